Background: an optimization exercise with open tools, aiming at small area, a short achievable clock period and few clock cycles per item. Do not read the settings as production practice.
Where RTL was checked, it was by simulation tests only, not by an equivalence proof against the original.
Order is by start time. A run may have started before the one above it ended, and the first run may already hold edits.
The series may have gaps, and a smaller design here may also do less where the tests do not look.
Function not checked in runs 3 to 5, 13, 19 and 20: the RTL went through the layout flow alone.

[design/flow/run.sh]
#!/bin/bash
# synth_recipe.tcl (not shown) runs the flow's synth.tcl, then flattens the netlist and writes it again
# the make line also repeats each setting of config.mk as NAME=value (left out here)
make -C /OpenROAD-flow-scripts/flow DESIGN_CONFIG=/design/flow/config.mk WORK_HOME=/design/flow/orfs CLKGATE_MAP_FILE= SYNTH_SCRIPT=/design/flow/synth_recipe.tcl finish
[design/flow/config.mk]
export PLATFORM = sky130hd
export DESIGN_NAME = prince_top
export DESIGN_NICKNAME = prince_top
export VERILOG_FILES = /design/flow/design.v
export SDC_FILE = /design/flow/constraint.sdc
export NUM_CORES = 4
export LEC_CHECK = 0
export CAP_MARGIN = 20
export CORE_MARGIN = 2
export CORE_UTILIZATION = 40
export SETUP_SLACK_MARGIN = 0.3
export SLEW_MARGIN = 20
[design/flow/constraint.sdc]
create_clock -name core_clock -period 5.5 [get_ports {clk}]
set_input_delay 1.1000 -clock core_clock [delete_from_list [all_inputs] [get_ports {clk}]]
set_output_delay 1.1000 -clock core_clock [all_outputs]
set_load 0.01 [all_outputs]
[design/flow/design.v]
`timescale 1ns / 1ps
module Sbox(
  input [3:0] in,
  output reg [3:0] out
);
  always @(*) begin
    case (in)
      4'h0: out = 4'hB;
      4'h1: out = 4'hF;
      4'h2: out = 4'h3;
      4'h3: out = 4'h2;
      4'h4: out = 4'hA;
      4'h5: out = 4'hC;
      4'h6: out = 4'h9;
      4'h7: out = 4'h1;
      4'h8: out = 4'h6;
      4'h9: out = 4'h7;
      4'hA: out = 4'h8;
      4'hB: out = 4'h0;
      4'hC: out = 4'hE;
      4'hD: out = 4'h5;
      4'hE: out = 4'hD;
      4'hF: out = 4'h4;
      default: out = 4'h0;
    endcase
  end
endmodule
`timescale 1ns / 1ps
module InvSbox(
  input [3:0] in,
  output reg [3:0] out
);
  always @(*) begin
    case (in)
      4'h0: out = 4'hB;
      4'h1: out = 4'h7;
      4'h2: out = 4'h3;
      4'h3: out = 4'h2;
      4'h4: out = 4'hF;
      4'h5: out = 4'hD;
      4'h6: out = 4'h8;
      4'h7: out = 4'h9;
      4'h8: out = 4'hA;
      4'h9: out = 4'h6;
      4'hA: out = 4'h4;
      4'hB: out = 4'h0;
      4'hC: out = 4'h5;
      4'hD: out = 4'hE;
      4'hE: out = 4'hC;
      4'hF: out = 4'h1;
      default: out = 4'h0;
    endcase
  end
endmodule
`timescale 1ns / 1ps
module MPrime(
  input [63:0] in,
  output [63:0] out
);
		assign out[63] = in[59] ^ in[55] ^ in[51];
        assign out[62] = in[62] ^ in[54] ^ in[50];
        assign out[61] = in[61] ^ in[57] ^ in[49];
        assign out[60] = in[60] ^ in[56] ^ in[52];
        assign out[59] = in[63] ^ in[59] ^ in[55];
        assign out[58] = in[58] ^ in[54] ^ in[50];
        assign out[57] = in[61] ^ in[53] ^ in[49];
        assign out[56] = in[60] ^ in[56] ^ in[48];
        assign out[55] = in[63] ^ in[59] ^ in[51];
        assign out[54] = in[62] ^ in[58] ^ in[54];
        assign out[53] = in[57] ^ in[53] ^ in[49];
        assign out[52] = in[60] ^ in[52] ^ in[48];
        assign out[51] = in[63] ^ in[55] ^ in[51];
        assign out[50] = in[62] ^ in[58] ^ in[50];
        assign out[49] = in[61] ^ in[57] ^ in[53];
        assign out[48] = in[56] ^ in[52] ^ in[48];
        assign out[47] = in[47] ^ in[43] ^ in[39];
        assign out[46] = in[42] ^ in[38] ^ in[34];
        assign out[45] = in[45] ^ in[37] ^ in[33];
        assign out[44] = in[44] ^ in[40] ^ in[32];
        assign out[43] = in[47] ^ in[43] ^ in[35];
        assign out[42] = in[46] ^ in[42] ^ in[38];
        assign out[41] = in[41] ^ in[37] ^ in[33];
        assign out[40] = in[44] ^ in[36] ^ in[32];
        assign out[39] = in[47] ^ in[39] ^ in[35];
        assign out[38] = in[46] ^ in[42] ^ in[34];
        assign out[37] = in[45] ^ in[41] ^ in[37];
        assign out[36] = in[40] ^ in[36] ^ in[32];
        assign out[35] = in[43] ^ in[39] ^ in[35];
        assign out[34] = in[46] ^ in[38] ^ in[34];
        assign out[33] = in[45] ^ in[41] ^ in[33];
        assign out[32] = in[44] ^ in[40] ^ in[36];
        assign out[31] = in[31] ^ in[27] ^ in[23];
        assign out[30] = in[26] ^ in[22] ^ in[18];
        assign out[29] = in[29] ^ in[21] ^ in[17];
        assign out[28] = in[28] ^ in[24] ^ in[16];
        assign out[27] = in[31] ^ in[27] ^ in[19];
        assign out[26] = in[30] ^ in[26] ^ in[22];
        assign out[25] = in[25] ^ in[21] ^ in[17];
        assign out[24] = in[28] ^ in[20] ^ in[16];
        assign out[23] = in[31] ^ in[23] ^ in[19];
        assign out[22] = in[30] ^ in[26] ^ in[18];
        assign out[21] = in[29] ^ in[25] ^ in[21];
        assign out[20] = in[24] ^ in[20] ^ in[16];
        assign out[19] = in[27] ^ in[23] ^ in[19];
        assign out[18] = in[30] ^ in[22] ^ in[18];
        assign out[17] = in[29] ^ in[25] ^ in[17];
        assign out[16] = in[28] ^ in[24] ^ in[20];
        assign out[15] = in[11] ^ in[7]  ^ in[3];
        assign out[14] = in[14] ^ in[6]  ^ in[2];
        assign out[13] = in[13] ^ in[9]  ^ in[1];
        assign out[12] = in[12] ^ in[8]  ^ in[4];
        assign out[11] = in[15] ^ in[11] ^ in[7];
        assign out[10] = in[10] ^ in[6]  ^ in[2];
        assign out[9]  = in[13] ^ in[5]  ^ in[1];
        assign out[8]  = in[12] ^ in[8]  ^ in[0];
        assign out[7]  = in[15] ^ in[11] ^ in[3];
        assign out[6]  = in[14] ^ in[10] ^ in[6];
        assign out[5]  = in[9]  ^ in[5]  ^ in[1];
        assign out[4]  = in[12] ^ in[4]  ^ in[0];
        assign out[3]  = in[15] ^ in[7]  ^ in[3];
        assign out[2]  = in[14] ^ in[10] ^ in[2];
        assign out[1]  = in[13] ^ in[9]  ^ in[5];
        assign out[0]  = in[8]  ^ in[4]  ^ in[0];
endmodule
`timescale 1ns / 1ps
module M(
  input [63:0] in,
  output [63:0] out
);
  wire [63:0] temp;
  assign out[63:60] = temp[63:60];
  assign out[59:56] = temp[43:40];
  assign out[55:52] = temp[23:20];
  assign out[51:48] = temp[3:0];
  assign out[47:44] = temp[47:44];
  assign out[43:40] = temp[27:24];
  assign out[39:36] = temp[7:4];
  assign out[35:32] = temp[51:48];
  assign out[31:28] = temp[31:28];
  assign out[27:24] = temp[11:8];
  assign out[23:20] = temp[55:52];
  assign out[19:16] = temp[35:32];
  assign out[15:12] = temp[15:12];
  assign out[11:8] = temp[59:56];
  assign out[7:4] = temp[39:36];
  assign out[3:0] = temp[19:16];
  MPrime mp1(.in(in), .out(temp));
endmodule
`timescale 1ns / 1ps
module Minv(
  input [63:0] in,
  output [63:0] out
);
  wire [63:0] temp;
  assign temp[63 : 60] = in[63 : 60];
  assign temp[59 : 56] = in[11 : 8];
  assign temp[55 : 52] = in[23 : 20];
  assign temp[51 : 48] = in[35 : 32];
  assign temp[47 : 44] = in[47 : 44];
  assign temp[43 : 40] = in[59 : 56];
  assign temp[39 : 36] = in[7 : 4];
  assign temp[35 : 32] = in[19 : 16];
  assign temp[31 : 28] = in[31 : 28];
  assign temp[27 : 24] = in[43 : 40];
  assign temp[23 : 20] = in[55 : 52];
  assign temp[19 : 16] = in[3 : 0];
  assign temp[15 : 12] = in[15 : 12];
  assign temp[11 : 8]  = in[27 : 24];
  assign temp[7 : 4]   = in[39 : 36];
  assign temp[3 : 0]   = in[51 : 48];
  MPrime mp1(.in(temp), .out(out));
endmodule
`timescale 1ns / 1ps
module PrinceCore(
  input clk,
  input rst,
  input [63:0] in,
  input start,
  input [63:0] key,
  output [63:0] out,
  output last
);
  wire [63:0] RC [12:0];
  wire [63:0] sb_out, M_out, MPr_out, isb_out, isbPr_out, im_out;
  reg [3:0] round;
  reg [63:0] temp, temp_next, isb_out_pre;
  assign RC[0] = 64'h0000000000000000;
  assign RC[1] = 64'h13198a2e03707344;
  assign RC[2] = 64'ha4093822299f31d0;
  assign RC[3] = 64'h082efa98ec4e6c89;
  assign RC[4] = 64'h452821e638d01377;
  assign RC[5] = 64'hbe5466cf34e90c6c;
  assign RC[6] = 64'hFFFFFFFFFFFFFFFF;
  assign RC[7] = 64'h7ef84f78fd955cb1;
  assign RC[8] = 64'h85840851f1ac43aa;
  assign RC[9] = 64'hc882d32f25323c54;
  assign RC[10] = 64'h64a51195e0e3610d;
  assign RC[11] = 64'hd3b5a399ca0c2399;
  assign RC[12] = 64'hc0ac29b7c97c50dd;
  Sbox s1(.in(temp_next[3:0]), .out(sb_out[3:0]));
  Sbox s2(.in(temp_next[7:4]), .out(sb_out[7:4]));
  Sbox s3(.in(temp_next[11:8]), .out(sb_out[11:8]));
  Sbox s4(.in(temp_next[15:12]), .out(sb_out[15:12]));
  Sbox s5(.in(temp_next[19:16]), .out(sb_out[19:16]));
  Sbox s6(.in(temp_next[23:20]), .out(sb_out[23:20]));
  Sbox s7(.in(temp_next[27:24]), .out(sb_out[27:24]));
  Sbox s8(.in(temp_next[31:28]), .out(sb_out[31:28]));
  Sbox s9(.in(temp_next[35:32]), .out(sb_out[35:32]));
  Sbox s10(.in(temp_next[39:36]), .out(sb_out[39:36]));
  Sbox s11(.in(temp_next[43:40]), .out(sb_out[43:40]));
  Sbox s12(.in(temp_next[47:44]), .out(sb_out[47:44]));
  Sbox s13(.in(temp_next[51:48]), .out(sb_out[51:48]));
  Sbox s14(.in(temp_next[55:52]), .out(sb_out[55:52]));
  Sbox s15(.in(temp_next[59:56]), .out(sb_out[59:56]));
  Sbox s16(.in(temp_next[63:60]), .out(sb_out[63:60]));
  M m1(.in(sb_out), .out(M_out));
  MPrime mp1(.in(sb_out), .out(MPr_out));
  InvSbox is1(.in(MPr_out[3:0]), .out(isbPr_out[3:0]));
  InvSbox is2(.in(MPr_out[7:4]), .out(isbPr_out[7:4]));
  InvSbox is3(.in(MPr_out[11:8]), .out(isbPr_out[11:8]));
  InvSbox is4(.in(MPr_out[15:12]), .out(isbPr_out[15:12]));
  InvSbox is5(.in(MPr_out[19:16]), .out(isbPr_out[19:16]));
  InvSbox is6(.in(MPr_out[23:20]), .out(isbPr_out[23:20]));
  InvSbox is7(.in(MPr_out[27:24]), .out(isbPr_out[27:24]));
  InvSbox is8(.in(MPr_out[31:28]), .out(isbPr_out[31:28]));
  InvSbox is9(.in(MPr_out[35:32]), .out(isbPr_out[35:32]));
  InvSbox is10(.in(MPr_out[39:36]), .out(isbPr_out[39:36]));
  InvSbox is11(.in(MPr_out[43:40]), .out(isbPr_out[43:40]));
  InvSbox is12(.in(MPr_out[47:44]), .out(isbPr_out[47:44]));
  InvSbox is13(.in(MPr_out[51:48]), .out(isbPr_out[51:48]));
  InvSbox is14(.in(MPr_out[55:52]), .out(isbPr_out[55:52]));
  InvSbox is15(.in(MPr_out[59:56]), .out(isbPr_out[59:56]));
  InvSbox is16(.in(MPr_out[63:60]), .out(isbPr_out[63:60]));
  Minv mi1(.in(temp), .out(im_out));
  InvSbox is17(.in(im_out[3:0]), .out(isb_out[3:0]));
  InvSbox is18(.in(im_out[7:4]), .out(isb_out[7:4]));
  InvSbox is19(.in(im_out[11:8]), .out(isb_out[11:8]));
  InvSbox is20(.in(im_out[15:12]), .out(isb_out[15:12]));
  InvSbox is21(.in(im_out[19:16]), .out(isb_out[19:16]));
  InvSbox is22(.in(im_out[23:20]), .out(isb_out[23:20]));
  InvSbox is23(.in(im_out[27:24]), .out(isb_out[27:24]));
  InvSbox is24(.in(im_out[31:28]), .out(isb_out[31:28]));
  InvSbox is25(.in(im_out[35:32]), .out(isb_out[35:32]));
  InvSbox is26(.in(im_out[39:36]), .out(isb_out[39:36]));
  InvSbox is27(.in(im_out[43:40]), .out(isb_out[43:40]));
  InvSbox is28(.in(im_out[47:44]), .out(isb_out[47:44]));
  InvSbox is30(.in(im_out[51:48]), .out(isb_out[51:48]));
  InvSbox is31(.in(im_out[55:52]), .out(isb_out[55:52]));
  InvSbox is32(.in(im_out[59:56]), .out(isb_out[59:56]));
  InvSbox is33(.in(im_out[63:60]), .out(isb_out[63:60]));
  always @(*) begin
    temp = 64'h0;
    if (round == 4'd0) temp = in ^ key ^ RC[0];
    else if (round <= 4'd5) temp = M_out ^ RC[round] ^ key;
    else if (round == 4'd6) temp = isbPr_out;
    else if (round == 4'd7) temp = temp_next ^ key ^ RC[round];
    else if (round > 4'd7) temp = isb_out_pre ^ key ^ RC[round];
  end
  always @(posedge clk) begin
      if(rst) round <= 'd0;
      else if(round == 4'd11) round <= 4'd0;
      else if(round != 4'd0 || start) round <= round + 1'b1;
  end
  always @(posedge clk) begin
      temp_next <= temp;
      isb_out_pre <= isb_out;
  end
  assign out = RC[12] ^ key ^ isb_out;
  assign last = (round == 4'd11);
endmodule
`timescale 1ns / 1ps
module Encrypt(
    input [63:0] data,
    input [127:0] key,
    input clk,
    input rst,
    input start,
    output [63:0] out,
    output last
    );
    wire [63:0] k0, k1, k0p;
    wire [63:0] corein, coreout;
    assign k0 = key[127:64];
    assign k1 = key[63:0];
    assign k0p = {k0[0], k0[63 : 2], (k0[1] ^ k0[63])};
    assign corein = data ^ k0;
    PrinceCore pc1(.clk(clk), .rst(rst), .start(start), .in(corein), .key(k1), .out(coreout), .last(last));
    assign out = coreout ^ k0p;
endmodule
`timescale 1ns / 1ps
module Decrypt(
    input [63:0] data,
    input [127:0] key,
    input clk,
    input rst,
    input start,
    output [63:0] out,
    output last
    );
    wire [63:0] k0, k1, k0p;
    wire [63:0] corein, coreout;
    wire [63:0] alpha;
    assign alpha = 64'hc0ac29b7c97c50dd;
    assign k0p = key[127:64];
    assign k1 = key[63:0] ^ alpha;
    assign k0 = {k0p[0], k0p[63 : 2], (k0p[1] ^ k0p[63])};
    assign corein = data ^ k0;
    PrinceCore pc1(.clk(clk), .rst(rst), .start(start), .in(corein), .key(k1), .out(coreout), .last(last));
    assign out = coreout ^ k0p;
endmodule
`timescale 1ns / 1ps
module prince_top(
  input [63:0] data,
  input [127:0] key,
  input en_de,
  input clk,
  input rst,
  input start,
  output reg [63:0] out,
  output reg done);
  wire [63:0] outEn, outDe;
  wire lastEn, lastDe;
  Encrypt e1(.data(data), .key(key), .clk(clk), .rst(rst), .start(start), .out(outEn), .last(lastEn));
  Decrypt d1(.data(data), .key(key), .clk(clk), .rst(rst), .start(start), .out(outDe), .last(lastDe));
  always @(posedge clk) begin
    if (rst) done <= 1'b0;
    else done <= lastEn;
    if (lastEn) out <= en_de ? outEn : outDe;
  end
endmodule
==> results of run 1 <==
==> synth_stat cells (all sizes together) (69+ instances only) <==
master | count | area (µm²)
dfxtp | 393 | 7870
a211oi | 119 | 961
a21oi | 271 | 1400
clkbuf | 165 | 619
ha | 413 | 5170
nor3 | 166 | 915
nand2 | 272 | 1030
nor2 | 307 | 1200
mux2i | 212 | 2160
xor2 | 345 | 3030
inv | 300 | 1130
nand2b | 69 | 432
o21ai | 275 | 1380
buf | 233 | 1400
a221oi | 79 | 898
xnor2 | 748 | 6810
xnor3 | 95 | 2140
nand3 | 98 | 495
==> cell type report <==
cell class	instances	area [µm²]	area share, %
antenna	9	22.5	0.0357
clock buffer	95	1890	3.01
clock inverter	25	325	0.516
inverter	306	1150	1.83
multi-input combinational	4556	38400	60.9
sequential	457	9810	15.6
tap	1650	2060	3.28
timing repair buffer	1085	9380	14.9
==> repair_timing <==
item,in CTS,in global routing
cloned,0,3
pin swaps,1,19
setup buffers,0,19
gates resized for setup,19,85
hold endpoints to repair,0,0
endpoints found under the setup margin,21,64
==> path summary, 6_finish.rpt <==
kind / slack [ns] / end / startpoint
setup / recovery: 0.41 / out[61] / e1.pc1.round[0]
hold / removal: 0.54 / d1.pc1.round[1] / d1.pc1.round[1]
hold reg to reg: 0.54 / d1.pc1.round[1] / d1.pc1.round[1]
setup reg to reg: 0.41 / out[61] / e1.pc1.round[0]
==> sequential cells by signal, indices dropped and copies added (netlist names), 64 cells and up <==
name / count
d1.pc1.isb_out_pre: 64
d1.pc1.temp_next: 64
e1.pc1.isb_out_pre: 64
e1.pc1.temp_next: 64
out: 64
==> metrics by stage <==
step / hold slack (ns) / utilization, % / setup slack (ns) / cell area, µm²
6_report: 0.540 / 50.1 / 0.409 / 63000
5_1_grt: 0.551 / 50.1 / 0.208 / 63000
4_1_cts: 0.575 / 49.6 / 0.130 / 62300
3_5_place_dp: 0.522 / 47.7 / -0.166 / 60000
3_3_place_gp: 0.506 / 47.7 / -0.116 / 60000
2_1_floorplan: 0.475 / - / 0.477 / 50700
==> routing by layer <==
metal | GRT usage (%) | share of wire [%] | up-vias
met1 | 52.6 | 40 | 24200
li1 | - | - | 21700
met3 | 10.9 | 12 | 655
met5 | 0.555 | 0.061 | -
met2 | 55.9 | 40 | 3202
met4 | 24.1 | 7.2 | 12
==> cell families after synthesis <==
kind of cell               Yosys count  share of synthesized area [%]
DFF                                457                           19.3
AOI/OAI and AO/OA                 1297                           18.5
buffers and inverters              704                           6.24
muxes                              262                           5.81
adders and majority gates          414                           10.2
and+or+nand+nor                   1350                           14.3
xor gates and xnor gates          1232                           25.7
==> critical path: cells and delay by family (launching register included) <==
family,cells,cell delay [ns]
fa+ha+maj,2,0.50
flops,1,0.34
simple gates,5,1.26
compound gates,8,1.29
xor+xnor,4,0.61
buf+inv,5,0.82
==> results.txt, run 1 <==
status: timing/DRC/antenna clean
count of cell types in the netlist: 144
Final ANT Viol Nets: 0
H-tree levels: 3
Die X: 360 µm
critical-path cell list: inv_1, ha_2, or3b_4, a21oi_4, a311oi_2, buf_4, nor2_2, xnor2_1, a221oi_2, o21ai_1, a31oi_2, buf_4, inv_1, xnor2_2, buf_4, xnor2_1, ha_1, nand4_1, a22oi_1, or4_1, o31a_1, xor2_1, nand3b_1, o2111ai_1
filler-free cell count of the finished design: 8183
CP dominant cell by count: buf_4
CTS max path bufs: 3
Fin. Hold Viols: 0
DR iter-0 viols: 7192
Root Buffer: clkbuf_16
Total Wirelength: 266 mm
via count: 49.9k
commonest non-fill, non-tap cell in the layout: buf_4
Worst setup EP type: flop
RePlAce Congestion: 1.09
Final setup viols: 0
relative slew slack: 29.0%
CP Launch Type: flop
register bit count reported by yosys: 457
crit path DAT: 5.51 ns
Worst Hold Class: reg2reg
Initial Util: 40.3%
initial antenna violation count: 16
die area: 130000 µm²
clock sinks: 457
Period minus WS final: 5.09 ns
Reg2Reg Depth: 24
most frequent cells in the layout: buf_4, xnor2_1, ha_1
Mapped Nets: 6325
final slew viol count: 0
# IOs: 261
DRC: 0
port buffer count: 260
post-synthesis sequential area ratio: 19.3%
Overflow after GRT: 0
Final nets: 7081
first-pass GRT wire length: 361 mm
Crit Path Class: reg2reg
core footprint: 126000 µm²
Clock Skew: 0.0367 ns
RSZ-0062 raised after global routing: true
Worst-Skew Late Latency: 0.69 ns
CTS tree: built
Post-synth top flop: dfxtp_1
aggregate global-route resource usage: 39.4%
Critical-path top delay cell: or4_1
pin slew with the least headroom to its limit: 1.06 ns
DR WL/cell: 32.5 µm
largest net degree at the start of global routing: 141
Syn Area/Cell: 8.87 µm²
Post-DP HPWL: 216 mm
fraction of layout cells with a size suffix above 1: 20.0%
vias in the first global route: 46.0k
Die Ht: 360 µm
Post-synth EDFFs: 64
Num CTS Buffers: 66
Max-Cap Viols: 0
FP Rows: 130
Syn Std Cell Area: 50700 µm²
Synth Warn #: 4
crit-path max cell delay: 0.53 ns
Period Utilization, post-route: 92.6%
fmax: 196 MHz
WP data required: 5.92 ns
Layout area overhead: 24.3%
Worst Path Max Fanout: 4
worst hold stages: 2
Post-Synthesis Cells: 5716
number of fill cells: 11.9k
CTS Hold Bufs: 0
Async SR Flop Fraction: 0%
Post-Route Setup TNS: 0 ns
drt first pass iters: 6
Avg Vias per Cell: 6.09
DP Cell Count: 8032
clock-pin slew on the worst setup and hold paths: 0.06 ns
Testbench counts, summed over its fixed seeds: cycles 28,808, items 2,400.
Power of run 1 is left out: the tool's default activity adds up to more than one toggle a clock period on the data nets, which glitch-free logic cannot reach.
==> inputs of run 2 (changes only) <==
==> design/flow/design.v (replaced) <==
module Sbox(
  input [3:0] in,
  output [3:0] out
);
  assign out[0] = (in == 4'h0) | (in == 4'h1) | (in == 4'h2) | (in == 4'h6) | (in == 4'h7) | (in == 4'h9) | (in == 4'hD) | (in == 4'hE);
  assign out[1] = (in == 4'h0) | (in == 4'h1) | (in == 4'h2) | (in == 4'h3) | (in == 4'h4) | (in == 4'h8) | (in == 4'h9) | (in == 4'hC);
  assign out[2] = (in == 4'h1) | (in == 4'h5) | (in == 4'h8) | (in == 4'h9) | (in == 4'hC) | (in == 4'hD) | (in == 4'hE) | (in == 4'hF);
  assign out[3] = (in == 4'h0) | (in == 4'h1) | (in == 4'h4) | (in == 4'h5) | (in == 4'h6) | (in == 4'hA) | (in == 4'hC) | (in == 4'hE);
endmodule
module InvSbox(
  input [3:0] in,
  output [3:0] out
);
  assign out[0] = (in == 4'h0) | (in == 4'h1) | (in == 4'h2) | (in == 4'h4) | (in == 4'h5) | (in == 4'h7) | (in == 4'hC) | (in == 4'hF);
  assign out[1] = (in == 4'h0) | (in == 4'h1) | (in == 4'h2) | (in == 4'h3) | (in == 4'h4) | (in == 4'h8) | (in == 4'h9) | (in == 4'hD);
  assign out[2] = (in == 4'h1) | (in == 4'h4) | (in == 4'h5) | (in == 4'h9) | (in == 4'hA) | (in == 4'hC) | (in == 4'hD) | (in == 4'hE);
  assign out[3] = (in == 4'h0) | (in == 4'h4) | (in == 4'h5) | (in == 4'h6) | (in == 4'h7) | (in == 4'h8) | (in == 4'hD) | (in == 4'hE);
endmodule
module MPrime(
  input [63:0] in,
  output [63:0] out
);
  assign out[63] = in[59] ^ in[55] ^ in[51];
  assign out[62] = in[62] ^ in[54] ^ in[50];
  assign out[61] = in[61] ^ in[57] ^ in[49];
  assign out[60] = in[60] ^ in[56] ^ in[52];
  assign out[59] = in[63] ^ in[59] ^ in[55];
  assign out[58] = in[58] ^ in[54] ^ in[50];
  assign out[57] = in[61] ^ in[53] ^ in[49];
  assign out[56] = in[60] ^ in[56] ^ in[48];
  assign out[55] = in[63] ^ in[59] ^ in[51];
  assign out[54] = in[62] ^ in[58] ^ in[54];
  assign out[53] = in[57] ^ in[53] ^ in[49];
  assign out[52] = in[60] ^ in[52] ^ in[48];
  assign out[51] = in[63] ^ in[55] ^ in[51];
  assign out[50] = in[62] ^ in[58] ^ in[50];
  assign out[49] = in[61] ^ in[57] ^ in[53];
  assign out[48] = in[56] ^ in[52] ^ in[48];
  assign out[47] = in[47] ^ in[43] ^ in[39];
  assign out[46] = in[42] ^ in[38] ^ in[34];
  assign out[45] = in[45] ^ in[37] ^ in[33];
  assign out[44] = in[44] ^ in[40] ^ in[32];
  assign out[43] = in[47] ^ in[43] ^ in[35];
  assign out[42] = in[46] ^ in[42] ^ in[38];
  assign out[41] = in[41] ^ in[37] ^ in[33];
  assign out[40] = in[44] ^ in[36] ^ in[32];
  assign out[39] = in[47] ^ in[39] ^ in[35];
  assign out[38] = in[46] ^ in[42] ^ in[34];
  assign out[37] = in[45] ^ in[41] ^ in[37];
  assign out[36] = in[40] ^ in[36] ^ in[32];
  assign out[35] = in[43] ^ in[39] ^ in[35];
  assign out[34] = in[46] ^ in[38] ^ in[34];
  assign out[33] = in[45] ^ in[41] ^ in[33];
  assign out[32] = in[44] ^ in[40] ^ in[36];
  assign out[31] = in[31] ^ in[27] ^ in[23];
  assign out[30] = in[26] ^ in[22] ^ in[18];
  assign out[29] = in[29] ^ in[21] ^ in[17];
  assign out[28] = in[28] ^ in[24] ^ in[16];
  assign out[27] = in[31] ^ in[27] ^ in[19];
  assign out[26] = in[30] ^ in[26] ^ in[22];
  assign out[25] = in[25] ^ in[21] ^ in[17];
  assign out[24] = in[28] ^ in[20] ^ in[16];
  assign out[23] = in[31] ^ in[23] ^ in[19];
  assign out[22] = in[30] ^ in[26] ^ in[18];
  assign out[21] = in[29] ^ in[25] ^ in[21];
  assign out[20] = in[24] ^ in[20] ^ in[16];
  assign out[19] = in[27] ^ in[23] ^ in[19];
  assign out[18] = in[30] ^ in[22] ^ in[18];
  assign out[17] = in[29] ^ in[25] ^ in[17];
  assign out[16] = in[28] ^ in[24] ^ in[20];
  assign out[15] = in[11] ^ in[7] ^ in[3];
  assign out[14] = in[14] ^ in[6] ^ in[2];
  assign out[13] = in[13] ^ in[9] ^ in[1];
  assign out[12] = in[12] ^ in[8] ^ in[4];
  assign out[11] = in[15] ^ in[11] ^ in[7];
  assign out[10] = in[10] ^ in[6] ^ in[2];
  assign out[9] = in[13] ^ in[5] ^ in[1];
  assign out[8] = in[12] ^ in[8] ^ in[0];
  assign out[7] = in[15] ^ in[11] ^ in[3];
  assign out[6] = in[14] ^ in[10] ^ in[6];
  assign out[5] = in[9] ^ in[5] ^ in[1];
  assign out[4] = in[12] ^ in[4] ^ in[0];
  assign out[3] = in[15] ^ in[7] ^ in[3];
  assign out[2] = in[14] ^ in[10] ^ in[2];
  assign out[1] = in[13] ^ in[9] ^ in[5];
  assign out[0] = in[8] ^ in[4] ^ in[0];
endmodule
module PrinceCore(
  input clk,
  input rst,
  input start,
  input en_de,
  input [63:0] data,
  input [127:0] key,
  output [63:0] out,
  output reg done
);
  reg [3:0] rnd;
  reg [63:0] st;
  reg idle, fwd, inv, last;    
  wire load = start & idle;
  wire [3:0] rnd_n = rst ? 4'd0 : last ? 4'd0 : (!idle || start) ? rnd + 4'd1 : rnd;
  wire [63:0] k0 = key[127:64];
  wire [63:0] k1 = key[63:0];
  wire [63:0] k0p = {k0[0], k0[63:2], k0[1] ^ k0[63]};
  wire use_k0 = (load & en_de) | (last & ~en_de);
  wire use_k0p = (load & ~en_de) | (last & en_de);
  wire [63:0] wk = ({64{use_k0}} & k0) | ({64{use_k0p}} & k0p);
  wire [63:0] alpha = 64'hc0ac29b7c97c50dd;
  reg [63:0] rc;
  always @(*) begin
    rc = 64'h0;
    if (rnd == 4'd1) rc = 64'h13198a2e03707344;
    if (rnd == 4'd2) rc = 64'ha4093822299f31d0;
    if (rnd == 4'd3) rc = 64'h082efa98ec4e6c89;
    if (rnd == 4'd4) rc = 64'h452821e638d01377;
    if (rnd == 4'd5) rc = 64'hbe5466cf34e90c6c;
    if (rnd == 4'd6) rc = 64'h7ef84f78fd955cb1;
    if (rnd == 4'd7) rc = 64'h85840851f1ac43aa;
    if (rnd == 4'd8) rc = 64'hc882d32f25323c54;
    if (rnd == 4'd9) rc = 64'h64a51195e0e3610d;
    if (rnd == 4'd10) rc = 64'hd3b5a399ca0c2399;
    if (rnd == 4'd11) rc = 64'hc0ac29b7c97c50dd;
  end
  wire [63:0] kk = k1 ^ rc ^ ({64{~en_de}} & alpha) ^ wk;
  wire [63:0] s1, a, m, s2, b, x;
  genvar i;
  generate for (i = 0; i < 16; i = i + 1) begin : g
    Sbox s(.in(st[4*i+3:4*i]), .out(s1[4*i+3:4*i]));
    InvSbox si(.in(m[4*i+3:4*i]), .out(s2[4*i+3:4*i]));
  end endgenerate
  wire [63:0] st_sri = {st[63:60], st[11:8], st[23:20], st[35:32], st[47:44], st[59:56], st[7:4], st[19:16], st[31:28], st[43:40], st[55:52], st[3:0], st[15:12], st[27:24], st[39:36], st[51:48]};
  assign a = fwd ? s1 : st_sri;
  MPrime mp(.in(a), .out(m));
  wire [63:0] m_sr = {m[63:60], m[43:40], m[23:20], m[3:0], m[47:44], m[27:24], m[7:4], m[51:48], m[31:28], m[11:8], m[55:52], m[35:32], m[15:12], m[59:56], m[39:36], m[19:16]};
  assign b = inv ? s2 : m_sr;
  assign x = load ? data : b;
  always @(posedge clk) begin
    rnd <= rnd_n;
    idle <= (rnd_n == 4'd0);
    fwd <= (rnd_n >= 4'd1) && (rnd_n <= 4'd6);
    inv <= (rnd_n >= 4'd6);
    last <= (rnd_n == 4'd11);
    if (rst) done <= 1'b0;
    else done <= last;
    st <= x ^ kk;
  end
  assign out = st;
endmodule
module prince_top(
  input [63:0] data,
  input [127:0] key,
  input en_de,
  input clk,
  input rst,
  input start,
  output [63:0] out,
  output done);
  PrinceCore core(.clk(clk), .rst(rst), .start(start), .en_de(en_de), .data(data), .key(key),
                  .out(out), .done(done));
endmodule
==> results.txt, run 2 <==
Post-DP HPWL: 35.3 mm
vias in the first global route: 10.4k
Avg Vias per Cell: 6.07
CP Launch Type: flop
Crit Path Class: reg2reg
RePlAce Congestion: 0.986
most common cell in the netlist: xnor2_1
Syn Std Cell Area: 11100 µm²
Post-Route Setup TNS: 0 ns
Root Buffer: clkbuf_16
Fin. Hold Viols: 0
port buffer count: 260
clock-pin slew on the worst setup and hold paths: 0.07 ns
status: timing/DRC/antenna clean
CTS tree: built
DRC: 0
Core Util, Final: 52.0%
Overflow after GRT: 0
Max-Cap Viols: 0
initial antenna violation count: 0
Clock Skew: 0.0144 ns
# IOs: 261
post-synthesis sequential area ratio: 13.2%
DP Worst Slack: 1.63 ns
drt first pass iters: 7
Post-synth top flop: dfxtp_1
Async SR Flop Fraction: 0%
Area contributors post-synth: xnor2_1, dfxtp_1, a21oi_1, xor2_1, a22oi_1
Post-synth EDFFs: 0
core footprint: 27000 µm²
ant diodes: 0
Layout area overhead: 27.1%
fmax: 260 MHz
Worst Path Max Fanout: 61
Die Ht: 170 µm
WP buf/inv: 1
Final nets: 1765
Critical-path top delay cell: buf_4
Initial Util: 40.9%
aggregate global-route resource usage: 30.2%
Worst setup EP type: flop
CTS Hold Bufs: 0
DR WL/cell: 23.3 µm
critical-path cell list: buf_4, a21boi_1, a22oi_1, xnor2_1, xor2_1, nand2b_1, mux2i_1, a21oi_1, o21ai_1, xnor2_1
Mapped Nets: 1572
WP data required: 5.72 ns
Worst-Skew Late Latency: 0.35 ns
Syn Area/Cell: 8.06 µm²
count of cell types in the netlist: 102
Worst Hold Class: reg2reg
Final ANT Viol Nets: 0
post-CTS sizing: 0
Synth Warn #: 1
Die X: 170 µm
fraction of layout cells with a size suffix above 1: 9.04%
CP top delay family: XOR/XNOR gates
via count: 11.6k
crit-path max cell delay: 0.70 ns
pin slew with the least headroom to its limit: 1.04 ns
post-CTS setup buffer count: 0
FP Rows: 60
crit path DAT: 4.07 ns
Yosys top cell by area: xnor2_1
top post-synthesis cells by count: xnor2_1, a21oi_1, nor2_1
Final setup viols: 0
RSZ-0062 raised after global routing: false
clock sinks: 73
largest net degree at the start of global routing: 62
H-tree levels: 3
die area: 29000 µm²
Period minus WS final: 3.85 ns
share of the synthesized area in the top cell type: 16.4%
final slew viol count: 0
max FFs per register: 64
final worst slack: 1.65 ns
Period Utilization, post-route: 69.9%
commonest non-fill, non-tap cell in the layout: clkdlybuf4s50_1
DR iter-0 viols: 1256
Total Wirelength: 44.4 mm
register bit count reported by yosys: 73
Regs by FF count: core.st x64, core.rnd x4
CTS max path bufs: 2
most frequent cells in the layout: clkdlybuf4s50_1, xnor2_1, a21oi_1
Post-Synthesis Cells: 1372
relative slew slack: 30.2%
CP dominant cell by count: xnor2_1
first-pass GRT wire length: 65.4 mm
Biggest register: core.st
Num CTS Buffers: 9
run 2: changes by cell type in the layout (fill, tap and decap cells not counted), sizes merged, moves of 141 or more:
| cell | previous run | this run |
|---|---|---|
| a21oi | 271 | 130 |
| xnor2 | 748 | 223 |
| nand2 | 272 | 63 |
| nor3 | 166 | 16 |
| buf | 824 | 15 |
| ha | 413 | 4 |
| xor2 | 345 | 84 |
| inv | 302 | 34 |
| dfxtp | 393 | 73 |
| mux2i | 212 | 15 |
| o21ai | 275 | 97 |
| nor2 | 308 | 96 |
run 2: final cells by class:
| class | count | area, µm² |
|---|---|---|
| inverter | 33 | 124 |
| multi-input combinational | 1174 | 9020 |
| fill | 2634 | 13000 |
| sequential | 73 | 1470 |
| clock buffer | 10 | 239 |
| timing repair buffer | 274 | 2700 |
| tap | 341 | 427 |
| clock inverter | 6 | 72.6 |
run 2: worst paths after layout:
kind	startpoint	end	slack (ns)	cells past startpoint
min reg2reg	core.last	core.done	0.52	1
min	core.last	core.done	0.52	1
max reg2reg	core.fwd	core.st[62]	1.65	10
max	core.fwd	core.st[62]	1.65	10
run 2: per-layer routing:
| layer | up-vias | track usage (%) | part of all wire, % |
|---|---|---|---|
| met2 | 667 | 44.7 | 43 |
| li1 | 5390 | - | - |
| met5 | - | 0 | 0 |
| met4 | 0 | 9.96 | 3.3 |
| met3 | 77 | 6.98 | 11 |
| met1 | 5461 | 42.9 | 43 |
run 2: stage by stage:
| stage | instances | area [µm²] | hold slack (ns) |
|---|---|---|---|
| 6_report | 1911 | 14100 | 0.519 |
| 5_1_grt | 1911 | 14100 | 0.538 |
| 4_1_cts | 1911 | 14100 | 0.525 |
| 3_5_place_dp | 1895 | 13700 | 0.508 |
| 3_3_place_gp | 1895 | 13700 | 0.508 |
| 2_1_floorplan | 1372 | 11100 | 0.602 |
run 2: kinds of logic after synthesis:
kind of cell / Yosys count / share of synthesized area, %
adder cells (fa/ha/maj): 8 / 0.837
AND/OR/NAND/NOR: 286 / 12.5
buffers and inverters: 125 / 5.34
XOR/XNOR: 328 / 31.3
multiplexers: 17 / 1.67
flip-flops: 73 / 13.2
AO/OA/AOI/OAI: 535 / 35.2
Testbench counts for the RTL of run 2, summed over its fixed seeds: cycles 28,808, items 2,400.
Power of run 2 is left out for the same reason.
==> inputs of run 3 (changes only) <==
--- a/design/flow/design.v
+++ b/design/flow/design.v
@@ -98,13 +98,12 @@
   reg [3:0] rnd;
   reg [63:0] st;
   reg idle, fwd, inv, last;    
-  wire load = start & idle;
   wire [3:0] rnd_n = rst ? 4'd0 : last ? 4'd0 : (!idle || start) ? rnd + 4'd1 : rnd;
   wire [63:0] k0 = key[127:64];
   wire [63:0] k1 = key[63:0];
   wire [63:0] k0p = {k0[0], k0[63:2], k0[1] ^ k0[63]};
-  wire use_k0 = (load & en_de) | (last & ~en_de);
-  wire use_k0p = (load & ~en_de) | (last & en_de);
+  wire use_k0 = (idle & en_de) | (last & ~en_de);
+  wire use_k0p = (idle & ~en_de) | (last & en_de);
   wire [63:0] wk = ({64{use_k0}} & k0) | ({64{use_k0p}} & k0p);
   wire [63:0] alpha = 64'hc0ac29b7c97c50dd;
   reg [63:0] rc;
@@ -134,7 +133,7 @@
   MPrime mp(.in(a), .out(m));
   wire [63:0] m_sr = {m[63:60], m[43:40], m[23:20], m[3:0], m[47:44], m[27:24], m[7:4], m[51:48], m[31:28], m[11:8], m[55:52], m[35:32], m[15:12], m[59:56], m[39:36], m[19:16]};
   assign b = inv ? s2 : m_sr;
-  assign x = load ? data : b;
+  assign x = idle ? data : b;
   always @(posedge clk) begin
     rnd <= rnd_n;
     idle <= (rnd_n == 4'd0);
--- a/design/flow/config.mk
+++ b/design/flow/config.mk
@@ -8,5 +8,5 @@
 export CAP_MARGIN = 20
 export CORE_MARGIN = 2
 export CORE_UTILIZATION = 40
-export SETUP_SLACK_MARGIN = 0.3
+export SETUP_SLACK_MARGIN = 2.6
 export SLEW_MARGIN = 20
==> results.txt, run 3 <==
relative slew slack: 34.1%
core footprint: 27000 µm²
Layout area overhead: 32.9%
startpoint of the worst hold path: core.rnd[1]
RePlAce Congestion: 0.970
worst hold stages: 2
post-synthesis sequential area ratio: 13.3%
Final nets: 1774
pin slew with the least headroom to its limit: 0.987 ns
commonest non-fill, non-tap cell in the layout: clkdlybuf4s50_1
Period Utilization, post-route: 51.8%
vias in the first global route: 10.5k
DRC: 0
first-pass GRT wire length: 65.9 mm
Final setup viols: 0
top post-synthesis cells by count: xnor2_1, a21oi_1, o21ai_0
Initial Util: 40.8%
FF-to-FF End: core.st[41]
Syn Area/Cell: 8.07 µm²
DP Worst Slack: 1.84 ns
Core Util, Final: 54.2%
WHS: 0.669 ns
fmax: 351 MHz
port buffer count: 260
Post-synth top flop: dfxtp_1
Hold Crit Endpoint: core.rnd[1]
final slew viol count: 0
DR WL/cell: 23.6 µm
Post-Route Setup TNS: 0 ns
aggregate global-route resource usage: 30.4%
Reg2Reg Depth: 9
crit path DAT: 3.12 ns
Worst-Skew Late Latency: 0.36 ns
Fin. Hold Viols: 0
Post-synth EDFFs: 0
drt first pass iters: 6
Async SR Flop Fraction: 0%
Regs by FF count: core.st x64, core.rnd x4
CP Launch Type: flop
RSZ-0062 raised after global routing: true
# IOs: 261
Root Buffer: clkbuf_16
Num CTS Buffers: 9
H-tree levels: 3
Overflow after GRT: 0
r2r setup slk: 2.65 ns
Die X: 170 µm
Max-Cap Viols: 0
register bit count reported by yosys: 73
Area contributors post-synth: xnor2_1, dfxtp_1, xor2_1, a21oi_1, a22oi_1
Syn Std Cell Area: 11000 µm²
fraction of layout cells with a size suffix above 1: 13.0%
Avg Vias per Cell: 6.07
CTS tree: built
most common cell in the netlist: xnor2_1
Post-Synthesis Cells: 1365
Biggest register: core.st
Worst Path Max Fanout: 10
CTS max path bufs: 2
largest net degree at the start of global routing: 69
most frequent cells in the layout: clkdlybuf4s50_1, xnor2_1, a21oi_1
Mapped Nets: 1565
Worst setup EP type: flop
initial antenna violation count: 0
Yosys top cell by area: xnor2_1
Post-DP HPWL: 35.3 mm
max FFs per register: 64
Clock Skew: 0.00824 ns
clock-pin slew on the worst setup and hold paths: 0.07 ns
die area: 28900 µm²
via count: 11.7k
Synth Warn #: 1
Total Wirelength: 45.3 mm
final worst slack: 2.65 ns
Worst Hold Class: reg2reg
Period minus WS final: 2.85 ns
ant diodes: 0
status: timing/DRC/antenna clean
crit path from: core.st[37]
Final ANT Viol Nets: 0
DR iter-0 viols: 1358
Die Ht: 170 µm
count of cell types in the netlist: 103
clock sinks: 73
share of the synthesized area in the top cell type: 16.1%
RR Startpoint: core.st[37]
Crit Path Class: reg2reg
WP data required: 5.78 ns
FP Rows: 60
run 3: worst max-delay path: stages, from the launching register on:
cell,delay [ns]
dfxtp_2,0.49
mux2i_1,0.12
or2_1,0.23
a41oi_2,0.24
xnor3_2,0.58
or3_1,0.40
o2111ai_1,0.13
o21ai_1,0.10
o21ai_1,0.31
xnor2_1,0.17
run 3: timing repair:
action,in CTS,in global routing
setup buffers,3,12
resized for setup,29,69
setup endpoints to repair,63,54
pin swaps,5,13
gates cloned,0,1
hold buffers,0,0
run 3: per-layer routing:
metal,GRT usage [%],vias up,wire (µm)
li1,-,5427,-
met1,43.9,5543,20000
met2,46.9,639,20100
met3,4.53,47,4130
met4,8.32,0,991
met5,0,-,0
run 3: cell type report:
class / count / area [µm²]
clock inverter: 6 / 50.0
inverter: 37 / 139
sequential: 73 / 1490
timing repair buffer: 290 / 2870
tap: 341 / 427
clock buffer: 10 / 239
fill: 2571 / 12400
multi-input combinational: 1163 / 9430
run 3: cells by family after synthesis:
group | synth area share [%]
compound gates | 34.8
xor+xnor | 32.2
fa+ha+maj | 0.647
buf+inv | 5.20
flops | 13.3
mux | 1.85
simple gates | 12.0
run 3: metrics by stage:
step,std cells,instance area (µm²)
2_1_floorplan,1365,11000
3_3_place_gp,1888,13700
3_5_place_dp,1888,13700
4_1_cts,1907,14200
5_1_grt,1920,14600
6_report,1920,14600
run 3: worst max-delay path by stage:
| stage | endpoint | slack [ns] |
|---|---|---|
| after floorplan | core.st[53] | 2.84 |
| after global placement | core.st[0] | 1.88 |
| after detailed placement | core.st[0] | 1.84 |
| after CTS | core.st[20] | 2.61 |
| after global routing | core.st[32] | 2.52 |
| final | core.st[41] | 2.65 |
Power of run 3 is left out for the same reason.
==> inputs of run 4 (changes only) <==
--- a/design/flow/config.mk
+++ b/design/flow/config.mk
@@ -8,5 +8,5 @@
 export CAP_MARGIN = 20
 export CORE_MARGIN = 2
 export CORE_UTILIZATION = 40
-export SETUP_SLACK_MARGIN = 2.6
+export SETUP_SLACK_MARGIN = 3.4
 export SLEW_MARGIN = 20
==> results.txt, run 4 <==
max FFs per register: 64
CP Launch Type: flop
Core Util, Final: 72.5%
H-tree levels: 3
Regs by FF count: core.st x64, core.rnd x4
Overflow after GRT: 0
synthesized-area fraction occupied by and/or/nand/nor cells: 12.0%
Worst-Skew Late Latency: 0.37 ns
die area: 28900 µm²
DP Worst Slack: 1.71 ns
fmax: 350 MHz
Final ANT Viol Nets: 0
fraction of synthesized area in multiplexers: 1.85%
Clock Skew: 0.0161 ns
DR iter-0 viols: 2124
Mapped Nets: 1565
most frequent cells in the layout: buf_4, clkdlybuf4s50_1, xnor2_1
Final setup viols: 0
Final nets: 2049
FF+latch area: 1710 µm²
Syn Area/Cell: 8.07 µm²
register bit count reported by yosys: 73
main combinational cell family by area after synthesis: compound AO/OA/AOI/OAI gates
Initial Util: 40.8%
count of cell types in the netlist: 103
drt first pass iters: 8
Worst Path Max Fanout: 6
initial antenna violation count: 1
port buffer count: 260
Async SR Flop Fraction: 0%
Die Ht: 170 µm
Synth Warn #: 1
largest net degree at the start of global routing: 62
Worst Hold Class: reg2reg
commonest non-fill, non-tap cell in the layout: buf_4
pin slew with the least headroom to its limit: 1.11 ns
Biggest register: core.st
via count: 14.0k
most common cell in the netlist: xnor2_1
Crit Path Class: reg2reg
Post-synth EDFFs: 0
Post-Synthesis Cells: 1365
final slew viol count: 0
Multi-input gate area: 11500 µm²
Period minus WS final: 2.86 ns
vias in the first global route: 12.7k
Post-Route Setup TNS: 0 ns
Worst setup EP type: flop
Max-Cap Viols: 0
Layout area overhead: 77.9%
aggregate global-route resource usage: 37.1%
Die X: 170 µm
RePlAce Congestion: 0.950
share of the synthesized area in the top cell type: 16.1%
Yosys top cell by area: xnor2_1
number of fill cells: 1916
fraction of layout cells with a size suffix above 1: 46.5%
CTS max path bufs: 2
FP Rows: 60
RSZ-0062 raised after global routing: true
Syn Std Cell Area: 11000 µm²
Period Utilization, post-route: 51.9%
CTS tree: built
Root Buffer: clkbuf_16
relative slew slack: 25.9%
WP data required: 5.78 ns
Compound-Gate Fraction of Synth Area: 34.8%
clock sinks: 73
Post-DP HPWL: 36.7 mm
post-synthesis sequential area ratio: 13.3%
DR WL/cell: 27.1 µm
Fin. Hold Viols: 0
first-pass GRT wire length: 79.7 mm
# IOs: 261
adder-cell share of the synthesized area: 0.647%
status: timing/DRC/antenna clean
Post-Synth XOR/XNOR Area: 32.2%
DRC: 0
clock-pin slew on the worst setup and hold paths: 0.07 ns
Area contributors post-synth: xnor2_1, dfxtp_1, xor2_1, a21oi_1, a22oi_1
Total Wirelength: 59.5 mm
top post-synthesis cells by count: xnor2_1, a21oi_1, o21ai_0
crit path DAT: 3.14 ns
Num CTS Buffers: 9
Post-synth top flop: dfxtp_1
Avg Vias per Cell: 6.35
core footprint: 27000 µm²
final worst slack: 2.64 ns
[run 4: cell counts after synthesis]
Identical to the previous run, type by type.
[run 4: logic make-up after synthesis]
family          count (synthesis)
simple gates                  280
mux                            20
fa+ha+maj                       6
compound gates                530
buf+inv                       130
xor+xnor                      326
flops                          73
[run 4: final timing paths]
path	from	to	slack (ns)	cells past startpoint
hold / removal	core.rnd[1]	core.rnd[1]	0.77	2
hold reg to reg	core.rnd[1]	core.rnd[1]	0.77	2
setup reg to reg	core.fwd	core.st[59]	2.64	12
setup / recovery	core.fwd	core.st[59]	2.64	12
[run 4: area by class of cell]
cell class | count | area share, %
multi-input cells | 1166 | 58.5
repair buffers | 561 | 28.1
flip-flops and latches | 73 | 8.72
well taps | 341 | 2.18
clock buffers | 10 | 1.22
inverters | 37 | 0.792
clock inverters | 6 | 0.370
repair inverters | 1 | 0.0575
diodes | 1 | 0.0128
[run 4: timing repair]
item,CTS,global route
endpoints found under the setup margin,135,114
pin swaps,165,114
endpoints found under the hold margin,0,0
resized for setup,614,181
hold buffers,0,0
buffers inserted,194,83
gates cloned,12,1
[run 4: critical path, stage by stage, from the launching register on]
cell and delay (ns):
dfxtp_4 0.37, buf_12 0.15, buf_16 0.14, nor2b_1 0.13, a32o_2 0.27, a31oi_4 0.32
xnor2_4 0.20, buf_6 0.18, xnor2_4 0.11, a31oi_2 0.39, o22ai_4 0.15, a21oi_4 0.22
xnor2_1 0.13
[run 4: layer usage]
metal	global-route usage [%]	routed length [µm]	part of all wire, %	up-vias
met3	10.1	7040	12	263
met2	56.9	25900	43	1034
met4	15.6	3620	6.1	0
met1	49.1	23000	39	6657
li1	-	-	-	5997
met5	0	0	0	-
[run 4: metrics by stage]
step	cell area, µm²	cells	hold slack (ns)
floorplan	11900	1365	0.609
global route	19600	2196	0.823
CTS	18200	2111	0.718
finish	19600	2196	0.770
global placement	14400	1888	0.649
detailed placement	14400	1889	0.656
Power of run 4 is left out for the same reason.
==> inputs of run 5 (changes only) <==
--- a/design/flow/config.mk
+++ b/design/flow/config.mk
@@ -8,5 +8,5 @@
 export CAP_MARGIN = 20
 export CORE_MARGIN = 2
 export CORE_UTILIZATION = 40
-export SETUP_SLACK_MARGIN = 3.4
+export SETUP_SLACK_MARGIN = 3.0
 export SLEW_MARGIN = 20
==> results.txt, run 5 <==
Final setup viols: 0
Crit Path Class: reg2reg
Post-Route Setup TNS: 0 ns
Num CTS Buffers: 9
CTS Hold Bufs: 0
fraction of layout cells with a size suffix above 1: 32.1%
Worst Path Max Fanout: 7
status: timing/DRC/antenna clean
top post-synthesis cells by count: xnor2_1, a21oi_1, o21ai_0
Post-Synthesis Cells: 1365
Post-synth top flop: dfxtp_1
aggregate global-route resource usage: 34.1%
Reg2Reg Depth: 13
die area: 28900 µm²
clock-pin slew on the worst setup and hold paths: 0.07 ns
Period minus WS final: 2.80 ns
FF+latch area: 1610 µm²
Post-DP HPWL: 35.7 mm
port buffer count: 260
Area contributors post-synth: xnor2_1, dfxtp_1, xor2_1, a21oi_1, a22oi_1
startpoint of the worst hold path: core.rnd[1]
H-tree levels: 3
core footprint: 27000 µm²
DR iter-0 viols: 1777
final slew viol count: 0
vias in the first global route: 11.7k
Clock Skew: 0.0116 ns
Core Util, Final: 65.0%
Overflow after GRT: 0
max FFs per register: 64
clock sinks: 73
most frequent cells in the layout: clkdlybuf4s50_1, xnor2_1, buf_4
Die Ht: 170 µm
Fin. Hold Viols: 0
Worst Hold Class: reg2reg
GR Layer Usage met3: 5.19%
Regs by FF count: core.st x64, core.rnd x4
count of cell types in the netlist: 103
relative slew slack: 49.4%
most common cell in the netlist: xnor2_1
Worst-Skew Late Latency: 0.36 ns
Root Buffer: clkbuf_16
ant diodes: 0
CTS tree: built
FP Rows: 60
share of the synthesized area in the top cell type: 16.1%
Syn Area/Cell: 8.07 µm²
Worst setup EP type: flop
fmax: 357 MHz
CTS max path bufs: 2
Final nets: 1932
commonest non-fill, non-tap cell in the layout: clkdlybuf4s50_1
Avg Vias per Cell: 6.33
Max-Cap Viols: 0
Async SR Flop Fraction: 0%
# IOs: 261
number of fill cells: 2144
GR Util met2: 52.5%
RePlAce Congestion: 0.978
Synth Warn #: 1
post-synthesis sequential area ratio: 13.3%
Period Utilization, post-route: 50.9%
Hold Crit Endpoint: core.rnd[1]
Biggest register: core.st
pin slew with the least headroom to its limit: 0.759 ns
RR Startpoint: core.fwd
RSZ-0062 raised after global routing: true
Yosys top cell by area: xnor2_1
initial antenna violation count: 0
Post-synth EDFFs: 0
Total Wirelength: 53.1 mm
largest net degree at the start of global routing: 54
r2r setup slk: 2.70 ns
worst hold stages: 2
register bit count reported by yosys: 73
DRC: 0
WP data required: 5.77 ns
Multi-input gate area: 10600 µm²
DR WL/cell: 25.5 µm
via count: 13.2k
crit path DAT: 3.07 ns
Mapped Nets: 1565
Layout area overhead: 59.5%
M1 GR Usage: 47.5%
Die X: 170 µm
drt first pass iters: 6
Syn Std Cell Area: 11000 µm²
Final ANT Viol Nets: 0
CP Launch Type: flop
layer with the highest usage: met2
FF-to-FF End: core.st[59]
first-pass GRT wire length: 73.4 mm
Initial Util: 40.8%
[run 5: cell counts after synthesis]
No cell type changed its count.
[run 5: critical path: stages (launching register included)]
cell and delay [ns]:
dfxtp_4 0.42, clkinvlp_4 0.12, buf_12 0.16, buf_8 0.13, a32o_2 0.24, a31oi_4 0.27, xnor2_4 0.15, buf_12 0.16
xnor2_4 0.24, buf_6 0.15, and3_4 0.19, o22ai_4 0.07, a21oi_4 0.23, xnor2_1 0.17
[run 5: cell families after synthesis]
logic type      share of synthesized area [%]
xor+xnor                                 32.2
fa+ha+maj                               0.647
flops                                    13.3
compound gates                           34.8
mux                                      1.85
simple gates                             12.0
buf+inv                                  5.20
[run 5: routing by layer]
| layer | share of wire [%] | vias up | wire length (µm) |
|---|---|---|---|
| met2 | 43 | 994 | 23000 |
| met1 | 40 | 6240 | 21200 |
| met4 | 5.4 | 0 | 2870 |
| li1 | - | 5751 | - |
| met5 | 0 | - | 0 |
| met3 | 11 | 178 | 6040 |
[run 5: layout make-up]
class	instances	area share, %
Clock buffer	9	1.28
Clock inverter	7	0.712
Inverter	37	0.812
Multi-Input combinational cell	1166	60.4
Sequential cell	73	9.17
Tap cell	341	2.43
Timing Repair Buffer	445	25.2
[run 5: worst max path at each step]
stage,startpoint,end,cells past startpoint
floorplan,core.st[33],core.st[41],10
global placement,en_de,core.st[20],7
detailed placement,en_de,core.st[25],7
CTS,core.fwd,core.st[55],11
global route,core.fwd,core.st[59],13
finish,core.fwd,core.st[59],13
[run 5: timing repair]
| action | in CTS | in global routing |
|---|---|---|
| setup buffers | 103 | 57 |
| pin swaps | 116 | 120 |
| endpoints found under the setup margin | 121 | 85 |
| resized for setup | 288 | 154 |
| cloned | 10 | 0 |
[run 5: metrics by stage]
| stage | hold WS (ns) | setup slack (ns) | instance area (µm²) | std cells |
|---|---|---|---|---|
| finish | 0.676 | 2.70 | 17600 | 2078 |
| global route | 0.693 | 2.64 | 17600 | 2078 |
| CTS | 0.671 | 2.79 | 16400 | 2021 |
| detailed placement | 0.655 | 1.88 | 13800 | 1892 |
| global placement | 0.662 | 1.93 | 13800 | 1892 |
| floorplan | 0.602 | 3.01 | 11000 | 1365 |
Power of run 5 is left out for the same reason.
==> inputs of run 6 (changes only) <==
==> design/flow/design.v (replaced) <==
module Sbox(
  input [3:0] in,
  output [3:0] out
);
  assign out[0] = (in == 4'h0) | (in == 4'h1) | (in == 4'h2) | (in == 4'h6) | (in == 4'h7) | (in == 4'h9) | (in == 4'hD) | (in == 4'hE);
  assign out[1] = (in == 4'h0) | (in == 4'h1) | (in == 4'h2) | (in == 4'h3) | (in == 4'h4) | (in == 4'h8) | (in == 4'h9) | (in == 4'hC);
  assign out[2] = (in == 4'h1) | (in == 4'h5) | (in == 4'h8) | (in == 4'h9) | (in == 4'hC) | (in == 4'hD) | (in == 4'hE) | (in == 4'hF);
  assign out[3] = (in == 4'h0) | (in == 4'h1) | (in == 4'h4) | (in == 4'h5) | (in == 4'h6) | (in == 4'hA) | (in == 4'hC) | (in == 4'hE);
endmodule
module InvSbox(
  input [3:0] in,
  output [3:0] out
);
  assign out[0] = (in == 4'h0) | (in == 4'h1) | (in == 4'h2) | (in == 4'h4) | (in == 4'h5) | (in == 4'h7) | (in == 4'hC) | (in == 4'hF);
  assign out[1] = (in == 4'h0) | (in == 4'h1) | (in == 4'h2) | (in == 4'h3) | (in == 4'h4) | (in == 4'h8) | (in == 4'h9) | (in == 4'hD);
  assign out[2] = (in == 4'h1) | (in == 4'h4) | (in == 4'h5) | (in == 4'h9) | (in == 4'hA) | (in == 4'hC) | (in == 4'hD) | (in == 4'hE);
  assign out[3] = (in == 4'h0) | (in == 4'h4) | (in == 4'h5) | (in == 4'h6) | (in == 4'h7) | (in == 4'h8) | (in == 4'hD) | (in == 4'hE);
endmodule
module MPrime(
  input [63:0] in,
  output [63:0] out
);
  wire p0 = in[63] ^ in[59] ^ in[55] ^ in[51];
  assign out[63] = p0 ^ in[63];
  assign out[59] = p0 ^ in[51];
  assign out[55] = p0 ^ in[55];
  assign out[51] = p0 ^ in[59];
  wire p1 = in[62] ^ in[58] ^ in[54] ^ in[50];
  assign out[62] = p1 ^ in[58];
  assign out[58] = p1 ^ in[62];
  assign out[54] = p1 ^ in[50];
  assign out[50] = p1 ^ in[54];
  wire p2 = in[61] ^ in[57] ^ in[53] ^ in[49];
  assign out[61] = p2 ^ in[53];
  assign out[57] = p2 ^ in[57];
  assign out[53] = p2 ^ in[61];
  assign out[49] = p2 ^ in[49];
  wire p3 = in[60] ^ in[56] ^ in[52] ^ in[48];
  assign out[60] = p3 ^ in[48];
  assign out[56] = p3 ^ in[52];
  assign out[52] = p3 ^ in[56];
  assign out[48] = p3 ^ in[60];
  wire p4 = in[47] ^ in[43] ^ in[39] ^ in[35];
  assign out[47] = p4 ^ in[35];
  assign out[43] = p4 ^ in[39];
  assign out[39] = p4 ^ in[43];
  assign out[35] = p4 ^ in[47];
  wire p5 = in[46] ^ in[42] ^ in[38] ^ in[34];
  assign out[46] = p5 ^ in[46];
  assign out[42] = p5 ^ in[34];
  assign out[38] = p5 ^ in[38];
  assign out[34] = p5 ^ in[42];
  wire p6 = in[45] ^ in[41] ^ in[37] ^ in[33];
  assign out[45] = p6 ^ in[41];
  assign out[41] = p6 ^ in[45];
  assign out[37] = p6 ^ in[33];
  assign out[33] = p6 ^ in[37];
  wire p7 = in[44] ^ in[40] ^ in[36] ^ in[32];
  assign out[44] = p7 ^ in[36];
  assign out[40] = p7 ^ in[40];
  assign out[36] = p7 ^ in[44];
  assign out[32] = p7 ^ in[32];
  wire p8 = in[31] ^ in[27] ^ in[23] ^ in[19];
  assign out[31] = p8 ^ in[19];
  assign out[27] = p8 ^ in[23];
  assign out[23] = p8 ^ in[27];
  assign out[19] = p8 ^ in[31];
  wire p9 = in[30] ^ in[26] ^ in[22] ^ in[18];
  assign out[30] = p9 ^ in[30];
  assign out[26] = p9 ^ in[18];
  assign out[22] = p9 ^ in[22];
  assign out[18] = p9 ^ in[26];
  wire p10 = in[29] ^ in[25] ^ in[21] ^ in[17];
  assign out[29] = p10 ^ in[25];
  assign out[25] = p10 ^ in[29];
  assign out[21] = p10 ^ in[17];
  assign out[17] = p10 ^ in[21];
  wire p11 = in[28] ^ in[24] ^ in[20] ^ in[16];
  assign out[28] = p11 ^ in[20];
  assign out[24] = p11 ^ in[24];
  assign out[20] = p11 ^ in[28];
  assign out[16] = p11 ^ in[16];
  wire p12 = in[15] ^ in[11] ^ in[7] ^ in[3];
  assign out[15] = p12 ^ in[15];
  assign out[11] = p12 ^ in[3];
  assign out[7] = p12 ^ in[7];
  assign out[3] = p12 ^ in[11];
  wire p13 = in[14] ^ in[10] ^ in[6] ^ in[2];
  assign out[14] = p13 ^ in[10];
  assign out[10] = p13 ^ in[14];
  assign out[6] = p13 ^ in[2];
  assign out[2] = p13 ^ in[6];
  wire p14 = in[13] ^ in[9] ^ in[5] ^ in[1];
  assign out[13] = p14 ^ in[5];
  assign out[9] = p14 ^ in[9];
  assign out[5] = p14 ^ in[13];
  assign out[1] = p14 ^ in[1];
  wire p15 = in[12] ^ in[8] ^ in[4] ^ in[0];
  assign out[12] = p15 ^ in[0];
  assign out[8] = p15 ^ in[4];
  assign out[4] = p15 ^ in[8];
  assign out[0] = p15 ^ in[12];
endmodule
module PrinceCore(
  input clk,
  input rst,
  input start,
  input en_de,
  input [63:0] data,
  input [127:0] key,
  output [63:0] out,
  output reg done
);
  reg idle, h, fwd, last;
  reg [2:0] m;
  reg [63:0] st;
  reg idle_n, h_n;
  reg [2:0] m_n;
  always @(*) begin
    idle_n = idle; h_n = h; m_n = m;
    if (rst) begin
      idle_n = 1'b1; h_n = 1'b0; m_n = 3'd0;
    end else if (idle) begin
      if (start) begin idle_n = 1'b0; m_n = 3'd1; end
    end else if (!h) begin
      if (m == 3'd5) h_n = 1'b1;
      else m_n = m + 3'd1;
    end else begin
      if (m == 3'd0) begin idle_n = 1'b1; h_n = 1'b0; end
      else m_n = m - 3'd1;
    end
  end
  wire [63:0] k0 = key[127:64];
  wire [63:0] k1 = key[63:0];
  wire [63:0] k0p = {k0[0], k0[63:2], k0[1] ^ k0[63]};
  wire use_k0 = (idle & en_de) | (last & ~en_de);
  wire use_k0p = (idle & ~en_de) | (last & en_de);
  wire [63:0] wk = ({64{use_k0}} & k0) | ({64{use_k0p}} & k0p);
  wire [63:0] alpha = 64'hc0ac29b7c97c50dd;
  reg [63:0] rct;
  always @(*) begin
    rct = 64'h0;
    if (m == 3'd1) rct = 64'h13198a2e03707344;
    if (m == 3'd2) rct = 64'ha4093822299f31d0;
    if (m == 3'd3) rct = 64'h082efa98ec4e6c89;
    if (m == 3'd4) rct = 64'h452821e638d01377;
    if (m == 3'd5) rct = 64'hbe5466cf34e90c6c;
  end
  wire ax = ~(h ^ en_de);
  wire [63:0] kk = k1 ^ rct ^ ({64{ax}} & alpha) ^ wk;
  wire [63:0] s1, a, mo, s2, b, x;
  genvar i;
  generate for (i = 0; i < 16; i = i + 1) begin : g
    Sbox s(.in(st[4*i+3:4*i]), .out(s1[4*i+3:4*i]));
    InvSbox si(.in(mo[4*i+3:4*i]), .out(s2[4*i+3:4*i]));
  end endgenerate
  wire [63:0] st_sri = {st[63:60], st[11:8], st[23:20], st[35:32], st[47:44], st[59:56], st[7:4], st[19:16], st[31:28], st[43:40], st[55:52], st[3:0], st[15:12], st[27:24], st[39:36], st[51:48]};
  assign a = fwd ? s1 : st_sri;
  MPrime mp(.in(a), .out(mo));
  wire [63:0] m_sr = {mo[63:60], mo[43:40], mo[23:20], mo[3:0], mo[47:44], mo[27:24], mo[7:4], mo[51:48], mo[31:28], mo[11:8], mo[55:52], mo[35:32], mo[15:12], mo[59:56], mo[39:36], mo[19:16]};
  assign b = h ? s2 : m_sr;
  assign x = idle ? data : b;
  always @(posedge clk) begin
    idle <= idle_n;
    h <= h_n;
    m <= m_n;
    fwd <= !idle_n && (!h_n || m_n == 3'd5);
    last <= !idle_n && h_n && m_n == 3'd0;
    if (rst) done <= 1'b0;
    else done <= last;
    st <= x ^ kk;
  end
  assign out = st;
endmodule
module prince_top(
  input [63:0] data,
  input [127:0] key,
  input en_de,
  input clk,
  input rst,
  input start,
  output [63:0] out,
  output done);
  PrinceCore core(.clk(clk), .rst(rst), .start(start), .en_de(en_de), .data(data), .key(key),
                  .out(out), .done(done));
endmodule
==> design/flow/flow/run.sh (new file) <==
#!/bin/bash
# The standard layout, with the smallest plain buffer (buf_1) as the port buffer instead of
# the delay buffer that buffer_ports picks on its own. Every port still gets its buffer.
export BUFFER_PORTS_ARGS="-buffer_cell sky130_fd_sc_hd__buf_1"
bash standard.sh > standard.log 2>&1
==> design/flow/standard.sh (new file) <==
#!/bin/bash
# synth_recipe.tcl (not shown) runs the flow's synth.tcl, then flattens the netlist and writes it again
# the make line also repeats each setting of config.mk as NAME=value (left out here)
make -C /OpenROAD-flow-scripts/flow DESIGN_CONFIG=/design/flow/config.mk WORK_HOME=/design/flow/orfs CLKGATE_MAP_FILE= SYNTH_SCRIPT=/design/flow/synth_recipe.tcl "${@:-finish}"
removed: design/flow/run.sh
==> results.txt, run 6 <==
status: timing/DRC/antenna clean
Biggest register: core.st
Syn Area/Cell: 8.03 µm²
DR iter-0 viols: 1252
Synth Warn #: 1
Total Wirelength: 49.3 mm
fmax: 368 MHz
Worst Path Max Fanout: 7
Post-synth EDFFs: 0
Clock Skew: 0.0121 ns
initial antenna violation count: 0
core footprint: 25000 µm²
Period minus WS final: 2.72 ns
first-pass GRT wire length: 65.1 mm
Async SR Flop Fraction: 0%
most frequent cells in the layout: buf_1, xnor2_1, buf_4
die area: 26500 µm²
Worst-Skew Late Latency: 0.37 ns
adder-cell share of the synthesized area: 1.07%
clock-pin slew on the worst setup and hold paths: 0.07 ns
Mapped Nets: 1460
via count: 12.2k
top post-synthesis cells by count: xnor2_1, a22oi_1, a21oi_1, o21ai_0, xor2_1
Post-synth top flop: dfxtp_1
Post-Synth XOR/XNOR Area: 34.0%
Post-DP HPWL: 32.7 mm
FP Rows: 58
# IOs: 261
Worst setup EP type: flop
Compound-Gate Fraction of Synth Area: 33.6%
relative slew slack: 27.3%
critical-path cell list: a22oi_1, o21ai_0, a22oi_2, buf_4, xnor3_2, xor2_1, o22ai_1, a222oi_1, xnor2_1
clock sinks: 72
main combinational cell family by area after synthesis: XOR/XNOR gates
crit path DAT: 2.97 ns
count of cell types in the netlist: 94
DRC: 0
aggregate global-route resource usage: 32.9%
fraction of layout cells with a size suffix above 1: 32.1%
Syn Std Cell Area: 10100 µm²
Num CTS Buffers: 9
Initial Util: 40.5%
CTS tree: built
share of the synthesized area in the top cell type: 19.6%
M1 GR Usage: 44.1%
commonest non-fill, non-tap cell in the layout: buf_1
Die Ht: 163 µm
Die X: 163 µm
Layout area overhead: 50.3%
Crit Path Class: reg2reg
RR Startpoint: core.st[24]
layer with the highest usage: met2
Critical-path top delay cell: dfxtp_1
largest net degree at the start of global routing: 52
pin slew with the least headroom to its limit: 1.09 ns
CTS max path bufs: 2
CP Launch Type: flop
drt first pass iters: 7
Final setup viols: 0
crit path from: core.st[24]
Yosys top cell by area: xnor2_1
Post-Route Setup TNS: 0 ns
ant diodes: 0
DR WL/cell: 24.8 µm
post-synthesis sequential area ratio: 14.3%
Regs by FF count: core.st x64, core.m x3
H-tree levels: 3
startpoint of the worst hold path: core.last
CTS Hold Bufs: 0
RSZ-0062 raised after global routing: true
Period Utilization, post-route: 49.5%
GR Layer Usage met3: 5.35%
synthesized-area fraction occupied by and/or/nand/nor cells: 10.5%
Root Buffer: clkbuf_16
vias in the first global route: 10.5k
Avg Vias per Cell: 6.16
Worst Hold Class: reg2reg
crit-path max cell delay: 0.46 ns
register bit count reported by yosys: 72
max FFs per register: 64
Final ANT Viol Nets: 0
final slew viol count: 0
WP data required: 5.75 ns
RePlAce Congestion: 0.956
Post-Synthesis Cells: 1258
Final nets: 1852
Overflow after GRT: 0
fraction of synthesized area in multiplexers: 1.45%
Area contributors post-synth: xnor2_1, dfxtp_1, xor2_1, a22oi_1, a21oi_1
GR Util met2: 53.6%
Max-Cap Viols: 0
most common cell in the netlist: xnor2_1
Fin. Hold Viols: 0
port buffer count: 260
[run 6: timing repair]
| action | 4_1_cts | 5_1_grt |
|---|---|---|
| setup buffers | 66 | 106 |
| endpoints found under the setup margin | 67 | 66 |
| gates cloned | 7 | 9 |
| gates resized for setup | 189 | 215 |
| pin swaps | 50 | 115 |
| hold endpoints to repair | 0 | 0 |
[run 6: final timing paths]
path	end	slack (ns)	depth (start not counted)
hold reg to reg	core.done	0.63	1
setup / recovery	core.st[19]	2.78	9
setup reg to reg	core.st[19]	2.78	9
hold / removal	core.done	0.63	1
[run 6: through the flow]
step | hold slack [ns] | utilization (%) | std cells | area [µm²] | worst slack [ns]
2_1_floorplan | 0.456 | - | 1258 | 10200 | 2.85
3_3_place_gp | 0.497 | 45.1 | 1781 | 11300 | 1.88
3_5_place_dp | 0.489 | 45.1 | 1781 | 11300 | 1.82
4_1_cts | 0.619 | 52.9 | 1870 | 13200 | 2.89
5_1_grt | 0.635 | 60.8 | 1985 | 15200 | 2.76
6_report | 0.627 | 60.8 | 1985 | 15200 | 2.78
[run 6: per-layer routing]
| layer | vias up | routed length, µm |
|---|---|---|
| met5 | - | 0 |
| met4 | 0 | 2440 |
| met3 | 187 | 5580 |
| met2 | 891 | 22400 |
| met1 | 5770 | 18900 |
| li1 | 5379 | - |
[run 6: critical path, delay by kind of cell (launching register included)]
kind / cells / cell delay (ns)
AOI/OAI and AO/OA: 5 / 1.20
xor gates and xnor gates: 3 / 0.76
DFF: 1 / 0.46
buffers and inverters: 1 / 0.19
[run 6: logic make-up after synthesis]
family	Yosys count
flip-flops	72
buffers and inverters	116
AO/OA/AOI/OAI	486
multiplexers	14
adder cells (fa/ha/maj)	9
AND/OR/NAND/NOR	221
XOR/XNOR	340
[run 6: cell type report]
type | count | area [µm²]
multi-input combinational | 1077 | 9970
fill | 2199 | 9790
timing repair buffer | 448 | 2760
sequential | 72 | 1540
tap | 330 | 413
clock buffer | 10 | 250
inverter | 42 | 174
clock inverter | 6 | 66.3
Testbench counts for the RTL of run 6, summed over its fixed seeds: cycles 28,808, items 2,400.
Power of run 6 is not shown: the default activity estimate is doubtful for this run.
==> inputs of run 7 (changes only) <==
==> design/flow/flow/run.sh (replaced) <==
#!/bin/bash
# The standard layout, with the smallest plain buffer (buf_2) as the port buffer instead of
# the delay buffer that buffer_ports picks on its own. Every port still gets its buffer.
export BUFFER_PORTS_ARGS="-buffer_cell sky130_fd_sc_hd__buf_2"
bash standard.sh > standard.log 2>&1
--- a/design/flow/config.mk
+++ b/design/flow/config.mk
@@ -8,5 +8,5 @@
 export CAP_MARGIN = 20
 export CORE_MARGIN = 2
 export CORE_UTILIZATION = 40
-export SETUP_SLACK_MARGIN = 3.0
+export SETUP_SLACK_MARGIN = 2.6
 export SLEW_MARGIN = 20
==> results.txt, run 7 <==
status: timing/DRC/antenna clean
WP depth: 8
WP data required: 5.71 ns
Worst setup EP type: flop
Final setup viols: 0
Yosys top cell by area: xnor2_1
Crit Path Class: reg2reg
via count: 10.8k
drt first pass iters: 6
Final ANT Viol Nets: 0
# IOs: 261
die area: 26500 µm²
count of cell types in the netlist: 94
Post-Synthesis Cells: 1258
Synth Warn #: 1
DRC: 0
fraction of synthesized area in multiplexers: 1.45%
main combinational cell family by area after synthesis: XOR/XNOR gates
largest net degree at the start of global routing: 65
worst hold stages: 1
Post-DP HPWL: 32.3 mm
Multi-input gate area: 8600 µm²
register bit count reported by yosys: 72
vias in the first global route: 9572
Final nets: 1686
Worst Hold Class: reg2reg
RSZ-0062 raised after global routing: true
pin slew with the least headroom to its limit: 1.11 ns
DR WL/cell: 23.0 µm
most common cell in the netlist: xnor2_1
Layout area overhead: 24.7%
most frequent cells in the layout: buf_2, xnor2_1, o21ai_0
relative slew slack: 25.8%
commonest non-fill, non-tap cell in the layout: buf_2
crit path DAT: 3.09 ns
max FFs per register: 64
core footprint: 25000 µm²
Die Ht: 163 µm
Overflow after GRT: 0
Die X: 163 µm
Post-synth EDFFs: 0
Fin. Hold Viols: 0
critical-path cell list: mux2i_1, or2_2, a41oi_4, xnor3_2, xor2_1, o22ai_1, a222oi_1, xnor2_1
Compound-Gate Fraction of Synth Area: 33.6%
first-pass GRT wire length: 59.5 mm
Period Utilization, post-route: 52.3%
Post-synth top flop: dfxtp_1
Period minus WS final: 2.88 ns
crit-path max cell delay: 0.55 ns
initial antenna violation count: 1
Clock Skew: 0.0118 ns
Avg Vias per Cell: 5.95
DR iter-0 viols: 1190
Worst-Skew Late Latency: 0.36 ns
top post-synthesis cells by count: xnor2_1, a22oi_1, a21oi_1, o21ai_0, xor2_1
share of the synthesized area in the top cell type: 19.6%
final slew viol count: 0
Area contributors post-synth: xnor2_1, dfxtp_1, xor2_1, a22oi_1, a21oi_1
number of fill cells: 2498
Worst Path Max Fanout: 10
CTS tree: built
ant diodes: 0
Post-Route Setup TNS: 0 ns
FF+latch area: 1470 µm²
clock-pin slew on the worst setup and hold paths: 0.07 ns
CP Launch Type: flop
synthesized-area fraction occupied by and/or/nand/nor cells: 10.5%
fraction of layout cells with a size suffix above 1: 29.3%
post-synthesis sequential area ratio: 14.3%
Critical-path top delay cell: a222oi_1
Total Wirelength: 41.9 mm
port buffer count: 260
Initial Util: 40.5%
CP top delay family: compound AO/OA/AOI/OAI gates
Async SR Flop Fraction: 0%
aggregate global-route resource usage: 30.1%
WP buf/inv: 0
H-tree levels: 3
clock sinks: 72
Post-Synth XOR/XNOR Area: 34.0%
Regs by FF count: core.st x64, core.m x3
Max-Cap Viols: 0
RePlAce Congestion: 0.906
fmax: 348 MHz
Num CTS Buffers: 9
Syn Std Cell Area: 10100 µm²
Syn Area/Cell: 8.03 µm²
CTS max path bufs: 2
CTS Hold Bufs: 0
adder-cell share of the synthesized area: 1.07%
Biggest register: core.st
Root Buffer: clkbuf_16
Reg2Reg Depth: 8
FP Rows: 58
Mapped Nets: 1460
[run 7: cell counts after synthesis]
Identical to the previous run, type by type.
[run 7: area by class of cell]
type / count / area share, %
Inverter: 42 / 1.31
Sequential cell: 72 / 11.7
Clock buffer: 12 / 2.12
Timing Repair Buffer: 289 / 12.7
Clock inverter: 4 / 0.596
Tap cell: 330 / 3.28
Multi-Input combinational cell: 1070 / 68.3
[run 7: routing by layer]
layer / GRT usage [%] / share of wire [%] / vias up
li1: - / - / 5040
met1: 41.7 / 42 / 5072
met2: 46.4 / 44 / 641
met3: 6.85 / 11 / 70
met4: 9.73 / 2.9 / 2
met5: 0 / 0.031 / -
[run 7: final timing paths]
kind / from / end / slack, ns
setup / recovery: core.st[57] / core.st[51] / 2.62
hold / removal: core.last / core.done / 0.51
setup reg to reg: core.st[57] / core.st[51] / 2.62
hold reg to reg: core.last / core.done / 0.51
[run 7: per-stage QoR]
step	cell area, µm²	hold slack [ns]	utilization [%]	setup slack, ns	cells
2_1_floorplan	10100	0.454	-	2.69	1258
3_3_place_gp	11600	0.481	46.3	2.10	1784
3_5_place_dp	11600	0.489	46.3	2.05	1784
4_1_cts	12100	0.503	48.3	2.45	1800
5_1_grt	12600	0.529	50.4	2.51	1819
6_report	12600	0.505	50.4	2.62	1819
[run 7: what timing repair did]
item                                    4_1_cts  5_1_grt
cloned                                        0        2
resized for setup                            29       73
endpoints found under the setup margin       48       53
pin swaps                                     1       14
buffers inserted                              0       16
hold endpoints to repair                      0        0
[run 7: worst register-to-register path: cells and delay by family (launching register included)]
family          cells  cell delay, ns
compound gates      3            0.97
xor+xnor            3            0.92
flops               1            0.45
simple gates        1            0.30
mux                 1            0.09
[run 7: kinds of logic after synthesis]
kind of cell    after synthesis
compound gates              486
xor+xnor                    340
fa+ha+maj                     9
buf+inv                     116
flops                        72
mux                          14
simple gates                221
Power of run 7 is not shown: the default activity estimate is doubtful for this run.
==> inputs of run 8 (changes only) <==
==> design/flow/flow/run.sh (replaced) <==
#!/bin/bash
# The standard layout, with the smallest plain buffer (buf_1) as the port buffer instead of
# the delay buffer that buffer_ports picks on its own. Every port still gets its buffer.
export BUFFER_PORTS_ARGS="-buffer_cell sky130_fd_sc_hd__buf_1"
bash standard.sh > standard.log 2>&1
--- a/design/flow/config.mk
+++ b/design/flow/config.mk
@@ -8,5 +8,5 @@
 export CAP_MARGIN = 20
 export CORE_MARGIN = 2
 export CORE_UTILIZATION = 40
-export SETUP_SLACK_MARGIN = 2.6
+export SETUP_SLACK_MARGIN = 2.75
 export SLEW_MARGIN = 20
==> results.txt, run 8 <==
Period minus WS final: 2.74 ns
Mapped Nets: 1460
final slew viol count: 0
initial antenna violation count: 0
fraction of layout cells with a size suffix above 1: 15.5%
crit-path max cell delay: 0.47 ns
count of cell types in the netlist: 94
Yosys top cell by area: xnor2_1
core footprint: 25000 µm²
most frequent cells in the layout: buf_1, xnor2_1, a21oi_1
fmax: 366 MHz
Initial Util: 40.5%
Syn Std Cell Area: 10100 µm²
DR WL met2: 19.5 mm
Post-Route Setup TNS: 0 ns
aggregate global-route resource usage: 30.8%
Synth Warn #: 1
vias in the first global route: 9988
max FFs per register: 64
Num CTS Buffers: 9
most common cell in the netlist: xnor2_1
# IOs: 261
DR iter-0 viols: 1276
Die X: 163 µm
clock-pin slew on the worst setup and hold paths: 0.06 ns
DR WL/cell: 23.2 µm
WP data required: 5.79 ns
CTS max path bufs: 2
largest net degree at the start of global routing: 64
pin slew with the least headroom to its limit: 1.20 ns
top post-synthesis cells by count: xnor2_1, a22oi_1, a21oi_1, o21ai_0, xor2_1
number of fill cells: 2492
CTS tree: built
CTS Hold Bufs: 0
clock sinks: 72
crit path DAT: 3.02 ns
Final ANT Viol Nets: 0
status: timing/DRC/antenna clean
Layout area overhead: 24.8%
Period Utilization, post-route: 49.7%
Worst setup EP type: flop
first-pass GRT wire length: 61.2 mm
critical-path cell list: buf_8, o221ai_1, o21ai_1, xor2_2, xnor2_1, mux2_1, a32o_1, o31ai_2, xnor2_1
Max-Cap Viols: 0
ant diodes: 0
Critical-path top delay cell: dfxtp_4
Final nets: 1710
Clock Skew: 0.00880 ns
Overflow after GRT: 0
Avg Vias per Cell: 6.01
Area contributors post-synth: xnor2_1, dfxtp_1, xor2_1, a22oi_1, a21oi_1
post-synthesis sequential area ratio: 14.3%
register bit count reported by yosys: 72
via count: 11.1k
DRC: 0
Post-DP HPWL: 32.2 mm
drt first pass iters: 8
FP Rows: 58
Fin. Hold Viols: 0
Worst Path Max Fanout: 27
Syn Area/Cell: 8.03 µm²
CP dominant cell by count: xnor2_1
Worst Hold Class: reg2reg
WP buf/inv: 1
share of the synthesized area in the top cell type: 19.6%
port buffer count: 260
relative slew slack: 20.2%
Root Buffer: clkbuf_16
Biggest register: core.st
Die Ht: 163 µm
Post-synth EDFFs: 0
Total Wirelength: 42.6 mm
DR top layer: met4
Crit Path Class: reg2reg
RSZ-0062 raised after global routing: true
Async SR Flop Fraction: 0%
CP top delay family: compound AO/OA/AOI/OAI gates
H-tree levels: 3
RePlAce Congestion: 0.933
die area: 26500 µm²
Met3 Wirelength: 4.47 mm
commonest non-fill, non-tap cell in the layout: buf_1
Post-synth top flop: dfxtp_1
Worst-Skew Late Latency: 0.36 ns
CP Launch Type: flop
Post-Synthesis Cells: 1258
met1 wire length: 17.7 mm
Final setup viols: 0
Regs by FF count: core.st x64, core.m x3
==> run 8: cell counts after synthesis <==
Identical to the previous run, type by type.
==> run 8: what timing repair did <==
item,CTS,global route
pin swaps,8,23
setup endpoints to repair,65,60
cloned,1,0
setup buffers,14,28
resized for setup,67,82
==> run 8: path summary, 6_finish.rpt <==
check	from	slack, ns	depth (start not counted)	end
worst max-delay path	core.fwd	2.76	9	core.st[12]
worst min-delay path	core.last	0.53	1	core.done
worst max register to register	core.fwd	2.76	9	core.st[12]
worst min register to register	core.last	0.53	1	core.done
==> run 8: logic make-up after synthesis <==
family	after synthesis	synth area share [%]
flip-flops	72	14.3
multiplexers	14	1.45
buffers and inverters	116	5.08
XOR/XNOR	340	34.0
AO/OA/AOI/OAI	486	33.6
adder cells (fa/ha/maj)	9	1.07
AND/OR/NAND/NOR	221	10.5
==> run 8: stage by stage <==
stage	cells	worst slack [ns]	cell area (µm²)	util (%)	hold slack, ns
after CTS	1813	2.75	12000	48.1	0.516
final	1841	2.76	12600	50.5	0.528
after global routing	1841	2.65	12600	50.5	0.524
after detailed placement	1784	1.83	11300	45.1	0.490
after floorplan	1258	2.79	10100	-	0.454
after global placement	1784	1.93	11300	45.1	0.508
==> run 8: cell type report <==
type	instances	area (µm²)	area share, %
tap	330	413	3.28
sequential	72	1480	11.7
multi-input combinational	1070	8820	70.0
timing repair buffer	313	1470	11.7
inverter	42	165	1.31
clock inverter	1	5.00	0.0397
clock buffer	13	250	1.99
==> run 8: routing by layer <==
| metal | vias up | track usage, % |
|---|---|---|
| li1 | 5099 | - |
| met1 | 5203 | 41.9 |
| met2 | 684 | 49.7 |
| met3 | 74 | 5.68 |
| met4 | 0 | 9.01 |
| met5 | - | 0 |
Power of run 8 is not shown: the default activity estimate is doubtful for this run.
==> inputs of run 9 (changes only) <==
--- a/design/flow/config.mk
+++ b/design/flow/config.mk
@@ -8,5 +8,7 @@
 export CAP_MARGIN = 20
 export CORE_MARGIN = 2
 export CORE_UTILIZATION = 40
-export SETUP_SLACK_MARGIN = 2.75
+export CTS_BUF_LIST = sky130_fd_sc_hd__clkbuf_4 sky130_fd_sc_hd__clkbuf_8
+export CTS_CLUSTER_SIZE = 24
+export SETUP_SLACK_MARGIN = 2.6
 export SLEW_MARGIN = 20
==> results.txt, run 9 <==
status: timing/DRC/antenna clean
register bit count reported by yosys: 72
Worst-Skew Late Latency: 0.40 ns
Async SR Flop Fraction: 0%
GR Util met2: 47.9%
FP Rows: 58
Post-synth top flop: dfxtp_1
pin slew with the least headroom to its limit: 1.23 ns
Mapped Nets: 1460
DRC: 0
Final ANT Viol Nets: 0
clock-pin slew on the worst setup and hold paths: 0.11 ns
relative slew slack: 18.2%
CTS max path bufs: 2
worst hold stages: 1
Post-Route Setup TNS: 0 ns
Total Wirelength: 41.8 mm
Final setup viols: 0
ant diodes: 0
Worst setup EP type: flop
CP top delay family: XOR/XNOR gates
core footprint: 25000 µm²
RSZ-0062 raised after global routing: true
Overflow after GRT: 0
WP buf/inv: 2
die area: 26500 µm²
WP data required: 5.79 ns
Synth Warn #: 1
Fin. Hold Viols: 0
Worst Hold Class: reg2reg
Syn Std Cell Area: 10100 µm²
GR Layer Usage met3: 5.17%
Reg2Reg Depth: 9
critical-path cell list: inv_1, o21ai_0, a22oi_2, xnor2_1, xor2_2, inv_1, a22oi_2, mux2i_1, or4_1
Final nets: 1681
Area contributors post-synth: xnor2_1, dfxtp_1, xor2_1, a22oi_1, a21oi_1
CTS tree: built
Initial Util: 40.5%
most common cell in the netlist: xnor2_1
via count: 10.8k
crit path from: core.st[29]
crit path DAT: 3.15 ns
drt first pass iters: 6
Biggest register: core.st
commonest non-fill, non-tap cell in the layout: buf_1
Post-DP HPWL: 32.3 mm
Layout area overhead: 19.7%
vias in the first global route: 9554
Clock Skew: 0.0273 ns
max FFs per register: 64
count of cell types in the netlist: 94
Regs by FF count: core.st x64, core.m x3
RR Startpoint: core.st[29]
Root Buffer: clkbuf_8
Period minus WS final: 2.86 ns
clock sinks: 72
Worst Path Max Fanout: 8
RePlAce Congestion: 0.934
share of the synthesized area in the top cell type: 19.6%
Critical-path top delay cell: dfxtp_1
most frequent cells in the layout: buf_1, xnor2_1, o21ai_0, a21oi_1, a22oi_1
first-pass GRT wire length: 59.7 mm
Avg Vias per Cell: 5.96
Num CTS Buffers: 9
CP Launch Type: flop
top post-synthesis cells by count: xnor2_1, a22oi_1, a21oi_1, o21ai_0, xor2_1
Crit Path Class: reg2reg
initial antenna violation count: 0
aggregate global-route resource usage: 30.1%
fmax: 350 MHz
fraction of layout cells with a size suffix above 1: 11.7%
Die X: 163 µm
DR iter-0 viols: 1290
r2r setup slk: 2.64 ns
Die Ht: 163 µm
crit-path max cell delay: 0.54 ns
M1 GR Usage: 42.2%
port buffer count: 260
final slew viol count: 0
largest net degree at the start of global routing: 64
H-tree levels: 3
# IOs: 261
FF-to-FF End: core.st[24]
layer with the highest usage: met2
Hold Crit Endpoint: core.done
DR WL/cell: 23.1 µm
Max-Cap Viols: 0
post-synthesis sequential area ratio: 14.3%
Period Utilization, post-route: 51.9%
Syn Area/Cell: 8.03 µm²
Post-Synthesis Cells: 1258
startpoint of the worst hold path: core.last
Yosys top cell by area: xnor2_1
Post-synth EDFFs: 0
## run 9: cell counts after synthesis
No cell type changed its count.
## run 9: layout make-up
| class | instances | area, µm² |
|---|---|---|
| timing repair buffer | 283 | 1210 |
| sequential | 72 | 1470 |
| inverter | 42 | 163 |
| fill | 2575 | 12900 |
| multi-input combinational | 1071 | 8640 |
| clock buffer | 9 | 124 |
| tap | 330 | 413 |
| clock inverter | 7 | 70.1 |
## run 9: repair_timing
item,4_1_cts,5_1_grt
gates cloned,0,2
pin swaps,3,3
resized for setup,42,55
buffers inserted,5,7
hold buffers,0,0
endpoints found under the setup margin,64,58
## run 9: stage by stage
step	setup WS (ns)	util [%]	hold slack (ns)	cells	instance area, µm²
floorplan	2.69	-	0.454	1258	10100
global placement	1.93	45.0	0.481	1784	11200
detailed placement	1.84	45.0	0.491	1784	11200
CTS	2.52	46.8	0.510	1805	11700
global route	2.50	48.4	0.562	1814	12100
finish	2.64	48.4	0.551	1814	12100
## run 9: cells by family after synthesis
kind of cell	synth area share (%)
AO/OA/AOI/OAI	33.6
AND/OR/NAND/NOR	10.5
buffers and inverters	5.08
flip-flops	14.3
adder cells (fa/ha/maj)	1.07
XOR/XNOR	34.0
multiplexers	1.45
## run 9: layer usage
layer | wire [µm] | part of all wire [%] | vias to the layer above
li1 | - | - | 5029
met1 | 17900 | 43 | 5125
met2 | 19000 | 45 | 605
met3 | 4020 | 9.6 | 49
met4 | 888 | 2.1 | 0
met5 | 0 | 0 | -
## run 9: how the worst max path moves through the flow
stage	end	slack, ns	depth (start not counted)
finish	core.st[24]	2.64	9
global route	core.st[24]	2.50	9
CTS	core.st[59]	2.52	9
detailed placement	core.st[24]	1.84	7
global placement	core.st[24]	1.93	7
floorplan	core.st[24]	2.69	7
Power of run 9 is not shown: the default activity estimate is doubtful for this run.
==> inputs of run 10 (changes only) <==
--- a/design/flow/config.mk
+++ b/design/flow/config.mk
@@ -8,7 +8,5 @@
 export CAP_MARGIN = 20
 export CORE_MARGIN = 2
 export CORE_UTILIZATION = 40
-export CTS_BUF_LIST = sky130_fd_sc_hd__clkbuf_4 sky130_fd_sc_hd__clkbuf_8
-export CTS_CLUSTER_SIZE = 24
 export SETUP_SLACK_MARGIN = 2.6
 export SLEW_MARGIN = 20
==> results.txt, run 10 <==
max FFs per register: 64
Critical-path top delay cell: or4_1
Layout area overhead: 21.1%
ant diodes: 0
FF+latch area: 1470 µm²
Post-Route Setup TNS: 0 ns
most common cell in the netlist: xnor2_1
fmax: 352 MHz
relative slew slack: 21.1%
Biggest register: core.st
r2r setup slk: 2.66 ns
Num CTS Buffers: 9
Post-Synthesis Cells: 1258
Multi-input gate area: 8630 µm²
Area contributors post-synth: xnor2_1, dfxtp_1, xor2_1, a22oi_1, a21oi_1
WHS: 0.544 ns
initial antenna violation count: 0
status: timing/DRC/antenna clean
Fin. Hold Viols: 0
Regs by FF count: core.st x64, core.m x3
crit-path max cell delay: 0.52 ns
drt first pass iters: 6
clock-pin slew on the worst setup and hold paths: 0.07 ns
WP data required: 5.74 ns
DR iter-0 viols: 1239
top post-synthesis cells by count: xnor2_1, a22oi_1, a21oi_1, o21ai_0, xor2_1
RR Startpoint: core.st[17]
fraction of layout cells with a size suffix above 1: 12.1%
aggregate global-route resource usage: 30.3%
fraction of synthesized area in multiplexers: 1.45%
first-pass GRT wire length: 60.1 mm
Final nets: 1687
Root Buffer: clkbuf_16
FP Rows: 58
Worst Hold Class: reg2reg
WP depth: 9
Post-DP HPWL: 32.3 mm
core footprint: 25000 µm²
Syn Std Cell Area: 10100 µm²
Yosys top cell by area: xnor2_1
clock sinks: 72
Die Ht: 163 µm
pin slew with the least headroom to its limit: 1.18 ns
die area: 26500 µm²
CP top delay family: simple AND/OR/NAND/NOR gates
DR WL/cell: 23.0 µm
RePlAce Congestion: 0.934
CP Launch Type: flop
Worst setup EP type: flop
post-synthesis sequential area ratio: 14.3%
Final setup viols: 0
Period minus WS final: 2.84 ns
commonest non-fill, non-tap cell in the layout: buf_1
Post-Synth XOR/XNOR Area: 34.0%
adder-cell share of the synthesized area: 1.07%
Total Wirelength: 41.8 mm
crit path DAT: 3.08 ns
share of the synthesized area in the top cell type: 19.6%
final slew viol count: 0
port buffer count: 260
Post-synth top flop: dfxtp_1
Worst Path Max Fanout: 9
DRC: 0
FF-to-FF End: core.st[24]
Worst-Skew Late Latency: 0.36 ns
synthesized-area fraction occupied by and/or/nand/nor cells: 10.5%
largest net degree at the start of global routing: 64
register bit count reported by yosys: 72
Compound-Gate Fraction of Synth Area: 33.6%
RSZ-0062 raised after global routing: true
Max-Cap Viols: 0
Syn Area/Cell: 8.03 µm²
Overflow after GRT: 0
# IOs: 261
Period Utilization, post-route: 51.7%
via count: 10.9k
Worst Setup EP: core.st[24]
critical-path cell list: mux2i_1, or2_1, a41oi_4, xnor2_2, xor2_2, xnor2_1, a22oi_2, mux2i_1, or4_1
Clock Skew: 0.0168 ns
number of fill cells: 2567
Final ANT Viol Nets: 0
Avg Vias per Cell: 5.98
Crit Path Class: reg2reg
CTS Hold Bufs: 0
Mapped Nets: 1460
vias in the first global route: 9592
H-tree levels: 3
CTS max path bufs: 2
main combinational cell family by area after synthesis: XOR/XNOR gates
Initial Util: 40.5%
worst hold stages: 1
Synth Warn #: 1
Async SR Flop Fraction: 0%
CP dominant cell by count: mux2i_1
Reg2Reg Depth: 9
CTS tree: built
count of cell types in the netlist: 94
Post-synth EDFFs: 0
most frequent cells in the layout: buf_1, xnor2_1, o21ai_0
WP buf/inv: 0
crit path from: core.st[17]
Die X: 163 µm
run 10: kinds of logic (layout without fill, tap and decap cells):
kind of cell,Yosys count,after routing
buffers and inverters,116,347
muxes,14,15
xor gates and xnor gates,340,340
and+or+nand+nor,221,221
AOI/OAI and AO/OA,486,486
adders and majority gates,9,9
DFF,72,72
run 10: final cells by class:
| class | count | share of cell area (%) |
|---|---|---|
| clock buffer | 9 | 1.84 |
| clock inverter | 7 | 0.573 |
| inverter | 42 | 1.33 |
| multi-input combinational | 1071 | 70.6 |
| sequential | 72 | 12.0 |
| tap | 330 | 3.38 |
| timing repair buffer | 289 | 10.3 |
run 10: worst reg2reg max path, delay by kind of cell (launching register included):
kind | cells | cell delay [ns]
mux | 2 | 0.21
compound gates | 2 | 0.56
flops | 1 | 0.50
simple gates | 2 | 0.77
xor+xnor | 3 | 0.68
run 10: per-layer routing:
| layer | track usage, % | share of wire, % | vias up |
|---|---|---|---|
| li1 | - | - | 5055 |
| met5 | 0 | 0 | - |
| met2 | 48.0 | 45 | 643 |
| met1 | 42.3 | 42 | 5131 |
| met3 | 5.40 | 10 | 61 |
| met4 | 8.25 | 2.7 | 0 |
run 10: per-stage QoR:
step           instance area, µm²  worst slack (ns)  utilization (%)  std cells
6_report                    12200              2.66             49.0       1820
5_1_grt                     12200              2.57             49.0       1820
4_1_cts                     11800              2.50             47.3       1808
3_5_place_dp                11200              1.84             45.0       1784
3_3_place_gp                11200              1.93             45.0       1784
2_1_floorplan               10100              2.69                -       1258
run 10: repair_timing:
item | CTS | global route
hold endpoints to repair | 0 | 0
resized for setup | 42 | 56
pin swaps | 3 | 7
setup endpoints to repair | 64 | 58
cloned | 1 | 1
setup buffers | 7 | 11
run 10: worst min-delay path by stage:
stage | startpoint | end
finish | core.last | core.done
global route | core.last | core.done
CTS | core.last | core.done
detailed placement | core.last | core.done
global placement | core.last | core.done
floorplan | core.last | core.done
Power of run 10 is not shown: the default activity estimate is doubtful for this run.
==> inputs of run 11 (changes only) <==
--- a/design/flow/config.mk
+++ b/design/flow/config.mk
@@ -7,6 +7,6 @@
 export LEC_CHECK = 0
 export CAP_MARGIN = 20
 export CORE_MARGIN = 2
-export CORE_UTILIZATION = 40
+export CORE_UTILIZATION = 60
 export SETUP_SLACK_MARGIN = 2.6
 export SLEW_MARGIN = 20
==> results.txt, run 11 <==
status: timing/DRC/antenna clean
DR WL met2: 17.3 mm
final slew viol count: 0
pin slew with the least headroom to its limit: 0.986 ns
Yosys top cell by area: xnor2_1
RR Startpoint: core.fwd
Period minus WS final: 2.89 ns
Total Wirelength: 38.7 mm
RSZ-0062 raised after global routing: true
met1 wire length: 15.3 mm
r2r setup slk: 2.61 ns
Period Utilization, post-route: 52.6%
initial antenna violation count: 0
FP Rows: 47
Post-synth EDFFs: 0
Regs by FF count: core.st x64, core.m x3
clock sinks: 72
commonest non-fill, non-tap cell in the layout: buf_1
largest net degree at the start of global routing: 56
Worst setup EP type: flop
RePlAce Congestion: 0.988
DR iter-0 viols: 1450
via count: 11.2k
DP Worst Slack: 1.98 ns
fmax: 346 MHz
top post-synthesis cells by count: xnor2_1, a22oi_1, a21oi_1, o21ai_0, xor2_1
Crit Path Class: reg2reg
aggregate global-route resource usage: 41.0%
Syn Std Cell Area: 10100 µm²
CTS Hold Bufs: 0
fraction of layout cells with a size suffix above 1: 11.6%
Die X: 134 µm
Die Ht: 134 µm
Layout area overhead: 18.7%
Area contributors post-synth: xnor2_1, dfxtp_1, xor2_1, a22oi_1, a21oi_1
Final ANT Viol Nets: 0
post-synthesis sequential area ratio: 14.3%
Fin. Hold Viols: 0
Post-Synthesis Cells: 1258
Clock Skew: 0.00768 ns
ant diodes: 0
Num CTS Buffers: 9
Max-Cap Viols: 0
Synth Warn #: 1
share of the synthesized area in the top cell type: 19.6%
register bit count reported by yosys: 72
Final nets: 1693
Post-Route Setup TNS: 0 ns
die area: 17900 µm²
Root Buffer: clkbuf_16
Avg Vias per Cell: 6.53
final worst slack: 2.61 ns
port buffer count: 260
Post-synth top flop: dfxtp_1
crit path from: core.fwd
# IOs: 261
relative slew slack: 34.0%
Met3 Wirelength: 4.43 mm
Area after DPL: 11100 µm²
Multi-input gate area: 8530 µm²
H-tree levels: 3
count of cell types in the netlist: 94
CTS max path bufs: 2
Syn Area/Cell: 8.03 µm²
DR WL/cell: 22.5 µm
Async SR Flop Fraction: 0%
core footprint: 16500 µm²
max FFs per register: 64
crit path DAT: 3.12 ns
startpoint of the worst hold path: core.last
Mapped Nets: 1460
DR top layer: met4
Final setup viols: 0
number of fill cells: 1386
Worst Hold Class: reg2reg
vias in the first global route: 9654
first-pass GRT wire length: 55.8 mm
CTS tree: built
most frequent cells in the layout: buf_1, xnor2_1, o21ai_0
CP Launch Type: flop
WP data required: 5.73 ns
Worst-Skew Late Latency: 0.35 ns
Worst Path Max Fanout: 11
FF+latch area: 1460 µm²
Biggest register: core.st
design area: 12000 µm²
clock-pin slew on the worst setup and hold paths: 0.06 ns
drt first pass iters: 7
Post-DP HPWL: 28.7 mm
Initial Util: 61.1%
most common cell in the netlist: xnor2_1
DRC: 0
Overflow after GRT: 0
[run 11: per-layer routing]
metal,up-vias,global-route usage [%]
met5,-,0
met4,0,16.8
met3,104,5.56
met2,802,64.3
met1,5235,56.8
li1,5057,-
[run 11: per-stage QoR]
| stage | hold WS [ns] | std cells | util, % |
|---|---|---|---|
| final | 0.527 | 1715 | 72.6 |
| after CTS | 0.520 | 1693 | 70.1 |
| after detailed placement | 0.501 | 1674 | 67.1 |
| after global routing | 0.530 | 1715 | 72.6 |
| after floorplan | 0.454 | 1258 | - |
| after global placement | 0.507 | 1674 | 67.1 |
[run 11: cells by family (layout without fill, tap and decap cells)]
family | after synthesis | count (layout) | share of synthesized area (%)
and+or+nand+nor | 221 | 221 | 10.5
adders and majority gates | 9 | 9 | 1.07
buffers and inverters | 116 | 352 | 5.08
AOI/OAI and AO/OA | 486 | 487 | 33.6
DFF | 72 | 72 | 14.3
muxes | 14 | 14 | 1.45
xor gates and xnor gates | 340 | 340 | 34.0
[run 11: worst max-delay path, cell delays in order (launching register included)]
cell,delay (ns)
dfxtp_4,0.42
buf_4,0.23
a21boi_0,0.14
a22oi_1,0.46
xnor2_2,0.23
xnor2_1,0.45
o21ai_0,0.16
a221oi_1,0.35
o22ai_1,0.16
xnor2_1,0.15
[run 11: what timing repair did]
item	4_1_cts	5_1_grt
gates resized for setup	30	46
pin swaps	2	8
setup endpoints to repair	64	52
gates cloned	0	2
buffers inserted	4	20
[run 11: final cells by class]
| type | instances | area share, % |
|---|---|---|
| sequential | 72 | 12.2 |
| clock inverter | 4 | 0.167 |
| clock buffer | 11 | 2.11 |
| multi-input combinational | 1071 | 71.1 |
| inverter | 42 | 1.36 |
| tap | 220 | 2.30 |
| timing repair buffer | 295 | 10.7 |
[run 11: final timing paths]
kind / end / depth (start not counted)
worst max-delay path: core.st[9] / 9
worst min-delay path: core.done / 1
worst max register to register: core.st[9] / 9
worst min register to register: core.done / 1
Power of run 11 is not shown: the default activity estimate is doubtful for this run.
==> inputs of run 12 (changes only) <==
--- a/design/flow/config.mk
+++ b/design/flow/config.mk
@@ -7,6 +7,7 @@
 export LEC_CHECK = 0
 export CAP_MARGIN = 20
 export CORE_MARGIN = 2
-export CORE_UTILIZATION = 60
+export CORE_UTILIZATION = 40
+export GPL_TIMING_DRIVEN = 1
 export SETUP_SLACK_MARGIN = 2.6
 export SLEW_MARGIN = 20
==> results.txt, run 12 <==
Final setup viols: 0
Async SR Flop Fraction: 0%
Syn Area/Cell: 8.03 µm²
clock sinks: 72
Reg2Reg Depth: 9
Synth Warn #: 1
drt first pass iters: 6
adder-cell share of the synthesized area: 1.07%
Post-synth EDFFs: 0
initial antenna violation count: 0
Yosys top cell by area: xnor2_1
status: timing/DRC/antenna clean
port buffer count: 260
# IOs: 261
most common cell in the netlist: xnor2_1
RSZ-0062 raised after global routing: true
register bit count reported by yosys: 72
Fin. Hold Viols: 0
r2r setup slk: 2.66 ns
main combinational cell family by area after synthesis: XOR/XNOR gates
CTS tree: built
Regs by FF count: core.st x64, core.m x3
Worst-Skew Late Latency: 0.36 ns
Layout area overhead: 21.1%
DR iter-0 viols: 1239
DP Worst Slack: 1.84 ns
WP data required: 5.74 ns
Mapped Nets: 1460
Initial Util: 40.5%
first-pass GRT wire length: 60.1 mm
Max-Cap Viols: 0
crit path from: core.st[17]
CP Launch Type: flop
Num CTS Buffers: 9
DRC: 0
via count: 10.9k
ant diodes: 0
DR WL/cell: 23.0 µm
Final nets: 1687
Post-Synth XOR/XNOR Area: 34.0%
largest net degree at the start of global routing: 64
top post-synthesis cells by count: xnor2_1, a22oi_1, a21oi_1, o21ai_0, xor2_1
Worst Setup EP: core.st[24]
Root Buffer: clkbuf_16
CTS max path bufs: 2
Critical-path top delay cell: or4_1
Post-Route Setup TNS: 0 ns
fmax: 352 MHz
crit path DAT: 3.08 ns
Die Ht: 163 µm
final worst slack: 2.66 ns
Period minus WS final: 2.84 ns
share of the synthesized area in the top cell type: 19.6%
Area after DPL: 11200 µm²
Worst Path Max Fanout: 9
Worst setup EP type: flop
crit-path max cell delay: 0.52 ns
synthesized-area fraction occupied by and/or/nand/nor cells: 10.5%
Clock Skew: 0.0168 ns
aggregate global-route resource usage: 30.3%
worst hold stages: 1
Worst Hold Class: reg2reg
fraction of layout cells with a size suffix above 1: 12.1%
Post-synth top flop: dfxtp_1
FF-to-FF End: core.st[24]
clock-pin slew on the worst setup and hold paths: 0.07 ns
final slew viol count: 0
most frequent cells in the layout: buf_1, xnor2_1, o21ai_0
die area: 26500 µm²
count of cell types in the netlist: 94
Biggest register: core.st
Area contributors post-synth: xnor2_1, dfxtp_1, xor2_1, a22oi_1, a21oi_1
critical-path cell list: mux2i_1, or2_1, a41oi_4, xnor2_2, xor2_2, xnor2_1, a22oi_2, mux2i_1, or4_1
pin slew with the least headroom to its limit: 1.18 ns
core footprint: 25000 µm²
fraction of synthesized area in multiplexers: 1.45%
RePlAce Congestion: 0.934
Overflow after GRT: 0
CP dominant cell by count: mux2i_1
WP buf/inv: 0
Post-DP HPWL: 32.3 mm
max FFs per register: 64
Post-Synthesis Cells: 1258
FP Rows: 58
Total Wirelength: 41.8 mm
CP top delay family: simple AND/OR/NAND/NOR gates
commonest non-fill, non-tap cell in the layout: buf_1
Die X: 163 µm
H-tree levels: 3
Crit Path Class: reg2reg
design area: 12200 µm²
Period Utilization, post-route: 51.7%
Compound-Gate Fraction of Synth Area: 33.6%
vias in the first global route: 9592
Syn Std Cell Area: 10100 µm²
RR Startpoint: core.st[17]
relative slew slack: 21.1%
WP depth: 9
Avg Vias per Cell: 5.98
Final ANT Viol Nets: 0
post-synthesis sequential area ratio: 14.3%
-- run 12: cell type report --
cell class                      count  area (µm²)
Fill cell                        2567       12700
Multi-Input combinational cell   1071        8630
Sequential cell                    72        1470
Clock inverter                      7        70.1
Clock buffer                        9         225
Timing Repair Buffer              289        1260
Inverter                           42         163
Tap cell                          330         413
-- run 12: how the worst min path moves through the flow --
stage / slack, ns / endpoint / start
after floorplan: 0.45 / core.done / core.last
after global placement: 0.48 / core.done / core.last
after detailed placement: 0.49 / core.done / core.last
after CTS: 0.54 / core.done / core.last
after global routing: 0.56 / core.done / core.last
final: 0.54 / core.done / core.last
-- run 12: cell families (layout without fill, tap and decap cells) --
group	count (synthesis)	after routing
adders and majority gates	9	9
AOI/OAI and AO/OA	486	486
buffers and inverters	116	347
and+or+nand+nor	221	221
DFF	72	72
xor gates and xnor gates	340	340
muxes	14	15
-- run 12: per-layer routing --
layer	vias to the layer above	GRT usage [%]	share of wire, %
met5	-	0	0
met4	0	8.25	2.7
met3	61	5.40	10
met2	643	48.0	45
met1	5131	42.3	42
li1	5055	-	-
-- run 12: stage by stage --
step	std cells	util [%]	hold slack, ns
floorplan	1258	-	0.454
global placement	1784	45.0	0.481
detailed placement	1784	45.0	0.491
CTS	1808	47.3	0.543
global route	1820	49.0	0.556
finish	1820	49.0	0.544
-- run 12: worst register-to-register path: stages (launching register included) --
cell     delay [ns]
dfxtp_2        0.50
mux2i_1        0.12
or2_1          0.25
a41oi_4        0.33
xnor2_2        0.22
xor2_2         0.31
xnor2_1        0.15
a22oi_2        0.23
mux2i_1        0.09
or4_1          0.52
-- run 12: what timing repair did --
action	CTS	global route
cloned	1	1
setup endpoints to repair	64	58
hold endpoints to repair	0	0
hold buffers	0	0
gates resized for setup	42	56
pin swaps	3	7
setup buffers	7	11
Power of run 12 is not shown: the default activity estimate is doubtful for this run.
==> inputs of run 13 (changes only) <==
--- a/design/flow/design.v
+++ b/design/flow/design.v
@@ -20,86 +20,70 @@
   input [63:0] in,
   output [63:0] out
 );
-  wire p0 = in[63] ^ in[59] ^ in[55] ^ in[51];
-  assign out[63] = p0 ^ in[63];
-  assign out[59] = p0 ^ in[51];
-  assign out[55] = p0 ^ in[55];
-  assign out[51] = p0 ^ in[59];
-  wire p1 = in[62] ^ in[58] ^ in[54] ^ in[50];
-  assign out[62] = p1 ^ in[58];
-  assign out[58] = p1 ^ in[62];
-  assign out[54] = p1 ^ in[50];
-  assign out[50] = p1 ^ in[54];
-  wire p2 = in[61] ^ in[57] ^ in[53] ^ in[49];
-  assign out[61] = p2 ^ in[53];
-  assign out[57] = p2 ^ in[57];
-  assign out[53] = p2 ^ in[61];
-  assign out[49] = p2 ^ in[49];
-  wire p3 = in[60] ^ in[56] ^ in[52] ^ in[48];
-  assign out[60] = p3 ^ in[48];
-  assign out[56] = p3 ^ in[52];
-  assign out[52] = p3 ^ in[56];
-  assign out[48] = p3 ^ in[60];
-  wire p4 = in[47] ^ in[43] ^ in[39] ^ in[35];
-  assign out[47] = p4 ^ in[35];
-  assign out[43] = p4 ^ in[39];
-  assign out[39] = p4 ^ in[43];
-  assign out[35] = p4 ^ in[47];
-  wire p5 = in[46] ^ in[42] ^ in[38] ^ in[34];
-  assign out[46] = p5 ^ in[46];
-  assign out[42] = p5 ^ in[34];
-  assign out[38] = p5 ^ in[38];
-  assign out[34] = p5 ^ in[42];
-  wire p6 = in[45] ^ in[41] ^ in[37] ^ in[33];
-  assign out[45] = p6 ^ in[41];
-  assign out[41] = p6 ^ in[45];
-  assign out[37] = p6 ^ in[33];
-  assign out[33] = p6 ^ in[37];
-  wire p7 = in[44] ^ in[40] ^ in[36] ^ in[32];
-  assign out[44] = p7 ^ in[36];
-  assign out[40] = p7 ^ in[40];
-  assign out[36] = p7 ^ in[44];
-  assign out[32] = p7 ^ in[32];
-  wire p8 = in[31] ^ in[27] ^ in[23] ^ in[19];
-  assign out[31] = p8 ^ in[19];
-  assign out[27] = p8 ^ in[23];
-  assign out[23] = p8 ^ in[27];
-  assign out[19] = p8 ^ in[31];
-  wire p9 = in[30] ^ in[26] ^ in[22] ^ in[18];
-  assign out[30] = p9 ^ in[30];
-  assign out[26] = p9 ^ in[18];
-  assign out[22] = p9 ^ in[22];
-  assign out[18] = p9 ^ in[26];
-  wire p10 = in[29] ^ in[25] ^ in[21] ^ in[17];
-  assign out[29] = p10 ^ in[25];
-  assign out[25] = p10 ^ in[29];
-  assign out[21] = p10 ^ in[17];
-  assign out[17] = p10 ^ in[21];
-  wire p11 = in[28] ^ in[24] ^ in[20] ^ in[16];
-  assign out[28] = p11 ^ in[20];
-  assign out[24] = p11 ^ in[24];
-  assign out[20] = p11 ^ in[28];
-  assign out[16] = p11 ^ in[16];
-  wire p12 = in[15] ^ in[11] ^ in[7] ^ in[3];
-  assign out[15] = p12 ^ in[15];
-  assign out[11] = p12 ^ in[3];
-  assign out[7] = p12 ^ in[7];
-  assign out[3] = p12 ^ in[11];
-  wire p13 = in[14] ^ in[10] ^ in[6] ^ in[2];
-  assign out[14] = p13 ^ in[10];
-  assign out[10] = p13 ^ in[14];
-  assign out[6] = p13 ^ in[2];
-  assign out[2] = p13 ^ in[6];
-  wire p14 = in[13] ^ in[9] ^ in[5] ^ in[1];
-  assign out[13] = p14 ^ in[5];
-  assign out[9] = p14 ^ in[9];
-  assign out[5] = p14 ^ in[13];
-  assign out[1] = p14 ^ in[1];
-  wire p15 = in[12] ^ in[8] ^ in[4] ^ in[0];
-  assign out[12] = p15 ^ in[0];
-  assign out[8] = p15 ^ in[4];
-  assign out[4] = p15 ^ in[8];
-  assign out[0] = p15 ^ in[12];
+  assign out[63] = in[59] ^ in[55] ^ in[51];
+  assign out[62] = in[62] ^ in[54] ^ in[50];
+  assign out[61] = in[61] ^ in[57] ^ in[49];
+  assign out[60] = in[60] ^ in[56] ^ in[52];
+  assign out[59] = in[63] ^ in[59] ^ in[55];
+  assign out[58] = in[58] ^ in[54] ^ in[50];
+  assign out[57] = in[61] ^ in[53] ^ in[49];
+  assign out[56] = in[60] ^ in[56] ^ in[48];
+  assign out[55] = in[63] ^ in[59] ^ in[51];
+  assign out[54] = in[62] ^ in[58] ^ in[54];
+  assign out[53] = in[57] ^ in[53] ^ in[49];
+  assign out[52] = in[60] ^ in[52] ^ in[48];
+  assign out[51] = in[63] ^ in[55] ^ in[51];
+  assign out[50] = in[62] ^ in[58] ^ in[50];
+  assign out[49] = in[61] ^ in[57] ^ in[53];
+  assign out[48] = in[56] ^ in[52] ^ in[48];
+  assign out[47] = in[47] ^ in[43] ^ in[39];
+  assign out[46] = in[42] ^ in[38] ^ in[34];
+  assign out[45] = in[45] ^ in[37] ^ in[33];
+  assign out[44] = in[44] ^ in[40] ^ in[32];
+  assign out[43] = in[47] ^ in[43] ^ in[35];
+  assign out[42] = in[46] ^ in[42] ^ in[38];
+  assign out[41] = in[41] ^ in[37] ^ in[33];
+  assign out[40] = in[44] ^ in[36] ^ in[32];
+  assign out[39] = in[47] ^ in[39] ^ in[35];
+  assign out[38] = in[46] ^ in[42] ^ in[34];
+  assign out[37] = in[45] ^ in[41] ^ in[37];
+  assign out[36] = in[40] ^ in[36] ^ in[32];
+  assign out[35] = in[43] ^ in[39] ^ in[35];
+  assign out[34] = in[46] ^ in[38] ^ in[34];
+  assign out[33] = in[45] ^ in[41] ^ in[33];
+  assign out[32] = in[44] ^ in[40] ^ in[36];
+  assign out[31] = in[31] ^ in[27] ^ in[23];
+  assign out[30] = in[26] ^ in[22] ^ in[18];
+  assign out[29] = in[29] ^ in[21] ^ in[17];
+  assign out[28] = in[28] ^ in[24] ^ in[16];
+  assign out[27] = in[31] ^ in[27] ^ in[19];
+  assign out[26] = in[30] ^ in[26] ^ in[22];
+  assign out[25] = in[25] ^ in[21] ^ in[17];
+  assign out[24] = in[28] ^ in[20] ^ in[16];
+  assign out[23] = in[31] ^ in[23] ^ in[19];
+  assign out[22] = in[30] ^ in[26] ^ in[18];
+  assign out[21] = in[29] ^ in[25] ^ in[21];
+  assign out[20] = in[24] ^ in[20] ^ in[16];
+  assign out[19] = in[27] ^ in[23] ^ in[19];
+  assign out[18] = in[30] ^ in[22] ^ in[18];
+  assign out[17] = in[29] ^ in[25] ^ in[17];
+  assign out[16] = in[28] ^ in[24] ^ in[20];
+  assign out[15] = in[11] ^ in[7] ^ in[3];
+  assign out[14] = in[14] ^ in[6] ^ in[2];
+  assign out[13] = in[13] ^ in[9] ^ in[1];
+  assign out[12] = in[12] ^ in[8] ^ in[4];
+  assign out[11] = in[15] ^ in[11] ^ in[7];
+  assign out[10] = in[10] ^ in[6] ^ in[2];
+  assign out[9] = in[13] ^ in[5] ^ in[1];
+  assign out[8] = in[12] ^ in[8] ^ in[0];
+  assign out[7] = in[15] ^ in[11] ^ in[3];
+  assign out[6] = in[14] ^ in[10] ^ in[6];
+  assign out[5] = in[9] ^ in[5] ^ in[1];
+  assign out[4] = in[12] ^ in[4] ^ in[0];
+  assign out[3] = in[15] ^ in[7] ^ in[3];
+  assign out[2] = in[14] ^ in[10] ^ in[2];
+  assign out[1] = in[13] ^ in[9] ^ in[5];
+  assign out[0] = in[8] ^ in[4] ^ in[0];
 endmodule
 module PrinceCore(
   input clk,
--- a/design/flow/config.mk
+++ b/design/flow/config.mk
@@ -8,6 +8,5 @@
 export CAP_MARGIN = 20
 export CORE_MARGIN = 2
 export CORE_UTILIZATION = 40
-export GPL_TIMING_DRIVEN = 1
 export SETUP_SLACK_MARGIN = 2.6
 export SLEW_MARGIN = 20
==> results.txt, run 13 <==
status: timing/DRC/antenna clean
CP dominant cell by count: xor2_2
fraction of layout cells with a size suffix above 1: 14.2%
FP Rows: 58
Period Utilization, post-route: 52.9%
Worst setup EP type: flop
fmax: 343 MHz
CTS max path bufs: 2
drt first pass iters: 5
Async SR Flop Fraction: 0%
ant diodes: 0
Final ANT Viol Nets: 0
RSZ-0062 raised after global routing: true
pin slew with the least headroom to its limit: 0.786 ns
register bit count reported by yosys: 72
Compound-Gate Fraction of Synth Area: 33.5%
Post-synth EDFFs: 0
met1 wire length: 17.6 mm
Post-Synthesis Cells: 1256
WP buf/inv: 1
Met3 Wirelength: 4.90 mm
Period minus WS final: 2.91 ns
Final nets: 1694
most common cell in the netlist: xnor2_1
Initial Util: 40.6%
share of the synthesized area in the top cell type: 19.6%
Clock Skew: 0.0144 ns
DR iter-0 viols: 1013
Mapped Nets: 1458
crit-path max cell delay: 0.57 ns
Final setup viols: 0
relative slew slack: 47.1%
critical-path cell list: bufbuf_16, o21ai_1, xor2_2, xor2_2, a21oi_1, a21o_1, a222oi_1, xnor2_1
Worst Hold Class: reg2reg
Syn Std Cell Area: 10200 µm²
top post-synthesis cells by count: xnor2_1, o21ai_0, a21oi_1
CTS Hold Bufs: 0
Die Ht: 164 µm
first-pass GRT wire length: 61.6 mm
commonest non-fill, non-tap cell in the layout: buf_1
# IOs: 261
Post-DP HPWL: 33.8 mm
Worst-Skew Late Latency: 0.36 ns
Post-Route Setup TNS: 0 ns
RePlAce Congestion: 0.964
Die X: 164 µm
DR top layer: met4
WP depth: 8
DR WL/cell: 23.5 µm
Max-Cap Viols: 0
Num CTS Buffers: 9
Worst Path Max Fanout: 44
port buffer count: 260
clock-pin slew on the worst setup and hold paths: 0.07 ns
Reg2Reg Depth: 8
Syn Area/Cell: 8.15 µm²
Biggest register: core.st
Root Buffer: clkbuf_16
synthesized-area fraction occupied by and/or/nand/nor cells: 10.6%
DRC: 0
max FFs per register: 64
CTS tree: built
most frequent cells in the layout: buf_1, xnor2_1, o21ai_0
largest net degree at the start of global routing: 60
Critical-path top delay cell: o21ai_1
CP Launch Type: flop
WP data required: 5.77 ns
crit path DAT: 3.18 ns
Avg Vias per Cell: 5.99
Yosys top cell by area: xnor2_1
post-synthesis sequential area ratio: 14.1%
Regs by FF count: core.st x64, core.m x3
Overflow after GRT: 0
Fin. Hold Viols: 0
clock sinks: 72
Area contributors post-synth: xnor2_1, dfxtp_1, a22oi_1, xor2_1, o21ai_0
via count: 10.9k
initial antenna violation count: 0
Post-Synth XOR/XNOR Area: 34.1%
main combinational cell family by area after synthesis: XOR/XNOR gates
Post-synth top flop: dfxtp_1
die area: 26900 µm²
adder-cell share of the synthesized area: 1.24%
final slew viol count: 0
Layout area overhead: 22.6%
fraction of synthesized area in multiplexers: 1.79%
core footprint: 25200 µm²
Crit Path Class: reg2reg
aggregate global-route resource usage: 30.9%
vias in the first global route: 9953
CP top delay family: compound AO/OA/AOI/OAI gates
H-tree levels: 3
Total Wirelength: 43.0 mm
Synth Warn #: 1
DR WL met2: 19.3 mm
worst hold stages: 1
count of cell types in the netlist: 101
[run 13: cell types whose count changed in the layout (fill, tap and decap cells not counted), moves of 7 or more]
cell      before  now
a31oi_1       16    6
dfxtp_2       11   19
xnor2_4        1    8
a211oi_1       5   13
o21ai_1       21   11
mux2i_1        9   16
nor2_1        57   65
buf_4         22   29
o22ai_1       35   27
xnor2_2       23   37
[run 13: cell families (layout without fill, tap and decap cells)]
group                    count (synthesis)  count (layout)
XOR/XNOR                               344             344
multiplexers                            18              18
adder cells (fa/ha/maj)                 11              11
buffers and inverters                  106             347
flip-flops                              72              72
AO/OA/AOI/OAI                          483             483
AND/OR/NAND/NOR                        222             222
[run 13: through the flow]
| step | area [µm²] | instances | setup slack (ns) | util (%) | hold WS [ns] |
|---|---|---|---|---|---|
| 3_5_place_dp | 11400 | 1788 | 2.10 | 45.3 | 0.478 |
| 4_1_cts | 11900 | 1805 | 2.57 | 47.1 | 0.505 |
| 5_1_grt | 12500 | 1827 | 2.43 | 49.8 | 0.531 |
| 6_report | 12500 | 1827 | 2.59 | 49.8 | 0.521 |
| 2_1_floorplan | 10200 | 1256 | 2.89 | - | 0.454 |
| 3_3_place_gp | 11400 | 1788 | 2.11 | 45.3 | 0.494 |
[run 13: final timing paths]
| check | from | to | slack, ns |
|---|---|---|---|
| min reg2reg | core.last | core.done | 0.52 |
| max | core.fwd | core.st[50] | 2.59 |
| min | core.last | core.done | 0.52 |
| max reg2reg | core.fwd | core.st[50] | 2.59 |
[run 13: timing repair]
| action | 4_1_cts | 5_1_grt |
|---|---|---|
| resized for setup | 26 | 82 |
| pin swaps | 0 | 9 |
| buffers inserted | 0 | 22 |
| gates cloned | 1 | 0 |
| setup endpoints to repair | 64 | 56 |
[run 13: layer usage]
metal,vias up,track usage [%]
li1,5051,-
met2,589,48.7
met3,55,6.72
met5,-,0
met1,5251,42.2
met4,0,9.61
[run 13: layout make-up]
| type | count | area [µm²] |
|---|---|---|
| multi-input cells | 1078 | 8900 |
| clock inverters | 7 | 72.6 |
| inverters | 36 | 135 |
| repair buffers | 295 | 1320 |
| fillers | 2496 | 12600 |
| well taps | 330 | 413 |
| flip-flops and latches | 72 | 1470 |
| clock buffers | 9 | 225 |
Power of run 13 is not shown: the default activity estimate is doubtful for this run.
==> inputs of run 14 (changes only) <==
==> design/flow/design.v: back to that of run 6 <==
--- a/design/flow/config.mk
+++ b/design/flow/config.mk
@@ -8,5 +8,7 @@
 export CAP_MARGIN = 20
 export CORE_MARGIN = 2
 export CORE_UTILIZATION = 40
+export CTS_BUF_LIST = sky130_fd_sc_hd__clkbuf_8
+export CTS_CLUSTER_SIZE = 16
 export SETUP_SLACK_MARGIN = 2.6
 export SLEW_MARGIN = 20
==> results.txt, run 14 <==
status: timing/DRC/antenna clean
Synth Warn #: 1
Reg2Reg Depth: 9
register bit count reported by yosys: 72
fraction of layout cells with a size suffix above 1: 11.7%
critical-path cell list: inv_1, o21ai_0, a22oi_2, xnor2_1, xor2_2, inv_1, a22oi_2, mux2i_1, or4_1
relative slew slack: 18.2%
Num CTS Buffers: 9
Post-DP HPWL: 32.3 mm
Syn Std Cell Area: 10100 µm²
Async SR Flop Fraction: 0%
Period minus WS final: 2.86 ns
Overflow after GRT: 0
most common cell in the netlist: xnor2_1
Avg Vias per Cell: 5.96
CTS max path bufs: 2
DR WL/cell: 23.1 µm
share of the synthesized area in the top cell type: 19.6%
Worst setup EP type: flop
drt first pass iters: 6
RePlAce Congestion: 0.934
Mapped Nets: 1460
core footprint: 25000 µm²
Post-Synthesis Cells: 1258
Fin. Hold Viols: 0
clock sinks: 72
Syn Area/Cell: 8.03 µm²
top post-synthesis cells by count: xnor2_1, a22oi_1, a21oi_1, o21ai_0, xor2_1
Critical-path top delay cell: dfxtp_1
FP Rows: 58
most frequent cells in the layout: buf_1, xnor2_1, o21ai_0, a21oi_1, a22oi_1
first-pass GRT wire length: 59.7 mm
Initial Util: 40.5%
Worst Path Max Fanout: 8
Crit Path Class: reg2reg
WP depth: 9
Final nets: 1681
max FFs per register: 64
worst hold stages: 1
Period Utilization, post-route: 51.9%
final slew viol count: 0
CP Launch Type: flop
CTS Hold Bufs: 0
CP top delay family: XOR/XNOR gates
count of cell types in the netlist: 94
Worst Hold Class: reg2reg
Final setup viols: 0
port buffer count: 260
Post-synth EDFFs: 0
# IOs: 261
vias in the first global route: 9554
Clock Skew: 0.0273 ns
WP data required: 5.79 ns
crit path DAT: 3.15 ns
post-synthesis sequential area ratio: 14.3%
via count: 10.8k
Die Ht: 163 µm
Max-Cap Viols: 0
crit-path max cell delay: 0.54 ns
Post-synth top flop: dfxtp_1
largest net degree at the start of global routing: 64
Die X: 163 µm
Layout area overhead: 19.7%
ant diodes: 0
number of fill cells: 2575
aggregate global-route resource usage: 30.1%
commonest non-fill, non-tap cell in the layout: buf_1
Regs by FF count: core.st x64, core.m x3
Biggest register: core.st
pin slew with the least headroom to its limit: 1.23 ns
Final ANT Viol Nets: 0
H-tree levels: 3
Area contributors post-synth: xnor2_1, dfxtp_1, xor2_1, a22oi_1, a21oi_1
initial antenna violation count: 0
Post-Route Setup TNS: 0 ns
Worst-Skew Late Latency: 0.40 ns
CTS tree: built
Root Buffer: clkbuf_8
die area: 26500 µm²
DRC: 0
Total Wirelength: 41.8 mm
fmax: 350 MHz
RSZ-0062 raised after global routing: true
Yosys top cell by area: xnor2_1
clock-pin slew on the worst setup and hold paths: 0.11 ns
WP buf/inv: 2
DR iter-0 viols: 1290
[run 14: layout make-up]
type	instances	area (µm²)	area share (%)
Clock buffer	9	124	1.02
Clock inverter	7	70.1	0.580
Inverter	42	163	1.35
Multi-Input combinational cell	1071	8640	71.5
Sequential cell	72	1470	12.1
Tap cell	330	413	3.42
Timing Repair Buffer	283	1210	10.0
[run 14: cell families after synthesis]
logic type / synth area share (%)
multiplexers: 1.45
XOR/XNOR: 34.0
AO/OA/AOI/OAI: 33.6
flip-flops: 14.3
adder cells (fa/ha/maj): 1.07
buffers and inverters: 5.08
AND/OR/NAND/NOR: 10.5
[run 14: what timing repair did]
item                                    CTS  global route
endpoints found under the setup margin   64            58
endpoints found under the hold margin     0             0
gates cloned                              0             2
gates resized for setup                  42            55
setup buffers                             5             7
pin swaps                                 3             3
[run 14: metal layers]
metal	vias to the layer above	part of all wire, %	track usage, %
met3	49	9.6	5.17
met4	0	2.1	7.32
met1	5125	43	42.2
met5	-	0	0
met2	605	45	47.9
li1	5029	-	-
[run 14: worst paths after layout]
kind	startpoint	endpoint	slack, ns
max	core.st[29]	core.st[24]	2.64
min	core.last	core.done	0.55
max reg2reg	core.st[29]	core.st[24]	2.64
min reg2reg	core.last	core.done	0.55
[run 14: stage by stage]
| step | instances | util (%) | area [µm²] | worst slack [ns] | hold slack (ns) |
|---|---|---|---|---|---|
| 2_1_floorplan | 1258 | - | 10100 | 2.69 | 0.454 |
| 3_3_place_gp | 1784 | 45.0 | 11200 | 1.93 | 0.481 |
| 3_5_place_dp | 1784 | 45.0 | 11200 | 1.84 | 0.491 |
| 4_1_cts | 1805 | 46.8 | 11700 | 2.52 | 0.510 |
| 5_1_grt | 1814 | 48.4 | 12100 | 2.50 | 0.562 |
| 6_report | 1814 | 48.4 | 12100 | 2.64 | 0.551 |
Testbench counts for the RTL of run 14, summed over its fixed seeds: cycles 28,808, items 2,400.
Power of run 14 is not shown: the default activity estimate is doubtful for this run.
==> inputs of run 15 (changes only) <==
--- a/design/flow/config.mk
+++ b/design/flow/config.mk
@@ -8,7 +8,5 @@
 export CAP_MARGIN = 20
 export CORE_MARGIN = 2
 export CORE_UTILIZATION = 40
-export CTS_BUF_LIST = sky130_fd_sc_hd__clkbuf_8
-export CTS_CLUSTER_SIZE = 16
-export SETUP_SLACK_MARGIN = 2.6
+export SETUP_SLACK_MARGIN = 2.7
 export SLEW_MARGIN = 20
==> results.txt, run 15 <==
vias in the first global route: 9800
top post-synthesis cells by count: xnor2_1, a22oi_1, a21oi_1, o21ai_0, xor2_1
Worst setup EP type: flop
Core Util, Final: 50.3%
DR WL/cell: 23.3 µm
FF+latch area: 1480 µm²
fmax: 357 MHz
Critical-path top delay cell: or4_1
Syn Std Cell Area: 10100 µm²
CTS tree: built
number of fill cells: 2524
DR iter-0 viols: 1126
Initial Util: 40.5%
Die X: 163 µm
port buffer count: 260
Area contributors post-synth: xnor2_1, dfxtp_1, xor2_1, a22oi_1, a21oi_1
CP top delay family: XOR/XNOR gates
Mapped Nets: 1460
relative slew slack: 27.2%
FP Rows: 58
post-synthesis sequential area ratio: 14.3%
Regs by FF count: core.st x64, core.m x3
largest net degree at the start of global routing: 61
CP Launch Type: flop
RSZ-0062 raised after global routing: true
status: timing/DRC/antenna clean
pin slew with the least headroom to its limit: 1.09 ns
most common cell in the netlist: xnor2_1
Crit Path Class: reg2reg
Root Buffer: clkbuf_16
Period Utilization, post-route: 50.9%
Max-Cap Viols: 0
share of the synthesized area in the top cell type: 19.6%
CP dominant cell by count: xor2_4
final slew viol count: 0
Worst Path Max Fanout: 15
RePlAce Congestion: 0.949
core footprint: 25000 µm²
Biggest register: core.st
WP buf/inv: 1
Clock Skew: 0.00895 ns
Post-Synthesis Cells: 1258
crit path DAT: 3.01 ns
die area: 26500 µm²
first-pass GRT wire length: 60.7 mm
count of cell types in the netlist: 94
Final ANT Viol Nets: 0
Final setup viols: 0
WP data required: 5.71 ns
Num CTS Buffers: 9
Synth Warn #: 1
Fin. Hold Viols: 0
Syn Area/Cell: 8.03 µm²
clock sinks: 72
Multi-input gate area: 8810 µm²
Post-Route Setup TNS: 0 ns
# IOs: 261
DRC: 0
Period minus WS final: 2.80 ns
Yosys top cell by area: xnor2_1
Final nets: 1705
max FFs per register: 64
H-tree levels: 3
aggregate global-route resource usage: 30.4%
commonest non-fill, non-tap cell in the layout: buf_1
Post-DP HPWL: 32.4 mm
ant diodes: 0
CTS max path bufs: 2
register bit count reported by yosys: 72
crit-path max cell delay: 0.53 ns
fraction of layout cells with a size suffix above 1: 14.3%
Post-synth top flop: dfxtp_1
most frequent cells in the layout: buf_1, xnor2_1, o21ai_0, a21oi_1, a22oi_1
Avg Vias per Cell: 5.94
Total Wirelength: 42.8 mm
Die Ht: 163 µm
drt first pass iters: 6
Worst-Skew Late Latency: 0.34 ns
critical-path cell list: buf_16, nand2b_1, a32oi_4, xor2_4, xor2_4, xnor2_1, a22oi_2, mux2i_1, or4_1
Post-synth EDFFs: 0
via count: 10.9k
clock-pin slew on the worst setup and hold paths: 0.06 ns
Layout area overhead: 24.3%
Async SR Flop Fraction: 0%
initial antenna violation count: 0
Overflow after GRT: 0
Worst Hold Class: reg2reg
[run 15: cell counts after synthesis]
Identical to the previous run, type by type.
[run 15: worst register-to-register path, cell delays in order, from the launching register on]
cell and delay (ns):
dfxtp_4 0.49, buf_16 0.20, nand2b_1 0.13, a32oi_4 0.29
xor2_4 0.29, xor2_4 0.27, xnor2_1 0.22, a22oi_2 0.14
mux2i_1 0.12, or4_1 0.53
[run 15: repair_timing]
action                                  in CTS  in global routing
endpoints found under the setup margin      64                 60
pin swaps                                    2                 16
gates cloned                                 1                  2
resized for setup                           57                 77
hold endpoints to repair                     0                  0
setup buffers                                3                 33
hold buffers                                 0                  0
[run 15: final cells by class]
cell class / count / share of cell area [%]
Timing Repair Buffer: 307 / 11.3
Clock buffer: 15 / 2.13
Inverter: 42 / 1.32
Sequential cell: 72 / 11.8
Multi-Input combinational cell: 1071 / 70.2
Tap cell: 330 / 3.29
[run 15: per-stage QoR]
stage / cell area, µm² / cells / setup WS, ns / hold slack [ns]
after global routing: 12600 / 1837 / 2.63 / 0.564
after detailed placement: 11200 / 1783 / 1.72 / 0.491
after global placement: 11200 / 1783 / 1.83 / 0.495
after CTS: 11900 / 1802 / 2.56 / 0.540
final: 12600 / 1837 / 2.70 / 0.549
after floorplan: 10100 / 1258 / 2.72 / 0.454
[run 15: kinds of logic after synthesis]
family                     after synthesis  synth area share [%]
AOI/OAI and AO/OA                      486                  33.6
adders and majority gates                9                  1.07
buffers and inverters                  116                  5.08
and+or+nand+nor                        221                  10.5
DFF                                     72                  14.3
muxes                                   14                  1.45
xor gates and xnor gates               340                  34.0
[run 15: final timing paths]
path / depth (start not counted) / startpoint / slack [ns] / to
hold reg to reg: 1 / core.last / 0.55 / core.done
setup reg to reg: 9 / core.fwd / 2.70 / core.st[24]
setup / recovery: 9 / core.fwd / 2.70 / core.st[24]
hold / removal: 1 / core.last / 0.55 / core.done
[run 15: routing by layer]
layer	wire length (µm)	GRT usage (%)
met2	18900	47.2
met5	0	0
met4	1670	11.0
met1	17800	42.1
met3	4420	5.53
Power of run 15 is not shown: the default activity estimate is doubtful for this run.
==> inputs of run 16 (changes only) <==
==> design/flow/run.sh (new file) <==
#!/bin/bash
# synth_recipe.tcl (not shown) runs the flow's synth.tcl, then flattens the netlist and writes it again
# the make line also repeats each setting of config.mk as NAME=value (left out here)
make -C /OpenROAD-flow-scripts/flow DESIGN_CONFIG=/design/flow/config.mk WORK_HOME=/design/flow/orfs CLKGATE_MAP_FILE= SYNTH_SCRIPT=/design/flow/synth_recipe.tcl finish
--- a/design/flow/config.mk
+++ b/design/flow/config.mk
@@ -8,5 +8,5 @@
 export CAP_MARGIN = 20
 export CORE_MARGIN = 2
 export CORE_UTILIZATION = 40
-export SETUP_SLACK_MARGIN = 2.7
+export SETUP_SLACK_MARGIN = 2.6
 export SLEW_MARGIN = 20
removed: design/flow/flow/run.sh
removed: design/flow/standard.sh
==> results.txt, run 16 <==
Die Ht: 163 µm
Post-Synthesis Cells: 1258
Total Wirelength: 42.6 mm
aggregate global-route resource usage: 31.2%
vias in the first global route: 9801
crit-path max cell delay: 0.56 ns
Critical-path top delay cell: dfxtp_1
count of cell types in the netlist: 94
Core Util, Final: 56.2%
Regs by FF count: core.st x64, core.m x3
first-pass GRT wire length: 61.9 mm
Worst Hold Class: reg2reg
initial antenna violation count: 1
Overflow after GRT: 0
fmax: 345 MHz
Yosys top cell by area: xnor2_1
Num CTS Buffers: 9
Avg Vias per Cell: 5.97
commonest non-fill, non-tap cell in the layout: clkdlybuf4s50_1
Multi-input gate area: 8680 µm²
Worst-Skew Late Latency: 0.36 ns
pin slew with the least headroom to its limit: 1.17 ns
Post-synth top flop: dfxtp_1
Period minus WS final: 2.90 ns
via count: 10.9k
Final ANT Viol Nets: 0
Root Buffer: clkbuf_16
CTS tree: built
die area: 26500 µm²
Mapped Nets: 1460
Final setup viols: 0
post-synthesis sequential area ratio: 14.3%
Fin. Hold Viols: 0
design area: 14000 µm²
WP buf/inv: 1
Worst setup EP type: flop
CTS max path bufs: 2
largest net degree at the start of global routing: 53
WHS: 0.541 ns
Post-synth EDFFs: 0
max FFs per register: 64
fraction of layout cells with a size suffix above 1: 12.6%
most frequent cells in the layout: clkdlybuf4s50_1, xnor2_1, o21ai_0, a21oi_1, a22oi_1
Async SR Flop Fraction: 0%
H-tree levels: 3
Period Utilization, post-route: 52.6%
Max-Cap Viols: 0
Die X: 163 µm
Syn Std Cell Area: 10100 µm²
most common cell in the netlist: xnor2_1
number of fill cells: 2250
share of the synthesized area in the top cell type: 19.6%
Synth Warn #: 1
critical-path cell list: inv_1, maj3_1, a21oi_1, mux2i_4, xor3_2, o21ai_0, a221oi_1, o22ai_1, xnor2_1
# IOs: 261
clock sinks: 72
Initial Util: 40.5%
register bit count reported by yosys: 72
Biggest register: core.st
top post-synthesis cells by count: xnor2_1, a22oi_1, a21oi_1, o21ai_0, xor2_1
core footprint: 25000 µm²
DR iter-0 viols: 1152
Clock Skew: 0.00874 ns
port buffer count: 260
Layout area overhead: 38.9%
crit path DAT: 3.12 ns
Final nets: 1693
status: timing/DRC/antenna clean
DR WL/cell: 23.3 µm
clock-pin slew on the worst setup and hold paths: 0.06 ns
DRC: 0
CP Launch Type: flop
Syn Area/Cell: 8.03 µm²
WP data required: 5.72 ns
drt first pass iters: 6
relative slew slack: 21.9%
CP top delay family: compound AO/OA/AOI/OAI gates
Crit Path Class: reg2reg
Worst Path Max Fanout: 7
CTS Hold Bufs: 0
FP Rows: 58
final slew viol count: 0
Area contributors post-synth: xnor2_1, dfxtp_1, xor2_1, a22oi_1, a21oi_1
Post-DP HPWL: 33.3 mm
Area after DPL: 12900 µm²
RePlAce Congestion: 0.921
FF+latch area: 1460 µm²
Post-Route Setup TNS: 0 ns
RSZ-0062 raised after global routing: true
ant diodes: 0
-- run 16: layout make-up --
| type | count | area share (%) |
|---|---|---|
| Timing Repair Buffer | 296 | 21.0 |
| Multi-Input combinational cell | 1070 | 61.9 |
| Tap cell | 330 | 2.94 |
| Clock inverter | 5 | 0.732 |
| Inverter | 42 | 1.16 |
| Sequential cell | 72 | 10.4 |
| Clock buffer | 11 | 1.80 |
-- run 16: layer usage --
metal,global-route usage [%],share of wire (%),routed length [µm],up-vias
met5,0,0,0,-
met1,45.4,44,18600,5152
li1,-,-,-,5051
met3,4.53,9.8,4190,51
met4,7.92,2.2,947,0
met2,48.4,44,18900,655
-- run 16: logic make-up after synthesis --
| logic type | count (synthesis) | share of synthesized area, % |
|---|---|---|
| flops | 72 | 14.3 |
| xor+xnor | 340 | 34.0 |
| buf+inv | 116 | 5.08 |
| compound gates | 486 | 33.6 |
| mux | 14 | 1.45 |
| simple gates | 221 | 10.5 |
| fa+ha+maj | 9 | 1.07 |
-- run 16: what timing repair did --
action / in CTS / in global routing
cloned: 0 / 1
endpoints found under the setup margin: 64 / 46
buffers inserted: 7 / 15
pin swaps: 3 / 14
gates resized for setup: 46 / 59
-- run 16: stage by stage --
step,setup slack [ns],std cells
after floorplan,2.69,1258
after global placement,1.75,1787
after detailed placement,1.69,1787
after CTS,2.60,1810
after global routing,2.51,1826
final,2.60,1826
-- run 16: path summary, 6_finish.rpt --
kind | end | slack, ns | startpoint | cells after the start
worst min register to register | core.done | 0.54 | core.last | 1
worst min-delay path | core.done | 0.54 | core.last | 1
worst max-delay path | core.st[9] | 2.60 | core.st[2] | 9
worst max register to register | core.st[9] | 2.60 | core.st[2] | 9
Power of run 16 is not shown: the default activity estimate is doubtful for this run.
==> inputs of run 17 (changes only) <==
==> design/flow/flow/run.sh (new file) <==
#!/bin/bash
# The standard layout, with the smallest plain buffer (buf_1) as the port buffer instead of
# the delay buffer that buffer_ports picks on its own. Every port still gets its buffer.
export BUFFER_PORTS_ARGS="-buffer_cell sky130_fd_sc_hd__buf_1"
bash standard.sh > standard.log 2>&1
==> design/flow/standard.sh (new file) <==
#!/bin/bash
# synth_recipe.tcl (not shown) runs the flow's synth.tcl, then flattens the netlist and writes it again
# the make line also repeats each setting of config.mk as NAME=value (left out here)
make -C /OpenROAD-flow-scripts/flow DESIGN_CONFIG=/design/flow/config.mk WORK_HOME=/design/flow/orfs CLKGATE_MAP_FILE= SYNTH_SCRIPT=/design/flow/synth_recipe.tcl "${@:-finish}"
--- a/design/flow/config.mk
+++ b/design/flow/config.mk
@@ -8,5 +8,6 @@
 export CAP_MARGIN = 20
 export CORE_MARGIN = 2
 export CORE_UTILIZATION = 40
+export PLACE_DENSITY = 0.75
 export SETUP_SLACK_MARGIN = 2.6
 export SLEW_MARGIN = 20
removed: design/flow/run.sh
==> results.txt, run 17 <==
vias in the first global route: 9706
CTS tree: built
Worst Path Max Fanout: 17
Period Utilization, post-route: 54.1%
Root Buffer: clkbuf_16
relative slew slack: 47.8%
RR Startpoint: core.fwd
most frequent cells in the layout: buf_1, xnor2_1, o21ai_0, a21oi_1, a22oi_1
Reg2Reg Depth: 10
WP data required: 5.73 ns
Async SR Flop Fraction: 0%
Layout area overhead: 20.2%
Clock Skew: 0.00932 ns
Max-Cap Viols: 0
Worst Hold Class: reg2reg
Syn Area/Cell: 8.03 µm²
FF-to-FF End: core.st[12]
RePlAce Congestion: 0.970
Worst Setup EP: core.st[24]
Multi-input gate area: 8570 µm²
Post-Route Setup TNS: 0 ns
top post-synthesis cells by count: xnor2_1, a22oi_1, a21oi_1, o21ai_0, xor2_1
Post-Synthesis Cells: 1258
CP Launch Type: input port
FF+latch area: 1450 µm²
Period minus WS final: 2.98 ns
Worst setup EP type: flop
Worst-Skew Late Latency: 0.36 ns
Avg Vias per Cell: 6.08
max FFs per register: 64
crit path from: en_de
pin slew with the least headroom to its limit: 0.777 ns
Post-synth top flop: dfxtp_1
die area: 26500 µm²
FP Rows: 58
Overflow after GRT: 0
Regs by FF count: core.st x64, core.m x3
ant diodes: 0
Fin. Hold Viols: 0
Die X: 163 µm
final slew viol count: 0
fraction of layout cells with a size suffix above 1: 10.7%
crit path DAT: 3.21 ns
Num CTS Buffers: 9
RSZ-0062 raised after global routing: true
post-synthesis sequential area ratio: 14.3%
Final setup viols: 0
H-tree levels: 3
most common cell in the netlist: xnor2_1
Final nets: 1677
CTS max path bufs: 2
core footprint: 25000 µm²
status: timing/DRC/antenna clean
Yosys top cell by area: xnor2_1
initial antenna violation count: 0
Crit Path Class: in2reg
DR iter-0 viols: 1354
via count: 11.0k
aggregate global-route resource usage: 29.6%
Mapped Nets: 1460
DRC: 0
drt first pass iters: 6
Die Ht: 163 µm
Post-DP HPWL: 32.0 mm
first-pass GRT wire length: 59.2 mm
Synth Warn #: 1
Critical-path top delay cell: or4_1
port buffer count: 260
r2r setup slk: 2.55 ns
CTS Hold Bufs: 0
largest net degree at the start of global routing: 59
commonest non-fill, non-tap cell in the layout: buf_1
critical-path cell list: buf_2, xor2_4, buf_4, xor2_1, xnor2_1, xnor2_2, or2_2, mux2i_1, or4_1
Syn Std Cell Area: 10100 µm²
DR WL/cell: 22.8 µm
register bit count reported by yosys: 72
share of the synthesized area in the top cell type: 19.6%
Final ANT Viol Nets: 0
Area contributors post-synth: xnor2_1, dfxtp_1, xor2_1, a22oi_1, a21oi_1
count of cell types in the netlist: 94
Post-synth EDFFs: 0
# IOs: 261
Total Wirelength: 41.2 mm
crit-path max cell delay: 0.51 ns
number of fill cells: 2412
Biggest register: core.st
clock-pin slew on the worst setup and hold paths: 0.07 ns
clock sinks: 72
startpoint of the worst hold path: core.last
Initial Util: 40.5%
fmax: 336 MHz
## run 17: cell counts after synthesis
No cell type changed its count.
## run 17: cells by family after synthesis
logic type / count (synthesis) / share of synthesized area, %
DFF: 72 / 14.3
xor gates and xnor gates: 340 / 34.0
and+or+nand+nor: 221 / 10.5
adders and majority gates: 9 / 1.07
buffers and inverters: 116 / 5.08
muxes: 14 / 1.45
AOI/OAI and AO/OA: 486 / 33.6
## run 17: how the worst min path moves through the flow
stage | to | depth (start not counted)
2_1_floorplan | core.done | 1
3_5_place_dp | core.done | 1
5_1_grt | core.done | 1
3_3_place_gp | core.done | 1
6_report | core.done | 1
4_1_cts | core.done | 1
## run 17: layout make-up
type,instances,area share (%)
Timing Repair Buffer,280,9.63
Multi-Input combinational cell,1070,70.6
Inverter,42,1.34
Sequential cell,72,12.0
Clock buffer,11,2.00
Tap cell,330,3.40
Clock inverter,5,1.05
## run 17: repair_timing
action / in CTS / in global routing
setup endpoints to repair: 49 / 49
gates resized for setup: 19 / 58
pin swaps: 0 / 4
cloned: 0 / 1
setup buffers: 0 / 7
## run 17: through the flow
| stage | hold slack (ns) | instances | area (µm²) | setup WS, ns | util, % |
|---|---|---|---|---|---|
| global route | 0.535 | 1810 | 12100 | 2.40 | 48.6 |
| CTS | 0.520 | 1802 | 11700 | 2.43 | 47.0 |
| global placement | 0.502 | 1786 | 11300 | 1.86 | 45.1 |
| floorplan | 0.454 | 1258 | 10100 | 2.69 | - |
| detailed placement | 0.505 | 1786 | 11300 | 1.82 | 45.1 |
| finish | 0.528 | 1810 | 12100 | 2.52 | 48.6 |
## run 17: worst max-delay path: cells and delay by family
kind	cells	cell delay, ns
AND/OR/NAND/NOR	2	0.67
multiplexers	1	0.06
buffers and inverters	2	0.53
XOR/XNOR	4	0.85
## run 17: routing by layer
layer | GRT usage (%) | vias to the layer above | wire length (µm)
li1 | - | 5030 | -
met5 | 0 | - | 0
met4 | 11.2 | 0 | 1710
met2 | 46.8 | 746 | 18100
met1 | 39.8 | 5122 | 16800
met3 | 5.78 | 99 | 4540
Power of run 17 is not shown: the default activity estimate is doubtful for this run.
==> inputs of run 18 (changes only) <==
==> design/flow/config.mk (replaced) <==
export PLATFORM = sky130hd
export DESIGN_NAME = prince_top
export DESIGN_NICKNAME = prince_top
export VERILOG_FILES = /design/flow/design.v
export SDC_FILE = /design/flow/constraint.sdc
export NUM_CORES = 4
export LEC_CHECK = 0
export CAP_MARGIN = 5
export CORE_MARGIN = 2
export CORE_UTILIZATION = 40
export SETUP_SLACK_MARGIN = 2.6
export SLEW_MARGIN = 5
==> results.txt, run 18 <==
clock sinks: 72
DP Cell Count: 1784
Layout area overhead: 21.1%
post-synthesis sequential area ratio: 14.3%
Overflow after GRT: 0
most frequent cells in the layout: buf_1, xnor2_1, o21ai_0
critical-path cell list: mux2i_1, or2_1, a41oi_4, xnor2_2, xor2_2, xnor2_1, a22oi_2, mux2i_1, or4_1
DRC: 0
CTS tree: built
most common cell in the netlist: xnor2_1
filler-free cell count of the finished design: 1820
Die X: 163 µm
worst hold stages: 1
DR WL/cell: 23.0 µm
Regs by FF count: core.st x64, core.m x3
DR iter-0 viols: 1239
Final setup viols: 0
drt first pass iters: 6
Clock Skew: 0.0168 ns
Period Utilization, post-route: 51.7%
port buffer count: 260
Worst Path Max Fanout: 9
status: timing/DRC/antenna clean
Hold Crit Endpoint: core.done
DP Worst Slack: 1.84 ns
crit-path max cell delay: 0.52 ns
RR Startpoint: core.st[17]
# IOs: 261
Area contributors post-synth: xnor2_1, dfxtp_1, xor2_1, a22oi_1, a21oi_1
ant diodes: 0
Synth Warn #: 1
fmax: 352 MHz
startpoint of the worst hold path: core.last
Post-Synthesis Cells: 1258
max FFs per register: 64
register bit count reported by yosys: 72
Crit Path Class: reg2reg
Mapped Nets: 1460
WP depth: 9
Post-synth EDFFs: 0
Initial Util: 40.5%
CP Launch Type: flop
FF+latch area: 1470 µm²
Die Ht: 163 µm
pin slew with the least headroom to its limit: 1.18 ns
Worst setup EP type: flop
core footprint: 25000 µm²
Multi-input gate area: 8630 µm²
crit path DAT: 3.08 ns
Avg Vias per Cell: 5.98
share of the synthesized area in the top cell type: 19.6%
die area: 26500 µm²
Reg2Reg Depth: 9
Worst-Skew Late Latency: 0.36 ns
Worst Hold Class: reg2reg
Syn Std Cell Area: 10100 µm²
Max-Cap Viols: 0
relative slew slack: 21.1%
Total Wirelength: 41.8 mm
RSZ-0062 raised after global routing: true
Yosys top cell by area: xnor2_1
number of fill cells: 2567
Biggest register: core.st
FP Rows: 58
aggregate global-route resource usage: 30.3%
Final ANT Viol Nets: 0
RePlAce Congestion: 0.934
commonest non-fill, non-tap cell in the layout: buf_1
final worst slack: 2.66 ns
Critical-path top delay cell: or4_1
FF-to-FF End: core.st[24]
Post-DP HPWL: 32.3 mm
Syn Area/Cell: 8.03 µm²
Num CTS Buffers: 9
Fin. Hold Viols: 0
Final nets: 1687
clock-pin slew on the worst setup and hold paths: 0.07 ns
r2r setup slk: 2.66 ns
CP dominant cell by count: mux2i_1
WP data required: 5.74 ns
Async SR Flop Fraction: 0%
WP buf/inv: 0
CTS Hold Bufs: 0
CP top delay family: simple AND/OR/NAND/NOR gates
Period minus WS final: 2.84 ns
fraction of layout cells with a size suffix above 1: 12.1%
initial antenna violation count: 0
vias in the first global route: 9592
H-tree levels: 3
final slew viol count: 0
Post-Route Setup TNS: 0 ns
via count: 10.9k
top post-synthesis cells by count: xnor2_1, a22oi_1, a21oi_1, o21ai_0, xor2_1
count of cell types in the netlist: 94
largest net degree at the start of global routing: 64
Root Buffer: clkbuf_16
CTS max path bufs: 2
first-pass GRT wire length: 60.1 mm
Post-synth top flop: dfxtp_1
[run 18: worst register-to-register path: cells and delay by family (launching register included)]
| family | cells | cell delay (ns) |
|---|---|---|
| and+or+nand+nor | 2 | 0.77 |
| muxes | 2 | 0.21 |
| xor gates and xnor gates | 3 | 0.68 |
| AOI/OAI and AO/OA | 2 | 0.56 |
| DFF | 1 | 0.50 |
[run 18: repair_timing]
action,in CTS,in global routing
endpoints found under the setup margin,64,58
gates cloned,1,1
resized for setup,42,56
pin swaps,3,7
hold endpoints to repair,0,0
buffers inserted,7,11
[run 18: final cells by class]
class	count	share of cell area, %
inverter	42	1.33
multi-input combinational	1071	70.6
clock inverter	7	0.573
clock buffer	9	1.84
sequential	72	12.0
tap	330	3.38
timing repair buffer	289	10.3
[run 18: logic make-up after synthesis]
family	Yosys count	synth area share, %
AOI/OAI and AO/OA	486	33.6
adders and majority gates	9	1.07
xor gates and xnor gates	340	34.0
and+or+nand+nor	221	10.5
muxes	14	1.45
buffers and inverters	116	5.08
DFF	72	14.3
[run 18: worst max path at each step]
stage                 from     endpoint  slack (ns)
2_1_floorplan        en_de  core.st[24]        2.69
3_3_place_gp         en_de  core.st[24]        1.93
3_5_place_dp         en_de  core.st[24]        1.84
4_1_cts           core.fwd  core.st[57]        2.50
5_1_grt        core.st[29]  core.st[24]        2.57
6_report       core.st[17]  core.st[24]        2.66
[run 18: through the flow]
stage               area (µm²)  hold slack (ns)  utilization (%)
floorplan                10100            0.454                -
global placement         11200            0.481             45.0
detailed placement       11200            0.491             45.0
CTS                      11800            0.543             47.3
global route             12200            0.556             49.0
finish                   12200            0.544             49.0
[run 18: per-layer routing]
layer | part of all wire, % | routed length (µm) | up-vias | global-route usage (%)
met1 | 42 | 17600 | 5131 | 42.3
li1 | - | - | 5055 | -
met2 | 45 | 18800 | 643 | 48.0
met3 | 10 | 4270 | 61 | 5.40
met5 | 0 | 0 | - | 0
met4 | 2.7 | 1110 | 0 | 8.25
Power of run 18 is not shown: the default activity estimate is doubtful for this run.
==> inputs of run 19 (changes only) <==
--- a/design/flow/design.v
+++ b/design/flow/design.v
@@ -20,86 +20,102 @@
   input [63:0] in,
   output [63:0] out
 );
-  wire p0 = in[63] ^ in[59] ^ in[55] ^ in[51];
-  assign out[63] = p0 ^ in[63];
-  assign out[59] = p0 ^ in[51];
-  assign out[55] = p0 ^ in[55];
-  assign out[51] = p0 ^ in[59];
-  wire p1 = in[62] ^ in[58] ^ in[54] ^ in[50];
-  assign out[62] = p1 ^ in[58];
-  assign out[58] = p1 ^ in[62];
-  assign out[54] = p1 ^ in[50];
-  assign out[50] = p1 ^ in[54];
-  wire p2 = in[61] ^ in[57] ^ in[53] ^ in[49];
-  assign out[61] = p2 ^ in[53];
-  assign out[57] = p2 ^ in[57];
-  assign out[53] = p2 ^ in[61];
-  assign out[49] = p2 ^ in[49];
-  wire p3 = in[60] ^ in[56] ^ in[52] ^ in[48];
-  assign out[60] = p3 ^ in[48];
-  assign out[56] = p3 ^ in[52];
-  assign out[52] = p3 ^ in[56];
-  assign out[48] = p3 ^ in[60];
-  wire p4 = in[47] ^ in[43] ^ in[39] ^ in[35];
-  assign out[47] = p4 ^ in[35];
-  assign out[43] = p4 ^ in[39];
-  assign out[39] = p4 ^ in[43];
-  assign out[35] = p4 ^ in[47];
-  wire p5 = in[46] ^ in[42] ^ in[38] ^ in[34];
-  assign out[46] = p5 ^ in[46];
-  assign out[42] = p5 ^ in[34];
-  assign out[38] = p5 ^ in[38];
-  assign out[34] = p5 ^ in[42];
-  wire p6 = in[45] ^ in[41] ^ in[37] ^ in[33];
-  assign out[45] = p6 ^ in[41];
-  assign out[41] = p6 ^ in[45];
-  assign out[37] = p6 ^ in[33];
-  assign out[33] = p6 ^ in[37];
-  wire p7 = in[44] ^ in[40] ^ in[36] ^ in[32];
-  assign out[44] = p7 ^ in[36];
-  assign out[40] = p7 ^ in[40];
-  assign out[36] = p7 ^ in[44];
-  assign out[32] = p7 ^ in[32];
-  wire p8 = in[31] ^ in[27] ^ in[23] ^ in[19];
-  assign out[31] = p8 ^ in[19];
-  assign out[27] = p8 ^ in[23];
-  assign out[23] = p8 ^ in[27];
-  assign out[19] = p8 ^ in[31];
-  wire p9 = in[30] ^ in[26] ^ in[22] ^ in[18];
-  assign out[30] = p9 ^ in[30];
-  assign out[26] = p9 ^ in[18];
-  assign out[22] = p9 ^ in[22];
-  assign out[18] = p9 ^ in[26];
-  wire p10 = in[29] ^ in[25] ^ in[21] ^ in[17];
-  assign out[29] = p10 ^ in[25];
-  assign out[25] = p10 ^ in[29];
-  assign out[21] = p10 ^ in[17];
-  assign out[17] = p10 ^ in[21];
-  wire p11 = in[28] ^ in[24] ^ in[20] ^ in[16];
-  assign out[28] = p11 ^ in[20];
-  assign out[24] = p11 ^ in[24];
-  assign out[20] = p11 ^ in[28];
-  assign out[16] = p11 ^ in[16];
-  wire p12 = in[15] ^ in[11] ^ in[7] ^ in[3];
-  assign out[15] = p12 ^ in[15];
-  assign out[11] = p12 ^ in[3];
-  assign out[7] = p12 ^ in[7];
-  assign out[3] = p12 ^ in[11];
-  wire p13 = in[14] ^ in[10] ^ in[6] ^ in[2];
-  assign out[14] = p13 ^ in[10];
-  assign out[10] = p13 ^ in[14];
-  assign out[6] = p13 ^ in[2];
-  assign out[2] = p13 ^ in[6];
-  wire p14 = in[13] ^ in[9] ^ in[5] ^ in[1];
-  assign out[13] = p14 ^ in[5];
-  assign out[9] = p14 ^ in[9];
-  assign out[5] = p14 ^ in[13];
-  assign out[1] = p14 ^ in[1];
-  wire p15 = in[12] ^ in[8] ^ in[4] ^ in[0];
-  assign out[12] = p15 ^ in[0];
-  assign out[8] = p15 ^ in[4];
-  assign out[4] = p15 ^ in[8];
-  assign out[0] = p15 ^ in[12];
+  wire p0a = in[63] ^ in[59];
+  wire p0b = in[55] ^ in[51];
+  assign out[63] = in[59] ^ p0b;
+  assign out[59] = p0a ^ in[55];
+  assign out[55] = p0a ^ in[51];
+  assign out[51] = in[63] ^ p0b;
+  wire p1a = in[62] ^ in[58];
+  wire p1b = in[54] ^ in[50];
+  assign out[62] = in[62] ^ p1b;
+  assign out[58] = in[58] ^ p1b;
+  assign out[54] = p1a ^ in[54];
+  assign out[50] = p1a ^ in[50];
+  wire p2a = in[61] ^ in[57];
+  wire p2b = in[53] ^ in[49];
+  assign out[61] = p2a ^ in[49];
+  assign out[57] = in[61] ^ p2b;
+  assign out[53] = in[57] ^ p2b;
+  assign out[49] = p2a ^ in[53];
+  wire p3a = in[60] ^ in[56];
+  wire p3b = in[52] ^ in[48];
+  assign out[60] = p3a ^ in[52];
+  assign out[56] = p3a ^ in[48];
+  assign out[52] = in[60] ^ p3b;
+  assign out[48] = in[56] ^ p3b;
+  wire p4a = in[47] ^ in[43];
+  wire p4b = in[39] ^ in[35];
+  assign out[47] = p4a ^ in[39];
+  assign out[43] = p4a ^ in[35];
+  assign out[39] = in[47] ^ p4b;
+  assign out[35] = in[43] ^ p4b;
+  wire p5a = in[46] ^ in[42];
+  wire p5b = in[38] ^ in[34];
+  assign out[46] = in[42] ^ p5b;
+  assign out[42] = p5a ^ in[38];
+  assign out[38] = p5a ^ in[34];
+  assign out[34] = in[46] ^ p5b;
+  wire p6a = in[45] ^ in[41];
+  wire p6b = in[37] ^ in[33];
+  assign out[45] = in[45] ^ p6b;
+  assign out[41] = in[41] ^ p6b;
+  assign out[37] = p6a ^ in[37];
+  assign out[33] = p6a ^ in[33];
+  wire p7a = in[44] ^ in[40];
+  wire p7b = in[36] ^ in[32];
+  assign out[44] = p7a ^ in[32];
+  assign out[40] = in[44] ^ p7b;
+  assign out[36] = in[40] ^ p7b;
+  assign out[32] = p7a ^ in[36];
+  wire p8a = in[31] ^ in[27];
+  wire p8b = in[23] ^ in[19];
+  assign out[31] = p8a ^ in[23];
+  assign out[27] = p8a ^ in[19];
+  assign out[23] = in[31] ^ p8b;
+  assign out[19] = in[27] ^ p8b;
+  wire p9a = in[30] ^ in[26];
+  wire p9b = in[22] ^ in[18];
+  assign out[30] = in[26] ^ p9b;
+  assign out[26] = p9a ^ in[22];
+  assign out[22] = p9a ^ in[18];
+  assign out[18] = in[30] ^ p9b;
+  wire p10a = in[29] ^ in[25];
+  wire p10b = in[21] ^ in[17];
+  assign out[29] = in[29] ^ p10b;
+  assign out[25] = in[25] ^ p10b;
+  assign out[21] = p10a ^ in[21];
+  assign out[17] = p10a ^ in[17];
+  wire p11a = in[28] ^ in[24];
+  wire p11b = in[20] ^ in[16];
+  assign out[28] = p11a ^ in[16];
+  assign out[24] = in[28] ^ p11b;
+  assign out[20] = in[24] ^ p11b;
+  assign out[16] = p11a ^ in[20];
+  wire p12a = in[15] ^ in[11];
+  wire p12b = in[7] ^ in[3];
+  assign out[15] = in[11] ^ p12b;
+  assign out[11] = p12a ^ in[7];
+  assign out[7] = p12a ^ in[3];
+  assign out[3] = in[15] ^ p12b;
+  wire p13a = in[14] ^ in[10];
+  wire p13b = in[6] ^ in[2];
+  assign out[14] = in[14] ^ p13b;
+  assign out[10] = in[10] ^ p13b;
+  assign out[6] = p13a ^ in[6];
+  assign out[2] = p13a ^ in[2];
+  wire p14a = in[13] ^ in[9];
+  wire p14b = in[5] ^ in[1];
+  assign out[13] = p14a ^ in[1];
+  assign out[9] = in[13] ^ p14b;
+  assign out[5] = in[9] ^ p14b;
+  assign out[1] = p14a ^ in[5];
+  wire p15a = in[12] ^ in[8];
+  wire p15b = in[4] ^ in[0];
+  assign out[12] = p15a ^ in[4];
+  assign out[8] = p15a ^ in[0];
+  assign out[4] = in[12] ^ p15b;
+  assign out[0] = in[8] ^ p15b;
 endmodule
 module PrinceCore(
   input clk,
--- a/design/flow/config.mk
+++ b/design/flow/config.mk
@@ -5,8 +5,8 @@
 export SDC_FILE = /design/flow/constraint.sdc
 export NUM_CORES = 4
 export LEC_CHECK = 0
-export CAP_MARGIN = 5
+export CAP_MARGIN = 20
 export CORE_MARGIN = 2
 export CORE_UTILIZATION = 40
 export SETUP_SLACK_MARGIN = 2.6
-export SLEW_MARGIN = 5
+export SLEW_MARGIN = 20
==> results.txt, run 19 <==
fmax: 349 MHz
DR WL/cell: 23.7 µm
Fin. Hold Viols: 0
via count: 10.9k
top post-synthesis cells by count: xnor2_1, a22oi_1, o21ai_0
RSZ-0062 raised after global routing: true
most frequent cells in the layout: buf_1, xnor2_1, a22oi_1
Period Utilization, post-route: 52.0%
Mapped Nets: 1461
Final nets: 1682
design area: 12300 µm²
H-tree levels: 3
status: timing/DRC/antenna clean
Worst Path Max Fanout: 11
Syn Std Cell Area: 10500 µm²
largest net degree at the start of global routing: 65
drt first pass iters: 6
port buffer count: 260
CP dominant cell by count: xnor2_1
clock sinks: 72
relative slew slack: 36.4%
WP buf/inv: 1
Clock Skew: 0.00900 ns
core footprint: 25900 µm²
Area after DPL: 11600 µm²
most common cell in the netlist: xnor2_1
vias in the first global route: 10.0k
die area: 27600 µm²
pin slew with the least headroom to its limit: 0.953 ns
Layout area overhead: 17.1%
fraction of layout cells with a size suffix above 1: 13.0%
Die X: 166 µm
crit path DAT: 3.08 ns
Max-Cap Viols: 0
clock-pin slew on the worst setup and hold paths: 0.07 ns
CTS max path bufs: 2
CTS Hold Bufs: 0
commonest non-fill, non-tap cell in the layout: buf_1
share of the synthesized area in the top cell type: 18.3%
final worst slack: 2.64 ns
register bit count reported by yosys: 72
post-synthesis sequential area ratio: 13.7%
Syn Area/Cell: 8.36 µm²
DR iter-0 viols: 976
CTS tree: built
CP top delay family: XOR/XNOR gates
Worst Hold Class: reg2reg
aggregate global-route resource usage: 30.0%
Period minus WS final: 2.86 ns
DP Worst Slack: 1.91 ns
Overflow after GRT: 0
Biggest register: core.st
Post-synth EDFFs: 0
Async SR Flop Fraction: 0%
initial antenna violation count: 0
Initial Util: 40.6%
Root Buffer: clkbuf_16
Post-DP HPWL: 33.0 mm
DRC: 0
Total Wirelength: 43.1 mm
Final setup viols: 0
max FFs per register: 64
first-pass GRT wire length: 63.0 mm
Post-synth top flop: dfxtp_1
Yosys top cell by area: xnor2_1
Crit Path Class: in2reg
Worst-Skew Late Latency: 0.36 ns
ant diodes: 0
count of cell types in the netlist: 98
# IOs: 261
Post-Synthesis Cells: 1259
Post-Route Setup TNS: 0 ns
Critical-path top delay cell: xnor2_1
Num CTS Buffers: 9
Avg Vias per Cell: 5.98
RePlAce Congestion: 0.919
Area contributors post-synth: xnor2_1, dfxtp_1, xor2_1, a22oi_1, xnor2_2
Synth Warn #: 1
Final ANT Viol Nets: 0
FP Rows: 59
critical-path cell list: buf_2, xor2_4, xnor2_1, xor2_1, xnor2_1, xnor2_1
crit-path max cell delay: 0.58 ns
final slew viol count: 0
Regs by FF count: core.st x64, core.m x3
Die Ht: 166 µm
WP data required: 5.72 ns
Worst setup EP type: flop
CP Launch Type: input port
[run 19: area by class of cell]
class | count | area [µm²]
timing repair buffer | 280 | 1200
inverter | 40 | 158
fill | 2619 | 13600
tap | 335 | 419
clock buffer | 9 | 225
sequential | 72 | 1450
multi-input combinational | 1077 | 8800
clock inverter | 7 | 72.6
[run 19: layer usage]
layer  vias to the layer above  part of all wire (%)  global-route usage (%)
met5                         -                     0                       0
li1                       5028                     -                       -
met2                       601                    45                    46.5
met3                        74                   8.9                    5.53
met1                      5185                    43                    41.1
met4                         0                   3.5                    11.9
[run 19: worst paths after layout]
check                     end  slack (ns)  cells past startpoint      start
setup / recovery  core.st[62]        2.64                      6      en_de
hold / removal      core.done        0.52                      1  core.last
setup reg to reg  core.st[20]        2.68                      9   core.fwd
hold reg to reg     core.done        0.52                      1  core.last
[run 19: cell families (layout without fill, tap and decap cells)]
group / after synthesis / in the layout / share of synthesized area [%]
DFF: 72 / 72 / 13.7
and+or+nand+nor: 220 / 220 / 9.92
xor gates and xnor gates: 347 / 348 / 34.0
adders and majority gates: 11 / 11 / 1.22
buffers and inverters: 112 / 336 / 5.08
muxes: 17 / 17 / 1.68
AOI/OAI and AO/OA: 480 / 481 / 34.4
[run 19: what timing repair did]
action | CTS | global route
setup endpoints to repair | 65 | 41
gates cloned | 2 | 0
resized for setup | 15 | 22
pin swaps | 3 | 5
buffers inserted | 5 | 7
[run 19: stage by stage]
step	instances	utilization [%]	hold slack, ns
after CTS	1813	46.7	0.518
after floorplan	1259	-	0.454
after global routing	1820	47.5	0.529
final	1820	47.5	0.517
after detailed placement	1790	44.9	0.496
after global placement	1790	44.9	0.508
Power of run 19 is not shown: the default activity estimate is doubtful for this run.
==> inputs of run 20 (changes only) <==
--- a/design/flow/config.mk
+++ b/design/flow/config.mk
@@ -8,5 +8,5 @@
 export CAP_MARGIN = 20
 export CORE_MARGIN = 2
 export CORE_UTILIZATION = 40
-export SETUP_SLACK_MARGIN = 2.6
+export SETUP_SLACK_MARGIN = 2.8
 export SLEW_MARGIN = 20
==> results.txt, run 20 <==
fraction of layout cells with a size suffix above 1: 20.4%
port buffer count: 260
number of fill cells: 2479
top post-synthesis cells by count: xnor2_1, a22oi_1, o21ai_0
# IOs: 261
core footprint: 25900 µm²
CP Launch Type: flop
vias in the first global route: 10.1k
clock-pin slew on the worst setup and hold paths: 0.07 ns
Final nets: 1731
RSZ-0062 raised after global routing: true
Worst Hold Class: reg2reg
Biggest register: core.st
Worst setup EP type: flop
Area contributors post-synth: xnor2_1, dfxtp_1, xor2_1, a22oi_1, xnor2_2
DR iter-0 viols: 1162
CTS tree: built
Post-Route Setup TNS: 0 ns
final slew viol count: 0
Fin. Hold Viols: 0
Yosys top cell by area: xnor2_1
Final setup viols: 0
Synth Warn #: 1
final worst slack: 2.81 ns
DRC: 0
Post-Synthesis Cells: 1259
RePlAce Congestion: 0.919
max FFs per register: 64
Avg Vias per Cell: 6.05
clock sinks: 72
Die X: 166 µm
aggregate global-route resource usage: 30.2%
crit-path max cell delay: 0.54 ns
Async SR Flop Fraction: 0%
status: timing/DRC/antenna clean
ant diodes: 0
FP Rows: 59
Worst Path Max Fanout: 8
Root Buffer: clkbuf_16
CTS max path bufs: 2
pin slew with the least headroom to its limit: 0.792 ns
Overflow after GRT: 0
die area: 27600 µm²
Syn Area/Cell: 8.36 µm²
Post-DP HPWL: 33.0 mm
relative slew slack: 46.8%
register bit count reported by yosys: 72
most frequent cells in the layout: buf_1, xnor2_1, a22oi_1
Total Wirelength: 45.0 mm
DP Worst Slack: 1.91 ns
critical-path cell list: inv_1, maj3_1, o31a_1, xnor3_2, or3b_1, a31oi_1, or3_1, o21ai_1, xnor2_1
Syn Std Cell Area: 10500 µm²
Critical-path top delay cell: dfxtp_1
WP buf/inv: 1
share of the synthesized area in the top cell type: 18.3%
Die Ht: 166 µm
Final ANT Viol Nets: 0
Post-synth EDFFs: 0
drt first pass iters: 5
count of cell types in the netlist: 98
DR WL/cell: 24.1 µm
Core Util, Final: 52.2%
H-tree levels: 3
Num CTS Buffers: 9
fmax: 371 MHz
initial antenna violation count: 0
Max-Cap Viols: 0
CTS Hold Bufs: 0
commonest non-fill, non-tap cell in the layout: buf_1
first-pass GRT wire length: 63.8 mm
post-synthesis sequential area ratio: 13.7%
Regs by FF count: core.st x64, core.m x3
Period Utilization, post-route: 49.0%
WP data required: 5.75 ns
Initial Util: 40.6%
Post-synth top flop: dfxtp_1
Mapped Nets: 1461
via count: 11.3k
Period minus WS final: 2.69 ns
Worst-Skew Late Latency: 0.36 ns
largest net degree at the start of global routing: 65
Crit Path Class: reg2reg
Layout area overhead: 28.5%
Clock Skew: 0.0120 ns
crit path DAT: 2.94 ns
most common cell in the netlist: xnor2_1
CP top delay family: XOR/XNOR gates
[run 20: changes by cell type in the layout (fill, tap and decap cells not counted), moves of 9 or more]
cell | before | now
buf_4 | 14 | 55
dfxtp_1 | 68 | 47
dfxtp_2 | 3 | 18
xnor2_4 | 5 | 20
xnor2_1 | 210 | 196
xor2_4 | 2 | 12
xor2_1 | 64 | 55
[run 20: layout make-up]
| type | count | area, µm² | share of cell area [%] |
|---|---|---|---|
| Timing Repair Buffer | 327 | 1640 | 12.2 |
| Multi-Input combinational cell | 1079 | 9500 | 70.3 |
| Clock inverter | 7 | 72.6 | 0.537 |
| Tap cell | 335 | 419 | 3.10 |
| Sequential cell | 72 | 1490 | 11.0 |
| Clock buffer | 9 | 225 | 1.67 |
| Inverter | 40 | 166 | 1.23 |
[run 20: final timing paths]
path	from	end	slack [ns]	cells past startpoint
hold / removal	core.last	core.done	0.61	1
setup reg to reg	core.st[42]	core.st[45]	2.81	9
hold reg to reg	core.last	core.done	0.61	1
setup / recovery	core.st[42]	core.st[45]	2.81	9
[run 20: metal layers]
layer	up-vias	GRT usage (%)	share of wire [%]
li1	5127	-	-
met1	5343	42.1	42
met2	703	47.4	45
met3	131	4.39	8.8
met4	0	11.0	4.5
met5	-	0	0
[run 20: cell families after synthesis]
| family | share of synthesized area (%) |
|---|---|
| flip-flops | 13.7 |
| AO/OA/AOI/OAI | 34.4 |
| multiplexers | 1.68 |
| adder cells (fa/ha/maj) | 1.22 |
| AND/OR/NAND/NOR | 9.92 |
| XOR/XNOR | 34.0 |
| buffers and inverters | 5.08 |
[run 20: stage by stage]
step / std cells / hold slack, ns / cell area (µm²)
final: 1869 / 0.615 / 13500
after global routing: 1869 / 0.614 / 13500
after CTS: 1829 / 0.532 / 12400
after detailed placement: 1790 / 0.496 / 11600
after global placement: 1790 / 0.508 / 11600
after floorplan: 1259 / 0.454 / 10500
[run 20: worst register-to-register path, delay by kind of cell, from the launching register on]
family | cells | cell delay (ns)
AOI/OAI and AO/OA | 3 | 0.52
xor gates and xnor gates | 2 | 0.63
adders and majority gates | 1 | 0.33
buffers and inverters | 1 | 0.08
DFF | 1 | 0.54
and+or+nand+nor | 2 | 0.49
[run 20: timing repair]
item,CTS,global route
endpoints found under the hold margin,0,0
buffers inserted,21,36
setup endpoints to repair,65,65
pin swaps,6,35
cloned,2,4
gates resized for setup,45,125
Power of run 20 is not shown: the default activity estimate is doubtful for this run.
==> inputs of run 21 (changes only) <==
==> design/flow/design.v: back to that of run 6 <==
--- a/design/flow/config.mk
+++ b/design/flow/config.mk
@@ -8,5 +8,7 @@
 export CAP_MARGIN = 20
 export CORE_MARGIN = 2
 export CORE_UTILIZATION = 40
-export SETUP_SLACK_MARGIN = 2.8
+export CTS_CLUSTER_DIAMETER = 200
+export CTS_CLUSTER_SIZE = 36
+export SETUP_SLACK_MARGIN = 2.6
 export SLEW_MARGIN = 20
==> results.txt, run 21 <==
fraction of layout cells with a size suffix above 1: 12.1%
share of the synthesized area in the top cell type: 19.6%
fmax: 352 MHz
Area after DPL: 11200 µm²
Reg2Reg Depth: 9
CTS max path bufs: 2
ant diodes: 0
Critical-path top delay cell: or4_1
FF-to-FF End: core.st[24]
Mapped Nets: 1460
Post-Route Setup TNS: 0 ns
Syn Std Cell Area: 10100 µm²
Die Ht: 163 µm
Layout area overhead: 21.1%
clock sinks: 72
most common cell in the netlist: xnor2_1
Syn Area/Cell: 8.03 µm²
clock-pin slew on the worst setup and hold paths: 0.07 ns
port buffer count: 260
DRC: 0
RePlAce Congestion: 0.934
Async SR Flop Fraction: 0%
FP Rows: 58
Final ANT Viol Nets: 0
Period Utilization, post-route: 51.7%
# IOs: 261
r2r setup slk: 2.66 ns
core footprint: 25000 µm²
met1 wire length: 17.6 mm
CTS tree: built
Post-Synthesis Cells: 1258
Initial Util: 40.5%
Root Buffer: clkbuf_16
Post-synth EDFFs: 0
Core Util, Final: 49.0%
WP data required: 5.74 ns
Worst-Skew Late Latency: 0.36 ns
Synth Warn #: 1
Area contributors post-synth: xnor2_1, dfxtp_1, xor2_1, a22oi_1, a21oi_1
design area: 12200 µm²
startpoint of the worst hold path: core.last
Period minus WS final: 2.84 ns
count of cell types in the netlist: 94
RSZ-0062 raised after global routing: true
initial antenna violation count: 0
number of fill cells: 2567
Post-synth top flop: dfxtp_1
Num CTS Buffers: 9
pin slew with the least headroom to its limit: 1.18 ns
crit path from: core.st[17]
status: timing/DRC/antenna clean
post-synthesis sequential area ratio: 14.3%
Regs by FF count: core.st x64, core.m x3
Crit Path Class: reg2reg
CP dominant cell by count: mux2i_1
max FFs per register: 64
final slew viol count: 0
relative slew slack: 21.1%
DR top layer: met4
Total Wirelength: 41.8 mm
commonest non-fill, non-tap cell in the layout: buf_1
Worst setup EP type: flop
Final setup viols: 0
Post-DP HPWL: 32.3 mm
Worst Setup EP: core.st[24]
Yosys top cell by area: xnor2_1
crit path DAT: 3.08 ns
aggregate global-route resource usage: 30.3%
register bit count reported by yosys: 72
vias in the first global route: 9592
critical-path cell list: mux2i_1, or2_1, a41oi_4, xnor2_2, xor2_2, xnor2_1, a22oi_2, mux2i_1, or4_1
DR WL met2: 18.8 mm
CP Launch Type: flop
Biggest register: core.st
drt first pass iters: 6
DR iter-0 viols: 1239
Clock Skew: 0.0168 ns
DR WL/cell: 23.0 µm
die area: 26500 µm²
Overflow after GRT: 0
crit-path max cell delay: 0.52 ns
largest net degree at the start of global routing: 64
top post-synthesis cells by count: xnor2_1, a22oi_1, a21oi_1, o21ai_0, xor2_1
first-pass GRT wire length: 60.1 mm
Die X: 163 µm
RR Startpoint: core.st[17]
Worst Hold Class: reg2reg
Max-Cap Viols: 0
Avg Vias per Cell: 5.98
via count: 10.9k
Met3 Wirelength: 4.27 mm
Final nets: 1687
Worst Path Max Fanout: 9
H-tree levels: 3
Fin. Hold Viols: 0
most frequent cells in the layout: buf_1, xnor2_1, o21ai_0
-- run 21: cell count changes after synthesis, sizes merged, moves of 5 or more --
cell	change
o31ai	-8
clkbuf	+7
and3	+5
o21ai	+5
o22ai	+13
nor3	+8
o221ai	-9
xnor3	+9
a2bb2oi	-7
buf	-5
xnor2	-17
-- run 21: final cells by class --
type                       count  area [µm²]  share of cell area (%)
clock buffer                   9         225                    1.84
clock inverter                 7        70.1                   0.573
inverter                      42         163                    1.33
multi-input combinational   1071        8630                    70.6
sequential                    72        1470                    12.0
tap                          330         413                    3.38
timing repair buffer         289        1260                    10.3
-- run 21: kinds of logic (layout without fill, tap and decap cells) --
group / after synthesis / after routing / share of synthesized area (%)
simple gates: 221 / 221 / 10.5
fa+ha+maj: 9 / 9 / 1.07
mux: 14 / 15 / 1.45
compound gates: 486 / 486 / 33.6
xor+xnor: 340 / 340 / 34.0
buf+inv: 116 / 347 / 5.08
flops: 72 / 72 / 14.3
-- run 21: routing by layer --
metal / track usage (%) / up-vias
li1: - / 5055
met1: 42.3 / 5131
met2: 48.0 / 643
met3: 5.40 / 61
met4: 8.25 / 0
met5: 0 / -
-- run 21: worst min-delay path by stage --
stage                      to  cells past startpoint
floorplan           core.done                      1
global placement    core.done                      1
detailed placement  core.done                      1
CTS                 core.done                      1
global route        core.done                      1
finish              core.done                      1
-- run 21: critical path, delay by kind of cell, from the launching register on --
kind,cells,cell delay [ns]
mux,2,0.21
simple gates,2,0.77
compound gates,2,0.56
xor+xnor,3,0.68
flops,1,0.50
-- run 21: metrics by stage --
stage / setup slack (ns) / std cells / hold slack, ns
floorplan: 2.69 / 1258 / 0.454
global placement: 1.93 / 1784 / 0.481
detailed placement: 1.84 / 1784 / 0.491
CTS: 2.50 / 1808 / 0.543
global route: 2.57 / 1820 / 0.556
finish: 2.66 / 1820 / 0.544
-- run 21: what timing repair did --
item                                    CTS  global route
hold buffers                              0             0
gates resized for setup                  42            56
pin swaps                                 3             7
setup buffers                             7            11
cloned                                    1             1
endpoints found under the setup margin   64            58
Testbench counts for the RTL of run 21, summed over its fixed seeds: cycles 28,808, items 2,400.
Power of run 21 is not shown: the default activity estimate is doubtful for this run.

## static timing again, ports no longer ideal
The results above use ideal ports. As a check the final layouts listed here were re-extracted and re-timed, cells and wires unchanged.
Step 1, drivers: a clkbuf_16 drives clk and a buf_2 each remaining input, both assumed.
Step 2, shift: input delay + t, output delay - t, t = (earliest + latest rising clock arrival at the registers) / 2. This alone moves slack from input paths to output paths.
Three values: ideal ports, drivers, drivers and shift; two values: the first two.
| run | shift t [ns] | slack for setup (ns) | latest minus earliest clock arrival (ns) | pins driven straight from the clock port |
|---|---|---|---|---|
| run 1 | 0.752 | 0.409 / 0.409 / -0.256 | 0.037 / 0.037 | 1 |
| run 2 | 0.396 | 1.653 / 1.653 / 1.590 | 0.014 / 0.014 | 1 |
| run 3 | 0.399 | 2.652 / 2.652 / 2.332 | 0.008 / 0.009 | 1 |
| run 4 | 0.413 | 2.644 / 2.644 / 2.469 | 0.016 / 0.016 | 1 |
| run 5 | 0.403 | 2.699 / 2.699 / 2.503 | 0.012 / 0.012 | 1 |
| run 6 | 0.409 | 2.779 / 2.779 / 2.534 | 0.013 / 0.012 | 1 |
| run 7 | 0.402 | 2.623 / 2.623 / 2.377 | 0.011 / 0.012 | 1 |
| run 8 | 0.401 | 2.765 / 2.765 / 2.442 | 0.009 / 0.009 | 1 |
| run 9 | 0.436 | 2.643 / 2.643 / 2.365 | 0.028 / 0.027 | 1 |
| run 10 | 0.406 | 2.657 / 2.657 / 2.373 | 0.017 / 0.017 | 1 |
| run 11 | 0.397 | 2.609 / 2.609 / 2.294 | 0.008 / 0.007 | 1 |
| run 12 | 0.406 | 2.657 / 2.657 / 2.373 | 0.017 / 0.017 | 1 |
| run 13 | 0.398 | 2.589 / 2.589 / 2.329 | 0.015 / 0.015 | 1 |
| run 14 | 0.436 | 2.643 / 2.643 / 2.365 | 0.028 / 0.027 | 1 |
| run 15 | 0.393 | 2.700 / 2.700 / 2.326 | 0.009 / 0.009 | 1 |
| run 16 | 0.402 | 2.605 / 2.605 / 2.403 | 0.009 / 0.009 | 1 |
| run 17 | 0.406 | 2.522 / 2.551 / 2.145 | 0.010 / 0.010 | 1 |
| run 18 | 0.406 | 2.657 / 2.657 / 2.373 | 0.017 / 0.017 | 1 |
| run 19 | 0.406 | 2.638 / 2.661 / 2.255 | 0.009 / 0.009 | 1 |
| run 20 | 0.403 | 2.806 / 2.806 / 2.495 | 0.012 / 0.012 | 1 |
| run 21 | 0.406 | 2.657 / 2.657 / 2.373 | 0.017 / 0.017 | 1 |
With both steps, setup timing fails in run 1, where it was met with ideal ports. The setup slack of run 1, which loses most, moves by 0.000 ns with the drivers and by -0.665 ns with both steps.
